Background: an optimization exercise with open tools, aiming at small area. Do not read the settings as production practice.
At most, simulation tests tie the RTL to the original design; equivalence was not proved.
Order is by start time. A run may have started before the one above it ended, and the first run may already hold edits.
Some runs may be left out. An edit can pass the tests and still lose a function that they never use.
Function not checked in runs 5, 6 and 16: the RTL went through the layout flow alone.
The clock cells of runs 12 to 17 come from the design's own scripts or RTL, not from TritonCTS.
The flow treats the clock pin as an ideal source. Dropping or thinning the clock tree relies on that and would not hold on a real chip.

**flow/config.mk**
```make
export PLATFORM = sky130hd
export DESIGN_NAME = calc
export DESIGN_NICKNAME = calc
export VERILOG_FILES = /design/flow/design.v
export SDC_FILE = /design/flow/constraint.sdc
export NUM_CORES = 4
export LEC_CHECK = 0
export CAP_MARGIN = 20
export CORE_MARGIN = 2
export CORE_UTILIZATION = 40
export SLEW_MARGIN = 20
```
**flow/constraint.sdc**
```tcl
create_clock -name core_clock -period 150.0 [get_ports {clk}]
set_input_delay 30.0000 -clock core_clock [delete_from_list [all_inputs] [get_ports {clk}]]
set_output_delay 30.0000 -clock core_clock [all_outputs]
set_load 0.01 [all_outputs]
```
**flow/design.v**
```verilog
`timescale 1ns / 1ps
module bin2bcd (
    input [23:0] bin,
    output reg [23:0] bcd,
    output reg neg
);
  reg [23:0] foo;
  always @(bin) begin
    if (bin[23]) begin
      foo = 'd16777216 - bin;
      neg = 1;
    end else begin
      foo = bin;
      neg = 0;
    end
    bcd[3:0]   = foo % 'd10;
    bcd[7:4]   = foo / 'd10 % 'd10;
    bcd[11:8]  = foo / 'd100 % 'd10;
    bcd[15:12] = foo / 'd1000 % 'd10;
    bcd[19:16] = foo / 'd10000 % 'd10;
    bcd[23:20] = foo / 'd100000 % 'd10;
  end
endmodule
`timescale 1ns / 1ps
module calc (
    input         clk,
    input         rst,       
    input  [15:0] buttons,   
    output [23:0] bcd,       
    output        neg        
);
  reg [23:0] inputnumber;
  reg [23:0] resultnumber;
  reg [23:0] bin;
  bin2bcd trans (
      .bin(bin),
      .bcd(bcd),
      .neg(neg)
  );
  reg  [15:0] b0;
  reg  [15:0] b1;
  wire [15:0] br;
  assign br = b0 & ~b1;
  always @(posedge clk) begin
    if (rst) begin
      b0 <= 0;
      b1 <= 0;
      inputnumber = 0;
      resultnumber = 0;
      bin = 0;
    end else begin
    b0 <= buttons;
    b1 <= b0;
    if (br)
      if (br[3]) begin   
        if (inputnumber < 'd100000) inputnumber = inputnumber * 10;
        bin = inputnumber;
      end else if (br[7]) begin   
        if (inputnumber < 'd100000) inputnumber = inputnumber * 10 + 1;
        bin = inputnumber;
      end else if (br[6]) begin   
        if (inputnumber < 'd100000) inputnumber = inputnumber * 10 + 2;
        bin = inputnumber;
      end else if (br[5]) begin   
        if (inputnumber < 'd100000) inputnumber = inputnumber * 10 + 3;
        bin = inputnumber;
      end else if (br[11]) begin   
        if (inputnumber < 'd100000) inputnumber = inputnumber * 10 + 4;
        bin = inputnumber;
      end else if (br[10]) begin   
        if (inputnumber < 'd100000) inputnumber = inputnumber * 10 + 5;
        bin = inputnumber;
      end else if (br[9]) begin   
        if (inputnumber < 'd100000) inputnumber = inputnumber * 10 + 6;
        bin = inputnumber;
      end else if (br[15]) begin   
        if (inputnumber < 'd100000) inputnumber = inputnumber * 10 + 7;
        bin = inputnumber;
      end else if (br[14]) begin   
        if (inputnumber < 'd100000) inputnumber = inputnumber * 10 + 8;
        bin = inputnumber;
      end else if (br[13]) begin   
        if (inputnumber < 'd100000) inputnumber = inputnumber * 10 + 9;
        bin = inputnumber;
      end else if (br[2]) begin   
        inputnumber = inputnumber / 10;
        bin = inputnumber;
      end else if (br[1]) begin   
        resultnumber = 0;
        bin = resultnumber;
        inputnumber = 0;
      end else if (br[0]) begin   
        resultnumber = resultnumber + inputnumber;
        bin = resultnumber;
        inputnumber = 0;
      end else if (br[4]) begin   
        resultnumber = resultnumber - inputnumber;
        bin = resultnumber;
        inputnumber = 0;
      end else if (br[8]) begin   
        resultnumber = resultnumber * inputnumber;
        bin = resultnumber;
        inputnumber = 0;
      end else if (br[12]) begin   
        if (inputnumber == 0) resultnumber = 0;
        else if (resultnumber[23] == 0) resultnumber = resultnumber / inputnumber;
        else resultnumber = 'h1000000 - ('h1000000 - resultnumber) / inputnumber;
        bin = resultnumber;
        inputnumber = 0;
      end
    end
  end
endmodule
```
**flow/run.sh**
```bash
#!/bin/bash
# synth_recipe.tcl (not shown) runs the flow's synth.tcl, then flattens the netlist and writes it again
# the make line also repeats each setting of config.mk as NAME=value (left out here)
make -C /OpenROAD-flow-scripts/flow DESIGN_CONFIG=/design/flow/config.mk WORK_HOME=/design/flow/orfs CLKGATE_MAP_FILE= SYNTH_SCRIPT=/design/flow/synth_recipe.tcl finish
```
==> flow_summary.toml, run 1 <==
[run_status]
outcome = "no timing/DRC/antenna violations"

[synth]
synth_top_flop_cell = "dfxtp_1"
synth_edf_count = 0
synth_top_area_frac = 0.1784
netlist_instances = 9816
ys_top_cells_by_area = "ha_1 18%, o21a_1 7.0%, fa_1 6.3%, nor3_1 5.7%, nand2_1 5.4%"
avgSynthCellArea_sq_um = 7.017
yosysSeqAreaShare = 0.03023
async_flop_share = 0
ys_ff_latch = 104
syn_area_sq_um = 68870
synth.distinct_cells = 128
yosysTopAreaCell = "ha_1"
synth-warning-count = 2

[worst_setup_path]
required_ns = 150.30
critPathCaptureType = "flop"
r2r_slack_ns = 22.74
crit_path_frequent_cell = "o21a_1"
crit_cells = 599
critPathArrivalTime_ns = 127.55
crit_path_start_kind = "flop"
worstReg2RegEnd = "bin[18]"
path_max_fanout = 43
path_buf_inv = 20
cp_slowest_stage_delay_ns = 0.81
r2r_start = "inputnumber[22]"
crit_family = "compound AO/OA/AOI/OAI gates"
r2r_cells = 599
crit_start = "inputnumber[22]"
path_class = "flop to flop"
slowest_stage = "o21ai_1"
crit_end = "bin[18]"

[global_route]
grt_pass1_wl_mm = 400.2
antenna_found_initial = 8
grt_max_degree = 74
grt.total_usage = 0.2825
grt-ovfl-total = 0
grt_pass1_vias = 70490

[timing]
layout_min_cycle_time_ns = 127.26
drv_slew = 0
worst_pin_slew_ns = 1.093
maxSlewHeadroom = 0.2659
period_share = 0.8484
finalHoldViolations = 0
setup_viol = 0
fmax_mhz = 7.858
fin_skew_ns = 0.01651
tns_ns = 0
rsz0062_at_grt = "false"

[cts]
cts_root_buffer = "clkbuf_16"
clkLatencyLatePin_ns = 0.39
cts_tree = "done"
cts_buffer_depth = 2
cts.sinks = 104
cts_setup_buffers = 0
cts_hold_buf = 0
clk_pin_slew_ns = 0.09
cts_buffers = 9
cts_resized = 0
cts-htree-levels = 3

[detailed_routing]
drt-total-wl_mm = 257.5
wl_met1_mm = 112.2
avgRoutedWirePerCell_microns = 21.61
vias = 75270
wl_met3_mm = 17.34
met2_length_mm = 115.3
via_per_inst = 6.316
routed.top_layer = "met5"
ant_nets = 0
drt_iter0_markers = 6878
dr.pass1.iters = 6
drc = 0

[job]
cap_viol_max_count = 0

[floorplan]
placementRows = 152
die_area_sq_um = 175500
fp.dieH_microns = 419.0
ios = 43
core_area_sq_um = 171400
initial_core_util = 0.4019
die_x_microns = 419.0

[place]
io_buffers = 42
place_hpwl_mm = 199.0
globalplace.congestion = 0.9837

[cells_and_area]
fillers = 17670
synthToLayoutAreaGrowth_pct = 5.344
drive_above_1_share = 0.07871
regArea_sq_um = 2087
multiInputGateArea_sq_um = 63670
nNetsFinal = 10820

[hold_path]
hold_depth = 2
min_to = "resultnumber[8]"
min_from = "resultnumber[8]"
worstHoldPathType = "flop to flop"
## through the flow
step           std cells  hold WS (ns)  utilization  area (sq um)  setup slack (ns)
3_5_place_dp       11900        0.4565       0.4215         72230             24.19
3_3_place_gp       11900        0.4494       0.4215         72230             27.16
5_1_grt            11920        0.4850       0.4234         72560             12.88
6_report           11920        0.4645       0.4234         72560             22.74
4_1_cts            11910        0.4666       0.4233         72540             23.76
2_1_floorplan       9821        0.4161            -         68890             25.62
## cells in the mapped netlist (58+ instances only)
master and count:
nor2_1 911, inv_1 419, mux2i_1 92, a211oi_1 100
o21ai_0 473, dfxtp_1 104, o21bai_1 58, and2_1 167
xor2_1 119, o21a_1 640, nand3_1 167, or2_2 91
nand4_1 96, nor2b_1 100, nand2_1 987, mux2_2 251
a21o_1 100, or3_1 63, nand2b_1 112, clkbuf_1 409
ha_1 982, a21oi_1 571, nor3_1 786, fa_1 216
o31ai_1 355, a31oi_1 86, o211ai_1 82, xnor2_1 295
## routing by layer
metal  global-route usage  vias up
met1               0.3708    35970
met3              0.02926      542
li1                     -    36050
met2               0.4677     2701
met5                    0        -
met4               0.1214        4
## layout by cell type, fill, tap and decap left out, drive strengths merged, types with 58 or more instances in the layout
cell type,n
a211oi,108
a21o,100
a21oi,574
a31oi,88
and2,167
buf,206
dfxtp,104
fa,216
ha,982
inv,427
mux2,251
mux2i,94
nand2,987
nand2b,112
nand3,168
nand4,96
nor2,912
nor2b,100
nor3,791
nor4,60
o211ai,89
o21a,640
o21ai,533
o21bai,58
o31ai,363
or2,105
or3,64
xnor2,296
xor2,120
## kinds of logic (layout without fill, tap and decap cells)
group                    after synthesis  after routing  share of synthesized area
AO/OA/AOI/OAI                       3092           3092                     0.3099
XOR/XNOR                             416            416                    0.05312
adder cells (fa/ha/maj)             1230           1230                     0.2458
buffers and inverters                914            698                    0.05103
flip-flops                           104            104                    0.03023
multiplexers                         345            345                    0.05481
other                                  1              8                 0.00005445
AND/OR/NAND/NOR                     3714           3714                     0.2551
## state kept, by name (all words and copies together), names as in the netlist
name          cells
bin              24
inputnumber      24
b0               16
b1               16
resultnumber     24
## cell type report
cell class,instances,area share
Clock buffer,10,0.003294
Clock inverter,6,0.0009312
Inverter,434,0.02249
Timing Repair Buffer,248,0.02704
Sequential cell,104,0.02876
Antenna cell,2,0.00006898
Multi-Input combinational cell,8803,0.8776
Tap cell,2310,0.03984
Power of run 1 is not shown: the default activity estimate is doubtful for this run.
==> run 2, diff against run 1 <==
==> flow/design.v (replaced) <==
`timescale 1ns / 1ps
module calc (
    input         clk,
    input         rst,       
    input  [15:0] buttons,   
    output [23:0] bcd,       
    output        neg        
);
  reg [15:0] p;       
  reg [23:0] X;       
  reg [23:0] R;       
  reg [23:0] W;       
  reg [5:0]  cnt;     
  reg        showR;   
  reg        sg;      
  assign bcd = X;
  assign neg = showR & R[23];
  wire [15:0] e = buttons & ~p;
  reg isdig, isbs, isclr, isadd, issub, ismul, isdiv;
  reg [3:0] dig;
  always @* begin
    isdig = 1'b1; isbs = 1'b0; isclr = 1'b0; isadd = 1'b0;
    issub = 1'b0; ismul = 1'b0; isdiv = 1'b0; dig = 4'd0;
    if      (e[3])  dig = 4'd0;
    else if (e[7])  dig = 4'd1;
    else if (e[6])  dig = 4'd2;
    else if (e[5])  dig = 4'd3;
    else if (e[11]) dig = 4'd4;
    else if (e[10]) dig = 4'd5;
    else if (e[9])  dig = 4'd6;
    else if (e[15]) dig = 4'd7;
    else if (e[14]) dig = 4'd8;
    else if (e[13]) dig = 4'd9;
    else begin
      isdig = 1'b0;
      if      (e[2])  isbs  = 1'b1;
      else if (e[1])  isclr = 1'b1;
      else if (e[0])  isadd = 1'b1;
      else if (e[4])  issub = 1'b1;
      else if (e[8])  ismul = 1'b1;
      else if (e[12]) isdiv = 1'b1;
    end
  end
  wire busy = (cnt != 6'd0) | (e != 16'd0);
  localparam XH = 2'd0, XADD = 2'd1, XDD = 2'd2, XCLR = 2'd3;
  localparam RH = 2'd0, RSHL = 2'd1, RLX = 2'd2, RLW = 2'd3;
  localparam WH = 2'd0, WSHL = 2'd1, WLX = 2'd2, WLR = 2'd3;
  localparam WI0 = 2'd0, WIROT = 2'd1, WIQ = 2'd2;
  reg [1:0] xs, rs, ws, wi;
  reg a0, g, inv, b10, last, setsg, shw, setshw;
  reg [5:0] pb;   
  always @* begin
    xs = XH; rs = RH; ws = WH; wi = WI0;
    a0 = 1'b0; g = 1'b0; inv = 1'b0; b10 = 1'b0;
    last = 1'b0; setsg = 1'b0; shw = 1'b0; setshw = 1'b0;
    pb = 6'd25;
    if (isdig) begin
      if (cnt == 6'd0 && !(showR || X[23:20] == 4'd0)) last = 1'b1;
      else if (cnt == 6'd0) xs = XCLR;
      else if (cnt <= 6'd4) begin
        xs = XADD;
        a0 = dig[6'd4 - cnt];
        g  = cnt[0];
      end else if (cnt == 6'd5) begin
        ws = WLX; xs = XCLR;
      end else begin
        xs = XDD; ws = WSHL; wi = WIROT;
        if (cnt == 6'd29) begin last = 1'b1; setshw = 1'b1; end
      end
    end else if (isbs) begin
      if (cnt == 6'd0) xs = XCLR;
      else if (cnt <= 6'd24) begin
        xs = XADD; a0 = W[23]; g = 1'b1; b10 = 1'b1; inv = ~X[23];
        ws = WSHL; wi = WIQ;
      end else if (cnt == 6'd25) xs = XCLR;
      else begin
        xs = XDD; ws = WSHL; wi = WIROT;
        if (cnt == 6'd49) begin last = 1'b1; setshw = 1'b1; end
      end
    end else if (isclr) begin
      if (cnt == 6'd0) xs = XCLR;
      else begin
        rs = RLX; ws = WLX; last = 1'b1; setshw = 1'b1;
      end
    end else if (isadd | issub | ismul | isdiv) begin
      if (isdiv) pb = 6'd29;
      if (cnt < pb) begin
        if (!isdiv) begin
          if (cnt == 6'd0) xs = XCLR;
          else begin
            xs = XADD; rs = RSHL;
            if (ismul) g = R[23];
            else begin
              a0 = R[23];
              g = (cnt == 6'd24);
              inv = issub & g;
            end
          end
        end else begin
          if (cnt == 6'd0) begin
            rs = RLW; ws = WLR; xs = XCLR;
          end else if (cnt == 6'd1) begin
            xs = XADD; g = 1'b1; inv = W[23]; setsg = 1'b1;
          end else if (cnt == 6'd2) begin
            ws = WLR; rs = RLX; xs = XCLR;
          end else if (cnt <= 6'd26) begin
            xs = XADD; a0 = R[23]; g = 1'b1; inv = ~X[23]; rs = RSHL;
          end else if (cnt == 6'd27) begin
            ws = WLR; xs = XCLR;
          end else begin
            xs = XADD; g = ~(W[23] & W[22]); inv = sg & g;
          end
        end
      end else if (cnt == pb) begin
        rs = RLX; ws = WLX; xs = XCLR;
      end else if (cnt == pb + 6'd1) begin
        xs = XADD; g = 1'b1; inv = W[23];
      end else if (cnt == pb + 6'd2) begin
        ws = WLX; xs = XCLR;
      end else begin
        xs = XDD; ws = WSHL; wi = WI0;
        if (cnt == pb + 6'd26) begin last = 1'b1; setshw = 1'b1; shw = 1'b1; end
      end
    end
  end
  wire [23:0] bop = (b10 ? 24'd10 : W) & {24{g}};
  wire [23:0] sum = {X[22:0], a0} + (bop ^ {24{inv}}) + {23'd0, inv};
  wire q = ~sum[23];
  function [23:0] adj(input [23:0] v);
    integer i;
    begin
      for (i = 0; i < 6; i = i + 1)
        adj[4*i+:4] = (v[4*i+:4] >= 4'd5) ? v[4*i+:4] + 4'd3 : v[4*i+:4];
    end
  endfunction
  wire [23:0] xa = adj(X);
  always @(posedge clk) begin
    if (rst) begin
      p <= 16'd0;
      X <= 24'd0;
      R <= X;
      W <= X;
      cnt <= 6'd0;
      showR <= 1'b0;
    end else begin
      if (!busy || last) p <= buttons;
      if (busy) cnt <= last ? 6'd0 : cnt + 6'd1;
      if (setshw) showR <= shw;
      if (setsg) sg <= W[23];
      case (xs)
        XADD: X <= sum;
        XDD:  X <= {xa[22:0], W[23]};
        XCLR: X <= 24'd0;
        default: ;
      endcase
      case (rs)
        RSHL: R <= {R[22:0], q};
        RLX:  R <= X;
        RLW:  R <= W;
        default: ;
      endcase
      case (ws)
        WSHL: W <= {W[22:0], wi == WIROT ? W[23] : wi == WIQ ? q : 1'b0};
        WLX:  W <= X;
        WLR:  W <= R;
        default: ;
      endcase
    end
  end
endmodule
==> run 2 against run 1 <==
  * Synthesized cell count shrank 90%
  * First-iteration DRC count shrank 90%
  * Area after synthesis shrank 89%
  * Global-route usage shrank 5.4 points
  * Register-to-register slack gained 120 ns
  * Non-clock buffer count shrank 196
  * Die area shrank 89%
  * Clock skew shrank 0.0087 ns
  * Fmax grew to 3.5 times the previous value
  * Via count shrank 91%
  * Flip-flop and latch count shrank 8
  * Critical endpoint is now X[22]
==> flow_summary.toml, run 2 <==
[cells_and_area]
nNetsFinal = 1008
drive_above_1_share = 0.04522
diodes = 0
layout_commonest_cell = "nand2_1"
layout.cells.non_filler = 1180
final_cell_mix = "160 x nand2_1, 100 x o21ai_0, 73 x a21oi_1, 57 x a22oi_1, 55 x nor2_1"
synthToLayoutAreaGrowth_pct = 11.38

[floorplan]
ios = 43
placementRows = 49
die_area_sq_um = 19580
core_area_sq_um = 18020
fp.dieH_microns = 139.9
die_x_microns = 139.9
initial_core_util = 0.4100

[synth]
yosysMostFrequentCell = "nand2_1"
avgSynthCellArea_sq_um = 7.861
synth.distinct_cells = 68
ys_ff_latch = 96
synth_top_area_frac = 0.1991
yosysSeqAreaShare = 0.3264
synth_edf_count = 49
yosysTopAreaCell = "edfxtp_1"
ys_top_cells_by_area = "edfxtp_1 20%, dfxtp_1 13%, nand2_1 8.1%, ha_1 7.3%, o21ai_0 6.8%"
syn_area_sq_um = 7390
async_flop_share = 0
synth_common_cells = "160 x nand2_1, 100 x o21ai_0, 73 x a21oi_1"
synth_top_flop_cell = "edfxtp_1"
synth-warning-count = 1
netlist_instances = 940

[cts]
cts_resized = 0
clkLatencyLatePin_ns = 0.36
cts-htree-levels = 3
clk_pin_slew_ns = 0.07
cts_buffer_depth = 2
cts_tree = "done"
cts_buffers = 9
cts_hold_buf = 0
cts_setup_buffers = 0
cts.sinks = 96
cts_root_buffer = "clkbuf_16"

[place]
place_hpwl_mm = 15.93
dp_cells = 1164
io_buffers = 42
globalplace.congestion = 0.9003

[worst_setup_path]
r2r_start = "p[10]"
critPathArrivalTime_ns = 36.70
crit_path_start_kind = "primary input"
path_max_fanout = 25
path_class = "primary input to flop"
required_ns = 150.26
crit_start = "buttons[10]"
critPathCaptureType = "flop"

[global_route]
grt_pass1_vias = 6476
grt_most_used_layer = "met2"
grt_max_degree = 57
grt.met1_usage = 0.3403
use_met3 = 0.02735
grt_pass1_wl_mm = 36.01
antenna_found_initial = 0
grt_use_met2 = 0.3520
grt-ovfl-total = 0
grt.total_usage = 0.2282

[detailed_routing]
drt_iter0_markers = 712
via_per_inst = 5.879
drc = 0
vias = 6937
avgRoutedWirePerCell_microns = 18.78
dr.pass1.iters = 5
drt-total-wl_mm = 22.16
ant_nets = 0

[hold_path]
worstHoldPathType = "flop to flop"
min_from = "p[0]"

[timing]
period_share = 0.2430
setup_viol = 0
drv_slew = 0
rsz0062_at_grt = "false"
layout_min_cycle_time_ns = 36.44
fin_skew_ns = 0.007773
tns_ns = 0
worst_pin_slew_ns = 1.080
maxSlewHeadroom = 0.2802
finalHoldViolations = 0
fmax_mhz = 27.44

[job]
cap_viol_max_count = 0

[run_status]
outcome = "no timing/DRC/antenna violations"
[run 2: cell count changes after synthesis, moves of 272 or more]
cell	change
o31ai_1	-354
o21a_1	-638
nor3_1	-769
a21oi_1	-498
inv_1	-381
o21ai_0	-373
xnor2_1	-272
nor2_1	-856
clkbuf_1	-358
ha_1	-939
nand2_1	-827
[run 2: stage by stage]
| step | hold slack (ns) | area (sq um) | util | setup WS [ns] |
|---|---|---|---|---|
| 2_1_floorplan | 0.4267 | 7390 | - | 114.52 |
| 3_3_place_gp | 0.4334 | 7965 | 0.4419 | 113.36 |
| 3_5_place_dp | 0.4414 | 7965 | 0.4419 | 113.27 |
| 4_1_cts | 0.4513 | 8230 | 0.4566 | 113.63 |
| 5_1_grt | 0.4677 | 8230 | 0.4566 | 113.02 |
| 6_report | 0.4520 | 8230 | 0.4566 | 113.56 |
[run 2: final cells by class]
cell class	count	area, sq um
flip-flops and latches	96	2412
well taps	229	286.5
repair buffers	52	490.5
inverters	40	150.1
clock inverters	5	32.53
fillers	1836	9794
clock buffers	11	232.7
multi-input cells	747	4626
[run 2: final timing paths]
path / endpoint / slack (ns) / depth (start not counted)
hold / removal: p[0] / 0.45 / 2
hold reg to reg: p[0] / 0.45 / 2
setup / recovery: X[22] / 113.56 / 25
setup reg to reg: X[22] / 143.32 / 24
[run 2: logic make-up (layout without fill, tap and decap cells)]
logic type	Yosys count	in the layout	share of synthesized area
and+or+nand+nor	327	327	0.2051
AOI/OAI and AO/OA	322	322	0.2784
buffers and inverters	97	108	0.05012
DFF	96	96	0.3264
xor gates and xnor gates	51	51	0.06045
adders and majority gates	44	44	0.07552
muxes	3	3	0.004064
[run 2: worst max-delay path, cell delays in order]
cell	delay (ns)
clkdlybuf4s50_1	0.44
nor2b_4	0.16
a2111oi_4	0.43
nand4_1	0.28
nor3_2	0.38
inv_2	0.11
ha_1	0.32
nor2b_1	0.13
o21ai_0	0.37
nand4_1	0.18
or3_1	0.45
a2bb2oi_4	0.16
buf_4	0.26
xor2_1	0.24
fa_1	0.45
a21o_1	0.17
a21o_1	0.19
a21oi_1	0.19
o21ai_0	0.21
a2111o_1	0.47
a31oi_1	0.41
o31ai_1	0.16
a41oi_1	0.27
xnor2_1	0.09
a22o_1	0.19
[run 2: metal layers]
metal  vias to the layer above  share of wire  wire, microns
met2                       255           0.44           9824
met5                         -              0              0
met1                      3242           0.48          10650
met4                         0          0.016            347
li1                       3412              -              -
met3                        28          0.060           1339
Power of run 2 is not shown: the default activity estimate is doubtful for this run.
==> run 3, diff against run 2 <==
==> flow/design.v (replaced) <==
`timescale 1ns / 1ps
module calc (
    input         clk,
    input         rst,       
    input  [15:0] buttons,   
    output [23:0] bcd,       
    output        neg        
);
  reg [15:0] p;       
  reg [3:0]  k;       
  reg [23:0] X;       
  reg [23:0] R;       
  reg [23:0] W;       
  reg [5:0]  cnt;     
  reg        s;       
  reg        showR;   
  assign bcd = X;
  assign neg = showR & (R[23] | (s & (R != 24'd0)));
  wire [15:0] e = buttons & ~p;
  reg [3:0] kc;
  always @* begin
    if      (e[3])  kc = 4'd0;
    else if (e[7])  kc = 4'd1;
    else if (e[6])  kc = 4'd2;
    else if (e[5])  kc = 4'd3;
    else if (e[11]) kc = 4'd4;
    else if (e[10]) kc = 4'd5;
    else if (e[9])  kc = 4'd6;
    else if (e[15]) kc = 4'd7;
    else if (e[14]) kc = 4'd8;
    else if (e[13]) kc = 4'd9;
    else if (e[2])  kc = 4'd10;
    else if (e[1])  kc = 4'd11;
    else if (e[0])  kc = 4'd12;
    else if (e[4])  kc = 4'd13;
    else if (e[8])  kc = 4'd14;
    else            kc = 4'd15;
  end
  wire isdig = ~(k[3] & (k[2] | k[1]));
  wire isbs  = (k == 4'd10);
  wire isclr = (k == 4'd11);
  wire isadd = (k == 4'd12);
  wire issub = (k == 4'd13);
  wire ismul = (k == 4'd14);
  wire isdiv = (k == 4'd15);
  localparam XH = 2'd0, XADD = 2'd1, XDD = 2'd2, XCLR = 2'd3;
  reg [1:0] xs;
  reg rshl, rlx, wshl, wlx, rrot, wrot, ddr;
  reg a0, g, inv, b10, last, flips, sets, clrs, setshw, shw;
  always @* begin
    xs = XH; rshl = 1'b0; rlx = 1'b0; wshl = 1'b0; wlx = 1'b0;
    rrot = 1'b0; wrot = 1'b0; ddr = 1'b0;
    a0 = 1'b0; g = 1'b0; inv = 1'b0; b10 = 1'b0; last = 1'b0;
    flips = 1'b0; sets = 1'b0; clrs = 1'b0; setshw = 1'b0; shw = 1'b0;
    if (cnt == 6'd0) begin
    end else if (isdig) begin
      if (cnt == 6'd1 && !(showR || X[23:20] == 4'd0)) last = 1'b1;
      else if (cnt == 6'd1) xs = XCLR;
      else if (lt(cnt, 6'd6)) begin
        xs = XADD;
        a0 = cnt[1] ? (cnt[0] ? k[2] : k[3]) : (cnt[0] ? k[0] : k[1]);
        g  = ~cnt[0];
      end else if (cnt == 6'd6) begin
        wlx = 1'b1; xs = XCLR;
      end else begin
        xs = XDD; wshl = 1'b1; wrot = 1'b1;
        if (cnt == 6'd30) begin last = 1'b1; setshw = 1'b1; end
      end
    end else if (isbs) begin
      if (cnt == 6'd1) xs = XCLR;
      else if (lt(cnt, 6'd26)) begin
        xs = XADD; a0 = W[23]; g = 1'b1; b10 = 1'b1; inv = ~X[23];
        wshl = 1'b1;
      end else if (cnt == 6'd26) xs = XCLR;
      else begin
        xs = XDD; wshl = 1'b1; wrot = 1'b1;
        if (cnt == 6'd50) begin last = 1'b1; setshw = 1'b1; end
      end
    end else if (isclr) begin
      if (cnt == 6'd1) xs = XCLR;
      else begin
        rlx = 1'b1; wlx = 1'b1; clrs = 1'b1; last = 1'b1; setshw = 1'b1;
      end
    end else if (isdiv) begin
      if (cnt == 6'd1) begin
        xs = XCLR; sets = R[23];
      end else if (lt(cnt, 6'd26)) begin
        xs = XADD; a0 = R[23]; g = 1'b1; inv = ~X[23]; rshl = 1'b1;
      end else if (cnt == 6'd26) xs = XCLR;
      else if (cnt == 6'd27) begin
        wlx = 1'b1; rlx = R[23] & R[22];   
      end else begin
        xs = XDD; rshl = 1'b1; rrot = 1'b1; ddr = 1'b1;
        if (cnt == 6'd51) begin last = 1'b1; setshw = 1'b1; shw = 1'b1; end
      end
    end else begin
      if (cnt == 6'd1) xs = XCLR;
      else if (lt(cnt, 6'd26)) begin
        xs = XADD; rshl = 1'b1;
        if (ismul) g = R[23];
        else begin
          a0 = R[23];
          g = (cnt == 6'd25);
          inv = (issub ^ s) & g;
        end
      end else if (cnt == 6'd26) begin
        wlx = 1'b1; xs = XCLR; flips = X[23];
      end else if (cnt == 6'd27) begin
        xs = XADD; g = 1'b1; inv = W[23];
      end else if (cnt == 6'd28) begin
        rlx = 1'b1; xs = XCLR;
      end else begin
        if (cnt == 6'd29) wlx = 1'b1;
        xs = XDD; rshl = 1'b1; rrot = 1'b1; ddr = 1'b1;
        if (cnt == 6'd52) begin last = 1'b1; setshw = 1'b1; shw = 1'b1; end
      end
    end
  end
  wire [23:0] bop = ((b10 ? 24'd10 : W) & {24{g}}) ^ {24{inv}};
  wire [23:0] aop = {X[22:0], a0};
  wire [24:0] c;
  wire [23:0] sum;
  assign c[0] = inv;
  genvar i;
  generate
    for (i = 0; i < 24; i = i + 1) begin : fa
      assign sum[i] = aop[i] ^ bop[i] ^ c[i];
      assign c[i+1] = (aop[i] & bop[i]) | (c[i] & (aop[i] ^ bop[i]));
    end
  endgenerate
  wire q = ~sum[23];
  function [3:0] adj(input [3:0] a);
    begin
      adj[3] = a[3] | (a[2] & (a[1] | a[0]));
      adj[2] = (a[2] & ~a[1] & ~a[0]) | (a[3] & a[0]);
      adj[1] = (a[3] & ~a[0]) | (a[1] & (~a[2] | a[0]));
      adj[0] = (~a[3] & ~a[2] & a[0]) | (a[2] & a[1] & ~a[0]) | (a[3] & ~a[0]);
    end
  endfunction
  wire [23:0] xa;
  generate
    for (i = 0; i < 6; i = i + 1) begin : dd
      assign xa[4*i+:4] = adj(X[4*i+:4]);
    end
  endgenerate
  function lt(input [5:0] a, input [5:0] b);
    integer j;
    reg r;
    begin
      r = 1'b0;
      for (j = 0; j < 6; j = j + 1)
        r = (~a[j] & b[j]) | (~(a[j] ^ b[j]) & r);
      lt = r;
    end
  endfunction
  wire [5:0] cinc;
  wire [6:0] cc;
  assign cc[0] = 1'b1;
  generate
    for (i = 0; i < 6; i = i + 1) begin : inc
      assign cinc[i] = cnt[i] ^ cc[i];
      assign cc[i+1] = cnt[i] & cc[i];
    end
  endgenerate
  always @(posedge clk) begin
    p <= rst ? 16'd0 : buttons;
    if (rst) begin
      X <= 24'd0;
      R <= X;
      W <= X;
      cnt <= 6'd0;
      s <= 1'b0;
      showR <= 1'b0;
    end else begin
      if (cnt == 6'd0) begin
        if (e != 16'd0) begin
          k <= kc;
          cnt <= 6'd1;
        end
      end else
        cnt <= last ? 6'd0 : cinc;
      if (setshw) showR <= shw;
      if (flips) s <= ~s;
      if (sets) s <= 1'b1;
      if (clrs) s <= 1'b0;
      case (xs)
        XADD: X <= sum;
        XDD:  X <= {xa[22:0], ddr ? R[23] : W[23]};
        XCLR: X <= 24'd0;
        default: ;
      endcase
      if (rlx) R <= X;
      else if (rshl) R <= {R[22:0], rrot ? R[23] : q};
      if (wlx) W <= X;
      else if (wshl) W <= {W[22:0], wrot ? W[23] : q};
    end
  end
endmodule
==> run 3 against run 2 <==
  * Highest routed layer unchanged
  * Critical path type is now flop to primary output
  * Die area decreased by 12%
  * Largest cell class unchanged
  * Area after synthesis decreased by 12%
  * Sequential share of layout area increased by 5.4 points
  * Clock-buffer cell count decreased by 2
  * Via count decreased by 24%
  * First-iteration DRC count decreased by 28%
==> flow_summary.toml, run 3 <==
[detailed_routing]
vias = 5291
drc = 0
ant_nets = 0
drt-total-wl_mm = 16.52
dr.pass1.iters = 7
drt_iter0_markers = 510
via_per_inst = 5.702
avgRoutedWirePerCell_microns = 17.80

[cts]
cts_buffers = 9
clkLatencyLatePin_ns = 0.36
cts_buffer_depth = 2
clk_pin_slew_ns = 0.07
cts_resized = 0
cts-htree-levels = 3
cts.sinks = 100
cts_hold_buf = 0
cts_setup_buffers = 0
cts_tree = "done"
cts_root_buffer = "clkbuf_16"

[job]
cap_viol_max_count = 0

[run_status]
outcome = "no timing/DRC/antenna violations"

[synth]
async_flop_share = 0
avgSynthCellArea_sq_um = 9.266
yosysMostFrequentCell = "nand2_1"
synth-warning-count = 1
synth_compound_area_frac = 0.1790
yosys.area_share.adder = 0.08140
synthMuxAreaShare = 0.08642
synth_top_flop_cell = "edfxtp_1"
netlist_instances = 700
ys_top_cells_by_area = "edfxtp_1 24%, dfxtp_1 15%, fa_1 6.8%, mux2_2 5.2%, o21ai_0 4.7%"
synthXorXnorAreaFrac = 0.009452
synth_top_area_frac = 0.2407
synth_top_family_by_area = "simple AND/OR/NAND/NOR gates"
syn_area_sq_um = 6486
ys_ff_latch = 100
synth_common_cells = "65 x nand2_1, 61 x o21ai_0, 52 x edfxtp_1"
synthSimpleGateAreaFrac = 0.1979
synth_edf_count = 52
synth.distinct_cells = 74
yosysSeqAreaShare = 0.3889
yosysTopAreaCell = "edfxtp_1"

[floorplan]
die_x_microns = 131.3
core_area_sq_um = 15890
ios = 43
initial_core_util = 0.4083
die_area_sq_um = 17250
fp.dieH_microns = 131.3
placementRows = 46

[cells_and_area]
nNetsFinal = 754
final_cell_mix = "64 x nand2_1, 61 x o21ai_0, 52 x edfxtp_1, 48 x dfxtp_1, 47 x nor2_1"
drive_above_1_share = 0.1011
layout_commonest_cell = "nand2_1"
synthToLayoutAreaGrowth_pct = 12.17
diodes = 0
layout.cells.non_filler = 928

[timing]
worst_pin_slew_ns = 0.8418
finalHoldViolations = 0
rsz0062_at_grt = "false"
fin_skew_ns = 0.007284
tns_ns = 0
setup_viol = 0
period_share = 0.2142
fmax_mhz = 31.12
layout_min_cycle_time_ns = 32.13
drv_slew = 0
setup_slack_ns = 117.87
maxSlewHeadroom = 0.4243

[worst_setup_path]
crit_family = "simple AND/OR/NAND/NOR gates"
crit_chain = "nor4_1, and4_1, nand3_1, a21oi_1, nor2b_1, clkdlybuf4s50_1"
critPathCaptureType = "primary output"
path_buf_inv = 1
path_max_fanout = 2
slowest_stage = "clkdlybuf4s50_1"
cp_slowest_stage_delay_ns = 0.47
crit_path_start_kind = "flop"
required_ns = 120.00
critPathArrivalTime_ns = 2.13
path_class = "flop to primary output"

[global_route]
grt.total_usage = 0.1953
grt-ovfl-total = 0
grt_pass1_vias = 5008
antenna_found_initial = 0
grt_max_degree = 52
grt_pass1_wl_mm = 26.94

[place]
io_buffers = 42
place_hpwl_mm = 11.42
dp_slack_ns = 117.78
globalplace.congestion = 0.9515
dp_cells = 912

[hold_path]
worstHoldPathType = "flop to flop"
## run 3: cell count changes in the layout (fill, tap and decap cells not counted), moves of 30 or more
| cell | previous run | this run |
|---|---|---|
| nand2_1 | 160 | 64 |
| a22oi_1 | 57 | 0 |
| a21oi_1 | 73 | 40 |
| o21ai_0 | 100 | 61 |
| ha_1 | 43 | 7 |
| mux2_2 | 0 | 30 |
## run 3: worst paths after layout
check        startpoint  endpoint  slack (ns)  cells past startpoint
max               R[11]       neg      117.87                      6
min               W[20]     W[21]        0.56                      2
max reg2reg      cnt[1]      R[0]      137.62                     38
min reg2reg       W[20]     W[21]        0.56                      2
## run 3: stage by stage
| stage | instance area [sq um] | hold WS, ns | util |
|---|---|---|---|
| floorplan | 6486 | 0.4974 | - |
| global placement | 6989 | 0.5356 | 0.4400 |
| detailed placement | 6989 | 0.5468 | 0.4400 |
| CTS | 7273 | 0.5647 | 0.4579 |
| global route | 7276 | 0.5996 | 0.4580 |
| finish | 7276 | 0.5605 | 0.4580 |
## run 3: worst min-delay path, cell delays in order (launching register included)
cell and delay, ns:
edfxtp_1 0.35, nand2_1 0.05, o21ai_0 0.06
## run 3: layer usage
metal	global-route usage	vias up	routed length, microns
li1	-	2541	-
met1	0.2832	2554	7875
met2	0.2965	168	7394
met3	0.03434	28	941
met4	0.06220	0	306
met5	0	-	0
## run 3: final cells by class
class	count	area, sq um
repair buffers	46	445.4
clock inverters	7	58.81
flip-flops and latches	100	2522
well taps	216	270.3
fillers	1531	8610
inverters	38	142.6
multi-input cells	512	3611
clock buffers	9	225.2
## run 3: logic make-up after synthesis
group	Yosys count
and+or+nand+nor	247
muxes	51
DFF	100
buffers and inverters	88
xor gates and xnor gates	7
AOI/OAI and AO/OA	178
adders and majority gates	29
Power of run 3 is not shown: the default activity estimate is doubtful for this run.
==> run 4, diff against run 3 <==
==> flow/design.v (replaced) <==
`timescale 1ns / 1ps
module calc (
    input         clk,
    input         rst,       
    input  [15:0] buttons,   
    output [23:0] bcd,       
    output        neg        
);
  reg [15:0] p;       
  reg [3:0]  k;       
  reg [23:0] X;       
  reg [23:0] R;       
  reg [23:0] W;       
  reg [5:0]  cnt;     
  reg        s;       
  reg        showR;   
  assign bcd = X;
  assign neg = showR & (R[23] | (s & (R != 24'd0)));
  wire [15:0] e = buttons & ~p;
  reg [3:0] kc;
  always @* begin
    if      (e[3])  kc = 4'd0;
    else if (e[7])  kc = 4'd1;
    else if (e[6])  kc = 4'd2;
    else if (e[5])  kc = 4'd3;
    else if (e[11]) kc = 4'd4;
    else if (e[10]) kc = 4'd5;
    else if (e[9])  kc = 4'd6;
    else if (e[15]) kc = 4'd7;
    else if (e[14]) kc = 4'd8;
    else if (e[13]) kc = 4'd9;
    else if (e[2])  kc = 4'd10;
    else if (e[1])  kc = 4'd11;
    else if (e[0])  kc = 4'd12;
    else if (e[4])  kc = 4'd13;
    else if (e[8])  kc = 4'd14;
    else            kc = 4'd15;
  end
  wire isdig = ~(k[3] & (k[2] | k[1]));
  wire isbs  = (k == 4'd10);
  wire issub = (k == 4'd13);
  wire ismul = (k == 4'd14);
  wire isdiv = (k == 4'd15);
  function lt(input [5:0] a, input [5:0] b);
    integer j;
    reg r;
    begin
      r = 1'b0;
      for (j = 0; j < 6; j = j + 1)
        r = (~a[j] & b[j]) | (~(a[j] ^ b[j]) & r);
      lt = r;
    end
  endfunction
  localparam A0 = 2'd0, AK = 2'd1, AR = 2'd2, AW = 2'd3;
  localparam RQ = 2'd0, RR = 2'd1, RW = 2'd2, R0 = 2'd3;
  reg [1:0] as, ri;
  reg xe, za, g, inv, b10, dd;
  reg rshl, wshl, wlx, wrot;
  reg last, flips, sets, setshw, shw, kmul;
  always @* begin
    as = A0; ri = RQ; xe = 1'b0; za = 1'b0; g = 1'b0; inv = 1'b0; b10 = 1'b0; dd = 1'b0;
    rshl = 1'b0; wshl = 1'b0; wlx = 1'b0; wrot = 1'b0;
    last = 1'b0; flips = 1'b0; sets = 1'b0; setshw = 1'b0; shw = 1'b0; kmul = 1'b0;
    if (rst) begin
      xe = 1'b1; za = 1'b1; rshl = 1'b1; ri = R0; wlx = 1'b1;
    end else if (cnt == 6'd0) begin
    end else if (isdig) begin
      if (cnt == 6'd1) begin
        if (!(showR || X[23:20] == 4'd0)) last = 1'b1;
        else begin xe = 1'b1; za = 1'b1; end
      end else if (lt(cnt, 6'd6)) begin
        xe = 1'b1; as = AK; g = ~cnt[0];
      end else if (cnt == 6'd6) begin
        wlx = 1'b1; xe = 1'b1; za = 1'b1;
      end else begin
        xe = 1'b1; dd = 1'b1; as = AW; wshl = 1'b1; wrot = 1'b1;
        if (cnt == 6'd30) begin last = 1'b1; setshw = 1'b1; end
      end
    end else if (isbs) begin
      if (cnt == 6'd1) begin xe = 1'b1; za = 1'b1; end
      else if (lt(cnt, 6'd26)) begin
        xe = 1'b1; as = AW; g = 1'b1; b10 = 1'b1; inv = ~X[23]; wshl = 1'b1;
      end else if (cnt == 6'd26) begin xe = 1'b1; za = 1'b1; end
      else begin
        xe = 1'b1; dd = 1'b1; as = AW; wshl = 1'b1; wrot = 1'b1;
        if (cnt == 6'd50) begin last = 1'b1; setshw = 1'b1; end
      end
    end else if (isdiv) begin
      if (cnt == 6'd1) begin
        xe = 1'b1; za = 1'b1; sets = R[23];
      end else if (lt(cnt, 6'd26)) begin
        xe = 1'b1; as = AR; g = 1'b1; inv = ~X[23]; rshl = 1'b1;
      end else if (cnt == 6'd26) begin
        xe = 1'b1; za = 1'b1; kmul = R[23] & R[22];
      end else begin
        xe = 1'b1; dd = 1'b1; as = AR; rshl = 1'b1; ri = RR; wshl = 1'b1;
        if (cnt == 6'd50) begin last = 1'b1; setshw = 1'b1; shw = 1'b1; end
      end
    end else begin
      if (cnt == 6'd1) begin xe = 1'b1; za = 1'b1; end
      else if (lt(cnt, 6'd26)) begin
        xe = 1'b1; rshl = 1'b1;
        if (k[1]) g = R[23] & k[2];
        else begin
          as = AR;
          g = (cnt == 6'd25);
          inv = (issub ^ s) & g;
        end
      end else if (cnt == 6'd26) begin
        wlx = 1'b1; xe = 1'b1; za = 1'b1; flips = X[23];
      end else if (cnt == 6'd27) begin
        xe = 1'b1; g = 1'b1; inv = W[23];
      end else if (cnt == 6'd28) begin
        wlx = 1'b1; xe = 1'b1; za = 1'b1;
      end else begin
        xe = 1'b1; dd = 1'b1; as = AW; wshl = 1'b1; rshl = 1'b1; ri = RW;
        if (cnt == 6'd52) begin last = 1'b1; setshw = 1'b1; shw = 1'b1; end
      end
    end
  end
  reg a0;
  always @* begin
    case (as)
      AK: a0 = cnt[1] ? (cnt[0] ? k[2] : k[3]) : (cnt[0] ? k[0] : k[1]);
      AR: a0 = R[23];
      AW: a0 = W[23];
      default: a0 = 1'b0;
    endcase
  end
  wire [23:0] ddb;
  genvar i;
  generate
    for (i = 0; i < 6; i = i + 1) begin : ddm
      wire m = dd & (X[4*i+3] | (X[4*i+2] & (X[4*i+1] | X[4*i])));
      assign ddb[4*i+:4] = {1'b0, m, m, 1'b0};
    end
  endgenerate
  wire [23:0] bop = (((b10 ? 24'd10 : W) & {24{g}}) | ddb) ^ {24{inv}};
  wire [23:0] aop = {X[22:0] & {23{~za}}, a0};
  wire [24:0] c;
  wire [23:0] sum;
  assign c[0] = inv;
  generate
    for (i = 0; i < 24; i = i + 1) begin : fa
      assign sum[i] = aop[i] ^ bop[i] ^ c[i];
      assign c[i+1] = (aop[i] & bop[i]) | (c[i] & (aop[i] ^ bop[i]));
    end
  endgenerate
  wire q = ~sum[23];
  wire [5:0] cinc;
  wire [6:0] cc;
  assign cc[0] = 1'b1;
  generate
    for (i = 0; i < 6; i = i + 1) begin : inc
      assign cinc[i] = cnt[i] ^ cc[i];
      assign cc[i+1] = cnt[i] & cc[i];
    end
  endgenerate
  reg rin;
  always @* begin
    case (ri)
      RQ: rin = q;
      RR: rin = R[23];
      RW: rin = W[23];
      default: rin = 1'b0;
    endcase
  end
  always @(posedge clk) begin
    p <= rst ? 16'd0 : buttons;
    if (rst) begin
      cnt <= 6'd0;
      s <= 1'b0;
      showR <= 1'b0;
    end else begin
      if (cnt == 6'd0) begin
        if (e != 16'd0) begin
          k <= kc;
          cnt <= 6'd1;
        end
      end else
        cnt <= last ? 6'd0 : cinc;
      if (kmul) k[0] <= 1'b0;
      if (setshw) showR <= shw;
      if (flips) s <= ~s;
      if (sets) s <= 1'b1;
    end
    if (xe) X <= sum;
    if (rshl) R <= {R[22:0], rin};
    if (wlx) W <= X;
    else if (wshl) W <= {W[22:0], wrot ? W[23] : (as == AW && !dd) ? q : 1'b0};
  end
endmodule
==> run 4 against run 3 <==
  * Worst setup slack got worse by 9.3 ns
  * Still clean on timing, DRC and antenna
  * Highest routed layer unchanged
  * Via count shrank 26%
  * Clock skew is 0.0038 ns higher
  * Hold slack got worse by 0.11 ns
==> flow_summary.toml, run 4 <==
[run_status]
outcome = "no timing/DRC/antenna violations"

[synth]
ys_ff_latch = 100
syn_area_sq_um = 5614
synth.distinct_cells = 68
yosysTopAreaCell = "edfxtp_1"
yosysMostFrequentCell = "edfxtp_1"
synth_top_area_frac = 0.4065
async_flop_share = 0
yosysSeqAreaShare = 0.4921
synth_common_cells = "76 x edfxtp_1, 57 x nand2_1, 34 x inv_1"
synth_top_flop_cell = "edfxtp_1"
avgSynthCellArea_sq_um = 11.21
synth_edf_count = 76
netlist_instances = 501
ys_top_cells_by_area = "edfxtp_1 41%, dfxtp_1 8.6%, fa_1 7.8%, mux2_2 4.8%, nand2_1 3.8%"
synth-warning-count = 1

[job]
cap_viol_max_count = 0

[timing]
fin_skew_ns = 0.01112
worst_pin_slew_ns = 0.9057
setup_viol = 0
fmax_mhz = 24.13
drv_slew = 0
maxSlewHeadroom = 0.3962
period_share = 0.2763
tns_ns = 0
finalHoldViolations = 0
layout_min_cycle_time_ns = 41.44
rsz0062_at_grt = "false"

[cts]
cts-htree-levels = 3
cts_hold_buf = 0
cts_setup_buffers = 0
clkLatencyLatePin_ns = 0.35
cts_root_buffer = "clkbuf_16"
cts.sinks = 100
cts_buffer_depth = 2
cts_resized = 0
cts_tree = "done"
cts_buffers = 9
clk_pin_slew_ns = 0.07

[global_route]
antenna_found_initial = 0
grt_pass1_vias = 3915
grt.total_usage = 0.1732
grt_max_degree = 32
grt-ovfl-total = 0
grt_pass1_wl_mm = 19.77

[cells_and_area]
multiInputGateArea_sq_um = 2628
synthToLayoutAreaGrowth_pct = 15.80
diodes = 0
fillers = 1311
final_cell_mix = "76 x edfxtp_1, 57 x nand2_1, 42 x clkdlybuf4s50_1, 34 x inv_1"
layout_commonest_cell = "edfxtp_1"
nNetsFinal = 588
regArea_sq_um = 2763
drive_above_1_share = 0.1099

[worst_setup_path]
critPathArrivalTime_ns = 41.54
required_ns = 150.09
cp_slowest_stage_delay_ns = 0.47
path_class = "primary input to flop"
critPathCaptureType = "flop"
crit_path_start_kind = "primary input"
crit_path_frequent_cell = "fa_1"
slowest_stage = "o32ai_1"
path_max_fanout = 31

[place]
place_hpwl_mm = 8.549
globalplace.congestion = 0.9106
io_buffers = 42

[floorplan]
fp.dieH_microns = 122.5
die_area_sq_um = 15000
ios = 43
placementRows = 43
die_x_microns = 122.5
initial_core_util = 0.4076
core_area_sq_um = 13770

[detailed_routing]
ant_nets = 0
drc = 0
via_per_inst = 5.421
vias = 3936
drt_iter0_markers = 417
dr.pass1.iters = 6
drt-total-wl_mm = 12.12
avgRoutedWirePerCell_microns = 16.70

[hold_path]
worstHoldPathType = "flop to flop"
[run 4: per-stage QoR]
step           utilization  area, sq um  std cells  hold slack [ns]  worst slack [ns]
2_1_floorplan            -         5614        501           0.4268            109.66
4_1_cts             0.4719         6500        726           0.4531            108.59
5_1_grt             0.4720         6501        726           0.4691            108.00
3_3_place_gp        0.4511         6213        710           0.4325            108.39
6_report            0.4720         6501        726           0.4512            108.56
3_5_place_dp        0.4512         6215        710           0.4387            108.21
[run 4: area by class of cell]
class	count	area share
Clock buffer	9	0.03464
Clock inverter	7	0.009238
Inverter	34	0.01963
Multi-Input combinational cell	347	0.4042
Sequential cell	100	0.4249
Tap cell	180	0.03464
Timing Repair Buffer	49	0.07275
[run 4: worst paths after layout]
| path | slack (ns) | depth (start not counted) | end | startpoint |
|---|---|---|---|---|
| setup / recovery | 108.56 | 34 | R[0] | rst |
| hold / removal | 0.45 | 0 | R[7] | R[6] |
| hold reg to reg | 0.45 | 0 | R[7] | R[6] |
| setup reg to reg | 137.46 | 35 | R[0] | cnt[1] |
[run 4: kinds of logic after synthesis]
family | Yosys count | share of synthesized area
adders and majority gates | 29 | 0.09405
buffers and inverters | 54 | 0.04034
and+or+nand+nor | 173 | 0.1638
muxes | 26 | 0.05460
xor gates and xnor gates | 29 | 0.04658
AOI/OAI and AO/OA | 90 | 0.1085
DFF | 100 | 0.4921
[run 4: worst max-delay path, delay by kind of cell]
kind / cells / cell delay (ns)
AO/OA/AOI/OAI: 5 / 1.37
AND/OR/NAND/NOR: 2 / 0.54
buffers and inverters: 3 / 0.72
XOR/XNOR: 2 / 0.39
adder cells (fa/ha/maj): 22 / 8.49
[run 4: routing by layer]
layer  part of all wire  wire length, microns  GRT usage  vias up
li1                   -                     -          -     1872
met4              0.034                   410    0.09195        0
met5                  0                     0          0        -
met1               0.46                  5557     0.2308     1896
met2               0.45                  5478     0.2642      132
met3              0.056                   677    0.03810       36
Power of run 4 is not shown: the default activity estimate is doubtful for this run.
==> run 5, diff against run 4 <==
==> flow/design.v (replaced) <==
`timescale 1ns / 1ps
module calc (
    input         clk,
    input         rst,       
    input  [15:0] buttons,   
    output [23:0] bcd,       
    output        neg        
);
  reg [15:0] p;       
  reg [3:0]  k;       
  reg [23:0] X;       
  reg [23:0] R;       
  reg [23:0] W;       
  reg [5:0]  cnt;     
  reg        s;       
  reg        showR;   
  assign bcd = X;
  assign neg = showR & (R[23] | (s & (R != 24'd0)));
  wire [15:0] e = buttons & ~p;
  reg [3:0] kc;
  always @* begin
    if      (e[3])  kc = 4'd0;
    else if (e[7])  kc = 4'd1;
    else if (e[6])  kc = 4'd2;
    else if (e[5])  kc = 4'd3;
    else if (e[11]) kc = 4'd4;
    else if (e[10]) kc = 4'd5;
    else if (e[9])  kc = 4'd6;
    else if (e[15]) kc = 4'd7;
    else if (e[14]) kc = 4'd8;
    else if (e[13]) kc = 4'd9;
    else if (e[2])  kc = 4'd10;
    else if (e[1])  kc = 4'd11;
    else if (e[0])  kc = 4'd12;
    else if (e[4])  kc = 4'd13;
    else if (e[8])  kc = 4'd14;
    else            kc = 4'd15;
  end
  wire isdig = ~(k[3] & (k[2] | k[1]));
  wire isbs  = (k == 4'd10);
  wire isdiv = (k == 4'd15);
  function lt(input [5:0] a, input [5:0] b);
    integer j;
    reg r;
    begin
      r = 1'b0;
      for (j = 0; j < 6; j = j + 1)
        r = (~a[j] & b[j]) | (~(a[j] ^ b[j]) & r);
      lt = r;
    end
  endfunction
  localparam A0 = 2'd0, AK = 2'd1, AR = 2'd2, AW = 2'd3;
  reg [1:0] as;
  reg xe, za, g, inv, b10, dd;
  reg rshl, rinw, wshl, wlx, wrot;
  reg last, flips, sets;
  wire arith = ~isdig & ~isbs;         
  wire sub   = (k == 4'd13);
  wire loop  = ~cnt[5] & ~(cnt[4] & cnt[3] & (cnt[1] | cnt[2])) & (cnt[4:1] != 4'd0);   
  wire ddph  = ~lt(cnt, 6'd29);
  always @* begin
    as = A0; xe = 1'b1; za = 1'b0; g = 1'b0; inv = 1'b0; b10 = 1'b0; dd = 1'b0;
    rshl = 1'b0; rinw = 1'b0; wshl = 1'b0; wlx = 1'b0; wrot = 1'b0;
    last = 1'b0; flips = 1'b0; sets = 1'b0;
    if (rst) begin
      za = 1'b1; rshl = 1'b1; wlx = 1'b1;
    end else if (cnt == 6'd0) begin
      xe = 1'b0;   
    end else if (loop) begin
      rshl = 1'b1;
      if (isdig) begin
        as = cnt[4] & (cnt[3] | (cnt[2] & cnt[1])) ? AK : A0;
        g = cnt[4] & (cnt[3] | (cnt[2] & cnt[1])) & ~cnt[0];
      end else if (isbs) begin
        as = AW; g = 1'b1; b10 = 1'b1; inv = ~X[23]; wshl = 1'b1;
      end else if (isdiv) begin
        as = AR; g = 1'b1; inv = ~X[23];
      end else if (k[1]) begin
        g = R[23] & k[2];   
      end else begin
        as = AR; g = (cnt == 6'd25); inv = (sub ^ s) & g;
      end
    end else if (ddph) begin
      dd = 1'b1; as = isdiv ? AR : AW; wshl = 1'b1; wrot = ~arith;
      rshl = 1'b1; rinw = arith & ~isdiv;
      last = (cnt == 6'd52);
    end else if (cnt == 6'd27) begin
      g = 1'b1; inv = W[23];
    end else begin
      za = 1'b1;
      if (cnt[4]) begin
        wlx = cnt[2] | ~(isbs | isdiv);
        flips = ~cnt[2] & X[23] & ~(isbs | isdiv);
      end else begin
        sets = isdiv & R[23];
        if (isdig & ~(showR | X[23:20] == 4'd0)) begin
          xe = 1'b0; last = 1'b1;
        end
      end
    end
  end
  reg a0;
  always @* begin
    case (as)
      AK: a0 = cnt[1] ? (cnt[0] ? k[2] : k[3]) : (cnt[0] ? k[0] : k[1]);   
      AR: a0 = R[23];
      AW: a0 = W[23];
      default: a0 = 1'b0;
    endcase
  end
  wire [23:0] ddb;
  genvar i;
  generate
    for (i = 0; i < 6; i = i + 1) begin : ddm
      wire m = dd & (X[4*i+3] | (X[4*i+2] & (X[4*i+1] | X[4*i])));
      assign ddb[4*i+:4] = {1'b0, m, m, 1'b0};
    end
  endgenerate
  wire [23:0] bop = (((b10 ? 24'd10 : W) & {24{g}}) | ddb) ^ {24{inv}};
  wire [23:0] aop = {X[22:0] & {23{~za}}, a0};
  wire [24:0] c;
  wire [23:0] sum;
  assign c[0] = inv;
  generate
    for (i = 0; i < 24; i = i + 1) begin : fa
      assign sum[i] = aop[i] ^ bop[i] ^ c[i];
      assign c[i+1] = (aop[i] & bop[i]) | (c[i] & (aop[i] ^ bop[i]));
    end
  endgenerate
  wire q = ~sum[23];
  wire [5:0] cinc;
  wire [6:0] cc;
  assign cc[0] = 1'b1;
  generate
    for (i = 0; i < 6; i = i + 1) begin : inc
      assign cinc[i] = cnt[i] ^ cc[i];
      assign cc[i+1] = cnt[i] & cc[i];
    end
  endgenerate
  wire rin = rst ? 1'b0 : ddph ? (rinw ? W[23] : R[23]) : (isdiv ? q : R[23]);
  always @(posedge clk) begin
    p <= rst ? 16'd0 : buttons;
    if (rst) begin
      cnt <= 6'd0;
      s <= 1'b0;
      showR <= 1'b0;
    end else begin
      if (cnt == 6'd0) begin
        if (e != 16'd0) begin
          k <= kc;
          cnt <= 6'd1;
        end
      end else
        cnt <= last ? 6'd0 : cinc;
      if (cnt == 6'd26 && isdiv && R[23] && R[22]) k[0] <= 1'b0;   
      if (last && cnt[5]) showR <= arith;
      if (flips) s <= ~s;
      if (sets) s <= 1'b1;
    end
    if (xe) X <= sum;
    if (rshl) R <= {R[22:0], rin};
    if (wlx) W <= X;
    else if (wshl) W <= {W[22:0], dd ? (wrot & W[23]) : q};
  end
endmodule
--- a/flow/config.mk
+++ b/flow/config.mk
@@ -7,5 +7,5 @@
 export LEC_CHECK = 0
 export CAP_MARGIN = 20
 export CORE_MARGIN = 2
-export CORE_UTILIZATION = 40
+export CORE_UTILIZATION = 70
 export SLEW_MARGIN = 20
==> run 5 against run 4 <==
  * Non-clock buffer count fell by 2
  * Area after synthesis fell by 3.9%
  * Wire length is 13% lower
  * Cell count fell by 14%
  * Final area fell by 6.1%
  * Fmax increased by 0.29%
  * Flip-flop and latch count did not move
  * First-iteration DRC count down 18%
  * Synthesized cell count decreased by 3.6%
  * Critical path depth fell by 3
  * Worst setup slack better by 0.12 ns
  * Critical path type unchanged
  * Critical endpoint is now R[0]
==> flow_summary.toml, run 5 <==
[detailed_routing]
drt_iter0_markers = 341
ant_nets = 0
drc = 0
avgRoutedWirePerCell_microns = 16.92
vias = 3739
dr.pass1.iters = 8
via_per_inst = 5.982
drt-total-wl_mm = 10.57

[timing]
drv_slew = 0
setup_viol = 0
finalHoldViolations = 0
fmax_mhz = 24.20
worst_pin_slew_ns = 1.042
period_share = 0.2755
fin_skew_ns = 0.008257
layout_min_cycle_time_ns = 41.33
rsz0062_at_grt = "false"
maxSlewHeadroom = 0.3054
tns_ns = 0

[floorplan]
die_x_microns = 91.79
die_area_sq_um = 8425
fp.dieH_microns = 91.79
core_area_sq_um = 7607
placementRows = 32
initial_core_util = 0.7092
ios = 43

[place]
io_buffers = 42
place_area_sq_um = 5894
globalplace.congestion = 0.8551
place_hpwl_mm = 7.370

[job]
cap_viol_max_count = 0

[global_route]
antenna_found_initial = 0
grt-ovfl-total = 0
grt_max_degree = 33
grt_pass1_vias = 3705
grt.total_usage = 0.2676
grt_pass1_wl_mm = 17.75

[cts]
cts_buffer_depth = 2
clk_pin_slew_ns = 0.09
cts_hold_buf = 0
clkLatencyLatePin_ns = 0.36
cts_root_buffer = "clkbuf_8"
cts_resized = 0
cts_buffers = 9
cts_setup_buffers = 0
cts-htree-levels = 3
cts.sinks = 100
cts_tree = "done"

[worst_setup_path]
path_max_fanout = 30
critPathCaptureType = "flop"
crit_path_frequent_cell = "fa_1"
critPathArrivalTime_ns = 41.51
cp_slowest_stage_delay_ns = 0.92
required_ns = 150.19
r2r_cells = 32
crit_family = "adder cells"
path_buf_inv = 4
crit_path_start_kind = "primary input"
crit_cells = 31
path_class = "primary input to flop"
slowest_stage = "and3_1"

[synth]
yosysMostFrequentCell = "edfxtp_1"
yosysTopAreaCell = "edfxtp_1"
synth_edf_count = 76
avgSynthCellArea_sq_um = 11.17
synth_top_area_frac = 0.4230
synth_top_flop_cell = "edfxtp_1"
ys_top_cells_by_area = "edfxtp_1 42%, dfxtp_1 8.9%, fa_1 8.2%, nand2_1 3.6%, mux2_2 3.5%"
ys_ff_latch = 100
yosysSeqAreaShare = 0.5121
syn_area_sq_um = 5395
netlist_instances = 483
synth.distinct_cells = 54
synth-warning-count = 1
async_flop_share = 0
synth_common_cells = "76 x edfxtp_1, 52 x nand2_1, 42 x inv_1"

[cells_and_area]
final_area_sq_um = 6107
layout_commonest_cell = "edfxtp_1"
drive_above_1_share = 0.1128
final_cell_mix = "76 x edfxtp_1, 52 x nand2_1, 42 x inv_1, 42 x clkdlybuf4s50_1, 32 x a21oi_1"
synthToLayoutAreaGrowth_pct = 13.20
nNetsFinal = 565
diodes = 0

[hold_path]
worstHoldPathType = "flop to flop"
hold_depth = 0

[run_status]
outcome = "no timing/DRC/antenna violations"
[run 5: path summary, 6_finish.rpt]
check / to / slack, ns / start
max: R[0] / 108.67 / rst
max reg2reg: R[0] / 137.65 / cnt[1]
min reg2reg: R[21] / 0.45 / R[20]
min: R[21] / 0.45 / R[20]
[run 5: cells by family (layout without fill, tap and decap cells)]
kind of cell / count (synthesis) / count (layout) / share of synthesized area
AO/OA/AOI/OAI: 87 / 87 / 0.1009
AND/OR/NAND/NOR: 152 / 152 / 0.1422
multiplexers: 31 / 31 / 0.06377
XOR/XNOR: 19 / 19 / 0.03363
flip-flops: 100 / 100 / 0.5121
adder cells (fa/ha/maj): 29 / 29 / 0.09787
buffers and inverters: 65 / 105 / 0.04963
[run 5: final cells by class]
class | count | area [sq um]
multi-input cells | 318 | 2405
clock buffers | 9 | 123.9
well taps | 102 | 127.6
inverters | 42 | 157.7
clock inverters | 7 | 72.57
flip-flops and latches | 100 | 2763
fillers | 473 | 1500
repair buffers | 47 | 457.9
[run 5: per-stage QoR]
| stage | hold slack, ns | std cells | worst slack [ns] | util |
|---|---|---|---|---|
| after floorplan | 0.4268 | 483 | 109.82 | - |
| after global placement | 0.4319 | 609 | 108.72 | 0.7748 |
| after detailed placement | 0.4358 | 609 | 108.44 | 0.7748 |
| after CTS | 0.4547 | 625 | 108.78 | 0.8007 |
| after global routing | 0.4778 | 625 | 108.27 | 0.8028 |
| final | 0.4538 | 625 | 108.67 | 0.8028 |
[run 5: worst reg2reg max path: cells and delay by family, from the launching register on]
kind	cells	cell delay, ns
buf+inv	2	0.12
xor+xnor	2	0.64
compound gates	2	0.42
simple gates	3	1.49
fa+ha+maj	23	8.91
flops	1	0.59
[run 5: layer usage]
metal  vias to the layer above  share of wire  track usage
li1                       1751              -            -
met3                        16          0.051      0.04273
met2                       145           0.48       0.4246
met5                         -              0            0
met1                      1827           0.46       0.3833
met4                         0          0.013      0.08831
Power of run 5 is not shown: the default activity estimate is doubtful for this run.
==> run 6, diff against run 5 <==
==> flow/flow/run.sh (new file) <==
#!/bin/bash
# The standard layout (standard.sh, unchanged synthesis, floorplan,
# power grid and routing), with two settings changed:
# - the port buffers that placement inserts are buf_1 cells;
# - clock tree synthesis uses clkbuf_8 buffers, clusters of up to 25 sinks
#   and no dummy loads.
set -euo pipefail
export BUFFER_PORTS_ARGS="-buffer_cell sky130_fd_sc_hd__buf_1"
export CTS_ARGS="-sink_clustering_enable -repair_clock_nets -dont_use_dummy_load -buf_list sky130_fd_sc_hd__clkbuf_8 -sink_clustering_size 25"
bash standard.sh > standard.log 2>&1
==> flow/standard.sh (new file) <==
#!/bin/bash
# synth_recipe.tcl (not shown) runs the flow's synth.tcl, then flattens the netlist and writes it again
# the make line also repeats each setting of config.mk as NAME=value (left out here)
make -C /OpenROAD-flow-scripts/flow DESIGN_CONFIG=/design/flow/config.mk WORK_HOME=/design/flow/orfs CLKGATE_MAP_FILE= SYNTH_SCRIPT=/design/flow/synth_recipe.tcl "${@:-finish}"
removed: flow/run.sh
==> run 6 against run 5 <==
  * Still clean on timing, DRC and antenna
  * Die area unchanged
  * Critical path depth is the same
  * First-iteration DRC count fell by 19%
  * Cell count is 0.96% lower
  * Final area shrank 5.5%
  * Wire length is 0.99% higher
  * Sequential share of layout area increased by 2.6 points
  * Via count rose by 0.72%
  * Hold slack got worse by 0.0037 ns
  * Clock skew up 0.014 ns
  * Global-route usage increased by 0.58 points
  * Highest routed layer unchanged
==> flow_summary.toml, run 6 <==
[timing]
tns_ns = 0
maxSlewHeadroom = 0.2895
drv_slew = 0
rsz0062_at_grt = "false"
fmax_mhz = 24.45
finalHoldViolations = 0
layout_min_cycle_time_ns = 40.90
setup_viol = 0
period_share = 0.2727
fin_skew_ns = 0.02210
worst_pin_slew_ns = 1.066

[worst_setup_path]
crit_path_start_kind = "primary input"
r2r_start = "cnt[1]"
path_max_fanout = 30
crit_path_frequent_cell = "fa_1"
required_ns = 150.19
worstReg2RegEnd = "R[0]"
r2r_cells = 32
critPathArrivalTime_ns = 41.10
cp_slowest_stage_delay_ns = 0.94
path_class = "primary input to flop"
critPathCaptureType = "flop"
r2r_slack_ns = 137.72
slowest_stage = "and3_1"

[job]
cap_viol_max_count = 0

[synth]
avgSynthCellArea_sq_um = 11.17
synth_top_area_frac = 0.4230
synth.distinct_cells = 54
yosysSeqAreaShare = 0.5121
synth-warning-count = 1
synth_top_flop_cell = "edfxtp_1"
synth_edf_count = 76
netlist_instances = 483
syn_area_sq_um = 5395
yosysMostFrequentCell = "edfxtp_1"
async_flop_share = 0
ys_top_cells_by_area = "edfxtp_1 42%, dfxtp_1 8.9%, fa_1 8.2%, nand2_1 3.6%, mux2_2 3.5%"
yosysTopAreaCell = "edfxtp_1"
ys_ff_latch = 100
synth_common_cells = "76 x edfxtp_1, 52 x nand2_1, 42 x inv_1"

[global_route]
grt.total_usage = 0.2733
grt_pass1_vias = 3722
grt_pass1_wl_mm = 17.92
grt-ovfl-total = 0
grt_max_degree = 33
antenna_found_initial = 0

[floorplan]
initial_core_util = 0.7092
ios = 43
die_area_sq_um = 8425
die_x_microns = 91.79
placementRows = 32
core_area_sq_um = 7607
fp.dieH_microns = 91.79

[cts]
cts_buffers = 9
cts_root_buffer = "clkbuf_8"
cts-htree-levels = 3
clkLatencyLatePin_ns = 0.37
cts_hold_buf = 0
cts.sinks = 100
cts_setup_buffers = 0
cts_buffer_depth = 2
cts_resized = 0
cts_tree = "done"
clk_pin_slew_ns = 0.09

[cells_and_area]
layout_commonest_cell = "edfxtp_1"
nNetsFinal = 566
drive_above_1_share = 0.1044
diodes = 0
synthToLayoutAreaGrowth_pct = 6.957
fin_util = 0.7586
final_cell_mix = "76 x edfxtp_1, 52 x nand2_1, 42 x inv_1, 42 x buf_1, 32 x a21oi_1"

[detailed_routing]
vias = 3766
via_per_inst = 6.084
avgRoutedWirePerCell_microns = 17.25
ant_nets = 0
drt_iter0_markers = 277
drt-total-wl_mm = 10.68
dr.pass1.iters = 6
drc = 0

[place]
globalplace.congestion = 0.8520
io_buffers = 42
place_hpwl_mm = 7.307

[hold_path]
min_to = "R[15]"
hold_depth = 0
min_from = "R[14]"
worstHoldPathType = "flop to flop"

[run_status]
outcome = "no timing/DRC/antenna violations"
run 6: cell families after synthesis:
group,share of synthesized area
XOR/XNOR,0.03363
flip-flops,0.5121
AND/OR/NAND/NOR,0.1422
multiplexers,0.06377
adder cells (fa/ha/maj),0.09787
AO/OA/AOI/OAI,0.1009
buffers and inverters,0.04963
run 6: critical path, delay by kind of cell:
family,cells,cell delay [ns]
AOI/OAI and AO/OA,1,0.26
adders and majority gates,22,8.51
and+or+nand+nor,2,1.28
xor gates and xnor gates,2,0.62
buffers and inverters,4,0.42
run 6: layout make-up:
| type | count | area (sq um) |
|---|---|---|
| Tap cell | 102 | 127.6 |
| Clock buffer | 9 | 123.9 |
| Sequential cell | 100 | 2763 |
| Multi-Input combinational cell | 318 | 2396 |
| Inverter | 42 | 157.7 |
| Timing Repair Buffer | 48 | 202.7 |
| Fill cell | 527 | 1837 |
run 6: layer usage:
metal,part of all wire,vias up,global-route usage,wire length (microns)
met5,0,-,0,0
met4,0.016,0,0.07463,170
met3,0.067,20,0.07149,712
met2,0.47,153,0.4240,5012
met1,0.45,1839,0.3891,4783
li1,-,1754,-,-
run 6: how the worst max path moves through the flow:
stage / from / to / slack (ns) / cells past startpoint
after CTS: rst / R[0] / 109.12 / 31
after global routing: rst / R[0] / 108.66 / 31
after floorplan: rst / R[0] / 109.82 / 32
final: rst / R[0] / 109.10 / 31
after detailed placement: rst / R[0] / 108.77 / 31
after global placement: rst / R[0] / 109.05 / 31
run 6: per-stage QoR:
stage	worst slack (ns)	hold slack, ns	instance area (sq um)	cells
after floorplan	109.82	0.4268	5395	483
after global placement	109.05	0.4291	5639	610
after detailed placement	108.77	0.4347	5639	610
after CTS	109.12	0.4381	5763	619
after global routing	108.66	0.4513	5771	619
final	109.10	0.4502	5771	619
Power of run 6 is not shown: the default activity estimate is doubtful for this run.
==> run 7, diff against run 6 <==
--- a/flow/design.v
+++ b/flow/design.v
@@ -53,24 +53,25 @@
   reg [1:0] as;
   reg xe, za, g, inv, b10, dd;
   reg rshl, rinw, wshl, wlx, wrot;
-  reg last, flips, sets;
+  reg flips, sets;
   wire arith = ~isdig & ~isbs;         
   wire sub   = (k == 4'd13);
-  wire loop  = ~cnt[5] & ~(cnt[4] & cnt[3] & (cnt[1] | cnt[2])) & (cnt[4:1] != 4'd0);   
-  wire ddph  = ~lt(cnt, 6'd29);
+  wire loop  = ~cnt[5] & (cnt[4] | cnt[3]);
+  wire ddph  = cnt[5] & (cnt[4] | cnt[3]);
+  wire skip  = (cnt == 6'd1) & isdig & ~(showR | X[23:20] == 4'd0);
   always @* begin
     as = A0; xe = 1'b1; za = 1'b0; g = 1'b0; inv = 1'b0; b10 = 1'b0; dd = 1'b0;
     rshl = 1'b0; rinw = 1'b0; wshl = 1'b0; wlx = 1'b0; wrot = 1'b0;
-    last = 1'b0; flips = 1'b0; sets = 1'b0;
+    flips = 1'b0; sets = 1'b0;
     if (rst) begin
       za = 1'b1; rshl = 1'b1; wlx = 1'b1;
-    end else if (cnt == 6'd0) begin
+    end else if (cnt == 6'd0 || skip) begin
       xe = 1'b0;   
     end else if (loop) begin
       rshl = 1'b1;
       if (isdig) begin
-        as = cnt[4] & (cnt[3] | (cnt[2] & cnt[1])) ? AK : A0;
-        g = cnt[4] & (cnt[3] | (cnt[2] & cnt[1])) & ~cnt[0];
+        as = cnt[4] & cnt[3] & cnt[2] ? AK : A0;
+        g = cnt[4] & cnt[3] & cnt[2] & ~cnt[0];
       end else if (isbs) begin
         as = AW; g = 1'b1; b10 = 1'b1; inv = ~X[23]; wshl = 1'b1;
       end else if (isdiv) begin
@@ -78,31 +79,26 @@
       end else if (k[1]) begin
         g = R[23] & k[2];   
       end else begin
-        as = AR; g = (cnt == 6'd25); inv = (sub ^ s) & g;
+        as = AR; g = (cnt[4:0] == 5'd31); inv = (sub ^ s) & g;
       end
     end else if (ddph) begin
       dd = 1'b1; as = isdiv ? AR : AW; wshl = 1'b1; wrot = ~arith;
       rshl = 1'b1; rinw = arith & ~isdiv;
-      last = (cnt == 6'd52);
-    end else if (cnt == 6'd27) begin
+    end else if (cnt[5] & (cnt[2:0] == 3'd1)) begin
       g = 1'b1; inv = W[23];
     end else begin
       za = 1'b1;
-      if (cnt[4]) begin
-        wlx = cnt[2] | ~(isbs | isdiv);
-        flips = ~cnt[2] & X[23] & ~(isbs | isdiv);
-      end else begin
+      if (cnt[5]) begin
+        wlx = (cnt[2:0] == 3'd2) | ((cnt[2:0] == 3'd0) & ~(isbs | isdiv));
+        flips = (cnt[2:0] == 3'd0) & X[23] & ~(isbs | isdiv);
+      end else
         sets = isdiv & R[23];
-        if (isdig & ~(showR | X[23:20] == 4'd0)) begin
-          xe = 1'b0; last = 1'b1;
-        end
-      end
     end
   end
   reg a0;
   always @* begin
     case (as)
-      AK: a0 = cnt[1] ? (cnt[0] ? k[2] : k[3]) : (cnt[0] ? k[0] : k[1]);   
+      AK: a0 = cnt[1] ? (cnt[0] ? k[0] : k[1]) : (cnt[0] ? k[2] : k[3]);   
       AR: a0 = R[23];
       AW: a0 = W[23];
       default: a0 = 1'b0;
@@ -151,9 +147,9 @@
           cnt <= 6'd1;
         end
       end else
-        cnt <= last ? 6'd0 : cinc;
-      if (cnt == 6'd26 && isdiv && R[23] && R[22]) k[0] <= 1'b0;   
-      if (last && cnt[5]) showR <= arith;
+        cnt <= skip ? 6'd0 : cinc;
+      if (cnt == 6'd32 && isdiv && R[23] && R[22]) k[0] <= 1'b0;   
+      if (cnt == 6'd63) showR <= arith;
       if (flips) s <= ~s;
       if (sets) s <= 1'b1;
     end
==> flow/flow/run.sh (replaced) <==
#!/bin/bash
# The standard layout (standard.sh, unchanged synthesis, floorplan,
# power grid and routing), with two settings changed:
# - the port buffers that placement inserts are buf_1 cells;
# - clock tree synthesis uses clkbuf_16 buffers, clusters of up to 50 sinks
#   and no dummy loads.
set -euo pipefail
export BUFFER_PORTS_ARGS="-buffer_cell sky130_fd_sc_hd__buf_1"
export CTS_ARGS="-sink_clustering_enable -repair_clock_nets -dont_use_dummy_load -buf_list sky130_fd_sc_hd__clkbuf_16 -sink_clustering_size 50 -sink_clustering_max_diameter 200"
bash standard.sh > standard.log 2>&1
==> run 7 against run 6 <==
  * Die area shrank 0.39%
  * Non-clock buffer count shrank 2
  * Critical path depth grew 4
  * Still clean on timing, DRC and antenna
  * Final area rose by 1.1%
  * Clock-buffer cell count unchanged
  * Area after synthesis fell by 0.42%
  * Via count shrank 0.24%
==> flow_summary.toml, run 7 <==
[run_status]
outcome = "no timing/DRC/antenna violations"

[synth]
netlist_instances = 482
ys_ff_latch = 100
yosysTopAreaCell = "edfxtp_1"
ys_top_cells_by_area = "edfxtp_1 42%, dfxtp_1 8.9%, fa_1 8.2%, xor2_1 3.7%, nand2_1 3.6%"
avgSynthCellArea_sq_um = 11.15
yosysSeqAreaShare = 0.5142
synth_common_cells = "76 x edfxtp_1, 52 x nand2_1, 42 x inv_1"
synth_edf_count = 76
syn_area_sq_um = 5373
yosysMostFrequentCell = "edfxtp_1"
synth_top_area_frac = 0.4248
synth.distinct_cells = 60
async_flop_share = 0
synth-warning-count = 1
synth_top_flop_cell = "edfxtp_1"

[timing]
fin_skew_ns = 0.01271
fmax_mhz = 24.10
setup_viol = 0
rsz0062_at_grt = "false"
worst_pin_slew_ns = 0.9989
maxSlewHeadroom = 0.3325
layout_min_cycle_time_ns = 41.50
drv_slew = 0
tns_ns = 0
period_share = 0.2767
finalHoldViolations = 0

[cells_and_area]
diodes = 0
nNetsFinal = 568
layout_commonest_cell = "edfxtp_1"
drive_above_1_share = 0.08092
final_cell_mix = "76 x edfxtp_1, 50 x nand2_1, 42 x inv_1, 42 x buf_1, 31 x a21oi_1"
synthToLayoutAreaGrowth_pct = 8.593
fillers = 455

[floorplan]
die_x_microns = 91.61
fp.dieH_microns = 91.61
placementRows = 31
core_area_sq_um = 7331
die_area_sq_um = 8392
initial_core_util = 0.7329
ios = 43

[detailed_routing]
avgRoutedWirePerCell_microns = 17.64
drt_iter0_markers = 345
via_per_inst = 6.079
ant_nets = 0
vias = 3757
dr.pass1.iters = 5
drc = 0
drt-total-wl_mm = 10.90

[cts]
cts_setup_buffers = 0
cts_resized = 0
cts_buffers = 9
cts_hold_buf = 0
cts_buffer_depth = 2
clkLatencyLatePin_ns = 0.34
cts-htree-levels = 3
cts.sinks = 100
clk_pin_slew_ns = 0.06
cts_tree = "done"
cts_root_buffer = "clkbuf_16"

[worst_setup_path]
crit_path_frequent_cell = "fa_1"
path_buf_inv = 5
crit_family = "adder cells"
required_ns = 150.06
crit_path_start_kind = "primary input"
cp_slowest_stage_delay_ns = 0.64
path_max_fanout = 29
r2r_cells = 34
critPathArrivalTime_ns = 41.56
critPathCaptureType = "flop"
path_class = "primary input to flop"
slowest_stage = "and2b_1"
crit_cells = 35

[hold_path]
worstHoldPathType = "flop to flop"
hold_depth = 0

[place]
io_buffers = 42
place_hpwl_mm = 7.435
globalplace.congestion = 0.9302

[global_route]
grt_pass1_vias = 3678
grt-ovfl-total = 0
grt_pass1_wl_mm = 17.91
grt.total_usage = 0.2777
antenna_found_initial = 0
grt_max_degree = 33

[job]
cap_viol_max_count = 0
-- run 7: layout make-up --
class                           count  area [sq um]  area share
Sequential cell                   100          2763      0.4735
Multi-Input combinational cell    322          2377      0.4075
Tap cell                           99         123.9     0.02123
Timing Repair Buffer               46         187.7     0.03217
Inverter                           42         157.7     0.02702
Clock buffer                        9         225.2     0.03860
-- run 7: worst paths after layout --
kind / endpoint / start / slack [ns]
hold / removal: R[21] / R[20] / 0.45
setup reg to reg: R[0] / X[23] / 137.30
setup / recovery: R[0] / rst / 108.50
hold reg to reg: R[21] / R[20] / 0.45
-- run 7: kinds of logic after synthesis --
| family | count (synthesis) | share of synthesized area |
|---|---|---|
| muxes | 22 | 0.04495 |
| DFF | 100 | 0.5142 |
| adders and majority gates | 29 | 0.09828 |
| AOI/OAI and AO/OA | 88 | 0.1020 |
| buffers and inverters | 60 | 0.04564 |
| xor gates and xnor gates | 31 | 0.05054 |
| and+or+nand+nor | 152 | 0.1444 |
-- run 7: stage by stage --
step / instance area [sq um] / hold WS, ns / cells / util / setup slack [ns]
floorplan: 5373 / 0.4268 / 482 / - / 109.66
global placement: 5604 / 0.4311 / 609 / 0.7645 / 108.75
detailed placement: 5604 / 0.4415 / 609 / 0.7645 / 108.36
CTS: 5829 / 0.4543 / 618 / 0.7952 / 108.57
global route: 5834 / 0.4651 / 618 / 0.7959 / 108.10
finish: 5834 / 0.4522 / 618 / 0.7959 / 108.50
-- run 7: worst reg2reg max path, delay by kind of cell (launching register included) --
family	cells	cell delay (ns)
adders and majority gates	22	8.96
xor gates and xnor gates	2	0.55
AOI/OAI and AO/OA	4	0.74
DFF	1	0.48
muxes	1	0.17
and+or+nand+nor	3	1.39
buffers and inverters	2	0.15
-- run 7: layer usage --
metal / track usage / wire [microns]
met1: 0.3768 / 4632
met4: 0.08207 / 236
met2: 0.4608 / 5312
met3: 0.05259 / 717
met5: 0 / 0
Power of run 7 is not shown: the default activity estimate is doubtful for this run.
==> run 8, diff against run 7 <==
--- a/flow/config.mk
+++ b/flow/config.mk
@@ -7,5 +7,5 @@
 export LEC_CHECK = 0
 export CAP_MARGIN = 20
 export CORE_MARGIN = 2
-export CORE_UTILIZATION = 70
+export CORE_UTILIZATION = 80
 export SLEW_MARGIN = 20
==> run 8 against run 7 <==
  * Cell count decreased by 3.2%
  * Fmax increased by 0.16%
  * Sequential share of layout area about the same
  * Flip-flop and latch count unchanged
  * Clock skew about the same
  * Worst setup slack improved by 0.066 ns
  * Global-route usage increased by 7.6 points
  * Still clean on timing, DRC and antenna
  * Non-clock buffer count increased by 2
  * First-iteration DRC count increased by 100%
  * Hold slack got worse by 0.0055 ns
==> flow_summary.toml, run 8 <==
[global_route]
grt-ovfl-total = 0
grt_pass1_wl_mm = 19.86
grt.total_usage = 0.3538
grt_pass1_vias = 3999
grt_max_degree = 33
antenna_found_initial = 0

[timing]
fin_skew_ns = 0.01237
worst_pin_slew_ns = 0.9883
finalHoldViolations = 0
rsz0062_at_grt = "false"
drv_slew = 0
fmax_mhz = 24.14
holdWs_ns = 0.4467
maxSlewHeadroom = 0.3396
layout_min_cycle_time_ns = 41.43
setup_viol = 0
period_share = 0.2762
tns_ns = 0

[worst_setup_path]
path_class = "primary input to flop"
crit_start = "rst"
critPathArrivalTime_ns = 41.52
r2r_slack_ns = 137.34
crit_path_frequent_cell = "fa_1"
crit_cells = 35
r2r_cells = 34
worstReg2RegEnd = "R[0]"
slowest_stage = "and2b_1"
crit_path_start_kind = "primary input"
critPathCaptureType = "flop"
required_ns = 150.08
crit_end = "R[0]"
r2r_start = "X[23]"
cp_slowest_stage_delay_ns = 0.61
crit_family = "adder cells"
path_max_fanout = 29
path_buf_inv = 5

[cells_and_area]
diodes = 0
nNetsFinal = 570
drive_above_1_share = 0.08061
synthToLayoutAreaGrowth_pct = 8.547
layout_commonest_cell = "edfxtp_1"
final_cell_mix = "76 x edfxtp_1, 52 x nand2_1, 42 x inv_1, 42 x buf_1, 31 x a21oi_1"
fillers = 258

[synth]
synth_top_area_frac = 0.4248
synth_top_flop_cell = "edfxtp_1"
yosysTopAreaCell = "edfxtp_1"
ys_ff_latch = 100
synth_edf_count = 76
async_flop_share = 0
synth_common_cells = "76 x edfxtp_1, 52 x nand2_1, 42 x inv_1"
syn_area_sq_um = 5373
netlist_instances = 482
synth-warning-count = 1
avgSynthCellArea_sq_um = 11.15
yosysSeqAreaShare = 0.5142
ys_top_cells_by_area = "edfxtp_1 42%, dfxtp_1 8.9%, fa_1 8.2%, xor2_1 3.7%, nand2_1 3.6%"
yosysMostFrequentCell = "edfxtp_1"
synth.distinct_cells = 60

[detailed_routing]
drt_iter0_markers = 694
avgRoutedWirePerCell_microns = 20.89
drt-total-wl_mm = 12.50
dr.pass1.iters = 6
ant_nets = 0
drc = 0
vias = 4043
via_per_inst = 6.761

[cts]
cts_root_buffer = "clkbuf_16"
cts_buffers = 9
cts_setup_buffers = 0
cts-htree-levels = 3
cts_tree = "done"
cts.sinks = 100
clkLatencyLatePin_ns = 0.34
cts_hold_buf = 0
cts_resized = 0
cts_buffer_depth = 2
clk_pin_slew_ns = 0.07

[hold_path]
min_from = "R[4]"
worstHoldPathType = "flop to flop"

[run_status]
outcome = "no timing/DRC/antenna violations"

[floorplan]
die_x_microns = 85.95
placementRows = 29
core_area_sq_um = 6422
fp.dieH_microns = 85.95
die_area_sq_um = 7387
ios = 43
initial_core_util = 0.8365

[job]
cap_viol_max_count = 0

[place]
io_buffers = 42
place_hpwl_mm = 7.747
globalplace.congestion = 0.9713
-- run 8: stage by stage --
step,setup WS (ns),area (sq um),std cells,util
after floorplan,109.66,5373,482,-
after global placement,108.83,5577,587,0.8683
after detailed placement,108.38,5577,587,0.8683
after CTS,108.72,5802,596,0.9034
after global routing,108.14,5832,598,0.9080
final,108.57,5832,598,0.9080
-- run 8: layout make-up --
class                   count  area [sq um]  share of cell area
clock buffers               9         225.2             0.03862
inverters                  42         157.7             0.02703
repair buffers             48         217.7             0.03733
multi-input cells         322          2372              0.4068
flip-flops and latches    100          2763              0.4737
well taps                  77         96.34             0.01652
-- run 8: worst reg2reg max path, delay by kind of cell, from the launching register on --
family	cells	cell delay (ns)
adders and majority gates	22	8.98
muxes	1	0.19
DFF	1	0.50
and+or+nand+nor	3	1.37
xor gates and xnor gates	2	0.44
buffers and inverters	2	0.16
AOI/OAI and AO/OA	4	0.74
-- run 8: cells by family after synthesis --
| group | count (synthesis) | synth area share |
|---|---|---|
| simple gates | 152 | 0.1444 |
| flops | 100 | 0.5142 |
| compound gates | 88 | 0.1020 |
| buf+inv | 60 | 0.04564 |
| xor+xnor | 31 | 0.05054 |
| fa+ha+maj | 29 | 0.09828 |
| mux | 22 | 0.04495 |
-- run 8: how the worst min path moves through the flow --
stage / endpoint / slack [ns] / cells after the start
2_1_floorplan: R[11] / 0.43 / 0
3_3_place_gp: R[19] / 0.43 / 0
3_5_place_dp: R[5] / 0.44 / 0
4_1_cts: R[5] / 0.45 / 0
5_1_grt: R[5] / 0.46 / 0
6_report: R[5] / 0.45 / 0
-- run 8: per-layer routing --
layer / up-vias / track usage / wire length [microns]
li1: 1752 / - / -
met1: 1910 / 0.4612 / 4685
met2: 311 / 0.5736 / 5979
met3: 70 / 0.06737 / 1317
met4: 0 / 0.1746 / 513
met5: - / 0 / 0
Power of run 8 is not shown: the default activity estimate is doubtful for this run.
==> run 9, diff against run 8 <==
==> flow/flow/run.sh (replaced) <==
#!/bin/bash
# The standard layout (standard.sh, unchanged synthesis, floorplan,
# power grid and routing), with two settings changed:
# - the port buffers that placement inserts are buf_1 cells;
# - clock tree synthesis uses clkbuf_8 buffers, clusters of up to 25 sinks
#   and no dummy loads.
set -euo pipefail
export BUFFER_PORTS_ARGS="-buffer_cell sky130_fd_sc_hd__buf_1"
export CTS_ARGS="-repair_clock_nets -dont_use_dummy_load -buf_list sky130_fd_sc_hd__clkbuf_8"
bash standard.sh > standard.log 2>&1
--- a/flow/config.mk
+++ b/flow/config.mk
@@ -7,5 +7,5 @@
 export LEC_CHECK = 0
 export CAP_MARGIN = 20
 export CORE_MARGIN = 2
-export CORE_UTILIZATION = 80
+export CORE_UTILIZATION = 70
 export SLEW_MARGIN = 20
==> run 9 against run 8 <==
  * Still clean
  * Fmax barely moved
  * Non-clock buffer count fell by 2
  * Critical path depth did not move
  * Final area fell by 1.7%
  * Clock-buffer cell count did not move
  * Wire length fell by 16%
  * Cell count rose by 3.3%
  * Die area rose by 14%
  * Register-to-register slack improved by 0.02 ns
  * Worst setup slack improved by 0.017 ns
==> flow_summary.toml, run 9 <==
[synth]
ys_ff_latch = 100
netlist_instances = 482
synth_top_area_frac = 0.4248
ys_top_cells_by_area = "edfxtp_1 42%, dfxtp_1 8.9%, fa_1 8.2%, xor2_1 3.7%, nand2_1 3.6%"
yosysMostFrequentCell = "edfxtp_1"
synth-warning-count = 1
synth_common_cells = "76 x edfxtp_1, 52 x nand2_1, 42 x inv_1"
async_flop_share = 0
synth_top_flop_cell = "edfxtp_1"
yosysSeqAreaShare = 0.5142
synth_edf_count = 76
avgSynthCellArea_sq_um = 11.15
synth.distinct_cells = 60
yosysTopAreaCell = "edfxtp_1"
syn_area_sq_um = 5373

[cts]
cts_resized = 0
cts_root_buffer = "clkbuf_8"
clk_pin_slew_ns = 0.08
cts_setup_buffers = 0
clkLatencyLatePin_ns = 0.36
cts-htree-levels = 3
cts.sinks = 100
cts_hold_buf = 0
cts_tree = "done"
cts_buffer_depth = 2
cts_buffers = 9

[global_route]
grt-ovfl-total = 0
grt.total_usage = 0.2653
grt_pass1_wl_mm = 17.22
grt_pass1_vias = 3574
grt_max_degree = 33
antenna_found_initial = 0

[worst_setup_path]
path_buf_inv = 5
critPathArrivalTime_ns = 41.51
path_class = "primary input to flop"
crit_path_frequent_cell = "fa_1"
slowest_stage = "and2b_1"
cp_slowest_stage_delay_ns = 0.64
path_max_fanout = 29
crit_family = "adder cells"
crit_path_start_kind = "primary input"
critPathCaptureType = "flop"
required_ns = 150.09

[run_status]
outcome = "no timing/DRC/antenna violations"

[timing]
tns_ns = 0
setup_viol = 0
finalHoldViolations = 0
fin_skew_ns = 0.01931
fmax_mhz = 24.15
rsz0062_at_grt = "false"
period_share = 0.2761
layout_min_cycle_time_ns = 41.42
drv_slew = 0
maxSlewHeadroom = 0.3307
worst_pin_slew_ns = 1.001

[job]
cap_viol_max_count = 0

[cells_and_area]
layout_commonest_cell = "edfxtp_1"
final_cell_mix = "76 x edfxtp_1, 50 x nand2_1, 42 x inv_1, 42 x buf_1, 31 x a21oi_1"
nNetsFinal = 568
synthToLayoutAreaGrowth_pct = 6.707
drive_above_1_share = 0.08092
diodes = 0

[floorplan]
fp.dieH_microns = 91.61
die_x_microns = 91.61
ios = 43
die_area_sq_um = 8392
core_area_sq_um = 7331
placementRows = 31
initial_core_util = 0.7329

[hold_path]
worstHoldPathType = "flop to flop"

[detailed_routing]
dr.pass1.iters = 5
drc = 0
via_per_inst = 6.019
drt-total-wl_mm = 10.50
vias = 3720
avgRoutedWirePerCell_microns = 16.99
ant_nets = 0
drt_iter0_markers = 372

[place]
io_buffers = 42
place_hpwl_mm = 7.435
globalplace.congestion = 0.9302
==> run 9: logic make-up (layout without fill, tap and decap cells) <==
family | after synthesis | count (layout) | share of synthesized area
flip-flops | 100 | 100 | 0.5142
multiplexers | 22 | 22 | 0.04495
buffers and inverters | 60 | 97 | 0.04564
adder cells (fa/ha/maj) | 29 | 29 | 0.09828
AO/OA/AOI/OAI | 88 | 88 | 0.1020
AND/OR/NAND/NOR | 152 | 152 | 0.1444
XOR/XNOR | 31 | 31 | 0.05054
==> run 9: metrics by stage <==
step	utilization	hold slack, ns	std cells	worst slack, ns	area, sq um
6_report	0.7820	0.4568	618	108.59	5733
5_1_grt	0.7820	0.4683	618	108.19	5733
4_1_cts	0.7814	0.4583	618	108.66	5728
3_5_place_dp	0.7645	0.4415	609	108.36	5604
3_3_place_gp	0.7645	0.4311	609	108.75	5604
2_1_floorplan	-	0.4268	482	109.66	5373
==> run 9: final timing paths <==
kind / startpoint / endpoint / slack [ns] / cells past startpoint
worst max-delay path: rst / R[0] / 108.59 / 35
worst min-delay path: R[20] / R[21] / 0.46 / 0
worst max register to register: X[23] / R[0] / 137.36 / 34
worst min register to register: R[20] / R[21] / 0.46 / 0
==> run 9: final cells by class <==
class / count / area [sq um]
timing repair buffer: 46 / 187.7
sequential: 100 / 2763
multi-input combinational: 322 / 2377
fill: 481 / 1598
tap: 99 / 123.9
inverter: 42 / 157.7
clock buffer: 9 / 123.9
==> run 9: layer usage <==
metal,GRT usage,share of wire
met4,0.08333,0.019
met1,0.3706,0.44
met5,0,0
met2,0.4265,0.48
met3,0.05012,0.067
Power of run 9 is not shown: the default activity estimate is doubtful for this run.
==> run 10, diff against run 9 <==
--- a/flow/flow/run.sh
+++ b/flow/flow/run.sh
@@ -6,5 +6,5 @@
 #   and no dummy loads.
 set -euo pipefail
 export BUFFER_PORTS_ARGS="-buffer_cell sky130_fd_sc_hd__buf_1"
-export CTS_ARGS="-repair_clock_nets -dont_use_dummy_load -buf_list sky130_fd_sc_hd__clkbuf_8"
+export CTS_ARGS="-sink_clustering_enable -sink_clustering_levels 1 -repair_clock_nets -dont_use_dummy_load -buf_list sky130_fd_sc_hd__clkbuf_16 -sink_clustering_size 40 -sink_clustering_max_diameter 150"
 bash standard.sh > standard.log 2>&1
==> run 10 against run 9 <==
  * Via count rose by 0.99%
  * Critical path type unchanged
  * Die area unchanged
  * Critical path depth is the same
  * Area after synthesis is the same
  * Global-route usage grew 1.2 points
  * Still clean on timing, DRC and antenna
  * Final area up 1.8%
  * First-iteration DRC count is 7.3% lower
==> flow_summary.toml, run 10 <==
[run_status]
outcome = "no timing/DRC/antenna violations"

[timing]
period_share = 0.2767
setup_viol = 0
fin_skew_ns = 0.01271
fmax_mhz = 24.10
drv_slew = 0
layout_min_cycle_time_ns = 41.50
worst_pin_slew_ns = 0.9989
finalHoldViolations = 0
tns_ns = 0
rsz0062_at_grt = "false"
maxSlewHeadroom = 0.3325

[detailed_routing]
drt-total-wl_mm = 10.90
ant_nets = 0
drc = 0
via_per_inst = 6.079
avgRoutedWirePerCell_microns = 17.64
drt_iter0_markers = 345
dr.pass1.iters = 5
vias = 3757

[cts]
cts.sinks = 100
cts_hold_buf = 0
clkLatencyLatePin_ns = 0.34
cts_buffers = 9
cts_tree = "done"
cts_setup_buffers = 0
cts-htree-levels = 3
cts_resized = 0
cts_buffer_depth = 2
clk_pin_slew_ns = 0.06
cts_root_buffer = "clkbuf_16"

[synth]
synth.distinct_cells = 60
synth_top_flop_cell = "edfxtp_1"
netlist_instances = 482
yosysMostFrequentCell = "edfxtp_1"
synth-warning-count = 1
synth_common_cells = "76 x edfxtp_1, 52 x nand2_1, 42 x inv_1"
synth_top_area_frac = 0.4248
ys_ff_latch = 100
avgSynthCellArea_sq_um = 11.15
yosysSeqAreaShare = 0.5142
ys_top_cells_by_area = "edfxtp_1 42%, dfxtp_1 8.9%, fa_1 8.2%, xor2_1 3.7%, nand2_1 3.6%"
syn_area_sq_um = 5373
synth_edf_count = 76
async_flop_share = 0
yosysTopAreaCell = "edfxtp_1"

[worst_setup_path]
crit_path_start_kind = "primary input"
required_ns = 150.06
path_class = "primary input to flop"
crit_path_frequent_cell = "fa_1"
cp_slowest_stage_delay_ns = 0.64
critPathCaptureType = "flop"
slowest_stage = "and2b_1"
critPathArrivalTime_ns = 41.56
path_max_fanout = 29

[global_route]
grt_pass1_wl_mm = 17.91
antenna_found_initial = 0
grt_pass1_vias = 3678
grt_max_degree = 33
grt-ovfl-total = 0
grt.total_usage = 0.2777

[cells_and_area]
diodes = 0
fillers = 455
nNetsFinal = 568
drive_above_1_share = 0.08092
final_cell_mix = "76 x edfxtp_1, 50 x nand2_1, 42 x inv_1, 42 x buf_1, 31 x a21oi_1"
synthToLayoutAreaGrowth_pct = 8.593
layout_commonest_cell = "edfxtp_1"

[job]
cap_viol_max_count = 0

[floorplan]
die_area_sq_um = 8392
placementRows = 31
ios = 43
fp.dieH_microns = 91.61
die_x_microns = 91.61
core_area_sq_um = 7331
initial_core_util = 0.7329

[place]
globalplace.congestion = 0.9302
place_hpwl_mm = 7.435
io_buffers = 42

[hold_path]
worstHoldPathType = "flop to flop"
## run 10: area by class of cell
class	instances	area, sq um	share of cell area
multi-input combinational	322	2377	0.4075
timing repair buffer	46	187.7	0.03217
clock buffer	9	225.2	0.03860
tap	99	123.9	0.02123
inverter	42	157.7	0.02702
sequential	100	2763	0.4735
## run 10: cell families after synthesis
logic type                 share of synthesized area
AOI/OAI and AO/OA                             0.1020
adders and majority gates                    0.09828
DFF                                           0.5142
xor gates and xnor gates                     0.05054
muxes                                        0.04495
and+or+nand+nor                               0.1444
buffers and inverters                        0.04564
## run 10: path summary, 6_finish.rpt
kind / start / end / slack [ns] / cells past startpoint
hold reg to reg: R[20] / R[21] / 0.45 / 0
hold / removal: R[20] / R[21] / 0.45 / 0
setup / recovery: rst / R[0] / 108.50 / 35
setup reg to reg: X[23] / R[0] / 137.30 / 34
## run 10: through the flow
step | setup slack [ns] | instances | hold slack [ns] | utilization | area [sq um]
after floorplan | 109.66 | 482 | 0.4268 | - | 5373
after global placement | 108.75 | 609 | 0.4311 | 0.7645 | 5604
after detailed placement | 108.36 | 609 | 0.4415 | 0.7645 | 5604
after CTS | 108.57 | 618 | 0.4543 | 0.7952 | 5829
after global routing | 108.10 | 618 | 0.4651 | 0.7959 | 5834
final | 108.50 | 618 | 0.4522 | 0.7959 | 5834
## run 10: metal layers
metal	GRT usage	share of wire
met1	0.3768	0.42
met2	0.4608	0.49
met3	0.05259	0.066
met4	0.08207	0.022
met5	0	0
## run 10: critical path, delay by kind of cell
family / cells / cell delay [ns]
AO/OA/AOI/OAI: 3 / 0.40
XOR/XNOR: 2 / 0.55
adder cells (fa/ha/maj): 22 / 8.96
buffers and inverters: 5 / 0.66
multiplexers: 1 / 0.17
AND/OR/NAND/NOR: 2 / 0.80
Power of run 10 is not shown: the default activity estimate is doubtful for this run.
==> run 11, diff against run 10 <==
==> flow/flow/run.sh (replaced) <==
#!/bin/bash
# The standard layout (standard.sh, unchanged synthesis, floorplan,
# power grid and routing), with two settings changed:
# - the port buffers that placement inserts are buf_1 cells;
# - clock tree synthesis uses clkbuf_8 buffers and no dummy loads.
# The make output goes to standard.log; each step's own log stays under
# orfs/logs/.
set -euo pipefail
export BUFFER_PORTS_ARGS="-buffer_cell sky130_fd_sc_hd__buf_1"
export CTS_ARGS="-repair_clock_nets -dont_use_dummy_load -buf_list sky130_fd_sc_hd__clkbuf_8"
bash standard.sh > standard.log 2>&1
==> run 11 against run 10 <==
  * Sequential share of layout area up 0.84 points
  * Flip-flop and latch count is the same
  * Die area is the same
  * Cell count did not move
  * Global-route usage is 1.2 points lower
  * Area after synthesis did not move
  * Synthesized cell count unchanged
  * Clock-buffer cell count is the same
  * Non-clock buffer count did not move
  * Register-to-register slack better by 0.06 ns
  * Wire length decreased by 3.7%
  * Critical path type unchanged
==> flow_summary.toml, run 11 <==
[run_status]
outcome = "no timing/DRC/antenna violations"

[cts]
cts_setup_buffers = 0
cts_root_buffer = "clkbuf_8"
cts_hold_buf = 0
cts_buffer_depth = 2
cts_resized = 0
clkLatencyLatePin_ns = 0.36
cts.sinks = 100
cts-htree-levels = 3
cts_buffers = 9
clk_pin_slew_ns = 0.08
cts_tree = "done"

[synth]
async_flop_share = 0
syn_area_sq_um = 5373
netlist_instances = 482
synth_edf_count = 76
synth_top_area_frac = 0.4248
avgSynthCellArea_sq_um = 11.15
synth.distinct_cells = 60
synth_top_flop_cell = "edfxtp_1"
yosysMostFrequentCell = "edfxtp_1"
yosysTopAreaCell = "edfxtp_1"
synth-warning-count = 1
ys_ff_latch = 100
yosysSeqAreaShare = 0.5142
synth_common_cells = "76 x edfxtp_1, 52 x nand2_1, 42 x inv_1"
ys_top_cells_by_area = "edfxtp_1 42%, dfxtp_1 8.9%, fa_1 8.2%, xor2_1 3.7%, nand2_1 3.6%"

[worst_setup_path]
crit_path_start_kind = "primary input"
critPathCaptureType = "flop"
critPathArrivalTime_ns = 41.51
crit_cells = 35
cp_slowest_stage_delay_ns = 0.64
r2r_cells = 34
path_max_fanout = 29
crit_path_frequent_cell = "fa_1"
path_buf_inv = 5
crit_family = "adder cells"
required_ns = 150.09
slowest_stage = "and2b_1"
path_class = "primary input to flop"

[floorplan]
die_area_sq_um = 8392
core_area_sq_um = 7331
fp.dieH_microns = 91.61
placementRows = 31
ios = 43
die_x_microns = 91.61
initial_core_util = 0.7329

[timing]
drv_slew = 0
fmax_mhz = 24.15
maxSlewHeadroom = 0.3307
fin_skew_ns = 0.01931
finalHoldViolations = 0
rsz0062_at_grt = "false"
tns_ns = 0
layout_min_cycle_time_ns = 41.42
setup_viol = 0
period_share = 0.2761
worst_pin_slew_ns = 1.001

[global_route]
grt_max_degree = 33
grt-ovfl-total = 0
antenna_found_initial = 0
grt_pass1_wl_mm = 17.22
grt_pass1_vias = 3574
grt.total_usage = 0.2653

[detailed_routing]
via_per_inst = 6.019
drt_iter0_markers = 372
drt-total-wl_mm = 10.50
vias = 3720
drc = 0
avgRoutedWirePerCell_microns = 16.99
dr.pass1.iters = 5
ant_nets = 0

[hold_path]
worstHoldPathType = "flop to flop"
hold_depth = 0

[place]
place_hpwl_mm = 7.435
globalplace.congestion = 0.9302
io_buffers = 42

[cells_and_area]
layout_commonest_cell = "edfxtp_1"
diodes = 0
drive_above_1_share = 0.08092
synthToLayoutAreaGrowth_pct = 6.707
fillers = 481
nNetsFinal = 568
final_cell_mix = "76 x edfxtp_1, 50 x nand2_1, 42 x inv_1, 42 x buf_1, 31 x a21oi_1"

[job]
cap_viol_max_count = 0
==> run 11: cell count changes in the layout (fill, tap and decap cells not counted) <==
cell / delta
clkbuf_8: +9
clkbuf_16: -9
==> run 11: cell type report <==
cell class	instances	area (sq um)	area share
Inverter	42	157.7	0.02750
Sequential cell	100	2763	0.4819
Multi-Input combinational cell	322	2377	0.4147
Timing Repair Buffer	46	187.7	0.03274
Clock buffer	9	123.9	0.02161
Tap cell	99	123.9	0.02161
==> run 11: worst register-to-register path: cells and delay by family (launching register included) <==
family,cells,cell delay (ns)
compound gates,4,0.72
simple gates,3,1.38
fa+ha+maj,22,8.92
buf+inv,2,0.15
xor+xnor,2,0.55
flops,1,0.50
mux,1,0.16
==> run 11: logic make-up after synthesis <==
kind of cell / share of synthesized area
adders and majority gates: 0.09828
xor gates and xnor gates: 0.05054
AOI/OAI and AO/OA: 0.1020
DFF: 0.5142
buffers and inverters: 0.04564
muxes: 0.04495
and+or+nand+nor: 0.1444
==> run 11: routing by layer <==
layer | vias to the layer above | share of wire | global-route usage
met5 | - | 0 | 0
met4 | 0 | 0.019 | 0.08333
met3 | 18 | 0.067 | 0.05012
met2 | 159 | 0.48 | 0.4265
met1 | 1791 | 0.44 | 0.3706
li1 | 1752 | - | -
==> run 11: path summary, 6_finish.rpt <==
check | from | end | slack, ns
hold / removal | R[20] | R[21] | 0.46
setup reg to reg | X[23] | R[0] | 137.36
setup / recovery | rst | R[0] | 108.59
hold reg to reg | R[20] | R[21] | 0.46
==> run 11: stage by stage <==
stage	utilization	cells	hold WS (ns)	cell area [sq um]	worst slack, ns
2_1_floorplan	-	482	0.4268	5373	109.66
3_3_place_gp	0.7645	609	0.4311	5604	108.75
3_5_place_dp	0.7645	609	0.4415	5604	108.36
4_1_cts	0.7814	618	0.4583	5728	108.66
5_1_grt	0.7820	618	0.4683	5733	108.19
6_report	0.7820	618	0.4568	5733	108.59
Power of run 11 is not shown: the default activity estimate is doubtful for this run.
==> run 12, diff against run 11 <==
==> flow/flow/run.sh (replaced) <==
#!/bin/bash
# The standard layout (standard.sh: unchanged synthesis, floorplan,
# power grid, placement and routing), with these changes:
# - the port buffers that placement inserts are buf_1 cells;
# - before the CTS step, flow/mancts.tcl sets combinational cells to drive
#   strength 1 and makes the clock tree by hand: one clkbuf_16 per group
#   of flip-flops, all driven by the clock port (TritonCTS is skipped).
# The make output goes to standard.log; each step's own log stays under
# orfs/logs/.
set -euo pipefail
export BUFFER_PORTS_ARGS="-buffer_cell sky130_fd_sc_hd__buf_1"
export PRE_CTS_TCL="$(pwd)/flow/mancts.tcl"
bash standard.sh > standard.log 2>&1
==> flow/flow/mancts.tcl (new file) <==
# Run before the CTS step (PRE_CTS_TCL).
# 1. Combinational cells that synthesis gave a drive strength above 1 are
#    set back to their smallest drive strength (the slack is large; the
#    global-route step repairs any slew or load limit this breaks).
#    Flip-flops and buffers of the clock tree are left as they are.
set mancts_ngroups 4
set mancts_buf sky130_fd_sc_hd__clkbuf_16

proc mancts_downsize {} {
  set db [ord::get_db]
  set block [ord::get_db_block]
  set n 0
  foreach inst [$block getInsts] {
    set name [[$inst getMaster] getName]
    if {![regexp {^(sky130_fd_sc_hd__[a-z0-9]+)_([0-9]+)$} $name -> base size]} { continue }
    if {$size <= 1} { continue }
    if {[regexp {df|dl|clkbuf|tap|fill|decap|conb} $base]} { continue }
    foreach s {1 0} {
      set m [$db findMaster ${base}_$s]
      if {$m != "NULL" && $m != ""} {
        $inst swapMaster $m
        incr n
        break
      }
    }
  }
  puts "mancts: $n cells set to drive strength 1"
}

proc mancts_build {ngroups bufname} {
  set block [ord::get_db_block]
  set clk_net [$block findNet clk]
  set sinks {}
  foreach it [$clk_net getITerms] {
    set loc [[$it getInst] getLocation]
    lappend sinks [list $it [lindex $loc 0] [lindex $loc 1]]
  }
  set sorted [lsort -integer -index 1 $sinks]
  set n [llength $sorted]
  set groups {}
  if {$ngroups == 4} {
    set h [expr {$n / 2}]
    foreach half [list [lrange $sorted 0 [expr {$h - 1}]] [lrange $sorted $h end]] {
      set s2 [lsort -integer -index 2 $half]
      set m [expr {[llength $s2] / 2}]
      lappend groups [lrange $s2 0 [expr {$m - 1}]] [lrange $s2 $m end]
    }
  } else {
    for {set g 0} {$g < $ngroups} {incr g} {
      set a [expr {$g * $n / $ngroups}]
      set b [expr {($g + 1) * $n / $ngroups - 1}]
      lappend groups [lrange $sorted $a $b]
    }
  }
  set master [[ord::get_db] findMaster $bufname]
  set i 0
  foreach grp $groups {
    set buf [odb::dbInst_create $block $master "mancts_buf_$i"]
    set net [odb::dbNet_create $block "mancts_net_$i"]
    $net setSigType CLOCK
    set sx 0
    set sy 0
    foreach s $grp {
      set sx [expr {$sx + [lindex $s 1]}]
      set sy [expr {$sy + [lindex $s 2]}]
    }
    set cx [expr {$sx / [llength $grp]}]
    set cy [expr {$sy / [llength $grp]}]
    $buf setLocation $cx $cy
    $buf setPlacementStatus PLACED
    [$buf findITerm A] connect $clk_net
    [$buf findITerm X] connect $net
    foreach s $grp {
      set it [lindex $s 0]
      $it disconnect
      $it connect $net
    }
    puts "mancts: buffer $i drives [llength $grp] sinks at ($cx, $cy)"
    incr i
  }
}

mancts_downsize
mancts_build $mancts_ngroups $mancts_buf
rename clock_tree_synthesis mancts_orig_cts
proc clock_tree_synthesis {args} {
  puts "mancts: clock_tree_synthesis $args skipped"
}
==> run 12 against run 11 <==
  * Cell count decreased by 0.81%
  * Via count decreased by 0.40%
  * Still clean
  * Largest cell class unchanged
  * Critical path depth unchanged
  * Critical endpoint unchanged
  * Critical path type unchanged
  * Flip-flop and latch count unchanged
  * Highest routed layer unchanged
==> flow_summary.toml, run 12 <==
[worst_setup_path]
r2r_start = "X[23]"
cp_slowest_stage_delay_ns = 0.64
slowest_stage = "and2b_1"
path_buf_inv = 5
path_max_fanout = 29
crit_path_start_kind = "primary input"
required_ns = 149.91
crit_path_frequent_cell = "fa_1"
critPathArrivalTime_ns = 41.90
crit_start = "rst"
crit_family = "adder cells"
path_class = "primary input to flop"
critPathCaptureType = "flop"

[synth]
synth_top_flop_cell = "edfxtp_1"
synth_compound_area_frac = 0.1020
ys_top_cells_by_area = "edfxtp_1 42%, dfxtp_1 8.9%, fa_1 8.2%, xor2_1 3.7%, nand2_1 3.6%"
avgSynthCellArea_sq_um = 11.15
synth_top_family_by_area = "simple AND/OR/NAND/NOR gates"
synth_top_area_frac = 0.4248
netlist_instances = 482
ys_ff_latch = 100
synth_common_cells = "76 x edfxtp_1, 52 x nand2_1, 42 x inv_1"
yosysTopAreaCell = "edfxtp_1"
yosys.area_share.adder = 0.09828
synthMuxAreaShare = 0.04495
yosysMostFrequentCell = "edfxtp_1"
synth.distinct_cells = 60
synthXorXnorAreaFrac = 0.05054
synth-warning-count = 1
yosysSeqAreaShare = 0.5142
async_flop_share = 0
syn_area_sq_um = 5373
synthSimpleGateAreaFrac = 0.1444
synth_edf_count = 76

[floorplan]
core_area_sq_um = 7331
fp.dieH_microns = 91.61
die_area_sq_um = 8392
ios = 43
initial_core_util = 0.7329
die_x_microns = 91.61
placementRows = 31

[cts]
cts_hold_buf = 0
cts_setup_buffers = 0
clkLatencyLatePin_ns = 0.16
cts_resized = 0
clk_pin_slew_ns = 0.09

[timing]
rsz0062_at_grt = "false"
layout_min_cycle_time_ns = 41.99
worst_pin_slew_ns = 1.099
finalHoldViolations = 0
period_share = 0.2799
holdWs_ns = 0.4635
setup_viol = 0
tns_ns = 0
fmax_mhz = 23.81
fin_skew_ns = 0.007292
maxSlewHeadroom = 0.2675
drv_slew = 0

[cells_and_area]
diodes = 0
nNetsFinal = 563
final_cell_mix = "76 x edfxtp_1, 51 x nand2_1, 43 x buf_1, 42 x inv_1, 32 x a21oi_1"
final_area_sq_um = 5660
multiInputGateArea_sq_um = 2340
drive_above_1_share = 0.01751
fin_util = 0.7721
synthToLayoutAreaGrowth_pct = 5.356
layout_commonest_cell = "edfxtp_1"
regArea_sq_um = 2763
fillers = 491

[hold_path]
min_from = "R[18]"
worstHoldPathType = "flop to flop"

[job]
cap_viol_max_count = 0

[place]
globalplace.congestion = 0.9302
place_hpwl_mm = 7.435
place_area_sq_um = 5604
io_buffers = 42

[global_route]
grt_pass1_wl_mm = 17.34
grt_max_degree = 33
antenna_found_initial = 0
grt-ovfl-total = 0
grt_pass1_vias = 3509
grt.total_usage = 0.2565

[detailed_routing]
drt_iter0_markers = 380
via_per_inst = 6.044
drt-total-wl_mm = 10.43
avgRoutedWirePerCell_microns = 17.02
ant_nets = 0
drc = 0
dr.pass1.iters = 5
vias = 3705

[run_status]
outcome = "no timing/DRC/antenna violations"
[run 12: cell counts after synthesis]
No cell type changed its count.
[run 12: cell type report]
cell class / count / area share
buffer: 4 / 0.01768
inverter: 42 / 0.02785
multi-input combinational: 322 / 0.4134
sequential: 100 / 0.4881
tap: 99 / 0.02188
timing repair buffer: 46 / 0.03117
[run 12: cells by family after synthesis]
logic type,after synthesis
fa+ha+maj,29
buf+inv,60
simple gates,152
compound gates,88
flops,100
xor+xnor,31
mux,22
[run 12: layer usage]
layer / share of wire / track usage / up-vias / routed length [microns]
met1: 0.44 / 0.3849 / 1806 / 4605
li1: - / - / 1738 / -
met5: 0 / 0 / - / 0
met3: 0.060 / 0.01315 / 14 / 630
met4: 0.013 / 0.02778 / 0 / 140
met2: 0.48 / 0.4357 / 147 / 5055
[run 12: worst register-to-register path: cells and delay by family (launching register included)]
family          cells  cell delay [ns]
compound gates      4             0.84
fa+ha+maj          22             8.95
flops               1             0.50
simple gates        3             1.43
buf+inv             2             0.15
mux                 1             0.17
xor+xnor            2             0.51
[run 12: path summary, 6_finish.rpt]
check                to  slack, ns  depth (start not counted)
setup / recovery   R[0]     108.01                         35
hold / removal    R[19]       0.46                          0
setup reg to reg   R[0]     137.20                         34
hold reg to reg   R[19]       0.46                          0
[run 12: per-stage QoR]
stage          cells  setup slack (ns)
6_report         613            108.01
5_1_grt          613            107.49
4_1_cts          613            107.28
3_5_place_dp     609            108.36
3_3_place_gp     609            108.75
2_1_floorplan    482            109.66
Power of run 12 is not shown: the default activity estimate is doubtful for this run.
==> run 13, diff against run 12 <==
--- a/flow/flow/mancts.tcl
+++ b/flow/flow/mancts.tcl
@@ -3,7 +3,7 @@
 #    set back to their smallest drive strength (the slack is large; the
 #    global-route step repairs any slew or load limit this breaks).
 #    Flip-flops and buffers of the clock tree are left as they are.
-set mancts_ngroups 4
+set mancts_ngroups 3
 set mancts_buf sky130_fd_sc_hd__clkbuf_16
 
 proc mancts_downsize {} {
==> run 13 against run 12 <==
  * Clock skew grew 0.011 ns
  * Flip-flop and latch count is the same
  * Die area is the same
  * Final area shrank 0.44%
  * Hold slack gained 0.0066 ns
  * Synthesized cell count is the same
  * Area after synthesis is the same
  * Global-route usage shrank 0.51 points
  * Highest routed layer unchanged
==> flow_summary.toml, run 13 <==
[cells_and_area]
nNetsFinal = 562
synthToLayoutAreaGrowth_pct = 4.890
drive_above_1_share = 0.01559
final_cell_mix = "76 x edfxtp_1, 51 x nand2_1, 43 x buf_1, 42 x inv_1, 32 x a21oi_1"
layout_commonest_cell = "edfxtp_1"
diodes = 0

[synth]
avgSynthCellArea_sq_um = 11.15
netlist_instances = 482
yosys.area_share.adder = 0.09828
syn_area_sq_um = 5373
synth_top_flop_cell = "edfxtp_1"
yosysMostFrequentCell = "edfxtp_1"
synth_compound_area_frac = 0.1020
yosysTopAreaCell = "edfxtp_1"
synth_common_cells = "76 x edfxtp_1, 52 x nand2_1, 42 x inv_1"
synth_top_area_frac = 0.4248
synth_edf_count = 76
synthXorXnorAreaFrac = 0.05054
synth_top_family_by_area = "simple AND/OR/NAND/NOR gates"
synth.distinct_cells = 60
async_flop_share = 0
ys_ff_latch = 100
synth-warning-count = 1
ys_top_cells_by_area = "edfxtp_1 42%, dfxtp_1 8.9%, fa_1 8.2%, xor2_1 3.7%, nand2_1 3.6%"
synthSimpleGateAreaFrac = 0.1444
synthMuxAreaShare = 0.04495
yosysSeqAreaShare = 0.5142

[cts]
cts_hold_buf = 0
cts_setup_buffers = 0
clk_pin_slew_ns = 0.12
clkLatencyLatePin_ns = 0.18
cts_resized = 0

[global_route]
grt_pass1_vias = 3541
grt_pass1_wl_mm = 17.09
grt.total_usage = 0.2514
antenna_found_initial = 0
grt-ovfl-total = 0
grt_max_degree = 35

[run_status]
outcome = "no timing/DRC/antenna violations"

[floorplan]
ios = 43
die_x_microns = 91.61
placementRows = 31
initial_core_util = 0.7329
die_area_sq_um = 8392
fp.dieH_microns = 91.61
core_area_sq_um = 7331

[timing]
finalHoldViolations = 0
worst_pin_slew_ns = 1.018
fin_skew_ns = 0.01804
layout_min_cycle_time_ns = 41.95
tns_ns = 0
period_share = 0.2797
maxSlewHeadroom = 0.3210
fmax_mhz = 23.84
rsz0062_at_grt = "false"
drv_slew = 0
setup_viol = 0

[detailed_routing]
drt_iter0_markers = 399
via_per_inst = 6.075
avgRoutedWirePerCell_microns = 17.04
vias = 3718
ant_nets = 0
drc = 0
dr.pass1.iters = 5
drt-total-wl_mm = 10.43

[worst_setup_path]
crit_path_start_kind = "primary input"
cp_slowest_stage_delay_ns = 0.63
path_class = "primary input to flop"
critPathArrivalTime_ns = 41.88
crit_path_frequent_cell = "fa_1"
slowest_stage = "and2b_1"
critPathCaptureType = "flop"
required_ns = 149.93
path_max_fanout = 29

[job]
cap_viol_max_count = 0

[place]
globalplace.congestion = 0.9302
io_buffers = 42
place_hpwl_mm = 7.435

[hold_path]
worstHoldPathType = "flop to flop"
## run 13: cell type report
| cell class | count | area (sq um) |
|---|---|---|
| fill | 495 | 1695 |
| buffer | 3 | 75.07 |
| tap | 99 | 123.9 |
| multi-input combinational | 322 | 2340 |
| sequential | 100 | 2763 |
| timing repair buffer | 46 | 176.4 |
| inverter | 42 | 157.7 |
## run 13: worst max-delay path, delay by kind of cell
kind / cells / cell delay [ns]
AND/OR/NAND/NOR: 2 / 0.85
AO/OA/AOI/OAI: 3 / 0.51
multiplexers: 1 / 0.17
adder cells (fa/ha/maj): 22 / 8.95
buffers and inverters: 5 / 0.91
XOR/XNOR: 2 / 0.49
## run 13: layer usage
metal  track usage  wire, microns  up-vias  part of all wire
met1        0.3670           4568     1809              0.44
met5             0              0        -                 0
li1              -              -     1739                 -
met4       0.03788            197        0             0.019
met3       0.01397            658       17             0.063
met2        0.4320           5005      153              0.48
## run 13: path summary, 6_finish.rpt
| kind | start | to | depth (start not counted) | slack [ns] |
|---|---|---|---|---|
| setup reg to reg | X[22] | R[0] | 34 | 137.20 |
| setup / recovery | rst | R[0] | 35 | 108.05 |
| hold reg to reg | R[20] | R[21] | 0 | 0.47 |
| hold / removal | R[20] | R[21] | 0 | 0.47 |
## run 13: stage by stage
stage	setup WS (ns)	util	hold slack [ns]	cells	area, sq um
after floorplan	109.66	-	0.4268	482	5373
after global placement	108.75	0.7645	0.4311	609	5604
after detailed placement	108.36	0.7645	0.4415	609	5604
after CTS	107.26	0.7675	0.4414	612	5627
after global routing	107.56	0.7687	0.4825	612	5635
final	108.05	0.7687	0.4701	612	5635
## run 13: logic make-up (layout without fill, tap and decap cells)
family / count (synthesis) / in the layout
fa+ha+maj: 29 / 29
simple gates: 152 / 152
xor+xnor: 31 / 31
mux: 22 / 22
flops: 100 / 100
buf+inv: 60 / 91
compound gates: 88 / 88
Power of run 13 is not shown: the default activity estimate is doubtful for this run.
==> run 14, diff against run 13 <==
--- a/flow/design.v
+++ b/flow/design.v
@@ -6,7 +6,7 @@
     output [23:0] bcd,       
     output        neg        
 );
-  reg [15:0] p;       
+  reg [15:0] pn;      
   reg [3:0]  k;       
   reg [23:0] X;       
   reg [23:0] R;       
@@ -14,9 +14,10 @@
   reg [5:0]  cnt;     
   reg        s;       
   reg        showR;   
+  reg        n;       
   assign bcd = X;
-  assign neg = showR & (R[23] | (s & (R != 24'd0)));
-  wire [15:0] e = buttons & ~p;
+  assign neg = n;
+  wire [15:0] e = buttons & pn;   
   reg [3:0] kc;
   always @* begin
     if      (e[3])  kc = 4'd0;
@@ -135,12 +136,14 @@
   endgenerate
   wire rin = rst ? 1'b0 : ddph ? (rinw ? W[23] : R[23]) : (isdiv ? q : R[23]);
   always @(posedge clk) begin
-    p <= rst ? 16'd0 : buttons;
+    pn <= ~buttons | {16{rst}};   
     if (rst) begin
       cnt <= 6'd0;
       s <= 1'b0;
       showR <= 1'b0;
+      n <= 1'b0;
     end else begin
+      if (ddph) n <= (n & (cnt != 6'd40)) | (arith & rin & (s | (cnt == 6'd40)));
       if (cnt == 6'd0) begin
         if (e != 16'd0) begin
           k <= kc;
--- a/flow/flow/mancts.tcl
+++ b/flow/flow/mancts.tcl
@@ -3,7 +3,7 @@
 #    set back to their smallest drive strength (the slack is large; the
 #    global-route step repairs any slew or load limit this breaks).
 #    Flip-flops and buffers of the clock tree are left as they are.
-set mancts_ngroups 3
+set mancts_ngroups 4
 set mancts_buf sky130_fd_sc_hd__clkbuf_16
 
 proc mancts_downsize {} {
==> run 14 against run 13 <==
  * Still clean on timing, DRC and antenna
  * Final area is 1.9% lower
  * First-iteration DRC count is 47% lower
  * Global-route usage fell by 0.085 points
  * Worst setup slack got worse by 0.42 ns
  * Hold slack lost 0.050 ns
  * Wire length decreased by 4.4%
  * Register-to-register slack worse by 0.38 ns
  * Area after synthesis fell by 2.5%
  * Via count down 2.5%
  * Critical endpoint is now R[0]
  * Highest routed layer unchanged
==> flow_summary.toml, run 14 <==
[synth]
async_flop_share = 0
synth_top_area_frac = 0.4355
synth_edf_count = 76
ys_top_cells_by_area = "edfxtp_1 44%, dfxtp_1 9.6%, nand2_1 9.2%, fa_1 8.4%, xnor2_1 4.0%"
ys_ff_latch = 101
synth_top_flop_cell = "edfxtp_1"
syn_area_sq_um = 5240
netlist_instances = 497
synth_common_cells = "128 x nand2_1, 76 x edfxtp_1, 37 x inv_1"
synth-warning-count = 1
yosysMostFrequentCell = "nand2_1"
avgSynthCellArea_sq_um = 10.54
yosysSeqAreaShare = 0.5310
synth.distinct_cells = 62
yosysTopAreaCell = "edfxtp_1"

[cells_and_area]
final_cell_mix = "127 x nand2_1, 76 x edfxtp_1, 43 x buf_1, 37 x inv_1"
synthToLayoutAreaGrowth_pct = 5.516
layout.cells.non_filler = 627
nNetsFinal = 577
drive_above_1_share = 0.01515
layout_commonest_cell = "nand2_1"
final_area_sq_um = 5529
diodes = 0

[floorplan]
core_area_sq_um = 7253
initial_core_util = 0.7224
fp.dieH_microns = 90.52
placementRows = 31
ios = 43
die_area_sq_um = 8194
die_x_microns = 90.52

[timing]
tns_ns = 0
rsz0062_at_grt = "false"
period_share = 0.2825
layout_min_cycle_time_ns = 42.37
fmax_mhz = 23.60
finalHoldViolations = 0
setup_viol = 0
fin_skew_ns = 0.01204
holdWs_ns = 0.4206
maxSlewHeadroom = 0.3409
worst_pin_slew_ns = 0.9886
drv_slew = 0

[worst_setup_path]
path_max_fanout = 23
critPathCaptureType = "flop"
cp_slowest_stage_delay_ns = 0.66
path_class = "primary input to flop"
slowest_stage = "and2b_1"
required_ns = 149.88
critPathArrivalTime_ns = 42.25
crit_path_frequent_cell = "fa_1"
crit_path_start_kind = "primary input"

[place]
io_buffers = 42
dp_cells = 623
globalplace.congestion = 0.8919
place_area_sq_um = 5480
place_hpwl_mm = 6.981

[job]
cap_viol_max_count = 0

[detailed_routing]
drt_iter0_markers = 212
drt-total-wl_mm = 9.972
drc = 0
via_per_inst = 5.781
avgRoutedWirePerCell_microns = 15.90
dr.pass1.iters = 5
vias = 3625
ant_nets = 0

[cts]
cts_hold_buf = 0
clk_pin_slew_ns = 0.10
cts_setup_buffers = 0
clkLatencyLatePin_ns = 0.16
cts_resized = 0

[run_status]
outcome = "no timing/DRC/antenna violations"

[global_route]
grt.total_usage = 0.2505
grt_max_degree = 33
grt_pass1_wl_mm = 16.99
antenna_found_initial = 0
grt_pass1_vias = 3643
grt-ovfl-total = 0

[hold_path]
worstHoldPathType = "flop to flop"
-- run 14: final timing paths --
check	startpoint	endpoint	slack (ns)	cells after the start
worst max-delay path	rst	R[0]	107.63	34
worst min-delay path	R[13]	R[14]	0.42	0
worst max register to register	X[22]	R[0]	136.82	34
worst min register to register	R[13]	R[14]	0.42	0
-- run 14: metal layers --
layer,up-vias,part of all wire,GRT usage
met4,0,0.027,0.06667
met3,26,0.059,0.02170
met1,1720,0.45,0.3589
met5,-,0,0
li1,1761,-,-
met2,118,0.47,0.4185
-- run 14: worst max-delay path: cells and delay by family --
kind	cells	cell delay, ns
adder cells (fa/ha/maj)	22	8.53
XOR/XNOR	1	0.20
AND/OR/NAND/NOR	2	0.86
buffers and inverters	3	0.92
AO/OA/AOI/OAI	5	1.36
multiplexers	1	0.38
-- run 14: kinds of logic after synthesis --
logic type                 count (synthesis)  synth area share
muxes                                      5           0.01313
DFF                                      101            0.5310
AOI/OAI and AO/OA                         86            0.1084
and+or+nand+nor                          193            0.1609
adders and majority gates                 29            0.1008
xor gates and xnor gates                  26           0.04346
buffers and inverters                     57           0.04226
-- run 14: stage by stage --
step | utilization | setup slack (ns)
floorplan | - | 109.69
global placement | 0.7556 | 107.91
detailed placement | 0.7556 | 107.57
CTS | 0.7614 | 107.43
global route | 0.7623 | 106.87
finish | 0.7623 | 107.63
-- run 14: area by class of cell --
class / count / area (sq um)
flip-flops and latches: 101 / 2783
multi-input cells: 339 / 2203
fillers: 510 / 1724
repair buffers: 46 / 176.4
inverters: 38 / 142.6
well taps: 99 / 123.9
plain buffers: 4 / 100.1
Power of run 14 is not shown: the default activity estimate is doubtful for this run.
==> run 15, diff against run 14 <==
==> flow/flow/run.sh (replaced) <==
#!/bin/bash
set -euo pipefail
work="$(pwd)"
export CALC_WORK="$work"
export CALC_ABC_SCRIPT="$work/flow/area.abc"
export BUFFER_PORTS_ARGS="-buffer_cell sky130_fd_sc_hd__buf_1"
export PRE_CTS_TCL="$work/flow/mancts.tcl"
sed "s|SYNTH_SCRIPT=[^ ]*|SYNTH_SCRIPT=$work/flow/synth.tcl|" standard.sh > calc_standard.sh
grep -q "SYNTH_SCRIPT=$work/flow/synth.tcl" calc_standard.sh
bash calc_standard.sh > standard.log 2>&1
==> flow/flow/area.abc (new file) <==
&get -n
&st
&deepsyn -T 20
&dch -f
&nf -R 1000 -p
&put
==> flow/flow/synth.tcl (new file) <==
# Synthesis: the standard flow's own synthesis script (synth_recipe.tcl in the work
# folder, which runs ORFS's synth.tcl with Yosys's fsm and share passes
# off), unchanged except that the ABC step that maps the logic to cells
# uses flow/area.abc (area-oriented: deep AIG synthesis, then area mapping)
# in place of ORFS's speed script. Flip-flops are mapped before this step,
# so the registers, their names and their cells stay as the standard
# synthesis makes them.
proc abc {args} {
  set i [lsearch -exact $args -script]
  if {$i >= 0} {
    lset args [expr {$i + 1}] $::env(CALC_ABC_SCRIPT)
  }
  yosys abc {*}$args
}
source $::env(CALC_WORK)/synth_recipe.tcl
==> run 15 against run 14 <==
  * Still clean on timing, DRC and antenna
  * Area after synthesis fell by 6.4%
  * Sequential share of layout area grew 2.1 points
  * Fmax down 2.3%
  * Clock skew shrank 0.0033 ns
  * Register-to-register slack about the same
  * Global-route usage is 0.46 points higher
  * Critical path type unchanged
  * Largest cell class unchanged
  * Highest routed layer unchanged
==> flow_summary.toml, run 15 <==
[cells_and_area]
synthToLayoutAreaGrowth_pct = 8.193
drive_above_1_share = 0.01512
diodes = 0
nNetsFinal = 512
final_cell_mix = "76 x edfxtp_1, 69 x nand2_1, 44 x buf_1, 37 x o21ai_0, 29 x a21oi_1"
layout_commonest_cell = "edfxtp_1"

[detailed_routing]
drt_iter0_markers = 253
dr.pass1.iters = 4
avgRoutedWirePerCell_microns = 16.91
vias = 3344
ant_nets = 0
drc = 0
routed.top_layer = "met4"
via_per_inst = 5.982
met2_length_mm = 4.545
wl_met1_mm = 4.281
drt-total-wl_mm = 9.450
wl_met3_microns = 473

[floorplan]
placementRows = 30
fp.dieH_microns = 87.69
die_area_sq_um = 7689
initial_core_util = 0.7215
core_area_sq_um = 6794
die_x_microns = 87.69
ios = 43

[global_route]
antenna_found_initial = 0
grt_max_degree = 31
grt-ovfl-total = 0
grt_pass1_vias = 3377
grt.total_usage = 0.2552
grt_pass1_wl_mm = 15.59

[synth]
ys_top_cells_by_area = "edfxtp_1 47%, dfxtp_1 10%, fa_1 9.0%, nand2_1 5.4%, mux2_1 5.3%"
avgSynthCellArea_sq_um = 11.87
syn_area_sq_um = 4902
yosysMostFrequentCell = "edfxtp_1"
ys_ff_latch = 101
synth.distinct_cells = 40
synth_top_area_frac = 0.4655
async_flop_share = 0
yosysSeqAreaShare = 0.5676
synth_edf_count = 76
yosysTopAreaCell = "edfxtp_1"
synth_top_flop_cell = "edfxtp_1"
synth-warning-count = 1
netlist_instances = 413
synth_common_cells = "76 x edfxtp_1, 70 x nand2_1, 38 x o21ai_0"

[worst_setup_path]
crit_path_frequent_cell = "fa_1"
critPathCaptureType = "flop"
cp_slowest_stage_delay_ns = 1.04
slowest_stage = "nand2_1"
worstReg2RegEnd = "R[0]"
critPathArrivalTime_ns = 43.37
crit_path_start_kind = "primary input"
path_max_fanout = 30
required_ns = 149.99
r2r_cells = 36
path_class = "primary input to flop"
r2r_slack_ns = 136.81
r2r_start = "cnt[4]"

[timing]
period_share = 0.2892
setup_viol = 0
layout_min_cycle_time_ns = 43.39
fin_skew_ns = 0.008756
rsz0062_at_grt = "false"
maxSlewHeadroom = 0.3112
tns_ns = 0
fmax_mhz = 23.05
drv_slew = 0
worst_pin_slew_ns = 1.031
finalHoldViolations = 0

[place]
globalplace.congestion = 0.9517
io_buffers = 42
place_hpwl_mm = 6.700

[cts]
cts_hold_buf = 0
clk_pin_slew_ns = 0.09
cts_setup_buffers = 0
cts_resized = 0
clkLatencyLatePin_ns = 0.16

[hold_path]
worstHoldPathType = "flop to flop"
min_from = "R[19]"
hold_depth = 0
min_to = "R[20]"

[job]
cap_viol_max_count = 0

[run_status]
outcome = "no timing/DRC/antenna violations"
[run 15: critical path: cells and delay by family]
kind | cells | cell delay [ns]
AO/OA/AOI/OAI | 4 | 0.62
XOR/XNOR | 3 | 0.53
adder cells (fa/ha/maj) | 22 | 8.52
buffers and inverters | 5 | 2.03
AND/OR/NAND/NOR | 5 | 1.64
[run 15: kinds of logic after synthesis]
| kind of cell | after synthesis | synth area share |
|---|---|---|
| AND/OR/NAND/NOR | 129 | 0.1184 |
| AO/OA/AOI/OAI | 94 | 0.1120 |
| multiplexers | 24 | 0.05743 |
| XOR/XNOR | 9 | 0.01608 |
| adder cells (fa/ha/maj) | 29 | 0.1077 |
| flip-flops | 101 | 0.5676 |
| buffers and inverters | 27 | 0.02067 |
[run 15: stage by stage]
stage	hold slack [ns]	util	setup WS, ns	instance area [sq um]	cells
after floorplan	0.4003	-	107.58	4902	413
after global placement	0.4047	0.7674	107.51	5214	555
after detailed placement	0.4063	0.7674	107.21	5214	555
after CTS	0.4170	0.7799	105.89	5299	559
after global routing	0.4387	0.7807	105.83	5304	559
final	0.4346	0.7807	106.61	5304	559
[run 15: final cells by class]
class	count	area [sq um]
tap	96	120.1
timing repair buffer	46	175.2
multi-input combinational	285	2024
fill	452	1490
inverter	27	101.3
sequential	101	2783
buffer	4	100.1
[run 15: how the worst max path moves through the flow]
stage / slack [ns] / to / start
floorplan: 107.58 / R[0] / rst
global placement: 107.51 / R[0] / rst
detailed placement: 107.21 / R[0] / rst
CTS: 105.89 / R[0] / rst
global route: 105.83 / W[0] / rst
finish: 106.61 / R[0] / rst
[run 15: per-layer routing]
| metal | vias up | track usage |
|---|---|---|
| met1 | 1631 | 0.3796 |
| met4 | 0 | 0.05455 |
| met2 | 111 | 0.4208 |
| met3 | 15 | 0.02074 |
| met5 | - | 0 |
| li1 | 1587 | - |
Power of run 15 is not shown: the default activity estimate is doubtful for this run.
==> run 16, diff against run 15 <==
--- a/flow/design.v
+++ b/flow/design.v
@@ -12,11 +12,10 @@
   reg [23:0] R;       
   reg [23:0] W;       
   reg [5:0]  cnt;     
-  reg        s;       
+  reg        n;       
   reg        showR;   
-  reg        n;       
   assign bcd = X;
-  assign neg = n;
+  assign neg = showR & n;
   wire [15:0] e = buttons & pn;   
   reg [3:0] kc;
   always @* begin
@@ -54,7 +53,6 @@
   reg [1:0] as;
   reg xe, za, g, inv, b10, dd;
   reg rshl, rinw, wshl, wlx, wrot;
-  reg flips, sets;
   wire arith = ~isdig & ~isbs;         
   wire sub   = (k == 4'd13);
   wire loop  = ~cnt[5] & (cnt[4] | cnt[3]);
@@ -63,7 +61,6 @@
   always @* begin
     as = A0; xe = 1'b1; za = 1'b0; g = 1'b0; inv = 1'b0; b10 = 1'b0; dd = 1'b0;
     rshl = 1'b0; rinw = 1'b0; wshl = 1'b0; wlx = 1'b0; wrot = 1'b0;
-    flips = 1'b0; sets = 1'b0;
     if (rst) begin
       za = 1'b1; rshl = 1'b1; wlx = 1'b1;
     end else if (cnt == 6'd0 || skip) begin
@@ -80,7 +77,7 @@
       end else if (k[1]) begin
         g = R[23] & k[2];   
       end else begin
-        as = AR; g = (cnt[4:0] == 5'd31); inv = (sub ^ s) & g;
+        as = AR; g = (cnt[4:0] == 5'd31); inv = (sub ^ n) & g;
       end
     end else if (ddph) begin
       dd = 1'b1; as = isdiv ? AR : AW; wshl = 1'b1; wrot = ~arith;
@@ -89,11 +86,8 @@
       g = 1'b1; inv = W[23];
     end else begin
       za = 1'b1;
-      if (cnt[5]) begin
+      if (cnt[5])
         wlx = (cnt[2:0] == 3'd2) | ((cnt[2:0] == 3'd0) & ~(isbs | isdiv));
-        flips = (cnt[2:0] == 3'd0) & X[23] & ~(isbs | isdiv);
-      end else
-        sets = isdiv & R[23];
     end
   end
   reg a0;
@@ -139,11 +133,11 @@
     pn <= ~buttons | {16{rst}};   
     if (rst) begin
       cnt <= 6'd0;
-      s <= 1'b0;
       showR <= 1'b0;
       n <= 1'b0;
     end else begin
-      if (ddph) n <= (n & (cnt != 6'd40)) | (arith & rin & (s | (cnt == 6'd40)));
+      if (cnt == 6'd32) showR <= n ^ (X[23] & ~isdiv);
+      if (ddph & arith) n <= (n & (cnt != 6'd40)) | (rin & (showR | (cnt == 6'd40)));
       if (cnt == 6'd0) begin
         if (e != 16'd0) begin
           k <= kc;
@@ -153,8 +147,6 @@
         cnt <= skip ? 6'd0 : cinc;
       if (cnt == 6'd32 && isdiv && R[23] && R[22]) k[0] <= 1'b0;   
       if (cnt == 6'd63) showR <= arith;
-      if (flips) s <= ~s;
-      if (sets) s <= 1'b1;
     end
     if (xe) X <= sum;
     if (rshl) R <= {R[22:0], rin};
==> run 16 against run 15 <==
  * Clock skew is essentially flat
  * Flip-flop and latch count down 1
  * Wire length is 0.56% lower
  * Utilization is 0.61 points higher
  * Cell count down 0.72%
  * Die area up 0.43%
  * Sequential share of layout area fell by 0.78 points
  * Critical path type unchanged
==> flow_summary.toml, run 16 <==
[cells_and_area]
synthToLayoutAreaGrowth_pct = 8.537
final_cell_mix = "81 x nand2_1, 76 x edfxtp_1, 45 x buf_1, 28 x clkinv_1"
drive_above_1_share = 0.01089
layout.cells.non_filler = 555
fin_util = 0.7867
layout_commonest_cell = "nand2_1"
nNetsFinal = 508
diodes = 0

[place]
globalplace.congestion = 0.8979
place_hpwl_mm = 6.612
io_buffers = 42
dp_cells = 550

[synth]
synth_top_flop_cell = "edfxtp_1"
synth_common_cells = "81 x nand2_1, 76 x edfxtp_1, 28 x clkinv_1"
netlist_instances = 409
avgSynthCellArea_sq_um = 12.04
synth-warning-count = 1
ys_ff_latch = 100
ys_top_cells_by_area = "edfxtp_1 46%, dfxtp_1 9.8%, fa_1 8.9%, nand2_1 6.2%, mux2_1 5.5%"
synth_edf_count = 76
yosysTopAreaCell = "edfxtp_1"
synth_top_area_frac = 0.4634
syn_area_sq_um = 4925
async_flop_share = 0
yosysSeqAreaShare = 0.5610
yosysMostFrequentCell = "nand2_1"
synth.distinct_cells = 40

[hold_path]
min_to = "R[8]"
min_from = "R[7]"
worstHoldPathType = "flop to flop"
hold_depth = 0

[timing]
tns_ns = 0
period_share = 0.2890
drv_slew = 0
rsz0062_at_grt = "false"
setup_viol = 0
fmax_mhz = 23.07
maxSlewHeadroom = 0.3171
fin_skew_ns = 0.009177
worst_pin_slew_ns = 1.022
finalHoldViolations = 0
layout_min_cycle_time_ns = 43.35

[worst_setup_path]
r2r_start = "cnt[3]"
path_class = "primary input to flop"
worstReg2RegEnd = "W[0]"
crit_path_frequent_cell = "fa_1"
path_max_fanout = 26
slowest_stage = "nand2_1"
required_ns = 149.99
critPathArrivalTime_ns = 43.33
r2r_slack_ns = 136.79
crit_path_start_kind = "primary input"
critPathCaptureType = "flop"
r2r_cells = 35
cp_slowest_stage_delay_ns = 0.97

[global_route]
grt_max_degree = 29
grt-ovfl-total = 0
grt_pass1_vias = 3253
grt.total_usage = 0.2467
grt_pass1_wl_mm = 15.04
antenna_found_initial = 0

[detailed_routing]
drt-total-wl_mm = 9.397
avgRoutedWirePerCell_microns = 16.93
ant_nets = 0
dr.pass1.iters = 4
via_per_inst = 5.876
drc = 0
vias = 3261
drt_iter0_markers = 189

[floorplan]
placementRows = 30
fp.dieH_microns = 87.88
ios = 43
core_area_sq_um = 6794
die_area_sq_um = 7722
initial_core_util = 0.7249
die_x_microns = 87.88

[cts]
clkLatencyLatePin_ns = 0.16
cts_hold_buf = 0
cts_setup_buffers = 0
cts_resized = 0
clk_pin_slew_ns = 0.09

[run_status]
outcome = "no timing/DRC/antenna violations"

[job]
cap_viol_max_count = 0
-- run 16: layout make-up --
type / instances / area, sq um
Buffer: 4 / 100.1
Fill cell: 433 / 1449
Tap cell: 96 / 120.1
Timing Repair Buffer: 46 / 196.4
Multi-Input combinational cell: 281 / 2061
Sequential cell: 100 / 2763
Inverter: 28 / 105.1
-- run 16: through the flow --
stage	hold WS, ns	setup slack, ns	instance area (sq um)
2_1_floorplan	0.4003	108.16	4925
3_3_place_gp	0.4050	107.12	5231
3_5_place_dp	0.4054	106.65	5231
4_1_cts	0.4054	106.53	5318
5_1_grt	0.4302	106.01	5345
6_report	0.4263	106.66	5345
-- run 16: critical path: cells and delay by family --
family	cells	cell delay, ns
buffers and inverters	4	1.32
muxes	1	0.15
and+or+nand+nor	4	1.63
adders and majority gates	22	9.16
xor gates and xnor gates	3	0.51
AOI/OAI and AO/OA	3	0.56
-- run 16: cell families after synthesis --
kind of cell | after synthesis | share of synthesized area
multiplexers | 26 | 0.06148
buffers and inverters | 28 | 0.02134
flip-flops | 100 | 0.5610
adder cells (fa/ha/maj) | 29 | 0.1072
AO/OA/AOI/OAI | 72 | 0.09349
AND/OR/NAND/NOR | 133 | 0.1181
XOR/XNOR | 21 | 0.03735
-- run 16: how the worst max path moves through the flow --
stage / cells past startpoint / end / slack [ns] / startpoint
global placement: 35 / W[0] / 107.12 / rst
detailed placement: 35 / W[0] / 106.65 / rst
CTS: 37 / W[0] / 106.53 / rst
global route: 37 / W[0] / 106.01 / rst
floorplan: 35 / W[0] / 108.16 / rst
finish: 37 / W[0] / 106.66 / rst
-- run 16: per-layer routing --
layer / vias up / part of all wire / global-route usage
li1: 1555 / - / -
met3: 24 / 0.048 / 0.01979
met1: 1567 / 0.44 / 0.3515
met5: - / 0 / 0
met2: 115 / 0.48 / 0.4167
met4: 0 / 0.027 / 0.06573
Power of run 16 is not shown: the default activity estimate is doubtful for this run.
==> run 17, diff against run 16 <==
--- a/flow/design.v
+++ b/flow/design.v
@@ -12,10 +12,11 @@
   reg [23:0] R;       
   reg [23:0] W;       
   reg [5:0]  cnt;     
+  reg        s;       
+  reg        showR;   
   reg        n;       
-  reg        showR;   
   assign bcd = X;
-  assign neg = showR & n;
+  assign neg = n;
   wire [15:0] e = buttons & pn;   
   reg [3:0] kc;
   always @* begin
@@ -53,6 +54,7 @@
   reg [1:0] as;
   reg xe, za, g, inv, b10, dd;
   reg rshl, rinw, wshl, wlx, wrot;
+  reg flips, sets;
   wire arith = ~isdig & ~isbs;         
   wire sub   = (k == 4'd13);
   wire loop  = ~cnt[5] & (cnt[4] | cnt[3]);
@@ -61,6 +63,7 @@
   always @* begin
     as = A0; xe = 1'b1; za = 1'b0; g = 1'b0; inv = 1'b0; b10 = 1'b0; dd = 1'b0;
     rshl = 1'b0; rinw = 1'b0; wshl = 1'b0; wlx = 1'b0; wrot = 1'b0;
+    flips = 1'b0; sets = 1'b0;
     if (rst) begin
       za = 1'b1; rshl = 1'b1; wlx = 1'b1;
     end else if (cnt == 6'd0 || skip) begin
@@ -77,7 +80,7 @@
       end else if (k[1]) begin
         g = R[23] & k[2];   
       end else begin
-        as = AR; g = (cnt[4:0] == 5'd31); inv = (sub ^ n) & g;
+        as = AR; g = (cnt[4:0] == 5'd31); inv = (sub ^ s) & g;
       end
     end else if (ddph) begin
       dd = 1'b1; as = isdiv ? AR : AW; wshl = 1'b1; wrot = ~arith;
@@ -86,8 +89,11 @@
       g = 1'b1; inv = W[23];
     end else begin
       za = 1'b1;
-      if (cnt[5])
+      if (cnt[5]) begin
         wlx = (cnt[2:0] == 3'd2) | ((cnt[2:0] == 3'd0) & ~(isbs | isdiv));
+        flips = (cnt[2:0] == 3'd0) & X[23] & ~(isbs | isdiv);
+      end else
+        sets = isdiv & R[23];
     end
   end
   reg a0;
@@ -133,11 +139,11 @@
     pn <= ~buttons | {16{rst}};   
     if (rst) begin
       cnt <= 6'd0;
+      s <= 1'b0;
       showR <= 1'b0;
       n <= 1'b0;
     end else begin
-      if (cnt == 6'd32) showR <= n ^ (X[23] & ~isdiv);
-      if (ddph & arith) n <= (n & (cnt != 6'd40)) | (rin & (showR | (cnt == 6'd40)));
+      if (ddph) n <= (n & (cnt != 6'd40)) | (arith & rin & (s | (cnt == 6'd40)));
       if (cnt == 6'd0) begin
         if (e != 16'd0) begin
           k <= kc;
@@ -147,6 +153,8 @@
         cnt <= skip ? 6'd0 : cinc;
       if (cnt == 6'd32 && isdiv && R[23] && R[22]) k[0] <= 1'b0;   
       if (cnt == 6'd63) showR <= arith;
+      if (flips) s <= ~s;
+      if (sets) s <= 1'b1;
     end
     if (xe) X <= sum;
     if (rshl) R <= {R[22:0], rin};
--- a/flow/flow/mancts.tcl
+++ b/flow/flow/mancts.tcl
@@ -3,7 +3,7 @@
 #    set back to their smallest drive strength (the slack is large; the
 #    global-route step repairs any slew or load limit this breaks).
 #    Flip-flops and buffers of the clock tree are left as they are.
-set mancts_ngroups 4
+set mancts_ngroups 3
 set mancts_buf sky130_fd_sc_hd__clkbuf_16
 
 proc mancts_downsize {} {
@@ -46,10 +46,24 @@
       lappend groups [lrange $s2 0 [expr {$m - 1}]] [lrange $s2 $m end]
     }
   } else {
+    # sectors of equal count around the centre of the flip-flops
+    set cx 0.0
+    set cy 0.0
+    foreach s $sinks {
+      set cx [expr {$cx + [lindex $s 1]}]
+      set cy [expr {$cy + [lindex $s 2]}]
+    }
+    set cx [expr {$cx / $n}]
+    set cy [expr {$cy / $n}]
+    set ang {}
+    foreach s $sinks {
+      lappend ang [concat $s [expr {atan2([lindex $s 2] - $cy, [lindex $s 1] - $cx)}]]
+    }
+    set ang [lsort -real -index 3 $ang]
     for {set g 0} {$g < $ngroups} {incr g} {
       set a [expr {$g * $n / $ngroups}]
       set b [expr {($g + 1) * $n / $ngroups - 1}]
-      lappend groups [lrange $sorted $a $b]
+      lappend groups [lrange $ang $a $b]
     }
   }
   set master [[ord::get_db] findMaster $bufname]
==> run 17 against run 16 <==
  * Flip-flop and latch count is 1 higher
  * Hold slack better by 0.015 ns
  * Wire length rose by 0.80%
  * First-iteration DRC count is 50% higher
  * Worst setup slack improved by 0.011 ns
  * Critical path depth rose by 2
  * Largest cell class unchanged
  * Global-route usage up 0.81 points
  * Area after synthesis shrank 0.46%
  * Register-to-register slack got worse by 0.05 ns
==> flow_summary.toml, run 17 <==
[run_status]
outcome = "no timing/DRC/antenna violations"

[worst_setup_path]
r2r_cells = 36
crit_cells = 39
path_class = "primary input to flop"
crit_family = "adder cells"
cp_slowest_stage_delay_ns = 1.04
path_max_fanout = 30
crit_start = "rst"
r2r_start = "cnt[4]"
crit_path_frequent_cell = "fa_1"
path_buf_inv = 5
slowest_stage = "nand2_1"
critPathArrivalTime_ns = 43.34
critPathCaptureType = "flop"
required_ns = 150.01
crit_path_start_kind = "primary input"

[timing]
drv_slew = 0
finalHoldViolations = 0
layout_min_cycle_time_ns = 43.33
worst_pin_slew_ns = 1.023
rsz0062_at_grt = "false"
tns_ns = 0
setup_slack_ns = 106.67
fin_skew_ns = 0.01091
maxSlewHeadroom = 0.3164
period_share = 0.2889
setup_viol = 0
fmax_mhz = 23.08

[hold_path]
min_from = "R[5]"
worstHoldPathType = "flop to flop"
hold_depth = 0

[floorplan]
core_area_sq_um = 6794
placementRows = 30
initial_core_util = 0.7215
fp.dieH_microns = 87.69
die_area_sq_um = 7689
ios = 43
die_x_microns = 87.69

[global_route]
grt-ovfl-total = 0
grt_max_degree = 35
grt_pass1_wl_mm = 15.59
grt.total_usage = 0.2548
grt_pass1_vias = 3376
antenna_found_initial = 0

[place]
dp_slack_ns = 107.21
io_buffers = 42
globalplace.congestion = 0.9517
place_hpwl_mm = 6.700

[cells_and_area]
fin_util = 0.7770
diodes = 0
final_cell_mix = "76 x edfxtp_1, 69 x nand2_1, 44 x buf_1, 37 x o21ai_0, 29 x a21oi_1"
nNetsFinal = 511
drive_above_1_share = 0.01299
synthToLayoutAreaGrowth_pct = 7.682
layout_commonest_cell = "edfxtp_1"
fillers = 458

[synth]
yosysMostFrequentCell = "edfxtp_1"
synth_top_area_frac = 0.4655
ys_ff_latch = 101
async_flop_share = 0
synth_top_flop_cell = "edfxtp_1"
netlist_instances = 413
yosysTopAreaCell = "edfxtp_1"
synth-warning-count = 1
yosysSeqAreaShare = 0.5676
synth_edf_count = 76
synth_common_cells = "76 x edfxtp_1, 70 x nand2_1, 38 x o21ai_0"
avgSynthCellArea_sq_um = 11.87
synth.distinct_cells = 40
syn_area_sq_um = 4902
ys_top_cells_by_area = "edfxtp_1 47%, dfxtp_1 10%, fa_1 9.0%, nand2_1 5.4%, mux2_1 5.3%"

[detailed_routing]
vias = 3351
ant_nets = 0
drt-total-wl_mm = 9.472
dr.pass1.iters = 5
drc = 0
avgRoutedWirePerCell_microns = 16.97
drt_iter0_markers = 284
via_per_inst = 6.005

[cts]
cts_resized = 0
cts_setup_buffers = 0
cts_hold_buf = 0
clk_pin_slew_ns = 0.11
clkLatencyLatePin_ns = 0.18

[job]
cap_viol_max_count = 0
run 17: worst paths after layout:
check / endpoint / slack (ns)
setup / recovery: R[0] / 106.67
hold / removal: R[6] / 0.44
setup reg to reg: R[0] / 136.74
hold reg to reg: R[6] / 0.44
run 17: cell families (layout without fill, tap and decap cells):
family / count (synthesis) / after routing / share of synthesized area
simple gates: 129 / 129 / 0.1184
buf+inv: 27 / 76 / 0.02067
xor+xnor: 9 / 9 / 0.01608
compound gates: 94 / 94 / 0.1120
mux: 24 / 24 / 0.05743
fa+ha+maj: 29 / 29 / 0.1077
flops: 101 / 101 / 0.5676
run 17: metal layers:
layer  track usage  routed length (microns)  up-vias
met5             0                        0        -
met4       0.05734                      177        0
met3       0.01791                      555       21
met2        0.4249                     4528      130
met1        0.3750                     4211     1613
li1              -                        -     1587
run 17: final cells by class:
class                   count  area (sq um)  area share
well taps                  96         120.1     0.02275
repair buffers             46         175.2     0.03318
inverters                  27         101.3     0.01920
multi-input cells         285          2024      0.3835
flip-flops and latches    101          2783      0.5271
plain buffers               3         75.07     0.01422
run 17: through the flow:
stage / instance area, sq um / cells / hold WS (ns)
floorplan: 4902 / 413 / 0.4003
global placement: 5214 / 555 / 0.4047
detailed placement: 5214 / 555 / 0.4063
CTS: 5274 / 558 / 0.4170
global route: 5279 / 558 / 0.4447
finish: 5279 / 558 / 0.4413
Power of run 17 is not shown: the default activity estimate is doubtful for this run.

-- re-timing with driven ports --
How much do the figures lean on ideal ports? The routed layouts below were timed once more, with nothing changed but the port constraints.
Step 1: set_driving_cell puts a clkbuf_16 on clk and a buf_2 on each other input, an assumption about the parent block.
Step 2 moves the port delays by t, midway between the first and last clock arrival at a register: inputs arrive t later, outputs are due t later. That takes back most of the time a late clock gives input paths.
Slacks: no drivers / after step 1 / after step 2; pairs: no drivers / after step 1.
run | shift t [ns] | slack for setup (ns) | latest minus earliest clock arrival (ns) | worst slew at a driven data input, ns
run 1 | 0.468 | 22.745 / 22.745 / 22.745 | 0.016 / 0.017 | 0.06
run 2 | 0.397 | 113.556 / 113.577 / 113.180 | 0.009 / 0.009 | 0.04
run 3 | 0.394 | 117.867 / 117.828 / 117.797 | 0.008 / 0.007 | 0.04
run 4 | 0.387 | 108.555 / 108.569 / 108.183 | 0.011 / 0.011 | 0.04
run 5 | 0.388 | 108.674 / 108.685 / 108.297 | 0.009 / 0.008 | 0.04
run 6 | 0.390 | 109.099 / 109.113 / 108.723 | 0.022 / 0.022 | 0.03
run 7 | 0.368 | 108.502 / 108.518 / 108.150 | 0.013 / 0.013 | 0.03
run 8 | 0.378 | 108.568 / 108.582 / 108.204 | 0.013 / 0.013 | 0.04
run 9 | 0.385 | 108.585 / 108.597 / 108.212 | 0.019 / 0.020 | 0.03
run 10 | 0.368 | 108.502 / 108.518 / 108.150 | 0.013 / 0.013 | 0.03
run 11 | 0.385 | 108.585 / 108.597 / 108.212 | 0.019 / 0.020 | 0.03
run 12 | 0.235 | 108.009 / 108.068 / 107.833 | 0.007 / 0.007 | 0.03
run 13 | 0.234 | 108.052 / 108.091 / 107.856 | 0.019 / 0.019 | 0.03
run 14 | 0.235 | 107.631 / 107.693 / 107.457 | 0.013 / 0.013 | 0.03
run 15 | 0.235 | 106.613 / 106.669 / 106.433 | 0.010 / 0.009 | 0.03
run 16 | 0.230 | 106.655 / 106.713 / 106.483 | 0.009 / 0.009 | 0.03
run 17 | 0.239 | 106.666 / 106.704 / 106.465 | 0.011 / 0.011 | 0.03
After both steps setup and hold are still met in every run listed. The setup slack of run 5, which loses most, moves by +0.011 ns with the drivers and by -0.377 ns with both steps.
